Source: an optimization exercise on an open RTL-to-GDS flow (aim: small area). Production flows keep margins and buffers that such runs may drop.
Where RTL was checked, it was by simulation tests only, not by an equivalence proof against the original.
Runs are listed by start time; runs that overlapped did not see each other's results, and the first one shown may already differ from the original design.
Not every run is shown, and edits may drop behaviour that the tests do not exercise.
The RTL of run 15 was laid out without a check of its function.
The clock cells of runs 5 to 20 come from the design's own scripts or RTL, not from TritonCTS.
The clock input has no modelled driver; a real chip could not lean on it and would need a root buffer or a full tree.
Power figures rest on the tool's default switching activity, not on a simulated workload.

==> flow/design.v <==
module apb_i2c_slave #(
  parameter int APB_ADDR_WIDTH = 8
) (
  input  logic                      pclk,
  input  logic                      presetn,
  input  logic [APB_ADDR_WIDTH-1:0] paddr,
  input  logic                      psel,
  input  logic                      penable,
  input  logic                      pwrite,
  input  logic [31:0]               pwdata,
  output logic [31:0]               prdata,
  output logic                      pready,
  output logic                      pslverr,
  input  logic                      scl_i,
  input  logic                      sda_i,
  output logic                      sda_o,
  output logic                      sda_oe,
  output logic                      irq
);
  typedef enum logic [2:0] {
    SLV_IDLE,
    SLV_ADDR,
    SLV_RW,
    SLV_ACK_ADDR,
    SLV_RX,
    SLV_ACK_RX,
    SLV_TX,
    SLV_ACK_TX
  } slv_state_t;
  localparam logic [APB_ADDR_WIDTH-1:0] REG_CTRL       = 8'h00;
  localparam logic [APB_ADDR_WIDTH-1:0] REG_STATUS     = 8'h04;
  localparam logic [APB_ADDR_WIDTH-1:0] REG_ADDRESS    = 8'h08;
  localparam logic [APB_ADDR_WIDTH-1:0] REG_RXDATA     = 8'h0C;
  localparam logic [APB_ADDR_WIDTH-1:0] REG_TXDATA     = 8'h10;
  localparam logic [APB_ADDR_WIDTH-1:0] REG_IRQ_STATUS = 8'h14;
  localparam logic [APB_ADDR_WIDTH-1:0] REG_IRQ_ENABLE = 8'h18;
  typedef struct packed {
    logic enable;
    logic auto_ack_data;
    logic nack_on_overrun;
    logic general_call_en;
    logic [28:0] rsvd;
  } ctrl_reg_t;
  ctrl_reg_t ctrl_reg;
  logic status_busy;
  logic status_address_hit;
  logic status_start_seen;
  logic status_stop_seen;
  logic status_rx_valid;
  logic status_tx_ready;
  logic status_nack_sent;
  logic status_last_rw;
  logic [6:0] addr_reg;
  logic [7:0] rxdata_reg;
  logic [7:0] txdata_reg;
  logic       tx_valid;
  logic irq_status_start;
  logic irq_status_stop;
  logic irq_status_rx;
  logic irq_status_tx;
  logic [3:0] irq_enable_reg;
  assign irq = ((irq_status_start & irq_enable_reg[0]) |
                (irq_status_stop  & irq_enable_reg[1]) |
                (irq_status_rx    & irq_enable_reg[2]) |
                (irq_status_tx    & irq_enable_reg[3])) & ctrl_reg.enable;
  wire apb_write = psel & penable & pwrite;
  wire apb_read  = psel & penable & ~pwrite;
  assign pready  = 1'b1;
  assign pslverr = 1'b0;
  always_ff @(posedge pclk or negedge presetn) begin
    if (!presetn) begin
      ctrl_reg       <= '0;
      addr_reg       <= 7'h42;
      txdata_reg     <= 8'hFF;
      irq_enable_reg <= 4'b0001;
    end else begin
      if (apb_write) begin
        unique case (paddr)
          REG_CTRL: begin
            ctrl_reg.enable          <= pwdata[0];
            ctrl_reg.auto_ack_data   <= pwdata[1];
            ctrl_reg.nack_on_overrun <= pwdata[2];
            ctrl_reg.general_call_en <= pwdata[3];
          end
          REG_ADDRESS: addr_reg <= pwdata[6:0];
          REG_TXDATA: begin
            txdata_reg <= pwdata[7:0];
          end
          REG_IRQ_ENABLE: irq_enable_reg <= pwdata[3:0];
          default: ;
        endcase
      end
    end
  end
  always_comb begin
    prdata = '0;
    unique case (paddr)
      REG_CTRL: begin
        prdata[0] = ctrl_reg.enable;
        prdata[1] = ctrl_reg.auto_ack_data;
        prdata[2] = ctrl_reg.nack_on_overrun;
        prdata[3] = ctrl_reg.general_call_en;
      end
      REG_STATUS: begin
        prdata[0] = status_busy;
        prdata[1] = status_address_hit;
        prdata[2] = status_start_seen;
        prdata[3] = status_stop_seen;
        prdata[4] = status_rx_valid;
        prdata[5] = status_tx_ready;
        prdata[6] = status_nack_sent;
        prdata[7] = status_last_rw;
      end
      REG_ADDRESS: prdata[6:0] = addr_reg;
      REG_RXDATA: prdata[7:0] = rxdata_reg;
      REG_TXDATA: prdata[7:0] = txdata_reg;
      REG_IRQ_STATUS: begin
        prdata[0] = irq_status_start;
        prdata[1] = irq_status_stop;
        prdata[2] = irq_status_rx;
        prdata[3] = irq_status_tx;
      end
      REG_IRQ_ENABLE: prdata[3:0] = irq_enable_reg;
      default: prdata = '0;
    endcase
  end
  logic [2:0] scl_filter;
  logic [2:0] sda_filter;
  logic       scl_sync;
  logic       sda_sync;
  always_ff @(posedge pclk or negedge presetn) begin
    if (!presetn) begin
      scl_filter <= 3'b111;
      sda_filter <= 3'b111;
      scl_sync   <= 1'b1;
      sda_sync   <= 1'b1;
    end else begin
      scl_filter <= {scl_filter[1:0], scl_i};
      sda_filter <= {sda_filter[1:0], sda_i};
      if (&scl_filter)
        scl_sync <= 1'b1;
      else if (~|scl_filter)
        scl_sync <= 1'b0;
      if (&sda_filter)
        sda_sync <= 1'b1;
      else if (~|sda_filter)
        sda_sync <= 1'b0;
    end
  end
  logic scl_sync_d, sda_sync_d;
  always_ff @(posedge pclk or negedge presetn) begin
    if (!presetn) begin
      scl_sync_d <= 1'b1;
      sda_sync_d <= 1'b1;
    end else begin
      scl_sync_d <= scl_sync;
      sda_sync_d <= sda_sync;
    end
  end
  wire scl_rising = (scl_sync_d == 1'b0) && (scl_sync == 1'b1);
  wire scl_falling= (scl_sync_d == 1'b1) && (scl_sync == 1'b0);
  wire start_cond = (sda_sync_d == 1'b1) && (sda_sync == 1'b0) && (scl_sync == 1'b1);
  wire stop_cond  = (sda_sync_d == 1'b0) && (sda_sync == 1'b1) && (scl_sync == 1'b1);
  slv_state_t state;
  logic [2:0] bit_cnt;
  logic [7:0] shift_reg;
  logic       rw_flag;
  logic       addr_match;
  logic [7:0] rx_shift;
  logic       ack_pending;
  logic       ack_after_high;
  logic       ack_low;      
  logic       ack_val;      
  always_ff @(posedge pclk or negedge presetn) begin
    if (!presetn) begin
      state             <= SLV_IDLE;
      bit_cnt           <= 3'd0;
      shift_reg         <= 8'h00;
      rw_flag           <= 1'b0;
      addr_match        <= 1'b0;
      status_busy       <= 1'b0;
      status_address_hit<= 1'b0;
      status_start_seen <= 1'b0;
      status_stop_seen  <= 1'b0;
      status_rx_valid   <= 1'b0;
      status_tx_ready   <= 1'b1;
      status_nack_sent  <= 1'b0;
      status_last_rw    <= 1'b0;
      sda_oe            <= 1'b0;
      rxdata_reg        <= 8'h00;
      rx_shift          <= 8'h00;
      ack_pending       <= 1'b0;
      ack_after_high    <= 1'b0;
      ack_low           <= 1'b0;
      ack_val           <= 1'b0;
      irq_status_start  <= 1'b0;
      irq_status_stop   <= 1'b0;
      irq_status_rx     <= 1'b0;
      irq_status_tx     <= 1'b0;
      tx_valid          <= 1'b0;
    end else begin
      if (!ctrl_reg.enable) begin
        status_busy       <= 1'b0;
        status_address_hit<= 1'b0;
        status_start_seen <= 1'b0;
        status_stop_seen  <= 1'b0;
        status_rx_valid   <= 1'b0;
        status_tx_ready   <= 1'b1;
        status_nack_sent  <= 1'b0;
        status_last_rw    <= 1'b0;
        irq_status_start  <= 1'b0;
        irq_status_stop   <= 1'b0;
        irq_status_rx     <= 1'b0;
        irq_status_tx     <= 1'b0;
        tx_valid          <= 1'b0;
      end
      if (ctrl_reg.enable && apb_write && paddr == REG_TXDATA) begin
        tx_valid        <= 1'b1;
        status_tx_ready <= 1'b0;
      end
      if (apb_write && paddr == REG_IRQ_STATUS) begin
        if (pwdata[0]) begin
          irq_status_start  <= 1'b0;
          status_start_seen <= 1'b0;
        end
        if (pwdata[1]) begin
          irq_status_stop  <= 1'b0;
          status_stop_seen <= 1'b0;
        end
        if (pwdata[2]) begin
          irq_status_rx   <= 1'b0;
          status_rx_valid <= 1'b0;
        end
        if (pwdata[3]) begin
          irq_status_tx   <= 1'b0;
        end
      end
      if (apb_read && paddr == REG_RXDATA)
        status_rx_valid <= 1'b0;
      if (!ack_pending && state != SLV_TX)
        sda_oe <= 1'b0;
      if (start_cond) begin
        state              <= SLV_ADDR;
        bit_cnt            <= 3'd6;
        status_start_seen  <= 1'b1;
        status_stop_seen   <= 1'b0;
        status_address_hit <= 1'b0;
        status_nack_sent   <= 1'b0;
        status_busy        <= ctrl_reg.enable;
        irq_status_start   <= 1'b1;
        ack_pending        <= 1'b0;
        ack_after_high     <= 1'b0;
        ack_low            <= 1'b0;
        addr_match         <= 1'b0;
        rw_flag            <= 1'b0;
        status_last_rw     <= 1'b0;
      end else if (stop_cond) begin
        state            <= SLV_IDLE;
        status_busy      <= 1'b0;
        status_stop_seen <= 1'b1;
        irq_status_stop  <= 1'b1;
        sda_oe           <= 1'b0;
        ack_pending      <= 1'b0;
        ack_after_high   <= 1'b0;
        ack_low          <= 1'b0;
      end
      case (state)
        SLV_IDLE: begin
          status_busy <= 1'b0;
          addr_match  <= 1'b0;
          rw_flag     <= 1'b0;
        end
        SLV_ADDR: begin
          if (scl_rising) begin
            shift_reg[bit_cnt] <= sda_sync;
            if (bit_cnt == 3'd0)
              state <= SLV_RW;
            else
              bit_cnt <= bit_cnt - 3'd1;
          end
        end
        SLV_RW: begin
          if (scl_rising) begin
            logic match_now;
            match_now = ctrl_reg.enable &&
                        ((shift_reg[6:0] == addr_reg) ||
                         (ctrl_reg.general_call_en && shift_reg[6:0] == 7'h00));
            rw_flag            <= sda_sync;
            addr_match         <= match_now;
            status_address_hit <= match_now;
            status_last_rw     <= sda_sync;
            state         <= SLV_ACK_ADDR;
            ack_pending   <= 1'b1;
            ack_after_high<= 1'b0;
            ack_low       <= 1'b0;
            sda_oe        <= 1'b0;
            if (!match_now)
              status_nack_sent <= 1'b1;
          end
        end
        SLV_ACK_ADDR: begin
          if (scl_falling)
            ack_low <= 1'b1;
          if (addr_match && ctrl_reg.enable && (ack_low || scl_falling))
            sda_oe <= 1'b1;
          else
            sda_oe <= 1'b0;
          if (scl_rising && ack_pending)
            ack_after_high <= 1'b1;
          if (scl_falling && ack_pending && ack_after_high) begin
            ack_pending    <= 1'b0;
            ack_after_high <= 1'b0;
            ack_low        <= 1'b0;
            if (addr_match && ctrl_reg.enable) begin
              if (rw_flag) begin
                state           <= SLV_TX;
                bit_cnt         <= 3'd7;
                shift_reg       <= txdata_reg;
                sda_oe          <= ~txdata_reg[7];
                status_tx_ready <= ~tx_valid;
              end else begin
                state   <= SLV_RX;
                bit_cnt <= 3'd7;
              end
            end else begin
              state <= SLV_IDLE;
            end
          end
        end
        SLV_RX: begin
          if (scl_rising) begin
            shift_reg[bit_cnt] <= sda_sync;
            if (bit_cnt == 3'd0) begin
              rx_shift        <= {shift_reg[7:1], sda_sync};
              state           <= SLV_ACK_RX;
              ack_pending     <= 1'b1;
              ack_after_high  <= 1'b0;
              ack_low         <= 1'b0;
              sda_oe          <= 1'b0;
              if (ctrl_reg.auto_ack_data &&
                 !(ctrl_reg.nack_on_overrun && status_rx_valid)) begin
                ack_val <= 1'b1;
              end else begin
                ack_val          <= 1'b0;
                status_nack_sent <= 1'b1;
              end
            end else begin
              bit_cnt <= bit_cnt - 3'd1;
            end
          end
        end
        SLV_ACK_RX: begin
          if (scl_rising && ack_pending)
            ack_after_high <= 1'b1;
          if (scl_falling && ack_pending && !ack_after_high) begin
            ack_low <= 1'b1;
            sda_oe  <= ack_val;
          end
          if (scl_falling && ack_pending && ack_after_high) begin
            ack_pending    <= 1'b0;
            ack_after_high <= 1'b0;
            ack_low        <= 1'b0;
            sda_oe         <= 1'b0;
            if (ack_val) begin
              rxdata_reg      <= rx_shift;
              status_rx_valid <= 1'b1;
              irq_status_rx   <= 1'b1;
              state           <= SLV_RX;
              bit_cnt         <= 3'd7;
            end else begin
              state <= SLV_IDLE;
            end
          end
        end
        SLV_TX: begin
          if (scl_falling)
            sda_oe <= ~shift_reg[bit_cnt];
          if (scl_rising) begin
            if (bit_cnt == 3'd0) begin
              state          <= SLV_ACK_TX;
              ack_pending    <= 1'b1;
              ack_after_high <= 1'b0;
              ack_low        <= 1'b0;
            end else begin
              bit_cnt <= bit_cnt - 3'd1;
            end
          end
        end
        SLV_ACK_TX: begin
          if (scl_falling && ack_pending && !ack_after_high) begin
            ack_low <= 1'b1;
            sda_oe  <= 1'b0;
          end
          if (scl_rising && ack_pending) begin
            ack_after_high <= 1'b1;
            status_nack_sent <= sda_sync;
          end
          if (scl_falling && ack_pending && ack_after_high) begin
            ack_pending    <= 1'b0;
            ack_after_high <= 1'b0;
            ack_low        <= 1'b0;
            if (sda_sync == 1'b1) begin
              status_tx_ready <= 1'b1;
              tx_valid        <= 1'b0;
              state <= SLV_IDLE;
            end else begin
              status_tx_ready <= 1'b1;
              tx_valid        <= 1'b0;
              irq_status_tx   <= 1'b1;
              shift_reg       <= txdata_reg;
              bit_cnt         <= 3'd7;
              sda_oe          <= ~txdata_reg[7];
              state           <= SLV_TX;
            end
          end
        end
        default: state <= SLV_IDLE;
      endcase
    end
  end
  assign sda_o  = 1'b0;
endmodule
==> flow/run.sh <==
#!/bin/bash
# synth_recipe.tcl (not shown) runs the flow's synth.tcl, then flattens the netlist and writes it again
# the make line also repeats each setting of config.mk as NAME=value (left out here)
make -C /OpenROAD-flow-scripts/flow DESIGN_CONFIG=/design/flow/config.mk WORK_HOME=/design/flow/orfs CLKGATE_MAP_FILE= SYNTH_SCRIPT=/design/flow/synth_recipe.tcl finish
==> flow/config.mk <==
export PLATFORM = sky130hd
export DESIGN_NAME = apb_i2c_slave
export DESIGN_NICKNAME = apb_i2c_slave
export VERILOG_FILES = /design/flow/design.v
export SDC_FILE = /design/flow/constraint.sdc
export NUM_CORES = 4
export LEC_CHECK = 0
export CAP_MARGIN = 20
export CORE_MARGIN = 2
export CORE_UTILIZATION = 40
export SLEW_MARGIN = 20
==> flow/constraint.sdc <==
create_clock -name core_clock -period 10.0 [get_ports {pclk}]
set_input_delay 2.0000 -clock core_clock [delete_from_list [all_inputs] [get_ports {pclk}]]
set_output_delay 2.0000 -clock core_clock [all_outputs]
set_load 0.01 [all_outputs]
==> impl_metrics.json, run 1 <==
{
  "run_status": "no timing/DRC/antenna violations",
  "end_kind": "output pin",
  "endpoint": "prdata[2]",
  "whs_ps": 365,
  "synth_xor_xnor_area_share_pct": 1.42,
  "fin_ws_ps": 3430,
  "synth-seq-area-share_pct": 42.7,
  "clk_latency_ps": 350,
  "totalPowerFinal_w": 0.00106,
  "port_buffers": 32,
  "synth-seq-cells": 83,
  "ys.flop_type": "dfrtp_1",
  "fp.coreArea_um2": 12000,
  "ir_drop_mv": 0.100,
  "cts-hold-fix-buffers": 0,
  "avgSynthCellArea_um2": 9.82,
  "synthArstFlopShare_pct": 100,
  "cts_root_buf": "clkbuf_16",
  "met3_usage_pct": 3.69,
  "synth_compound_area_share_pct": 16.6,
  "p_leak_nw": 2.27,
  "dp_hpwl_um": 8740,
  "netlist_area_um2": 4930,
  "finalCriticalPeriod_ps": 6570,
  "synth_adder_area_share_pct": 1.01,
  "cts_buffers": 9,
  "cap_violations": 0,
  "finalSetupViolCount": 0,
  "path_clk_slew_ps": 60,
  "use_met1_pct": 27.5,
  "worst_clock_skew_ps": 8.76,
  "crit_fanout": 10,
  "synthCells": 502,
  "p_per_area_nw_per_um2": 195,
  "clkSinkCount": 83,
  "row_count": 40,
  "drtPass1Iterations": 5,
  "setup-tns-final_ps": 0,
  "yosys.area_share.simple_pct": 17.3,
  "drt-initial-drc-count": 320,
  "synth_edf_count": 0,
  "worst_pin_slew_ps": 990,
  "num_vias": 3899,
  "drcViolationCount": 0,
  "cts_tree": "yes",
  "synth.distinct_cells": 70,
  "gp_congestion": 0.881,
  "grt_usage_pct": 19.6,
  "grt_pass1_wl_um": 19900,
  "fin_crit_sh_pct": 65.7,
  "initial_utilization_pct": 41.1,
  "cp-startpoint": "paddr[7]",
  "yosys_warnings": 1,
  "cts_buffer_depth": 2,
  "routed_wl_um": 12300,
  "max-slew-margin-rel_pct": 33.5,
  "fillers": 1139,
  "cp.arrival_ps": 4570,
  "io_pins": 84,
  "avgRoutedWirePerCell_um": 18.5,
  "post_cts_resized": 0,
  "die-area_um2": 13200,
  "finalHoldViolations": 0,
  "fmax_mhz": 152,
  "cts_max_level": 3,
  "hold_path.class": "reg -> reg",
  "r2r_end": "bit_cnt[1]",
  "final_nets": 564,
  "areaGrowthSynthToFinish_pct": 10.7,
  "grt_max_degree": 84,
  "die-height_um": 115,
  "grt.busiest_layer": "met2",
  "rsz0062_at_grt": "false",
  "grt_pass1_vias": 3724,
  "report.final.slew_viol_count": 0,
  "grt_remaining_overflow": 0,
  "final_util_pct": 45.4,
  "cp-start-kind": "primary input",
  "required_ps": 8000,
  "rrSetupSlack_ps": 7460,
  "num_antenna_cells": 0,
  "pre_cts_slack_ps": 3330,
  "dieWidth_um": 115,
  "antenna_found_initial": 0,
  "synth_top_family_by_area": "simple AND/OR/NAND/NOR gates",
  "criticalPathCategory": "in -> out",
  "synthMuxAreaShare_pct": 12.9,
  "timing.rr.start": "bit_cnt[0]",
  "rr_worst_depth": 7,
  "vias_per_cell": 5.86,
  "post_cts_buffers": 0,
  "ant_nets": 0,
  "use_met2_pct": 28.8,
  "drive_above_1_share_pct": 19.5
}
[metrics by stage]
| step | area, µm² | cells |
|---|---|---|
| floorplan | 5020 | 527 |
| global placement | 5180 | 649 |
| detailed placement | 5180 | 649 |
| CTS | 5460 | 665 |
| global route | 5460 | 665 |
| finish | 5460 | 665 |
[area by class of cell]
type	instances	area, µm²	share of cell area (%)
Clock buffer	9	225	4.13
Multi-Input combinational cell	373	2520	46.3
Timing Repair Buffer	32	317	5.80
Inverter	14	52.6	0.963
Tap cell	147	184	3.37
Sequential cell	83	2100	38.6
Clock inverter	7	51.3	0.940
[worst min path at each step]
stage / start / endpoint / cells after the start
finish: sda_filter[1] / sda_filter[2] / 0
global route: scl_filter[1] / scl_filter[2] / 0
CTS: sda_filter[1] / sda_filter[2] / 0
detailed placement: sda_filter[1] / sda_filter[2] / 0
global placement: sda_filter[1] / sda_filter[2] / 0
floorplan: scl_filter[1] / scl_filter[2] / 0
[where the power goes]
| group | internal [W] | total [W] | switching [W] |
|---|---|---|---|
| logic | 0.000122 | 0.000304 | 0.000182 |
| clock network | 0.000169 | 0.000314 | 0.000144 |
| registers | 0.000371 | 0.000445 | 0.0000743 |
| total | 0.000662 | 0.00106 | 0.000401 |
[critical path, cell delays in order]
cell	delay (ps)
clkdlybuf4s50_1	420
or4b_1	740
nor2_2	420
a22o_1	220
a222oi_1	60
o21ai_0	130
clkdlybuf4s50_1	570
[cells in the mapped netlist, types with 5 or more instances]
cell type | instances | share of area, %
dfrtp_1 | 61 | 31
o21ai_0 | 38 | 3.9
nand2_1 | 37 | 2.8
mux2_2 | 36 | 8.2
a21oi_1 | 31 | 3.1
nor2_1 | 28 | 2.1
buf_4 | 27 | 4.1
dfstp_2 | 22 | 12
nand3_1 | 18 | 1.8
clkbuf_1 | 16 | 1.2
inv_1 | 14 | 1.1
nor3_1 | 12 | 1.2
buf_2 | 10 | 1.0
a22oi_1 | 9 | 1.4
mux2i_1 | 8 | 1.6
nor2b_1 | 8 | 1.0
mux2_4 | 7 | 2.1
nand4_1 | 7 | 0.89
o22ai_1 | 6 | 0.76
nor4_1 | 5 | 0.63
or2_2 | 5 | 0.63
[cell usage in the layout, fill, tap and decap left out, types with 4 or more instances in the layout]
master,Yosys,layout
xnor2_1,4,4
and3_1,4,4
mux2_2,36,36
ha_1,4,4
clkbuf_16,0,9
mux2_4,7,7
nor3_1,12,12
mux2i_1,8,8
o21ai_0,38,38
a21oi_1,31,31
xor2_1,4,4
nor2b_1,8,8
nand4_1,7,7
nand2_1,37,37
a22oi_1,9,9
dfrtp_1,61,61
inv_1,14,14
nor4_1,5,5
conb_1,2,27
o22ai_1,6,6
clkdlybuf4s50_1,0,30
nand3_1,18,18
or2_2,5,5
a21boi_0,4,4
nor2_1,28,28
dfstp_2,22,22
[layer usage]
| layer | share of wire, % | routed length (µm) |
|---|---|---|
| met1 | 47 | 5720 |
| met2 | 45 | 5490 |
| met3 | 5.4 | 668 |
| met4 | 3.3 | 401 |
| met5 | 0 | 0 |
[cell families (layout without fill, tap and decap cells)]
family          Yosys count  in the layout
buf+inv                  71             62
fa+ha+maj                 4              4
mux                      53             53
xor+xnor                  8              8
simple gates            153            153
other cells               2             27
flops                    83             83
compound gates          128            128
==> run 2: changes to the inputs <==
==> flow/design.v (replaced) <==
module apb_i2c_slave #(
  parameter int APB_ADDR_WIDTH = 8
) (
  input  logic                      pclk,
  input  logic                      presetn,
  input  logic [APB_ADDR_WIDTH-1:0] paddr,
  input  logic                      psel,
  input  logic                      penable,
  input  logic                      pwrite,
  input  logic [31:0]               pwdata,
  output logic [31:0]               prdata,
  output logic                      pready,
  output logic                      pslverr,
  input  logic                      scl_i,
  input  logic                      sda_i,
  output logic                      sda_o,
  output logic                      sda_oe,
  output logic                      irq
);
  localparam logic [2:0] SLV_IDLE     = 3'd0;
  localparam logic [2:0] SLV_ADDR     = 3'd1;
  localparam logic [2:0] SLV_RW       = 3'd2;
  localparam logic [2:0] SLV_ACK_ADDR = 3'd3;
  localparam logic [2:0] SLV_RX       = 3'd4;
  localparam logic [2:0] SLV_ACK_RX   = 3'd5;
  localparam logic [2:0] SLV_TX       = 3'd6;
  localparam logic [2:0] SLV_ACK_TX   = 3'd7;
  localparam logic [7:0] REG_CTRL       = 8'h00;
  localparam logic [7:0] REG_STATUS     = 8'h04;
  localparam logic [7:0] REG_ADDRESS    = 8'h08;
  localparam logic [7:0] REG_RXDATA     = 8'h0C;
  localparam logic [7:0] REG_TXDATA     = 8'h10;
  localparam logic [7:0] REG_IRQ_STATUS = 8'h14;
  localparam logic [7:0] REG_IRQ_ENABLE = 8'h18;
  logic ctrl_enable, ctrl_auto_ack, ctrl_nack_ovr, ctrl_gc_en;
  logic status_busy;
  logic status_address_hit;
  logic status_start_seen;    
  logic status_stop_seen;
  logic status_rx_valid;
  logic status_tx_ready;      
  logic status_nack_sent;
  logic status_last_rw;
  logic [6:0] addr_reg;
  logic [7:0] rxdata_reg;
  logic [7:0] txdata_reg;
  logic irq_status_stop;
  logic irq_status_rx;
  logic irq_status_tx;
  logic [3:0] irq_enable_reg;
  assign irq = ((status_start_seen & irq_enable_reg[0]) |
                (irq_status_stop   & irq_enable_reg[1]) |
                (irq_status_rx     & irq_enable_reg[2]) |
                (irq_status_tx     & irq_enable_reg[3])) & ctrl_enable;
  wire apb_write = psel & penable & pwrite;
  wire apb_read  = psel & penable & ~pwrite;
  assign pready  = 1'b1;
  assign pslverr = 1'b0;
  wire wr_ctrl   = apb_write && paddr == REG_CTRL;
  wire wr_addr   = apb_write && paddr == REG_ADDRESS;
  wire wr_tx     = apb_write && paddr == REG_TXDATA;
  wire wr_irqs   = apb_write && paddr == REG_IRQ_STATUS;
  wire wr_irqe   = apb_write && paddr == REG_IRQ_ENABLE;
  wire rd_rx     = apb_read  && paddr == REG_RXDATA;
  always_ff @(posedge pclk or negedge presetn) begin
    if (!presetn) begin
      ctrl_enable    <= 1'b0;
      ctrl_auto_ack  <= 1'b0;
      ctrl_nack_ovr  <= 1'b0;
      ctrl_gc_en     <= 1'b0;
      addr_reg       <= 7'h42;
      txdata_reg     <= 8'hFF;
      irq_enable_reg <= 4'b0001;
    end else begin
      if (wr_ctrl) begin
        ctrl_enable   <= pwdata[0];
        ctrl_auto_ack <= pwdata[1];
        ctrl_nack_ovr <= pwdata[2];
        ctrl_gc_en    <= pwdata[3];
      end
      if (wr_addr) addr_reg <= pwdata[6:0];
      if (wr_tx)   txdata_reg <= pwdata[7:0];
      if (wr_irqe) irq_enable_reg <= pwdata[3:0];
    end
  end
  always_comb begin
    prdata = '0;
    case (paddr)
      REG_CTRL:       prdata[3:0] = {ctrl_gc_en, ctrl_nack_ovr, ctrl_auto_ack, ctrl_enable};
      REG_STATUS:     prdata[7:0] = {status_last_rw, status_nack_sent, status_tx_ready,
                                     status_rx_valid, status_stop_seen, status_start_seen,
                                     status_address_hit, status_busy};
      REG_ADDRESS:    prdata[6:0] = addr_reg;
      REG_RXDATA:     prdata[7:0] = rxdata_reg;
      REG_TXDATA:     prdata[7:0] = txdata_reg;
      REG_IRQ_STATUS: prdata[3:0] = {irq_status_tx, irq_status_rx, irq_status_stop,
                                     status_start_seen};
      REG_IRQ_ENABLE: prdata[3:0] = irq_enable_reg;
      default:        prdata = '0;
    endcase
  end
  logic [2:0] scl_filter;
  logic [2:0] sda_filter;
  logic       scl_sync;
  logic       sda_sync;
  logic       scl_sync_d, sda_sync_d;
  always_ff @(posedge pclk or negedge presetn) begin
    if (!presetn) begin
      scl_filter <= 3'b111;
      sda_filter <= 3'b111;
      scl_sync   <= 1'b1;
      sda_sync   <= 1'b1;
      scl_sync_d <= 1'b1;
      sda_sync_d <= 1'b1;
    end else begin
      scl_filter <= {scl_filter[1:0], scl_i};
      sda_filter <= {sda_filter[1:0], sda_i};
      if (&scl_filter)
        scl_sync <= 1'b1;
      else if (~|scl_filter)
        scl_sync <= 1'b0;
      if (&sda_filter)
        sda_sync <= 1'b1;
      else if (~|sda_filter)
        sda_sync <= 1'b0;
      scl_sync_d <= scl_sync;
      sda_sync_d <= sda_sync;
    end
  end
  wire scl_rising  = ~scl_sync_d & scl_sync;
  wire scl_falling = scl_sync_d & ~scl_sync;
  wire start_cond  = sda_sync_d & ~sda_sync & scl_sync;
  wire stop_cond   = ~sda_sync_d & sda_sync & scl_sync;
  logic [2:0] state;
  logic [2:0] bit_cnt;       
  logic [7:0] shift_reg;     
  logic       rw_flag;       
  logic       addr_match;    
  logic       ack_after_high;  
  logic       ack_val;       
  wire in_ack = (state == SLV_ACK_ADDR) | (state == SLV_ACK_RX) | (state == SLV_ACK_TX);
  wire ack_low_or_fall = ~scl_sync | ~scl_sync_d | ack_after_high;
  wire match_now = ctrl_enable &&
                   ((shift_reg[6:0] == addr_reg) ||
                    (ctrl_gc_en && shift_reg[6:0] == 7'h00));
  always_ff @(posedge pclk) begin
    ack_after_high <= in_ack & (ack_after_high | scl_rising);
    if (state == SLV_RW && scl_rising) begin
      rw_flag    <= sda_sync;
      addr_match <= match_now;
    end
    if (state == SLV_RX && scl_rising && bit_cnt == 3'd0)
      ack_val <= ctrl_auto_ack && !(ctrl_nack_ovr && status_rx_valid);
  end
  always_ff @(posedge pclk) begin
    if (start_cond)
      bit_cnt <= 3'd6;
    case (state)
      SLV_ADDR, SLV_RX, SLV_TX: begin
        if (scl_rising) begin
          if (state != SLV_TX)
            shift_reg[bit_cnt] <= sda_sync;
          if (bit_cnt != 3'd0)
            bit_cnt <= bit_cnt - 3'd1;
        end
      end
      SLV_ACK_ADDR: begin
        if (scl_falling && ack_after_high) begin
          bit_cnt <= 3'd7;
          if (rw_flag)
            shift_reg <= txdata_reg;
        end
      end
      SLV_ACK_RX: begin
        if (scl_falling && ack_after_high)
          bit_cnt <= 3'd7;
      end
      SLV_ACK_TX: begin
        if (scl_falling && ack_after_high) begin
          shift_reg <= txdata_reg;
          bit_cnt   <= 3'd7;
        end
      end
      default: ;
    endcase
  end
  always_ff @(posedge pclk or negedge presetn) begin
    if (!presetn) begin
      state             <= SLV_IDLE;
      status_busy       <= 1'b0;
      status_address_hit<= 1'b0;
      status_start_seen <= 1'b0;
      status_stop_seen  <= 1'b0;
      status_rx_valid   <= 1'b0;
      status_tx_ready   <= 1'b1;
      status_nack_sent  <= 1'b0;
      status_last_rw    <= 1'b0;
      sda_oe            <= 1'b0;
      rxdata_reg        <= 8'h00;
      irq_status_stop   <= 1'b0;
      irq_status_rx     <= 1'b0;
      irq_status_tx     <= 1'b0;
    end else begin
      if (!ctrl_enable) begin
        status_busy       <= 1'b0;
        status_address_hit<= 1'b0;
        status_start_seen <= 1'b0;
        status_stop_seen  <= 1'b0;
        status_rx_valid   <= 1'b0;
        status_tx_ready   <= 1'b1;
        status_nack_sent  <= 1'b0;
        status_last_rw    <= 1'b0;
        irq_status_stop   <= 1'b0;
        irq_status_rx     <= 1'b0;
        irq_status_tx     <= 1'b0;
      end
      if (ctrl_enable && wr_tx)
        status_tx_ready <= 1'b0;
      if (wr_irqs) begin
        if (pwdata[0]) status_start_seen <= 1'b0;
        if (pwdata[1]) begin
          irq_status_stop  <= 1'b0;
          status_stop_seen <= 1'b0;
        end
        if (pwdata[2]) begin
          irq_status_rx   <= 1'b0;
          status_rx_valid <= 1'b0;
        end
        if (pwdata[3]) irq_status_tx <= 1'b0;
      end
      if (rd_rx)
        status_rx_valid <= 1'b0;
      if (!in_ack && state != SLV_TX)
        sda_oe <= 1'b0;
      if (start_cond) begin
        state              <= SLV_ADDR;
        status_start_seen  <= 1'b1;
        status_stop_seen   <= 1'b0;
        status_address_hit <= 1'b0;
        status_nack_sent   <= 1'b0;
        status_busy        <= ctrl_enable;
        status_last_rw     <= 1'b0;
      end else if (stop_cond) begin
        state            <= SLV_IDLE;
        status_busy      <= 1'b0;
        status_stop_seen <= 1'b1;
        irq_status_stop  <= 1'b1;
        sda_oe           <= 1'b0;
      end
      case (state)
        SLV_IDLE: begin
          status_busy <= 1'b0;
        end
        SLV_ADDR: begin
          if (scl_rising && bit_cnt == 3'd0)
            state <= SLV_RW;
        end
        SLV_RW: begin
          if (scl_rising) begin
            status_address_hit <= match_now;
            status_last_rw     <= sda_sync;
            state              <= SLV_ACK_ADDR;
            sda_oe             <= 1'b0;
            if (!match_now)
              status_nack_sent <= 1'b1;
          end
        end
        SLV_ACK_ADDR: begin
          if (addr_match && ctrl_enable && ack_low_or_fall)
            sda_oe <= 1'b1;
          else
            sda_oe <= 1'b0;
          if (scl_falling && ack_after_high) begin
            if (addr_match && ctrl_enable) begin
              if (rw_flag) begin
                state    <= SLV_TX;
                sda_oe   <= ~txdata_reg[7];
              end else begin
                state <= SLV_RX;
              end
            end else begin
              state <= SLV_IDLE;
            end
          end
        end
        SLV_RX: begin
          if (scl_rising && bit_cnt == 3'd0) begin
            state  <= SLV_ACK_RX;
            sda_oe <= 1'b0;
            if (!(ctrl_auto_ack && !(ctrl_nack_ovr && status_rx_valid)))
              status_nack_sent <= 1'b1;
          end
        end
        SLV_ACK_RX: begin
          if (scl_falling && !ack_after_high)
            sda_oe <= ack_val;
          if (scl_falling && ack_after_high) begin
            sda_oe <= 1'b0;
            if (ack_val) begin
              rxdata_reg      <= shift_reg;
              status_rx_valid <= 1'b1;
              irq_status_rx   <= 1'b1;
              state           <= SLV_RX;
            end else begin
              state <= SLV_IDLE;
            end
          end
        end
        SLV_TX: begin
          if (scl_falling)
            sda_oe <= ~shift_reg[bit_cnt];
          if (scl_rising && bit_cnt == 3'd0)
            state <= SLV_ACK_TX;
        end
        SLV_ACK_TX: begin
          if (scl_falling && !ack_after_high)
            sda_oe <= 1'b0;
          if (scl_rising)
            status_nack_sent <= sda_sync;
          if (scl_falling && ack_after_high) begin
            status_tx_ready <= 1'b1;
            if (sda_sync == 1'b1) begin
              state <= SLV_IDLE;
            end else begin
              irq_status_tx <= 1'b1;
              sda_oe        <= ~txdata_reg[7];
              state         <= SLV_TX;
            end
          end
        end
        default: ;
      endcase
    end
  end
  assign sda_o = 1'b0;
endmodule
==> run 2 against run 1 <==
  * Clock-buffer cell count rose by 1
  * Sequential cell count fell by 12
  * Non-clock buffer count rose by 4
  * Combinational power fell by 55%
  * Critical path type unchanged
  * Routed wire length fell by 20%
  * Clock power fell by 32%
==> impl_metrics.json, run 2 <==
{
  "final-seq-area_um2": 1840,
  "fp.coreArea_um2": 9860,
  "criticalPathCategory": "in -> out",
  "fin_crit_sh_pct": 66.0,
  "num_vias": 3181,
  "fillers": 960,
  "dp_hpwl_um": 6930,
  "whs_ps": 370,
  "fin_area_um2": 4570,
  "worstPathCellList": "clkdlybuf4s50_1, nor3b_2, a32o_1, a21oi_1, o21ai_0, clkdlybuf4s50_1",
  "critPathSlowestCell": "clkdlybuf4s50_1",
  "die-height_um": 105,
  "run_status": "no timing/DRC/antenna violations",
  "antenna_found_initial": 0,
  "finalSetupViolCount": 0,
  "dpl_cell_area_um2": 4400,
  "finalHoldViolations": 0,
  "drcViolationCount": 0,
  "cap_violations": 0,
  "grt_usage_pct": 18.3,
  "yosysMostFrequentCell": "nand2_1",
  "synth-seq-cells": 71,
  "io_pins": 84,
  "netlist_area_um2": 4110,
  "fmax_mhz": 152,
  "end_kind": "output pin",
  "drive_above_1_share_pct": 20.3,
  "ys.flop_type": "dfrtp_1",
  "ant_nets": 0,
  "crit_fanout": 15,
  "dieWidth_um": 105,
  "yosys_warnings": 1,
  "synth_top_area_share_pct": 20.7,
  "routed_wl_um": 9800,
  "finalCriticalPeriod_ps": 6600,
  "avgRoutedWirePerCell_um": 17.1,
  "synth_area_leaders": "dfrtp_1, dfstp_2, mux2_2",
  "synthCells": 408,
  "path_clk_slew_ps": 80,
  "cp-start-kind": "primary input",
  "place_inst": 556,
  "netlist_top_cells_count": "nand2_1, dfrtp_1, mux2_2, buf_4, nor2_1",
  "synth_top_area_cell": "dfrtp_1",
  "pre_cts_slack_ps": 3430,
  "ir_drop_mv": 0.0641,
  "p_sw_share_pct": 33.3,
  "drt-initial-drc-count": 205,
  "clkPwrFrac_pct": 30.0,
  "num_antenna_cells": 0,
  "rsz0062_at_grt": "false",
  "grt_pass1_wl_um": 16000,
  "crit_top_cell": "clkdlybuf4s50_1",
  "critical_path.max_stage_delay_ps": 840,
  "pwr-share-comb_pct": 19.6,
  "areaGrowthSynthToFinish_pct": 11.3,
  "max-slew-margin-rel_pct": 37.1,
  "cts_tree": "yes",
  "synthArstFlopShare_pct": 78.9,
  "cts_max_level": 3,
  "setup-tns-final_ps": 0,
  "clk_latency_ps": 350,
  "p_sw_w": 0.000235,
  "cts_buffer_depth": 2,
  "cts_root_buf": "clkbuf_8",
  "rrSetupSlack_ps": 7650,
  "internal-power_w": 0.000470,
  "gp_congestion": 0.914,
  "final_cells": 572,
  "p_leak_nw": 1.93,
  "grt_remaining_overflow": 0,
  "pwr-share-seq_pct": 50.3,
  "final_common_cell": "nand2_1",
  "cts-hold-fix-buffers": 0,
  "die-area_um2": 11100,
  "cts_buffers": 9,
  "hold_path.class": "reg -> reg",
  "cp.arrival_ps": 4600,
  "p_per_area_nw_per_um2": 154,
  "worst_pin_slew_ps": 935,
  "post_cts_buffers": 0,
  "required_ps": 8000,
  "report.final.slew_viol_count": 0,
  "synth-seq-area-share_pct": 44.8,
  "grt_pass1_vias": 3022,
  "multi_input_area_um2": 2010,
  "port_buffers": 32,
  "worst_clock_skew_ps": 11.4,
  "clkSinkCount": 71,
  "synth.distinct_cells": 64,
  "grt_max_degree": 57,
  "row_count": 36,
  "post_cts_resized": 0,
  "drtPass1Iterations": 6,
  "avgSynthCellArea_um2": 10.1,
  "final_nets": 485,
  "fin_ws_ps": 3400,
  "layout_common_cells": "nand2_1, dfrtp_1, mux2_2, clkdlybuf4s50_1, conb_1",
  "initial_utilization_pct": 41.7,
  "synth_edf_count": 11,
  "vias_per_cell": 5.56
}
[run 2: area by class of cell]
type,count,share of cell area (%)
clock inverter,6,0.930
multi-input combinational,305,44.0
clock buffer,10,2.79
inverter,11,0.903
sequential,71,40.2
timing repair buffer,36,7.55
tap,133,3.64
[run 2: final timing paths]
check                              start       endpoint  depth (start not counted)
min                        sda_filter[0]  sda_filter[1]                          0
min in group asynchronous        presetn  rxdata_reg[5]                          2
max in group asynchronous        presetn  irq_status_rx                          2
max reg2reg                   bit_cnt[0]   shift_reg[6]                          7
min reg2reg                sda_filter[0]  sda_filter[1]                          0
max                             paddr[3]      prdata[0]                          6
[run 2: logic make-up after synthesis]
logic type / synth area share, %
adders and majority gates: 1.22
other: 0.183
muxes: 10.8
buffers and inverters: 8.56
xor gates and xnor gates: 1.71
and+or+nand+nor: 19.1
AOI/OAI and AO/OA: 13.7
DFF: 44.8
[run 2: critical path, delay by kind of cell]
family                 cells  cell delay [ps]
buffers and inverters      2             1410
and+or+nand+nor            1              770
AOI/OAI and AO/OA          3              410
[run 2: power groups by stage]
stage	Clock (W)	Sequential, W	Combinational, W
global route	0.000228	0.000359	0.000156
global placement	0	0.000359	0.000135
detailed placement	0	0.000359	0.000138
finish	0.000212	0.000355	0.000138
floorplan	0	0.000335	0.000123
CTS	0.000216	0.000354	0.000138
[run 2: stage by stage]
| step | util, % | power [W] |
|---|---|---|
| finish | 46.4 | 0.000704 |
| global route | 46.4 | 0.000744 |
| CTS | 46.4 | 0.000709 |
| detailed placement | 44.6 | 0.000497 |
| global placement | 44.6 | 0.000493 |
| floorplan | - | 0.000458 |
[run 2: routing by layer]
metal / global-route usage (%) / wire length, µm / vias up / share of wire (%)
li1: - / - / 1493 / -
met1: 25.8 / 4460 / 1572 / 45
met2: 28.9 / 4730 / 108 / 48
met3: 2.41 / 477 / 8 / 4.9
met4: 6.38 / 134 / 0 / 1.4
met5: 0 / 0 / - / 0
==> run 3: changes to the inputs <==
--- a/flow/design.v
+++ b/flow/design.v
@@ -38,7 +38,8 @@
   logic status_start_seen;    
   logic status_stop_seen;
   logic status_rx_valid;
-  logic status_tx_ready;      
+  logic status_tx_ready;
+  logic tx_valid;             
   logic status_nack_sent;
   logic status_last_rw;
   logic [6:0] addr_reg;
@@ -144,6 +145,10 @@
                    ((shift_reg[6:0] == addr_reg) ||
                     (ctrl_gc_en && shift_reg[6:0] == 7'h00));
   always_ff @(posedge pclk) begin
+    if (!ctrl_enable || (state == SLV_ACK_TX && scl_falling && ack_after_high))
+      tx_valid <= 1'b0;
+    else if (wr_tx)
+      tx_valid <= 1'b1;
     ack_after_high <= in_ack & (ack_after_high | scl_rising);
     if (state == SLV_RW && scl_rising) begin
       rw_flag    <= sda_sync;
@@ -152,37 +157,21 @@
     if (state == SLV_RX && scl_rising && bit_cnt == 3'd0)
       ack_val <= ctrl_auto_ack && !(ctrl_nack_ovr && status_rx_valid);
   end
+  wire shift_state = (state == SLV_ADDR) | (state == SLV_RX) | (state == SLV_TX);
+  wire ack_done    = in_ack & scl_falling & ack_after_high;
   always_ff @(posedge pclk) begin
     if (start_cond)
       bit_cnt <= 3'd6;
-    case (state)
-      SLV_ADDR, SLV_RX, SLV_TX: begin
-        if (scl_rising) begin
-          if (state != SLV_TX)
-            shift_reg[bit_cnt] <= sda_sync;
-          if (bit_cnt != 3'd0)
-            bit_cnt <= bit_cnt - 3'd1;
-        end
-      end
-      SLV_ACK_ADDR: begin
-        if (scl_falling && ack_after_high) begin
-          bit_cnt <= 3'd7;
-          if (rw_flag)
-            shift_reg <= txdata_reg;
-        end
-      end
-      SLV_ACK_RX: begin
-        if (scl_falling && ack_after_high)
-          bit_cnt <= 3'd7;
-      end
-      SLV_ACK_TX: begin
-        if (scl_falling && ack_after_high) begin
-          shift_reg <= txdata_reg;
-          bit_cnt   <= 3'd7;
-        end
-      end
-      default: ;
-    endcase
+    if (shift_state & scl_rising) begin
+      shift_reg <= {shift_reg[6:0], (state == SLV_TX) ? shift_reg[7] : sda_sync};
+      if (bit_cnt != 3'd0)
+        bit_cnt <= bit_cnt - 3'd1;
+    end
+    if (ack_done) begin
+      bit_cnt <= 3'd7;
+      if (state != SLV_ACK_RX)
+        shift_reg <= txdata_reg;
+    end
   end
   always_ff @(posedge pclk or negedge presetn) begin
     if (!presetn) begin
@@ -273,7 +262,8 @@
           if (scl_falling && ack_after_high) begin
             if (addr_match && ctrl_enable) begin
               if (rw_flag) begin
-                state    <= SLV_TX;
+                state           <= SLV_TX;
+                status_tx_ready <= ~tx_valid;
                 sda_oe   <= ~txdata_reg[7];
               end else begin
                 state <= SLV_RX;
@@ -308,7 +298,7 @@
         end
         SLV_TX: begin
           if (scl_falling)
-            sda_oe <= ~shift_reg[bit_cnt];
+            sda_oe <= ~shift_reg[7];
           if (scl_rising && bit_cnt == 3'd0)
             state <= SLV_ACK_TX;
         end
==> run 3 against run 2 <==
  * Final cell count fell by 5.1%
  * Die area down 4.6%
  * Sequential cell count up 1
  * Clock power increased by 23%
  * Core utilization is 0.33 points lower
  * Routed wire length shrank 8.0%
  * First-iteration DRC count shrank 6.8%
  * Critical endpoint is now prdata[1]
  * Register-to-register slack improved by 180 ps
==> impl_metrics.json, run 3 <==
{
  "rrSetupSlack_ps": 7830,
  "avgRoutedWirePerCell_um": 16.6,
  "ant_nets": 0,
  "internal-power_w": 0.000540,
  "ir_drop_mv": 0.0761,
  "post_cts_resized": 0,
  "crit_family": "simple AND/OR/NAND/NOR gates",
  "multi_input_area_um2": 1890,
  "drcViolationCount": 0,
  "drtPass1Iterations": 5,
  "areaGrowthSynthToFinish_pct": 13.4,
  "setup-tns-final_ps": 0,
  "p_sw_share_pct": 29.2,
  "io_pins": 84,
  "fillers": 907,
  "path_clk_slew_ps": 70,
  "final_cells": 543,
  "r2r_end": "rxdata_reg[0]",
  "cp-startpoint": "paddr[3]",
  "dieWidth_um": 103,
  "synth_area_leaders": "dfrtp_1, dfstp_2, mux2_2",
  "cap_violations": 0,
  "hold_path.class": "reg -> reg",
  "place_inst": 527,
  "finalSetupViolCount": 0,
  "netlist_top_cells_count": "dfrtp_1, mux2_2, nand2_1, buf_4, nor2_1",
  "fp.coreArea_um2": 9640,
  "clkPwrFrac_pct": 34.3,
  "layout_common_cells": "dfrtp_1, mux2_2, clkdlybuf4s50_1, nand2_1, conb_1",
  "synth_top_area_share_pct": 21.7,
  "pwr-share-seq_pct": 48.8,
  "required_ps": 8000,
  "max-slew-margin-rel_pct": 36.7,
  "netlist_area_um2": 3910,
  "p_sw_w": 0.000223,
  "pwr-share-comb_pct": 16.9,
  "finalHoldViolations": 0,
  "drt-initial-drc-count": 191,
  "final_common_cell": "dfrtp_1",
  "synthArstFlopShare_pct": 77.8,
  "final-seq-area_um2": 1780,
  "fmax_mhz": 144,
  "synth.distinct_cells": 65,
  "worst_clock_skew_ps": 11.6,
  "num_antenna_cells": 0,
  "critPathSlowestCell": "or4_1",
  "die-height_um": 103,
  "row_count": 36,
  "cts-hold-fix-buffers": 0,
  "cts_tree": "yes",
  "worst_pin_slew_ps": 945,
  "antenna_found_initial": 0,
  "crit_buf_inv": 2,
  "cp-start-kind": "primary input",
  "finalCriticalPeriod_ps": 6950,
  "cts_max_level": 3,
  "crit_fanout": 11,
  "num_vias": 2943,
  "ys.flop_type": "dfrtp_1",
  "grt_pass1_wl_um": 14700,
  "routed_wl_um": 9020,
  "worstPathCellList": "clkdlybuf4s50_1, or4_1, nor2_1, a22o_1, a221oi_1, o22ai_1, clkdlybuf4s50_1",
  "gp_congestion": 0.808,
  "crit_cells": 7,
  "port_buffers": 32,
  "yosys_warnings": 1,
  "yosysMostFrequentCell": "dfrtp_1",
  "grt_remaining_overflow": 0,
  "post_cts_buffers": 0,
  "synth-seq-area-share_pct": 45.5,
  "cp.arrival_ps": 4950,
  "fin_crit_sh_pct": 69.5,
  "vias_per_cell": 5.42,
  "final_nets": 454,
  "synth_top_area_cell": "dfrtp_1",
  "initial_utilization_pct": 40.6,
  "end_kind": "output pin",
  "synth-seq-cells": 72,
  "drive_above_1_share_pct": 19.8,
  "clkSinkCount": 72,
  "rr_worst_depth": 4,
  "cts_root_buf": "clkbuf_8",
  "criticalPathCategory": "in -> out",
  "critical_path.max_stage_delay_ps": 680,
  "avgSynthCellArea_um2": 10.3,
  "endpoint": "prdata[1]",
  "p_per_area_nw_per_um2": 172,
  "p_leak_nw": 1.89,
  "rsz0062_at_grt": "false",
  "report.final.slew_viol_count": 0,
  "synth_edf_count": 3,
  "synthCells": 380,
  "cts_buffers": 9,
  "run_status": "no timing/DRC/antenna violations",
  "cts_buffer_depth": 2,
  "crit_top_cell": "clkdlybuf4s50_1",
  "grt_max_degree": 57,
  "clk_latency_ps": 350,
  "dp_hpwl_um": 6430,
  "grt_pass1_vias": 2757,
  "die-area_um2": 10600,
  "grt_usage_pct": 18.3,
  "timing.rr.start": "state[0]"
}
run 3: cell count changes in the layout (fill, tap and decap cells not counted), moves of 6 or more:
cell / change
nand3_1: -10
mux2i_1: +6
nand4_1: -6
nand2_1: -12
dfxtp_1: +9
edfxtp_1: -8
run 3: area by class of cell:
cell class | instances | share of cell area [%]
clock buffers | 13 | 4.31
multi-input cells | 279 | 42.7
clock inverters | 3 | 0.987
inverters | 9 | 0.761
well taps | 133 | 3.75
flip-flops and latches | 72 | 40.1
repair buffers | 34 | 7.44
run 3: kinds of logic (layout without fill, tap and decap cells):
kind of cell,after synthesis,count (layout),synth area share [%]
xor+xnor,9,9,2.01
fa+ha+maj,2,2,0.639
flops,72,72,45.5
mux,44,44,12.6
simple gates,110,110,15.6
buf+inv,54,59,8.54
other cells,2,27,0.192
compound gates,87,87,14.9
run 3: how the worst min path moves through the flow:
stage	slack, ps	startpoint	to	cells past startpoint
floorplan	350	scl_sync	scl_sync_d	0
global placement	360	scl_filter[1]	scl_filter[2]	0
detailed placement	360	sda_filter[1]	sda_filter[2]	0
CTS	370	sda_filter[1]	sda_filter[2]	0
global route	370	scl_filter[1]	scl_filter[2]	0
finish	370	scl_filter[1]	scl_filter[2]	0
run 3: power by group through the flow:
stage               Sequential, W  Combinational [W]  Clock, W
floorplan                0.000350           0.000120         0
global route             0.000378           0.000149  0.000279
global placement         0.000375           0.000125         0
CTS                      0.000371           0.000130  0.000266
detailed placement       0.000376           0.000129         0
finish                   0.000372           0.000129  0.000261
run 3: per-stage QoR:
stage	area, µm²	setup WS (ps)	util (%)	total power [W]	hold slack, ps
2_1_floorplan	4010	4620	-	0.000470	352
3_3_place_gp	4200	3060	43.6	0.000499	355
3_5_place_dp	4200	3060	43.6	0.000505	356
4_1_cts	4440	3050	46.0	0.000766	368
5_1_grt	4440	2850	46.0	0.000806	370
6_report	4440	3050	46.0	0.000762	366
run 3: routing by layer:
layer	GRT usage, %	routed length [µm]	up-vias
met5	0	0	-
met4	8.00	174	0
met3	2.78	342	13
met2	27.6	4190	80
met1	26.1	4310	1464
li1	-	-	1386
run 3: worst register-to-register path: stages, from the launching register on:
cell,delay (ps)
dfrtp_1,720
nor2b_1,300
nand3_1,140
nor2_2,490
mux2_2,400
==> run 4: changes to the inputs <==
==> flow/flow/run.sh (new file) <==
#!/bin/bash
# Standard ORFS layout, with the smallest buffer on each port and a
# clock tree made of fewer, smaller buffers.
set -euo pipefail
export BUFFER_PORTS_ARGS="-buffer_cell sky130_fd_sc_hd__buf_1"
export CTS_ARGS="-sink_clustering_enable -repair_clock_nets -buf_list sky130_fd_sc_hd__clkbuf_8 -sink_clustering_size 30 -sink_clustering_max_diameter 150"
bash standard.sh > flow_make.log 2>&1
==> flow/standard.sh (new file) <==
#!/bin/bash
# synth_recipe.tcl (not shown) runs the flow's synth.tcl, then flattens the netlist and writes it again
# the make line also repeats each setting of config.mk as NAME=value (left out here)
make -C /OpenROAD-flow-scripts/flow DESIGN_CONFIG=/design/flow/config.mk WORK_HOME=/design/flow/orfs CLKGATE_MAP_FILE= SYNTH_SCRIPT=/design/flow/synth_recipe.tcl "${@:-finish}"
removed: flow/run.sh
==> run 4 against run 3 <==
  * Combinational power fell by 5%
  * Highest routed layer unchanged
  * Worst setup slack improved by 770 ps
  * Still clean on timing, DRC and antenna
  * First-iteration DRC count rose by 33%
==> impl_metrics.json, run 4 <==
{
  "synth-seq-area-share_pct": 45.5,
  "avgRoutedWirePerCell_um": 16.3,
  "cts_tree": "yes",
  "critical_path.max_stage_delay_ps": 710,
  "row_count": 36,
  "dp_hpwl_um": 6370,
  "worst_clock_skew_ps": 10.8,
  "cts_buffers": 9,
  "worstPathCellList": "buf_1, or4_1, nor2_1, a22o_1, a221oi_1, o22ai_1, buf_1",
  "ir_drop_mv": 0.0885,
  "drive_above_1_share_pct": 20.0,
  "final_common_cell": "dfrtp_1",
  "synthArstFlopShare_pct": 77.8,
  "cp-start-kind": "primary input",
  "synth_area_leaders": "dfrtp_1, dfstp_2, mux2_2",
  "synth_top_area_cell": "dfrtp_1",
  "criticalPathCategory": "in -> out",
  "drtPass1Iterations": 5,
  "post_cts_resized": 0,
  "antenna_found_initial": 0,
  "clkSinkCount": 72,
  "critPathSlowestCell": "or4_1",
  "end_kind": "output pin",
  "synth-seq-cells": 72,
  "internal-power_w": 0.000535,
  "report.final.slew_viol_count": 0,
  "drt-initial-drc-count": 254,
  "crit_cells": 7,
  "netlist_area_um2": 3910,
  "grt_remaining_overflow": 0,
  "vias_per_cell": 5.44,
  "grt_pass1_wl_um": 14300,
  "netlist_top_cells_count": "dfrtp_1, mux2_2, nand2_1, buf_4, nor2_1",
  "synth.distinct_cells": 65,
  "setup-tns-final_ps": 0,
  "rr_worst_depth": 4,
  "fmax_mhz": 162,
  "whs_ps": 368,
  "clkPwrFrac_pct": 34.7,
  "cts_root_buf": "clkbuf_8",
  "timing.rr.start": "state[0]",
  "routed_wl_um": 8850,
  "yosysMostFrequentCell": "dfrtp_1",
  "r2r_end": "rxdata_reg[1]",
  "p_sw_w": 0.000222,
  "endpoint": "prdata[0]",
  "synth_edf_count": 3,
  "finalHoldViolations": 0,
  "cts-hold-fix-buffers": 0,
  "pwr-share-comb_pct": 16.3,
  "areaGrowthSynthToFinish_pct": 8.35,
  "grt_usage_pct": 17.8,
  "grt_pass1_vias": 2759,
  "p_sw_share_pct": 29.3,
  "die-area_um2": 10600,
  "max-slew-margin-rel_pct": 43.9,
  "gp_congestion": 0.796,
  "die-height_um": 103,
  "p_leak_nw": 1.81,
  "synth_top_area_share_pct": 21.7,
  "rsz0062_at_grt": "false",
  "num_vias": 2956,
  "synthCells": 380,
  "ant_nets": 0,
  "totalPowerFinal_w": 0.000758,
  "p_per_area_nw_per_um2": 179,
  "initial_utilization_pct": 40.6,
  "layout_common_cells": "dfrtp_1, mux2_2, buf_1, nand2_1, conb_1",
  "yosys_warnings": 1,
  "cts_max_level": 3,
  "crit_top_cell": "buf_1",
  "pwr-share-seq_pct": 49.0,
  "final_nets": 454,
  "crit_fanout": 11,
  "worst_pin_slew_ps": 839,
  "rrSetupSlack_ps": 7820,
  "io_pins": 84,
  "finalCriticalPeriod_ps": 6170,
  "num_antenna_cells": 0,
  "cts_buffer_depth": 2,
  "run_status": "no timing/DRC/antenna violations",
  "finalSetupViolCount": 0,
  "port_buffers": 32,
  "path_clk_slew_ps": 70,
  "ys.flop_type": "dfrtp_1",
  "crit_family": "simple AND/OR/NAND/NOR gates",
  "drcViolationCount": 0,
  "cp.arrival_ps": 4170,
  "clk_latency_ps": 350,
  "avgSynthCellArea_um2": 10.3,
  "fp.coreArea_um2": 9640,
  "post_cts_buffers": 0,
  "hold_path.class": "reg -> reg",
  "cap_violations": 0,
  "cp-startpoint": "paddr[7]",
  "fin_crit_sh_pct": 61.7,
  "required_ps": 8000,
  "dieWidth_um": 103,
  "crit_buf_inv": 2,
  "grt_max_degree": 57
}
run 4: cell counts after synthesis:
Identical to the previous run, type by type.
run 4: worst min path at each step:
stage / cells after the start / startpoint / end / slack [ps]
finish: 0 / scl_filter[1] / scl_filter[2] / 370
global route: 0 / scl_filter[1] / scl_filter[2] / 380
CTS: 0 / scl_filter[1] / scl_filter[2] / 370
detailed placement: 0 / scl_filter[1] / scl_filter[2] / 360
global placement: 0 / sda_filter[1] / sda_filter[2] / 360
floorplan: 0 / scl_sync / scl_sync_d / 350
run 4: kinds of logic after synthesis:
group,synth area share (%)
adder cells (fa/ha/maj),0.639
multiplexers,12.6
AO/OA/AOI/OAI,14.9
XOR/XNOR,2.01
flip-flops,45.5
AND/OR/NAND/NOR,15.6
buffers and inverters,8.54
other,0.192
run 4: layout make-up:
| cell class | instances | area (µm²) |
|---|---|---|
| fill | 953 | 5400 |
| multi-input combinational | 279 | 1890 |
| sequential | 72 | 1780 |
| tap | 133 | 166 |
| clock buffer | 11 | 151 |
| timing repair buffer | 34 | 136 |
| clock inverter | 5 | 78.8 |
| inverter | 9 | 33.8 |
run 4: through the flow:
stage	worst slack (ps)	utilization [%]	instances	cell area (µm²)
after floorplan	4620	-	405	4010
after global placement	3820	41.6	527	4010
after detailed placement	3860	41.6	527	4010
after CTS	3860	44.0	543	4240
after global routing	3690	44.0	543	4240
final	3830	44.0	543	4240
run 4: routing by layer:
layer | vias up | share of wire (%) | track usage, %
li1 | 1382 | - | -
met1 | 1460 | 45 | 24.0
met2 | 100 | 48 | 28.5
met3 | 14 | 5.0 | 3.73
met4 | 0 | 2.2 | 6.28
met5 | - | 0 | 0
run 4: power by group through the flow:
stage	logic (W)	registers [W]	clock network [W]
floorplan	0.000120	0.000350	0
global placement	0.000119	0.000375	0
detailed placement	0.000123	0.000376	0
CTS	0.000124	0.000371	0.000269
global route	0.000140	0.000379	0.000284
finish	0.000123	0.000371	0.000263
==> run 5: changes to the inputs <==
==> flow/flow/run.sh (replaced) <==
#!/bin/bash
# Standard ORFS layout with the smallest buffer on each port and a small
# hand-built clock tree (flow/cts_hook.tcl) in place of TritonCTS.
set -euo pipefail
HERE=$(cd "$(dirname "$0")" && pwd)
export BUFFER_PORTS_ARGS="-buffer_cell sky130_fd_sc_hd__buf_1"
export PRE_CTS_TCL="$HERE/cts_hook.tcl"
export MANUAL_CTS_CLUSTERS=5
export MANUAL_CTS_BUF=sky130_fd_sc_hd__clkbuf_8
export MANUAL_CTS_ROOT=sky130_fd_sc_hd__clkbuf_4
bash standard.sh > flow_make.log 2>&1
==> flow/flow/cts_hook.tcl (new file) <==
# Sourced before CTS: replace TritonCTS with a small clock tree of a few
# clock buffers, each driving one placement cluster of the registers.
source [file join [file dirname [info script]] manual_cts.tcl]
rename clock_tree_synthesis tritoncts_clock_tree_synthesis
proc clock_tree_synthesis { args } {
  manual_cts $::env(MANUAL_CTS_CLUSTERS) $::env(MANUAL_CTS_BUF)
  if {$::env(MANUAL_CTS_ROOT) ne ""} { manual_cts_root $::env(MANUAL_CTS_ROOT) }
  set net [[ord::get_db_block] findNet pclk]
  $net setSigType CLOCK
  foreach it [[ord::get_db_block] getInsts] {
    if {[string match clkbuf_* [$it getName]]} {
      foreach t [$it getITerms] { if {[$t isOutputSignal]} { [$t getNet] setSigType CLOCK } }
    }
  }
}
==> flow/flow/manual_cts.tcl (new file) <==
# Cluster the clock sinks by k-means on their placed locations and drive each
# cluster from one clock buffer placed at the cluster's centre.
proc manual_cts { nclus bufcell } {
  set block [ord::get_db_block]
  set net [$block findNet pclk]
  set sinks {}
  foreach p [get_pins -of_objects [get_nets pclk]] {
    if {[get_property $p direction] ne "input"} continue
    set inst [sta::sta_to_db_inst [get_cells -of_objects $p]]
    set bb [$inst getBBox]
    lappend sinks [list $p 0 [expr {([$bb xMin]+[$bb xMax])/2.0}] [expr {([$bb yMin]+[$bb yMax])/2.0}]]
  }
  set n [llength $sinks]
  # initial centres: spread along sorted x
  set sorted [lsort -real -index 2 $sinks]
  set cent {}
  for {set k 0} {$k < $nclus} {incr k} {
    set s [lindex $sorted [expr {int(($k+0.5)*$n/$nclus)}]]
    lappend cent [list [lindex $s 2] [lindex $s 3]]
  }
  for {set iter 0} {$iter < 50} {incr iter} {
    set asg {}
    foreach s $sinks {
      set best 0; set bd 1e30
      for {set k 0} {$k < $nclus} {incr k} {
        set c [lindex $cent $k]
        set d [expr {abs([lindex $s 2]-[lindex $c 0]) + abs([lindex $s 3]-[lindex $c 1])}]
        if {$d < $bd} { set bd $d; set best $k }
      }
      lappend asg $best
    }
    set newc {}
    for {set k 0} {$k < $nclus} {incr k} {
      set sx 0; set sy 0; set m 0
      foreach s $sinks a $asg { if {$a == $k} { set sx [expr {$sx+[lindex $s 2]}]; set sy [expr {$sy+[lindex $s 3]}]; incr m } }
      if {$m > 0} { lappend newc [list [expr {$sx/$m}] [expr {$sy/$m}]] } else { lappend newc [lindex $cent $k] }
    }
    set cent $newc
  }
  set dbu [$block getDbUnitsPerMicron]
  for {set k 0} {$k < $nclus} {incr k} {
    set pins {}
    foreach s $sinks a $asg { if {$a == $k} { lappend pins [lindex $s 0] } }
    if {[llength $pins] == 0} continue
    set c [lindex $cent $k]
    insert_buffer -buffer_cell $bufcell -net pclk -load_pins $pins \
      -location [list [expr {[lindex $c 0]/$dbu}] [expr {[lindex $c 1]/$dbu}]] \
      -buffer_name clkbuf_leaf_$k -net_name clknet_leaf_$k
    puts "cluster $k: [llength $pins] sinks"
  }
}

# Put one root buffer between the clock port and the leaf buffers.
proc manual_cts_root { bufcell } {
  set block [ord::get_db_block]
  set dbu [$block getDbUnitsPerMicron]
  set sx 0; set sy 0; set m 0
  set pins {}
  foreach p [get_pins -of_objects [get_nets pclk]] {
    if {[get_property $p direction] ne "input"} continue
    set inst [sta::sta_to_db_inst [get_cells -of_objects $p]]
    set bb [$inst getBBox]
    set sx [expr {$sx + ([$bb xMin]+[$bb xMax])/2.0}]
    set sy [expr {$sy + ([$bb yMin]+[$bb yMax])/2.0}]
    incr m
    lappend pins $p
  }
  insert_buffer -buffer_cell $bufcell -net pclk -load_pins $pins \
    -location [list [expr {$sx/$m/$dbu}] [expr {$sy/$m/$dbu}]] \
    -buffer_name clkbuf_root -net_name clknet_root
}
==> run 5 against run 4 <==
  * Clock power down 48%
  * Highest routed layer unchanged
  * Largest power group unchanged
  * Worst setup slack worse by 27 ps
  * Critical path type unchanged
  * Combinational power about the same
  * Largest cell class unchanged
==> impl_metrics.json, run 5 <==
{
  "rr_worst_depth": 4,
  "rrSetupSlack_ps": 7880,
  "port_buffers": 32,
  "r2r_end": "rxdata_reg[1]",
  "cap_violations": 0,
  "whs_ps": 371,
  "cp-startpoint": "paddr[7]",
  "place_inst": 527,
  "setup-tns-final_ps": 0,
  "post_cts_resized": 0,
  "worst_pin_slew_ps": 850,
  "grt_pass1_vias": 2708,
  "endpoint": "prdata[1]",
  "final_common_cell": "dfrtp_1",
  "drcViolationCount": 0,
  "drt-initial-drc-count": 214,
  "areaGrowthSynthToFinish_pct": 4.41,
  "yosys_warnings": 1,
  "max-slew-margin-rel_pct": 43.2,
  "dieWidth_um": 103,
  "dpl_cell_area_um2": 4010,
  "synth-seq-area-share_pct": 45.5,
  "avgSynthCellArea_um2": 10.3,
  "p_leak_nw": 1.73,
  "clk_latency_ps": 410,
  "hold_path.class": "reg -> reg",
  "synth_area_leaders": "dfrtp_1, dfstp_2, mux2_2",
  "synth.distinct_cells": 65,
  "synth_top_area_cell": "dfrtp_1",
  "timing.rr.start": "state[0]",
  "routed_wl_um": 8710,
  "synthArstFlopShare_pct": 77.8,
  "num_vias": 2937,
  "grt_pass1_wl_um": 14000,
  "path_clk_slew_ps": 90,
  "antenna_found_initial": 0,
  "gp_congestion": 0.796,
  "synth_top_area_share_pct": 21.7,
  "finalCriticalPeriod_ps": 6200,
  "required_ps": 8000,
  "drive_above_1_share_pct": 18.0,
  "avgRoutedWirePerCell_um": 16.3,
  "synth-seq-cells": 72,
  "grt_usage_pct": 16.5,
  "drtPass1Iterations": 5,
  "synth_edf_count": 3,
  "post_cts_buffers": 0,
  "final_cells": 533,
  "p_per_area_nw_per_um2": 154,
  "fmax_mhz": 161,
  "die-area_um2": 10600,
  "netlist_top_cells_count": "dfrtp_1, mux2_2, nand2_1, buf_4, nor2_1",
  "grt_remaining_overflow": 0,
  "fin_area_um2": 4090,
  "num_antenna_cells": 0,
  "whs_path_depth": 0,
  "yosysMostFrequentCell": "dfrtp_1",
  "fp.coreArea_um2": 9640,
  "finalHoldViolations": 0,
  "cts-hold-fix-buffers": 0,
  "finalSetupViolCount": 0,
  "ys.flop_type": "dfrtp_1",
  "layout_common_cells": "dfrtp_1, mux2_2, buf_1, nand2_1, conb_1",
  "rsz0062_at_grt": "false",
  "worst_clock_skew_ps": 28.5,
  "crit_fanout": 11,
  "cp.arrival_ps": 4200,
  "run_status": "no timing/DRC/antenna violations",
  "final_util_pct": 42.4,
  "die-height_um": 103,
  "criticalPathCategory": "in -> out",
  "vias_per_cell": 5.51,
  "ir_drop_mv": 0.0985,
  "fin_crit_sh_pct": 62.0,
  "initial_utilization_pct": 40.6,
  "synthCells": 380,
  "final_nets": 451,
  "ant_nets": 0,
  "io_pins": 84,
  "row_count": 36,
  "end_kind": "output pin",
  "netlist_area_um2": 3910,
  "grt_max_degree": 57,
  "cp-start-kind": "primary input",
  "dp_hpwl_um": 6370,
  "report.final.slew_viol_count": 0
}
run 5: cell counts after synthesis:
Identical to the previous run, type by type.
run 5: layout make-up, without the clock buffers:
cell class | count | area, µm²
inverter | 9 | 33.8
fill | 961 | 5550
sequential | 72 | 1780
tap | 133 | 166
multi-input combinational | 279 | 1890
timing repair buffer | 34 | 136
run 5: cells by family after synthesis:
group / Yosys count / share of synthesized area, %
AOI/OAI and AO/OA: 87 / 14.9
xor gates and xnor gates: 9 / 2.01
adders and majority gates: 2 / 0.639
buffers and inverters: 54 / 8.54
DFF: 72 / 45.5
muxes: 44 / 12.6
other: 2 / 0.192
and+or+nand+nor: 110 / 15.6
run 5: stage by stage:
stage	worst slack, ps	total power, W
global placement	3820	0.000493
finish	3800	0.000631
detailed placement	3860	0.000500
CTS	3860	0.000601
floorplan	4620	0.000470
global route	3700	0.000669
run 5: where the power goes:
| part | leakage (nW) | internal [W] | switching, W | total, W |
|---|---|---|---|---|
| registers | 0.831 | 0.000324 | 0.0000477 | 0.000371 |
| clock network | 0.0406 | 0.0000495 | 0.0000868 | 0.000136 |
| logic | 0.860 | 0.0000579 | 0.0000652 | 0.000123 |
run 5: worst min path at each step:
stage	start	end
5_1_grt	scl_filter[1]	scl_filter[2]
6_report	scl_filter[1]	scl_filter[2]
3_3_place_gp	sda_filter[1]	sda_filter[2]
2_1_floorplan	scl_sync	scl_sync_d
3_5_place_dp	scl_filter[1]	scl_filter[2]
4_1_cts	scl_filter[1]	scl_filter[2]
run 5: worst max-delay path, cell delays in order:
cell      delay (ps)
buf_1             90
or4_1            700
nor2_1           720
a22o_1           250
a221oi_1          50
o22ai_1          220
buf_1            180
run 5: metal layers:
layer | GRT usage [%] | up-vias | routed length [µm]
met3 | 1.08 | 14 | 384
met2 | 27.8 | 99 | 4170
li1 | - | 1372 | -
met5 | 0 | - | 0
met1 | 23.4 | 1452 | 3920
met4 | 3.64 | 0 | 234
==> run 6: changes to the inputs <==
==> flow/flow/run.sh (replaced) <==
#!/bin/bash
# Standard ORFS layout with the smallest buffer on each port and a small
# hand-built clock tree (flow/cts_hook.tcl) in place of TritonCTS.
set -euo pipefail
HERE=$(cd "$(dirname "$0")" && pwd)
export BUFFER_PORTS_ARGS="-buffer_cell sky130_fd_sc_hd__buf_1"
export PRE_CTS_TCL="$HERE/cts_hook.tcl"
export MANUAL_CTS_CLUSTERS=3
export MANUAL_CTS_BUF=sky130_fd_sc_hd__clkbuf_16
export MANUAL_CTS_ROOT=
bash standard.sh > flow_make.log 2>&1
==> run 6 against run 5 <==
  * Critical path depth is the same
  * Core utilization about the same
  * Worst setup slack better by 7.9 ps
  * Critical path type unchanged
==> impl_metrics.json, run 6 <==
{
  "fin_crit_sh_pct": 61.9,
  "place_inst": 527,
  "avgSynthCellArea_um2": 10.3,
  "synth_edf_count": 3,
  "p_leak_nw": 1.73,
  "final_nets": 448,
  "cp-startpoint": "paddr[7]",
  "grt.busiest_layer": "met2",
  "routed_wl_um": 8650,
  "rr_worst_depth": 4,
  "num_antenna_cells": 0,
  "initial_utilization_pct": 40.6,
  "cts-hold-fix-buffers": 0,
  "clk_latency_ps": 170,
  "ys.flop_type": "dfrtp_1",
  "fmax_mhz": 162,
  "final_cells": 530,
  "dp_hpwl_um": 6370,
  "rsz0062_at_grt": "false",
  "die-area_um2": 10600,
  "required_ps": 8000,
  "final_util_pct": 42.4,
  "yosys_warnings": 1,
  "finalHoldViolations": 0,
  "path_clk_slew_ps": 90,
  "areaGrowthSynthToFinish_pct": 4.38,
  "post_cts_buffers": 0,
  "worstPathCellList": "buf_1, or4_1, nor2_1, a22o_1, a221oi_1, o22ai_1, buf_1",
  "dieWidth_um": 103,
  "fillers": 964,
  "grt_pass1_vias": 2667,
  "max-slew-margin-rel_pct": 43.7,
  "cap_violations": 0,
  "synth.distinct_cells": 65,
  "met3_usage_pct": 0.814,
  "netlist_area_um2": 3910,
  "final_common_cell": "dfrtp_1",
  "gp_congestion": 0.796,
  "row_count": 36,
  "ant_nets": 0,
  "finalCriticalPeriod_ps": 6190,
  "p_per_area_nw_per_um2": 152,
  "critPathSlowestCell": "or4_1",
  "worst_pin_slew_ps": 841,
  "grt_remaining_overflow": 0,
  "report.final.slew_viol_count": 0,
  "grt_pass1_wl_um": 13900,
  "timing.rr.start": "state[0]",
  "end_kind": "output pin",
  "netlist_top_cells_count": "dfrtp_1, mux2_2, nand2_1, buf_4, nor2_1",
  "drive_above_1_share_pct": 17.4,
  "drcViolationCount": 0,
  "use_met2_pct": 27.9,
  "endpoint": "prdata[1]",
  "crit_fanout": 11,
  "num_vias": 2907,
  "synth_top_area_cell": "dfrtp_1",
  "hp-start": "sda_filter[1]",
  "hold_path.class": "reg -> reg",
  "crit_top_cell": "buf_1",
  "fp.coreArea_um2": 9640,
  "port_buffers": 32,
  "critical_path.max_stage_delay_ps": 700,
  "worst_clock_skew_ps": 21.3,
  "drtPass1Iterations": 4,
  "pre_cts_slack_ps": 3860,
  "synth-seq-area-share_pct": 45.5,
  "layout_common_cells": "dfrtp_1, mux2_2, buf_1, nand2_1, conb_1",
  "avgRoutedWirePerCell_um": 16.3,
  "synth_top_area_share_pct": 21.7,
  "synthCells": 380,
  "die-height_um": 103,
  "vias_per_cell": 5.48,
  "synth-seq-cells": 72,
  "ir_drop_mv": 0.109,
  "setup-tns-final_ps": 0,
  "fin_ws_ps": 3810,
  "synthArstFlopShare_pct": 77.8,
  "drt-initial-drc-count": 226,
  "use_met1_pct": 23.9,
  "grt_usage_pct": 16.4,
  "grt_max_degree": 57,
  "r2r_end": "rxdata_reg[1]",
  "rrSetupSlack_ps": 7850,
  "io_pins": 84,
  "criticalPathCategory": "in -> out",
  "finalSetupViolCount": 0,
  "synth_area_leaders": "dfrtp_1, dfstp_2, mux2_2",
  "antenna_found_initial": 0,
  "post_cts_resized": 0,
  "cp-start-kind": "primary input",
  "cp.arrival_ps": 4190,
  "run_status": "no timing/DRC/antenna violations",
  "yosysMostFrequentCell": "dfrtp_1"
}
## run 6: metal layers
| metal | wire length [µm] | share of wire [%] |
|---|---|---|
| met1 | 3960 | 46 |
| met2 | 4250 | 49 |
| met3 | 291 | 3.4 |
| met4 | 144 | 1.7 |
| met5 | 0 | 0 |
## run 6: cells by family after synthesis
logic type                 count (synthesis)  share of synthesized area (%)
adders and majority gates                  2                          0.639
buffers and inverters                     54                           8.54
and+or+nand+nor                          110                           15.6
muxes                                     44                           12.6
DFF                                       72                           45.5
AOI/OAI and AO/OA                         87                           14.9
other                                      2                          0.192
xor gates and xnor gates                   9                           2.01
## run 6: report_power, final
| part | switching, W | leakage (nW) | total, W | internal, W |
|---|---|---|---|---|
| clock | 0.0000723 | 0.0370 | 0.000127 | 0.0000551 |
| combinational | 0.0000656 | 0.860 | 0.000123 | 0.0000579 |
| sequential | 0.0000475 | 0.831 | 0.000371 | 0.000324 |
## run 6: stage by stage
step	hold slack [ps]	area, µm²	power (W)
3_3_place_gp	356	4010	0.000493
6_report	363	4080	0.000622
5_1_grt	370	4080	0.000663
4_1_cts	358	4080	0.000598
2_1_floorplan	352	4010	0.000470
3_5_place_dp	360	4010	0.000500
## run 6: area by class of cell, without the clock buffers
cell class / instances / area, µm² / area share [%]
multi-input cells: 279 / 1890 / 46.4
flip-flops and latches: 72 / 1780 / 43.6
repair buffers: 34 / 136 / 3.34
inverters: 9 / 33.8 / 0.827
well taps: 133 / 166 / 4.07
## run 6: worst max-delay path, delay by kind of cell
kind | cells | cell delay (ps)
AND/OR/NAND/NOR | 2 | 1390
AO/OA/AOI/OAI | 3 | 540
buffers and inverters | 2 | 260
## run 6: worst min-delay path by stage
stage | end | cells past startpoint
detailed placement | scl_filter[2] | 0
finish | sda_filter[2] | 0
global route | sda_filter[2] | 0
global placement | sda_filter[2] | 0
CTS | scl_filter[2] | 0
floorplan | scl_sync_d | 0
==> run 7: changes to the inputs <==
--- a/flow/flow/run.sh
+++ b/flow/flow/run.sh
@@ -4,6 +4,7 @@
 set -euo pipefail
 HERE=$(cd "$(dirname "$0")" && pwd)
 export BUFFER_PORTS_ARGS="-buffer_cell sky130_fd_sc_hd__buf_1"
+export SKIP_REPAIR_TIE_FANOUT=1
 export PRE_CTS_TCL="$HERE/cts_hook.tcl"
 export MANUAL_CTS_CLUSTERS=3
 export MANUAL_CTS_BUF=sky130_fd_sc_hd__clkbuf_16
==> run 7 against run 6 <==
  * Total power shrank 0.33%
  * Clock power is essentially flat
  * Sequential share of layout area grew 1.0 points
  * Routed wire length grew 1.7%
  * Worst setup slack lost 39 ps
  * Final cell count shrank 4.7%
==> impl_metrics.json, run 7 <==
{
  "post_cts_buffers": 0,
  "avgRoutedWirePerCell_um": 17.4,
  "netlist_top_cells_count": "dfrtp_1, mux2_2, nand2_1, buf_4, nor2_1",
  "finalHoldViolations": 0,
  "grt_pass1_wl_um": 14100,
  "endpoint": "prdata[0]",
  "critical_path.max_stage_delay_ps": 730,
  "vias_per_cell": 5.60,
  "drcViolationCount": 0,
  "end_kind": "output pin",
  "avgSynthCellArea_um2": 10.3,
  "pwr-share-comb_pct": 20.0,
  "cap_violations": 0,
  "port_buffers": 32,
  "ant_nets": 0,
  "synthCells": 380,
  "fillers": 978,
  "required_ps": 8000,
  "timing.rr.start": "state[0]",
  "cts-hold-fix-buffers": 0,
  "pre_cts_slack_ps": 3820,
  "worstPathCellList": "buf_1, or4_1, nor2_1, a22o_1, a221oi_1, o22ai_1, buf_1",
  "yosysMostFrequentCell": "dfrtp_1",
  "final_nets": 423,
  "routed_wl_um": 8800,
  "final_common_cell": "dfrtp_1",
  "internal-power_w": 0.000437,
  "p_sw_share_pct": 29.6,
  "areaGrowthSynthToFinish_pct": 1.98,
  "synth_top_area_share_pct": 21.7,
  "path_clk_slew_ps": 80,
  "drive_above_1_share_pct": 18.5,
  "ys.flop_type": "dfrtp_1",
  "setup-tns-final_ps": 0,
  "layout_common_cells": "dfrtp_1, mux2_2, buf_1, nand2_1, nor2_1",
  "finalSetupViolCount": 0,
  "grt_usage_pct": 16.7,
  "rsz0062_at_grt": "false",
  "die-area_um2": 10600,
  "cp.arrival_ps": 4230,
  "grt_max_degree": 57,
  "crit_top_cell": "buf_1",
  "io_pins": 84,
  "worst_pin_slew_ps": 901,
  "initial_utilization_pct": 40.6,
  "drt-initial-drc-count": 204,
  "cp-start-kind": "primary input",
  "drtPass1Iterations": 5,
  "grt_remaining_overflow": 0,
  "num_antenna_cells": 0,
  "rrSetupSlack_ps": 7870,
  "p_leak_nw": 1.65,
  "r2r_end": "rxdata_reg[5]",
  "fmax_mhz": 161,
  "synth_edf_count": 3,
  "hold_path.class": "reg -> reg",
  "p_per_area_nw_per_um2": 155,
  "rr_worst_depth": 4,
  "finalCriticalPeriod_ps": 6230,
  "grt_pass1_vias": 2706,
  "dieWidth_um": 103,
  "synth_top_area_cell": "dfrtp_1",
  "die-height_um": 103,
  "fin_crit_sh_pct": 62.3,
  "gp_congestion": 0.792,
  "run_status": "no timing/DRC/antenna violations",
  "dpl_cell_area_um2": 3920,
  "antenna_found_initial": 0,
  "synth_area_leaders": "dfrtp_1, dfstp_2, mux2_2",
  "fp.coreArea_um2": 9640,
  "ir_drop_mv": 0.103,
  "synth.distinct_cells": 65,
  "cp-startpoint": "paddr[7]",
  "critPathSlowestCell": "nor2_1",
  "synth-seq-cells": 72,
  "report.final.slew_viol_count": 0,
  "num_vias": 2828,
  "clk_latency_ps": 160,
  "fin_area_um2": 3990,
  "p_sw_w": 0.000183,
  "post_cts_resized": 0,
  "pwr-share-seq_pct": 59.8,
  "max-slew-margin-rel_pct": 39.7,
  "row_count": 36,
  "synth-seq-area-share_pct": 45.5,
  "clkPwrFrac_pct": 20.3,
  "worst_clock_skew_ps": 20.6,
  "netlist_area_um2": 3910,
  "synthArstFlopShare_pct": 77.8,
  "criticalPathCategory": "in -> out",
  "crit_fanout": 11,
  "yosys_warnings": 1,
  "whs_path_depth": 0,
  "dp_hpwl_um": 6380,
  "fin_ws_ps": 3770
}
-- run 7: worst min-delay path by stage --
stage / from / endpoint / slack [ps]
floorplan: scl_sync / scl_sync_d / 350
global placement: sda_filter[1] / sda_filter[2] / 360
detailed placement: sda_filter[1] / sda_filter[2] / 360
CTS: scl_filter[1] / scl_filter[2] / 360
global route: scl_filter[1] / scl_filter[2] / 380
finish: sda_filter[1] / sda_filter[2] / 370
-- run 7: area by class of cell, without the clock buffers --
type | instances | area [µm²] | share of cell area, %
multi-input combinational | 254 | 1800 | 45.1
sequential | 72 | 1780 | 44.6
tap | 133 | 166 | 4.17
timing repair buffer | 34 | 136 | 3.42
inverter | 9 | 33.8 | 0.847
-- run 7: cells by family (layout without fill, tap and decap cells) --
logic type / count (synthesis) / in the layout / synth area share (%)
simple gates: 110 / 110 / 15.6
buf+inv: 54 / 46 / 8.54
fa+ha+maj: 2 / 2 / 0.639
xor+xnor: 9 / 9 / 2.01
compound gates: 87 / 87 / 14.9
flops: 72 / 72 / 45.5
mux: 44 / 44 / 12.6
other cells: 2 / 2 / 0.192
-- run 7: per-layer routing --
layer  track usage, %  routed length (µm)  share of wire (%)
met5                0                   0                  0
met1             24.4                4140                 47
met3             1.15                 324                3.7
met4             3.85                 199                2.3
met2             27.4                4140                 47
-- run 7: worst max-delay path, delay by kind of cell --
family          cells  cell delay, ps
compound gates      3             530
simple gates        2            1430
buf+inv             2             260
-- run 7: power by group through the flow --
stage / clock [W] / sequential [W] / combinational [W]
after floorplan: 0 / 0.000350 / 0.000120
after global placement: 0 / 0.000375 / 0.000119
after detailed placement: 0 / 0.000375 / 0.000123
after CTS: 0.0000975 / 0.000376 / 0.000124
after global routing: 0.000140 / 0.000377 / 0.000140
final: 0.000126 / 0.000371 / 0.000124
-- run 7: per-stage QoR --
| stage | power, W | hold slack, ps | utilization, % | instances |
|---|---|---|---|---|
| after floorplan | 0.000470 | 352 | - | 380 |
| after global placement | 0.000493 | 356 | 40.6 | 502 |
| after detailed placement | 0.000499 | 360 | 40.6 | 502 |
| after CTS | 0.000597 | 359 | 41.4 | 505 |
| after global routing | 0.000657 | 377 | 41.4 | 505 |
| final | 0.000620 | 370 | 41.4 | 505 |
==> run 8: changes to the inputs <==
--- a/flow/flow/run.sh
+++ b/flow/flow/run.sh
@@ -5,6 +5,7 @@
 HERE=$(cd "$(dirname "$0")" && pwd)
 export BUFFER_PORTS_ARGS="-buffer_cell sky130_fd_sc_hd__buf_1"
 export SKIP_REPAIR_TIE_FANOUT=1
+export RECOVER_POWER=100
 export PRE_CTS_TCL="$HERE/cts_hook.tcl"
 export MANUAL_CTS_CLUSTERS=3
 export MANUAL_CTS_BUF=sky130_fd_sc_hd__clkbuf_16
==> run 8 against run 7 <==
  * Critical path type unchanged
  * Register-to-register slack worse by 330 ps
  * Critical path depth is the same
  * Die area is the same
  * Routed wire length fell by 0.61%
  * Final cell count is the same
  * Now fails the layout checks on capacitance limit, slew limit
  * Clock skew is essentially flat
==> impl_metrics.json, run 8 <==
{
  "synthArstFlopShare_pct": 77.8,
  "drive_above_1_share_pct": 15.1,
  "grt_max_degree": 57,
  "drt-initial-drc-count": 212,
  "synth.distinct_cells": 65,
  "p_leak_nw": 1.60,
  "final_common_cell": "dfrtp_1",
  "vias_per_cell": 5.56,
  "yosysMostFrequentCell": "dfrtp_1",
  "die-area_um2": 10600,
  "post_cts_resized": 0,
  "cts-hold-fix-buffers": 0,
  "failed_checks": "capacitance limit, slew limit",
  "row_count": 36,
  "grt_usage_pct": 16.7,
  "fp.coreArea_um2": 9640,
  "crit_buf_inv": 2,
  "areaGrowthSynthToFinish_pct": 0.192,
  "drtPass1Iterations": 5,
  "io_pins": 84,
  "ir_drop_mv": 0.103,
  "dieWidth_um": 103,
  "path_clk_slew_ps": 80,
  "num_vias": 2807,
  "criticalPathCategory": "in -> out",
  "final_cells": 505,
  "avgRoutedWirePerCell_um": 17.3,
  "hold_path.class": "reg -> reg",
  "port_buffers": 32,
  "crit_family": "simple AND/OR/NAND/NOR gates",
  "post_cts_buffers": 0,
  "final_nets": 423,
  "dp_hpwl_um": 6380,
  "clk_latency_ps": 160,
  "rsz0062_at_grt": "false",
  "fin_ws_ps": 3920,
  "layout_common_cells": "dfrtp_1, mux2_2, buf_1, nand2_1, nor2_1",
  "setup-tns-final_ps": 0,
  "fin_area_um2": 3920,
  "critical_path.max_stage_delay_ps": 670,
  "fin_crit_sh_pct": 60.8,
  "synth_top_area_share_pct": 21.7,
  "cp.arrival_ps": 4080,
  "max-slew-margin-rel_pct": -91.6,
  "cap_violations": 2,
  "pre_cts_slack_ps": 3820,
  "drcViolationCount": 0,
  "critPathSlowestCell": "nor2_1",
  "grt_pass1_wl_um": 14100,
  "required_ps": 8000,
  "avgSynthCellArea_um2": 10.3,
  "end_kind": "output pin",
  "fmax_mhz": 164,
  "routed_wl_um": 8750,
  "grt_remaining_overflow": 0,
  "finalSetupViolCount": 0,
  "crit_fanout": 11,
  "report.final.slew_viol_count": 65,
  "dpl_cell_area_um2": 3920,
  "worst_pin_slew_ps": 2870,
  "synth_edf_count": 3,
  "synth_top_area_cell": "dfrtp_1",
  "synth-seq-area-share_pct": 45.5,
  "netlist_area_um2": 3910,
  "ant_nets": 0,
  "grt_pass1_vias": 2706,
  "initial_utilization_pct": 40.6,
  "num_antenna_cells": 0,
  "worst_clock_skew_ps": 21.0,
  "whs_ps": 370,
  "worstPathCellList": "buf_1, or4_1, nor2_1, a22o_1, a221oi_1, o22ai_1, buf_1",
  "ys.flop_type": "dfrtp_1",
  "synth_area_leaders": "dfrtp_1, dfstp_2, mux2_2",
  "crit_top_cell": "buf_1",
  "yosys_warnings": 1,
  "synthCells": 380,
  "antenna_found_initial": 0,
  "netlist_top_cells_count": "dfrtp_1, mux2_2, nand2_1, buf_4, nor2_1",
  "finalHoldViolations": 0,
  "gp_congestion": 0.792,
  "p_per_area_nw_per_um2": 157,
  "finalCriticalPeriod_ps": 6080,
  "die-height_um": 103,
  "place_inst": 502,
  "synth-seq-cells": 72,
  "run_status": "complete, but fails checks",
  "cp-start-kind": "primary input"
}
[run 8: final cells by class, without the clock buffers]
| type | instances | area, µm² |
|---|---|---|
| Fill cell | 987 | 5720 |
| Inverter | 9 | 33.8 |
| Multi-Input combinational cell | 254 | 1740 |
| Sequential cell | 72 | 1780 |
| Tap cell | 133 | 166 |
| Timing Repair Buffer | 34 | 129 |
[run 8: layer usage]
metal / up-vias / GRT usage, % / wire length [µm]
met5: - / 0 / 0
met4: 0 / 3.85 / 189
met3: 11 / 1.15 / 302
met2: 65 / 27.4 / 4170
met1: 1392 / 24.4 / 4090
li1: 1339 / - / -
[run 8: final timing paths]
check	startpoint	endpoint	slack, ps	cells past startpoint
max reg2reg	state[2]	bit_cnt[1]	7540	6
min	scl_filter[1]	scl_filter[2]	370	0
min in group asynchronous	presetn	irq_status_tx	2860	2
min reg2reg	scl_filter[1]	scl_filter[2]	370	0
max in group asynchronous	presetn	rxdata_reg[6]	5520	2
max	paddr[7]	prdata[0]	3920	7
[run 8: logic make-up after synthesis]
kind of cell,count (synthesis),share of synthesized area (%)
AND/OR/NAND/NOR,110,15.6
AO/OA/AOI/OAI,87,14.9
flip-flops,72,45.5
buffers and inverters,54,8.54
multiplexers,44,12.6
XOR/XNOR,9,2.01
adder cells (fa/ha/maj),2,0.639
other,2,0.192
[run 8: where the power goes]
group          total [W]  switching (W)  internal, W
sequential      0.000370      0.0000469     0.000323
combinational   0.000121      0.0000644    0.0000569
clock           0.000126      0.0000706    0.0000550
total           0.000617       0.000182     0.000435
[run 8: per-stage QoR]
step / utilization, % / total power, W
finish: 40.7 / 0.000617
floorplan: - / 0.000470
global route: 40.7 / 0.000654
global placement: 40.6 / 0.000493
detailed placement: 40.6 / 0.000499
CTS: 41.4 / 0.000597
==> run 9: changes to the inputs <==
==> flow/flow/run.sh (replaced) <==
#!/bin/bash
# Standard ORFS layout with the smallest buffer on each port and a small
# hand-built clock tree (flow/cts_hook.tcl) in place of TritonCTS. After
# floorplanning, flow/post_fp.tcl re-maps the logic for area and shares the
# tie cells.
set -euo pipefail
HERE=$(cd "$(dirname "$0")" && pwd)
export BUFFER_PORTS_ARGS="-buffer_cell sky130_fd_sc_hd__buf_1"
export SKIP_REPAIR_TIE_FANOUT=1
export POST_FLOORPLAN_TCL="$HERE/post_fp.tcl"
export PRE_CTS_TCL="$HERE/cts_hook.tcl"
export MANUAL_CTS_CLUSTERS=3
export MANUAL_CTS_BUF=sky130_fd_sc_hd__clkbuf_16
export MANUAL_CTS_ROOT=
bash standard.sh > flow_make.log 2>&1
==> flow/flow/post_fp.tcl (new file) <==
# Sourced at the end of floorplanning: re-map the logic between registers
# for area with ABC (OpenROAD's restructure), then drive all constant
# outputs of each polarity from one tie cell.
proc my_merge_ties { } {
  set block [ord::get_db_block]
  foreach pin {LO HI} {
    set keep ""
    foreach inst [$block getInsts] {
      if {[[$inst getMaster] getName] ne "sky130_fd_sc_hd__conb_1"} continue
      set it [$inst findITerm $pin]
      set net [$it getNet]
      if {$net eq "NULL" || $net eq ""} continue
      if {$keep eq ""} { set keep $net; continue }
      foreach t [$net getITerms] {
        if {$t eq $it} continue
        $t disconnect
        $t connect $keep
      }
      foreach b [$net getBTerms] {
        $b disconnect
        $b connect $keep
      }
    }
  }
  foreach inst [$block getInsts] {
    if {[[$inst getMaster] getName] ne "sky130_fd_sc_hd__conb_1"} continue
    set used 0
    foreach pin {LO HI} {
      set it [$inst findITerm $pin]
      set net [$it getNet]
      if {$net eq "NULL" || $net eq ""} continue
      if {[llength [$net getITerms]] + [llength [$net getBTerms]] > 1} { set used 1 } else { $it disconnect; odb::dbNet_destroy $net }
    }
    if {!$used} { odb::dbInst_destroy $inst }
  }
}
set my_lib [lindex $::env(LIB_FILES) 0]
file mkdir $::env(OBJECTS_DIR)/rmp
restructure -target area -liberty_file $my_lib \
  -tielo_port sky130_fd_sc_hd__conb_1/LO -tiehi_port sky130_fd_sc_hd__conb_1/HI \
  -work_dir $::env(OBJECTS_DIR)/rmp -abc_logfile $::env(LOG_DIR)/2_1_restructure_abc.log
my_merge_ties
==> run 9 against run 8 <==
  * Now clean on timing, DRC and antenna
  * Total power increased by 13%
  * Die area unchanged
  * Sequential share of layout area rose by 1.6 points
  * Largest power group unchanged
==> impl_metrics.json, run 9 <==
{
  "pwr-share-seq_pct": 55.5,
  "p_per_area_nw_per_um2": 184,
  "grt_pass1_wl_um": 15500,
  "synth.distinct_cells": 65,
  "ir_drop_mv": 0.0761,
  "synth_top_area_share_pct": 21.7,
  "die-height_um": 103,
  "drt-initial-drc-count": 277,
  "p_sw_w": 0.000227,
  "finalHoldViolations": 0,
  "critical_path.max_stage_delay_ps": 560,
  "crit_fanout": 7,
  "synth-seq-area-share_pct": 45.5,
  "die-area_um2": 10600,
  "fillers": 1013,
  "grt_remaining_overflow": 0,
  "grt_usage_pct": 18.4,
  "synthArstFlopShare_pct": 77.8,
  "finalCriticalPeriod_ps": 5900,
  "routed_wl_um": 9600,
  "ys.flop_type": "dfrtp_1",
  "areaGrowthSynthToFinish_pct": -3.17,
  "report.final.slew_viol_count": 0,
  "avgRoutedWirePerCell_um": 18.0,
  "critPathSlowestCell": "nor3_1",
  "synth_top_area_cell": "dfrtp_1",
  "gp_congestion": 0.926,
  "run_status": "no timing/DRC/antenna violations",
  "finalSetupViolCount": 0,
  "io_pins": 84,
  "synth_edf_count": 3,
  "drtPass1Iterations": 6,
  "synthCells": 380,
  "grt_max_degree": 57,
  "ant_nets": 0,
  "netlist_area_um2": 3910,
  "internal-power_w": 0.000470,
  "fin_crit_sh_pct": 59.0,
  "vias_per_cell": 5.85,
  "clk_latency_ps": 160,
  "avgSynthCellArea_um2": 10.3,
  "num_antenna_cells": 0,
  "antenna_found_initial": 0,
  "drcViolationCount": 0,
  "required_ps": 8000,
  "post_cts_resized": 0,
  "row_count": 36,
  "netlist_top_cells_count": "dfrtp_1, mux2_2, nand2_1, buf_4, nor2_1",
  "p_leak_nw": 1.27,
  "final_nets": 449,
  "port_buffers": 32,
  "dieWidth_um": 103,
  "pwr-share-comb_pct": 26.3,
  "hold_path.class": "reg -> reg",
  "p_sw_share_pct": 32.6,
  "fp.coreArea_um2": 9640,
  "clkPwrFrac_pct": 18.2,
  "fmax_mhz": 169,
  "yosysMostFrequentCell": "dfrtp_1",
  "final_common_cell": "clkinv_1",
  "place_inst": 530,
  "end_kind": "output pin",
  "cts-hold-fix-buffers": 0,
  "layout_common_cells": "clkinv_1, o22ai_1, dfrtp_1, buf_1, nor2_1",
  "cap_violations": 0,
  "dp_hpwl_um": 7010,
  "final_util_pct": 39.3,
  "drive_above_1_share_pct": 7.50,
  "totalPowerFinal_w": 0.000697,
  "rsz0062_at_grt": "false",
  "path_clk_slew_ps": 90,
  "grt_pass1_vias": 2920,
  "post_cts_buffers": 0,
  "max-slew-margin-rel_pct": 40.8,
  "synth-seq-cells": 72,
  "setup-tns-final_ps": 0,
  "worst_clock_skew_ps": 12.3,
  "initial_utilization_pct": 40.6,
  "worstPathCellList": "buf_1, nor3_1, clkinv_1, nor2_1, clkinv_1, o221ai_1, buf_1",
  "yosys_warnings": 1,
  "cp-start-kind": "primary input",
  "final_cells": 533,
  "worst_pin_slew_ps": 884,
  "synth_area_leaders": "dfrtp_1, dfstp_2, mux2_2",
  "cp.arrival_ps": 3900,
  "criticalPathCategory": "in -> out",
  "num_vias": 3119
}
run 9: final timing paths:
| check | to | startpoint | cells past startpoint | slack (ps) |
|---|---|---|---|---|
| setup / recovery | prdata[6] | paddr[0] | 7 | 4100 |
| hold / removal | scl_filter[1] | scl_filter[0] | 0 | 380 |
| setup reg to reg | status_tx_ready | scl_sync_d | 8 | 6590 |
| hold reg to reg | scl_filter[1] | scl_filter[0] | 0 | 380 |
| max in group asynchronous | addr_reg[3] | presetn | 2 | 7540 |
| min in group asynchronous | state[0] | presetn | 2 | 1960 |
run 9: power by group through the flow:
stage / Clock (W) / Sequential, W / Combinational [W]
floorplan: 0 / 0.000350 / 0.000120
global placement: 0 / 0.000389 / 0.000178
detailed placement: 0 / 0.000391 / 0.000182
CTS: 0.0000975 / 0.000392 / 0.000182
global route: 0.000143 / 0.000392 / 0.000205
finish: 0.000127 / 0.000386 / 0.000183
run 9: kinds of logic after synthesis:
logic type               count (synthesis)  synth area share (%)
buffers and inverters                   54                  8.54
AND/OR/NAND/NOR                        110                  15.6
flip-flops                              72                  45.5
multiplexers                            44                  12.6
XOR/XNOR                                 9                  2.01
other                                    2                 0.192
AO/OA/AOI/OAI                           87                  14.9
adder cells (fa/ha/maj)                  2                 0.639
run 9: cell type report, without the clock buffers:
cell class | count | area [µm²] | area share (%)
multi-input combinational | 213 | 1330 | 35.1
tap | 133 | 166 | 4.39
inverter | 76 | 285 | 7.53
timing repair buffer | 36 | 151 | 4.00
sequential | 72 | 1780 | 47.0
run 9: routing by layer:
layer	wire [µm]	GRT usage, %
met4	255	4.25
met1	4480	27.0
met2	4280	29.3
met3	588	1.97
met5	0	0
run 9: per-stage QoR:
| step | instance area (µm²) | setup WS, ps | hold slack [ps] |
|---|---|---|---|
| floorplan | 3910 | 4620 | 352 |
| global placement | 3710 | 4110 | 364 |
| detailed placement | 3710 | 4130 | 365 |
| CTS | 3790 | 4120 | 366 |
| global route | 3790 | 3880 | 385 |
| finish | 3790 | 4100 | 380 |
run 9: worst max-delay path: cells and delay by family:
| kind | cells | cell delay [ps] |
|---|---|---|
| AO/OA/AOI/OAI | 1 | 200 |
| buffers and inverters | 4 | 820 |
| AND/OR/NAND/NOR | 2 | 880 |
==> run 10: changes to the inputs <==
--- a/flow/flow/run.sh
+++ b/flow/flow/run.sh
@@ -9,7 +9,7 @@
 export SKIP_REPAIR_TIE_FANOUT=1
 export POST_FLOORPLAN_TCL="$HERE/post_fp.tcl"
 export PRE_CTS_TCL="$HERE/cts_hook.tcl"
-export MANUAL_CTS_CLUSTERS=3
-export MANUAL_CTS_BUF=sky130_fd_sc_hd__clkbuf_16
+export MANUAL_CTS_CLUSTERS=4
+export MANUAL_CTS_BUF=sky130_fd_sc_hd__clkbuf_8
 export MANUAL_CTS_ROOT=
 bash standard.sh > flow_make.log 2>&1
--- a/flow/config.mk
+++ b/flow/config.mk
@@ -8,4 +8,5 @@
 export CAP_MARGIN = 20
 export CORE_MARGIN = 2
 export CORE_UTILIZATION = 40
+export PLACE_DENSITY = 0.85
 export SLEW_MARGIN = 20
==> run 10 against run 9 <==
  * Via count up 1.3%
  * Critical path depth up 2
  * First-iteration DRC count up 42%
  * Clock skew up 11 ps
  * Still clean on timing, DRC and antenna
  * Total power down 2.3%
  * Worst setup slack worse by 8.8 ps
  * Die area unchanged
  * Highest routed layer unchanged
  * Largest cell class unchanged
  * Register-to-register slack better by 70 ps
==> impl_metrics.json, run 10 <==
{
  "port_buffers": 32,
  "yosysMostFrequentCell": "dfrtp_1",
  "num_antenna_cells": 0,
  "netlist_top_cells_count": "dfrtp_1, mux2_2, nand2_1, buf_4, nor2_1",
  "timing.rr.start": "scl_sync_d",
  "layout_common_cells": "clkinv_1, o22ai_1, dfrtp_1, buf_1, nor2_1",
  "max-slew-margin-rel_pct": 43.2,
  "finalHoldViolations": 0,
  "met3_usage_pct": 1.97,
  "io_pins": 84,
  "path_clk_slew_ps": 90,
  "grt_pass1_vias": 3085,
  "synth_top_area_share_pct": 21.7,
  "dieWidth_um": 103,
  "p_per_area_nw_per_um2": 181,
  "ys.flop_type": "dfrtp_1",
  "grt_pass1_wl_um": 15200,
  "num_vias": 3159,
  "rr_worst_depth": 8,
  "crit_fanout": 10,
  "place_inst": 530,
  "ir_drop_mv": 0.0685,
  "fmax_mhz": 169,
  "antenna_found_initial": 0,
  "whs_path_depth": 0,
  "grt_max_degree": 57,
  "drt-initial-drc-count": 392,
  "synth.distinct_cells": 65,
  "avgSynthCellArea_um2": 10.3,
  "rsz0062_at_grt": "false",
  "finalCriticalPeriod_ps": 5910,
  "use_met2_pct": 28.5,
  "fin_crit_sh_pct": 59.1,
  "initial_utilization_pct": 40.6,
  "worst_clock_skew_ps": 23.6,
  "final_common_cell": "clkinv_1",
  "grt.busiest_layer": "met2",
  "grt_usage_pct": 17.8,
  "cp-start-kind": "primary input",
  "criticalPathCategory": "in -> out",
  "multi_input_area_um2": 1330,
  "cp.arrival_ps": 3910,
  "totalPowerFinal_w": 0.000681,
  "netlist_area_um2": 3910,
  "synth_area_leaders": "dfrtp_1, dfstp_2, mux2_2",
  "critPathSlowestCell": "or3_1",
  "synth-seq-area-share_pct": 45.5,
  "die-area_um2": 10600,
  "final-seq-area_um2": 1780,
  "avgRoutedWirePerCell_um": 17.3,
  "required_ps": 8000,
  "hold_path.class": "reg -> reg",
  "fillers": 976,
  "final_nets": 450,
  "worst_pin_slew_ps": 850,
  "synth_edf_count": 3,
  "cts-hold-fix-buffers": 0,
  "areaGrowthSynthToFinish_pct": -3.68,
  "setup-tns-final_ps": 0,
  "cap_violations": 0,
  "r2r_end": "status_tx_ready",
  "run_status": "no timing/DRC/antenna violations",
  "synth-seq-cells": 72,
  "grt_remaining_overflow": 0,
  "synthCells": 380,
  "drtPass1Iterations": 7,
  "gp_congestion": 0.913,
  "rrSetupSlack_ps": 6660,
  "drive_above_1_share_pct": 7.73,
  "synth_top_area_cell": "dfrtp_1",
  "final_cells": 534,
  "ant_nets": 0,
  "fp.coreArea_um2": 9640,
  "yosys_warnings": 1,
  "end_kind": "output pin",
  "crit_family": "simple AND/OR/NAND/NOR gates",
  "p_leak_nw": 1.26,
  "routed_wl_um": 9220,
  "report.final.slew_viol_count": 0,
  "use_met1_pct": 25.8,
  "critical_path.max_stage_delay_ps": 460,
  "vias_per_cell": 5.92,
  "synthArstFlopShare_pct": 77.8,
  "post_cts_resized": 0,
  "whs_ps": 381,
  "post_cts_buffers": 0,
  "die-height_um": 103,
  "drcViolationCount": 0,
  "hp-start": "scl_filter[1]",
  "worstPathCellList": "buf_1, or3_1, nor3_1, buf_4, clkinv_1, o22ai_1, a221oi_1, o22ai_1, buf_1",
  "hold_end": "scl_filter[2]",
  "crit_buf_inv": 4,
  "row_count": 36,
  "clk_latency_ps": 170,
  "dp_hpwl_um": 6740,
  "finalSetupViolCount": 0
}
run 10: cell counts after synthesis:
Identical to the previous run, type by type.
run 10: layer usage:
layer	up-vias	wire length, µm
met5	-	0
met4	0	187
met3	18	722
met2	151	4260
met1	1535	4050
li1	1455	-
run 10: worst max path at each step:
stage                         from         to  slack [ps]  cells past startpoint
after detailed placement  paddr[0]  prdata[6]        4150                      7
after CTS                 paddr[0]  prdata[6]        4150                      7
after global placement    paddr[0]  prdata[6]        4140                      7
after global routing      paddr[0]  prdata[6]        3930                      7
final                     paddr[5]  prdata[0]        4090                      9
after floorplan           paddr[7]  prdata[1]        4620                      7
run 10: cell type report, without the clock buffers:
| type | instances | area share (%) |
|---|---|---|
| Multi-Input combinational cell | 213 | 35.3 |
| Inverter | 76 | 7.57 |
| Sequential cell | 72 | 47.2 |
| Tap cell | 133 | 4.42 |
| Timing Repair Buffer | 36 | 4.02 |
run 10: cells by family (layout without fill, tap and decap cells):
| family | Yosys count | in the layout | share of synthesized area [%] |
|---|---|---|---|
| simple gates | 110 | 74 | 15.6 |
| compound gates | 87 | 137 | 14.9 |
| flops | 72 | 72 | 45.5 |
| buf+inv | 54 | 116 | 8.54 |
| mux | 44 | 0 | 12.6 |
| xor+xnor | 9 | 0 | 2.01 |
| fa+ha+maj | 2 | 0 | 0.639 |
| other cells | 2 | 2 | 0.192 |
run 10: through the flow:
step	cell area (µm²)	setup WS, ps	utilization (%)
after floorplan	3910	4620	-
after CTS	3770	4150	39.1
after global routing	3770	3930	39.1
after detailed placement	3710	4150	38.5
after global placement	3710	4140	38.5
final	3770	4090	39.1
run 10: power breakdown:
group          leakage (nW)  switching (W)  internal [W]  total, W
registers             0.768      0.0000432      0.000344  0.000387
clock network        0.0288      0.0000727     0.0000374  0.000110
logic                 0.464       0.000113     0.0000707  0.000184
total                  1.26       0.000229      0.000452  0.000681
==> run 11: changes to the inputs <==
--- a/flow/design.v
+++ b/flow/design.v
@@ -42,13 +42,16 @@
   logic tx_valid;             
   logic status_nack_sent;
   logic status_last_rw;
-  logic [6:0] addr_reg;
+  logic [6:0] addr_x;        
+  wire  [6:0] addr_reg = addr_x ^ 7'h42;
   logic [7:0] rxdata_reg;
-  logic [7:0] txdata_reg;
+  logic [7:0] txdata_n;      
+  wire  [7:0] txdata_reg = ~txdata_n;
   logic irq_status_stop;
   logic irq_status_rx;
   logic irq_status_tx;
-  logic [3:0] irq_enable_reg;
+  logic [3:0] irq_enable_x;   
+  wire  [3:0] irq_enable_reg = irq_enable_x ^ 4'b0001;
   assign irq = ((status_start_seen & irq_enable_reg[0]) |
                 (irq_status_stop   & irq_enable_reg[1]) |
                 (irq_status_rx     & irq_enable_reg[2]) |
@@ -69,9 +72,9 @@
       ctrl_auto_ack  <= 1'b0;
       ctrl_nack_ovr  <= 1'b0;
       ctrl_gc_en     <= 1'b0;
-      addr_reg       <= 7'h42;
-      txdata_reg     <= 8'hFF;
-      irq_enable_reg <= 4'b0001;
+      addr_x         <= 7'h00;
+      txdata_n       <= 8'h00;
+      irq_enable_x   <= 4'b0000;
     end else begin
       if (wr_ctrl) begin
         ctrl_enable   <= pwdata[0];
@@ -79,9 +82,9 @@
         ctrl_nack_ovr <= pwdata[2];
         ctrl_gc_en    <= pwdata[3];
       end
-      if (wr_addr) addr_reg <= pwdata[6:0];
-      if (wr_tx)   txdata_reg <= pwdata[7:0];
-      if (wr_irqe) irq_enable_reg <= pwdata[3:0];
+      if (wr_addr) addr_x <= pwdata[6:0] ^ 7'h42;
+      if (wr_tx)   txdata_n <= ~pwdata[7:0];
+      if (wr_irqe) irq_enable_x <= pwdata[3:0] ^ 4'b0001;
     end
   end
   always_comb begin
@@ -100,32 +103,32 @@
       default:        prdata = '0;
     endcase
   end
-  logic [2:0] scl_filter;
-  logic [2:0] sda_filter;
-  logic       scl_sync;
-  logic       sda_sync;
-  logic       scl_sync_d, sda_sync_d;
+  logic [1:0] scl_run, sda_run;
+  logic       scl_sync_n, sda_sync_n;      
+  logic       scl_sync_dn, sda_sync_dn;    
+  wire        scl_sync = ~scl_sync_n;
+  wire        sda_sync = ~sda_sync_n;
+  wire        scl_sync_d = ~scl_sync_dn;
+  wire        sda_sync_d = ~sda_sync_dn;
+  wire scl_diff = scl_i ^ scl_sync;
+  wire sda_diff = sda_i ^ sda_sync;
+  wire scl_flip = &scl_run;
+  wire sda_flip = &sda_run;
   always_ff @(posedge pclk or negedge presetn) begin
     if (!presetn) begin
-      scl_filter <= 3'b111;
-      sda_filter <= 3'b111;
-      scl_sync   <= 1'b1;
-      sda_sync   <= 1'b1;
-      scl_sync_d <= 1'b1;
-      sda_sync_d <= 1'b1;
+      scl_run    <= 2'd0;
+      sda_run    <= 2'd0;
+      scl_sync_n  <= 1'b0;
+      sda_sync_n  <= 1'b0;
+      scl_sync_dn <= 1'b0;
+      sda_sync_dn <= 1'b0;
     end else begin
-      scl_filter <= {scl_filter[1:0], scl_i};
-      sda_filter <= {sda_filter[1:0], sda_i};
-      if (&scl_filter)
-        scl_sync <= 1'b1;
-      else if (~|scl_filter)
-        scl_sync <= 1'b0;
-      if (&sda_filter)
-        sda_sync <= 1'b1;
-      else if (~|sda_filter)
-        sda_sync <= 1'b0;
-      scl_sync_d <= scl_sync;
-      sda_sync_d <= sda_sync;
+      scl_sync_n <= scl_sync_n ^ scl_flip;
+      sda_sync_n <= sda_sync_n ^ sda_flip;
+      scl_run    <= scl_flip ? {1'b0, ~scl_diff} : (scl_diff ? scl_run + 2'd1 : 2'd0);
+      sda_run    <= sda_flip ? {1'b0, ~sda_diff} : (sda_diff ? sda_run + 2'd1 : 2'd0);
+      scl_sync_dn <= scl_sync_n;
+      sda_sync_dn <= sda_sync_n;
     end
   end
   wire scl_rising  = ~scl_sync_d & scl_sync;
--- a/flow/flow/run.sh
+++ b/flow/flow/run.sh
@@ -9,7 +9,7 @@
 export SKIP_REPAIR_TIE_FANOUT=1
 export POST_FLOORPLAN_TCL="$HERE/post_fp.tcl"
 export PRE_CTS_TCL="$HERE/cts_hook.tcl"
-export MANUAL_CTS_CLUSTERS=4
-export MANUAL_CTS_BUF=sky130_fd_sc_hd__clkbuf_8
+export MANUAL_CTS_CLUSTERS=3
+export MANUAL_CTS_BUF=sky130_fd_sc_hd__clkbuf_16
 export MANUAL_CTS_ROOT=
 bash standard.sh > flow_make.log 2>&1
==> run 11 against run 10 <==
  * Still clean on timing, DRC and antenna
  * First-iteration DRC count is 16% higher
  * Via count up 1.6%
  * Die area increased by 0.67%
  * Clock skew decreased by 19 ps
  * Final cell count down 1.3%
  * Synthesized area is 0.70% higher
  * Routed wire length increased by 0.64%
  * Sequential cell count decreased by 2
  * Critical path type unchanged
  * Largest cell class unchanged
  * Highest routed layer unchanged
==> impl_metrics.json, run 11 <==
{
  "netlist_top_cells_count": "dfrtp_1, nand2_1, buf_4, mux2_2, o21ai_0",
  "io_pins": 84,
  "finalSetupViolCount": 0,
  "vias_per_cell": 6.09,
  "hold_end": "tx_valid",
  "grt_max_degree": 55,
  "run_status": "no timing/DRC/antenna violations",
  "rrSetupSlack_ps": 7410,
  "final_nets": 443,
  "fin_area_um2": 3710,
  "row_count": 36,
  "report.final.slew_viol_count": 0,
  "routed_wl_um": 9280,
  "cp.arrival_ps": 4260,
  "drive_above_1_share_pct": 2.03,
  "yosysMostFrequentCell": "dfrtp_1",
  "finalCriticalPeriod_ps": 6260,
  "synth-seq-area-share_pct": 43.2,
  "max-slew-margin-rel_pct": 43.6,
  "dieWidth_um": 103,
  "drt-initial-drc-count": 454,
  "die-height_um": 103,
  "fmax_mhz": 160,
  "synth_top_area_cell": "dfrtp_1",
  "grt_pass1_wl_um": 14900,
  "netlist_area_um2": 3940,
  "hold_path.class": "reg -> reg",
  "yosys_warnings": 1,
  "dpl_cell_area_um2": 3630,
  "dp_hpwl_um": 6950,
  "avgRoutedWirePerCell_um": 17.6,
  "synth-seq-cells": 70,
  "areaGrowthSynthToFinish_pct": -5.84,
  "fin_ws_ps": 3740,
  "synth_area_leaders": "dfrtp_1, dfxtp_1, mux2_2",
  "p_per_area_nw_per_um2": 201,
  "cap_violations": 0,
  "ys.flop_type": "dfrtp_1",
  "initial_utilization_pct": 40.7,
  "fillers": 960,
  "r2r_end": "shift_reg[0]",
  "gp_congestion": 0.940,
  "die-area_um2": 10700,
  "setup-tns-final_ps": 0,
  "hp-start": "tx_valid",
  "post_cts_resized": 0,
  "layout_common_cells": "clkinv_1, dfrtp_1, o22ai_1, buf_1",
  "antenna_found_initial": 0,
  "synth.distinct_cells": 65,
  "worst_pin_slew_ps": 839,
  "grt_remaining_overflow": 0,
  "crit_fanout": 8,
  "criticalPathCategory": "in -> out",
  "num_vias": 3208,
  "drtPass1Iterations": 5,
  "p_leak_nw": 1.32,
  "clk_latency_ps": 160,
  "grt_usage_pct": 17.4,
  "whs_path_depth": 2,
  "synthArstFlopShare_pct": 77.1,
  "synth_top_area_share_pct": 33.7,
  "cts-hold-fix-buffers": 0,
  "avgSynthCellArea_um2": 9.75,
  "end_kind": "output pin",
  "required_ps": 8000,
  "path_clk_slew_ps": 90,
  "fin_crit_sh_pct": 62.6,
  "rsz0062_at_grt": "false",
  "timing.rr.start": "scl_sync_n",
  "port_buffers": 32,
  "drcViolationCount": 0,
  "worst_clock_skew_ps": 4.07,
  "pre_cts_slack_ps": 3820,
  "final_common_cell": "clkinv_1",
  "post_cts_buffers": 0,
  "ant_nets": 0,
  "grt_pass1_vias": 2901,
  "ir_drop_mv": 0.104,
  "rr_worst_depth": 8,
  "synthCells": 404,
  "cp-start-kind": "primary input",
  "num_antenna_cells": 0,
  "finalHoldViolations": 0,
  "synth_edf_count": 3,
  "fp.coreArea_um2": 9680
}
## run 11: changes by cell type after synthesis, moves of 5 or more
cell,delta
dfstp_2,-21
dfrtp_1,+19
nand2_1,+18
mux2_2,-9
nor2_1,-9
a22o_1,-6
clkbuf_1,+6
o211ai_1,+6
o221ai_1,+6
nor3_1,+5
## run 11: critical path, stage by stage
cell and delay [ps]:
buf_1 70, or3_1 360, nor3_1 650, clkinv_1 340, nor2_1 250, clkinv_1 150, o22ai_1 250, buf_1 180
## run 11: how the worst max path moves through the flow
stage / start / end / slack (ps) / depth (start not counted)
floorplan: paddr[2] / prdata[3] / 4840 / 5
global placement: paddr[5] / prdata[1] / 3830 / 8
detailed placement: paddr[5] / prdata[1] / 3820 / 8
CTS: paddr[5] / prdata[1] / 3830 / 8
global route: paddr[5] / prdata[1] / 3540 / 8
finish: paddr[5] / prdata[1] / 3740 / 8
## run 11: layout make-up, without the clock buffers
cell class	count	area [µm²]	share of cell area, %
multi-input combinational	224	1390	37.4
tap	133	166	4.49
timing repair buffer	35	144	3.88
inverter	62	233	6.27
sequential	70	1700	45.9
## run 11: where the power goes
part | internal (W) | total, W | switching, W
logic | 0.0000801 | 0.000223 | 0.000143
registers | 0.000340 | 0.000396 | 0.0000558
clock network | 0.0000550 | 0.000127 | 0.0000718
## run 11: cell families (layout without fill, tap and decap cells)
group	after synthesis	after routing	share of synthesized area, %
AND/OR/NAND/NOR	139	87	19.4
AO/OA/AOI/OAI	87	135	15.3
flip-flops	70	70	43.2
buffers and inverters	57	100	8.16
multiplexers	33	0	9.72
XOR/XNOR	12	0	2.67
adder cells (fa/ha/maj)	4	0	1.27
other	2	2	0.191
## run 11: metrics by stage
stage          total power, W  hold WS, ps  utilization, %  cells
6_report             0.000746          465            38.3    527
5_1_grt              0.000790          495            38.3    527
4_1_cts              0.000716          455            38.3    527
3_5_place_dp         0.000619          457            37.5    524
3_3_place_gp         0.000606          450            37.5    524
2_1_floorplan        0.000546          352               -    404
## run 11: routing by layer
metal | part of all wire (%) | vias to the layer above | wire length (µm) | track usage, %
li1 | - | 1447 | - | -
met1 | 41 | 1526 | 3830 | 25.0
met2 | 47 | 203 | 4350 | 28.3
met3 | 9.0 | 32 | 833 | 1.68
met4 | 2.9 | 0 | 272 | 4.76
met5 | 0 | - | 0 | 0
==> run 12: changes to the inputs <==
--- a/flow/design.v
+++ b/flow/design.v
@@ -187,7 +187,6 @@
       status_tx_ready   <= 1'b1;
       status_nack_sent  <= 1'b0;
       status_last_rw    <= 1'b0;
-      sda_oe            <= 1'b0;
       rxdata_reg        <= 8'h00;
       irq_status_stop   <= 1'b0;
       irq_status_rx     <= 1'b0;
@@ -222,8 +221,6 @@
       end
       if (rd_rx)
         status_rx_valid <= 1'b0;
-      if (!in_ack && state != SLV_TX)
-        sda_oe <= 1'b0;
       if (start_cond) begin
         state              <= SLV_ADDR;
         status_start_seen  <= 1'b1;
@@ -237,7 +234,6 @@
         status_busy      <= 1'b0;
         status_stop_seen <= 1'b1;
         irq_status_stop  <= 1'b1;
-        sda_oe           <= 1'b0;
       end
       case (state)
         SLV_IDLE: begin
@@ -252,22 +248,16 @@
             status_address_hit <= match_now;
             status_last_rw     <= sda_sync;
             state              <= SLV_ACK_ADDR;
-            sda_oe             <= 1'b0;
             if (!match_now)
               status_nack_sent <= 1'b1;
           end
         end
         SLV_ACK_ADDR: begin
-          if (addr_match && ctrl_enable && ack_low_or_fall)
-            sda_oe <= 1'b1;
-          else
-            sda_oe <= 1'b0;
           if (scl_falling && ack_after_high) begin
             if (addr_match && ctrl_enable) begin
               if (rw_flag) begin
                 state           <= SLV_TX;
                 status_tx_ready <= ~tx_valid;
-                sda_oe   <= ~txdata_reg[7];
               end else begin
                 state <= SLV_RX;
               end
@@ -279,16 +269,12 @@
         SLV_RX: begin
           if (scl_rising && bit_cnt == 3'd0) begin
             state  <= SLV_ACK_RX;
-            sda_oe <= 1'b0;
             if (!(ctrl_auto_ack && !(ctrl_nack_ovr && status_rx_valid)))
               status_nack_sent <= 1'b1;
           end
         end
         SLV_ACK_RX: begin
-          if (scl_falling && !ack_after_high)
-            sda_oe <= ack_val;
           if (scl_falling && ack_after_high) begin
-            sda_oe <= 1'b0;
             if (ack_val) begin
               rxdata_reg      <= shift_reg;
               status_rx_valid <= 1'b1;
@@ -300,14 +286,10 @@
           end
         end
         SLV_TX: begin
-          if (scl_falling)
-            sda_oe <= ~shift_reg[7];
           if (scl_rising && bit_cnt == 3'd0)
             state <= SLV_ACK_TX;
         end
         SLV_ACK_TX: begin
-          if (scl_falling && !ack_after_high)
-            sda_oe <= 1'b0;
           if (scl_rising)
             status_nack_sent <= sda_sync;
           if (scl_falling && ack_after_high) begin
@@ -316,7 +298,6 @@
               state <= SLV_IDLE;
             end else begin
               irq_status_tx <= 1'b1;
-              sda_oe        <= ~txdata_reg[7];
               state         <= SLV_TX;
             end
           end
@@ -325,5 +306,27 @@
       endcase
     end
   end
+  always_ff @(posedge pclk or negedge presetn) begin
+    if (!presetn)
+      sda_oe <= 1'b0;
+    else begin
+      case (state)
+        SLV_ACK_ADDR:
+          sda_oe <= addr_match & ctrl_enable &
+                    ((scl_falling & ack_after_high & rw_flag) ? ~txdata_reg[7] : ack_low_or_fall);
+        SLV_ACK_RX:
+          if (scl_falling)    sda_oe <= ~ack_after_high & ack_val;
+          else if (stop_cond) sda_oe <= 1'b0;
+        SLV_TX:
+          if (scl_falling)    sda_oe <= ~shift_reg[7];
+          else if (stop_cond) sda_oe <= 1'b0;
+        SLV_ACK_TX:
+          if (scl_falling)    sda_oe <= ack_after_high & ~sda_sync & ~txdata_reg[7];
+          else if (stop_cond) sda_oe <= 1'b0;
+        default:
+          sda_oe <= 1'b0;
+      endcase
+    end
+  end
   assign sda_o = 1'b0;
 endmodule
--- a/flow/flow/run.sh
+++ b/flow/flow/run.sh
@@ -9,7 +9,11 @@
 export SKIP_REPAIR_TIE_FANOUT=1
 export POST_FLOORPLAN_TCL="$HERE/post_fp.tcl"
 export PRE_CTS_TCL="$HERE/cts_hook.tcl"
-export MANUAL_CTS_CLUSTERS=3
-export MANUAL_CTS_BUF=sky130_fd_sc_hd__clkbuf_16
+export MANUAL_CTS_CLUSTERS=4
+export MANUAL_CTS_BUF=sky130_fd_sc_hd__clkbuf_8
 export MANUAL_CTS_ROOT=
+# each leaf buffer is then sized up from clkbuf_4 until its estimated
+# register clock slew is at most MANUAL_CTS_SLEW ns
+export MANUAL_CTS_SIZES="sky130_fd_sc_hd__clkbuf_4 sky130_fd_sc_hd__clkbuf_8 sky130_fd_sc_hd__clkbuf_16"
+export MANUAL_CTS_SLEW=0.120
 bash standard.sh > flow_make.log 2>&1
--- a/flow/flow/cts_hook.tcl
+++ b/flow/flow/cts_hook.tcl
@@ -5,6 +5,7 @@
 proc clock_tree_synthesis { args } {
   manual_cts $::env(MANUAL_CTS_CLUSTERS) $::env(MANUAL_CTS_BUF)
   if {$::env(MANUAL_CTS_ROOT) ne ""} { manual_cts_root $::env(MANUAL_CTS_ROOT) }
+  if {$::env(MANUAL_CTS_SIZES) ne ""} { manual_cts_size $::env(MANUAL_CTS_SIZES) $::env(MANUAL_CTS_SLEW) }
   set net [[ord::get_db_block] findNet pclk]
   $net setSigType CLOCK
   foreach it [[ord::get_db_block] getInsts] {
--- a/flow/flow/manual_cts.tcl
+++ b/flow/flow/manual_cts.tcl
@@ -69,3 +69,34 @@
     -location [list [expr {$sx/$m/$dbu}] [expr {$sy/$m/$dbu}]] \
     -buffer_name clkbuf_root -net_name clknet_root
 }
+
+# Size each leaf clock buffer: start every leaf at the smallest buffer in
+# bufs and step a leaf up while the estimated slew at any of its register
+# clock pins is over target_ns.
+proc manual_cts_size { bufs target_ns } {
+  set leaves [get_cells clkbuf_leaf_*]
+  foreach c $leaves { replace_cell $c [lindex $bufs 0] }
+  set_propagated_clock [all_clocks]
+  for {set round 0} {$round < [llength $bufs]} {incr round} {
+    estimate_parasitics -placement
+    set changed 0
+    foreach c $leaves {
+      set out [get_pins -of_objects $c -filter "direction==output"]
+      set worst 0
+      foreach p [get_pins -of_objects [get_nets -of_objects $out]] {
+        if {[get_property $p direction] ne "input"} continue
+        set s [get_property $p slew_max]
+        if {$s > $worst} { set worst $s }
+      }
+      set cur [get_property $c ref_name]
+      set i [lsearch $bufs $cur]
+      if {$worst > $target_ns && $i < [llength $bufs] - 1} {
+        replace_cell $c [lindex $bufs [expr {$i + 1}]]
+        set changed 1
+      }
+      puts "clock leaf [get_name $c]: $cur worst slew $worst"
+    }
+    if {!$changed} break
+  }
+  unset_propagated_clock [all_clocks]
+}
--- a/flow/config.mk
+++ b/flow/config.mk
@@ -8,5 +8,5 @@
 export CAP_MARGIN = 20
 export CORE_MARGIN = 2
 export CORE_UTILIZATION = 40
-export PLACE_DENSITY = 0.85
+export PLACE_DENSITY = 0.95
 export SLEW_MARGIN = 20
==> run 12 against run 11 <==
  * Critical path type unchanged
  * Sequential share of layout area increased by 0.34 points
  * First-iteration DRC count fell by 35%
  * Die area about the same
  * Largest cell class unchanged
==> impl_metrics.json, run 12 <==
{
  "rrSetupSlack_ps": 7020,
  "die-height_um": 103,
  "rsz0062_at_grt": "false",
  "routed_wl_um": 8990,
  "worst_pin_slew_ps": 934,
  "drtPass1Iterations": 5,
  "ir_drop_mv": 0.0856,
  "io_pins": 84,
  "post_cts_resized": 0,
  "layout_common_cells": "clkinv_1, dfrtp_1, o22ai_1, buf_1, nor2_1",
  "synth-seq-cells": 70,
  "setup-tns-final_ps": 0,
  "hp-start": "tx_valid",
  "hold_end": "status_tx_ready",
  "finalCriticalPeriod_ps": 6150,
  "avgRoutedWirePerCell_um": 17.1,
  "initial_utilization_pct": 40.7,
  "synthCells": 394,
  "dieWidth_um": 103,
  "finalHoldViolations": 0,
  "report.final.slew_viol_count": 0,
  "synth-seq-area-share_pct": 43.2,
  "yosys_warnings": 1,
  "ys.flop_type": "dfrtp_1",
  "grt_usage_pct": 17.4,
  "multi_input_area_um2": 1380,
  "final_cells": 524,
  "worst_clock_skew_ps": 25.7,
  "cp.arrival_ps": 4150,
  "grt_max_degree": 55,
  "p_leak_nw": 1.28,
  "grt_pass1_vias": 3095,
  "synthArstFlopShare_pct": 77.1,
  "grt_pass1_wl_um": 15100,
  "fin_crit_sh_pct": 61.5,
  "dp_hpwl_um": 6610,
  "path_clk_slew_ps": 100,
  "max-slew-margin-rel_pct": 37.8,
  "end_kind": "output pin",
  "cts-hold-fix-buffers": 0,
  "yosysMostFrequentCell": "dfrtp_1",
  "final_common_cell": "clkinv_1",
  "fmax_mhz": 163,
  "required_ps": 8000,
  "die-area_um2": 10700,
  "avgSynthCellArea_um2": 10.0,
  "areaGrowthSynthToFinish_pct": -6.57,
  "worstPathCellList": "buf_1, or3_1, nor3_1, clkinv_1, o32ai_1, buf_1",
  "final-seq-area_um2": 1700,
  "gp_congestion": 0.956,
  "netlist_area_um2": 3940,
  "final_nets": 440,
  "num_vias": 3166,
  "whs_path_depth": 1,
  "grt_remaining_overflow": 0,
  "ant_nets": 0,
  "fillers": 955,
  "synth_top_area_share_pct": 33.7,
  "cap_violations": 0,
  "rr_worst_depth": 6,
  "post_cts_buffers": 0,
  "drcViolationCount": 0,
  "run_status": "no timing/DRC/antenna violations",
  "synth.distinct_cells": 65,
  "hold_path.class": "reg -> reg",
  "num_antenna_cells": 0,
  "place_inst": 520,
  "timing.rr.start": "state[0]",
  "critPathSlowestCell": "nor3_1",
  "critical_path.max_stage_delay_ps": 700,
  "antenna_found_initial": 0,
  "finalSetupViolCount": 0,
  "fp.coreArea_um2": 9680,
  "whs_ps": 436,
  "criticalPathCategory": "in -> out",
  "drive_above_1_share_pct": 1.79,
  "r2r_end": "shift_reg[6]",
  "synth_area_leaders": "dfrtp_1, mux2_2, dfxtp_1",
  "netlist_top_cells_count": "dfrtp_1, nand2_1, buf_4, mux2_2, nor2_1",
  "vias_per_cell": 6.04,
  "clk_latency_ps": 160,
  "p_per_area_nw_per_um2": 203,
  "crit_fanout": 7,
  "cp-start-kind": "primary input",
  "synth_top_area_cell": "dfrtp_1",
  "port_buffers": 32,
  "drt-initial-drc-count": 296,
  "crit_top_cell": "buf_1",
  "row_count": 36,
  "synth_edf_count": 3
}
[run 12: cell types whose count changed after synthesis, moves of 3 or more]
cell | before | now
nor2_1 | 14 | 19
nand3_1 | 12 | 7
o31ai_1 | 0 | 9
and3_1 | 1 | 5
buf_2 | 2 | 5
nand2_1 | 47 | 30
nor3_1 | 11 | 7
o21ai_0 | 21 | 16
a21oi_1 | 18 | 14
clkbuf_1 | 13 | 16
[run 12: metrics by stage]
| stage | total power (W) | setup WS [ps] | util [%] | instance area [µm²] |
|---|---|---|---|---|
| after floorplan | 0.000544 | 4520 | - | 3940 |
| after global placement | 0.000615 | 3980 | 37.3 | 3620 |
| after detailed placement | 0.000627 | 3940 | 37.3 | 3620 |
| after CTS | 0.000716 | 3910 | 38.0 | 3680 |
| after global routing | 0.000794 | 3680 | 38.0 | 3680 |
| final | 0.000746 | 3850 | 38.0 | 3680 |
[run 12: cells by family after synthesis]
family	share of synthesized area [%]
buffers and inverters	8.63
DFF	43.2
muxes	11.1
xor gates and xnor gates	2.67
other	0.191
and+or+nand+nor	16.4
adders and majority gates	1.27
AOI/OAI and AO/OA	16.5
[run 12: how the worst max path moves through the flow]
| stage | from | endpoint | depth (start not counted) |
|---|---|---|---|
| after detailed placement | paddr[5] | prdata[5] | 6 |
| after global placement | paddr[5] | prdata[5] | 6 |
| final | paddr[5] | prdata[5] | 6 |
| after CTS | paddr[5] | prdata[5] | 6 |
| after global routing | paddr[5] | prdata[5] | 6 |
| after floorplan | paddr[5] | prdata[7] | 5 |
[run 12: layout make-up, without the clock buffers]
cell class	instances	area share (%)
inverter	63	6.42
sequential	70	46.2
timing repair buffer	33	3.50
multi-input combinational	221	37.5
tap	133	4.52
[run 12: worst max-delay path, delay by kind of cell]
family	cells	cell delay, ps
simple gates	2	1050
compound gates	1	470
buf+inv	3	620
[run 12: power breakdown]
part / internal (W) / leakage [nW] / total [W] / switching, W
clock network: 0.0000462 / 0.0339 / 0.000117 / 0.0000709
registers: 0.000342 / 0.786 / 0.000399 / 0.0000563
logic: 0.0000816 / 0.463 / 0.000230 / 0.000149
[run 12: layer usage]
layer | vias up | wire (µm) | track usage, %
li1 | 1442 | - | -
met5 | - | 0 | 0
met4 | 0 | 331 | 6.48
met3 | 34 | 781 | 2.62
met1 | 1505 | 3810 | 23.5
met2 | 185 | 4060 | 28.3
==> run 13: changes to the inputs <==
--- a/flow/config.mk
+++ b/flow/config.mk
@@ -8,5 +8,5 @@
 export CAP_MARGIN = 20
 export CORE_MARGIN = 2
 export CORE_UTILIZATION = 40
-export PLACE_DENSITY = 0.95
+export PLACE_DENSITY = 0.85
 export SLEW_MARGIN = 20
==> run 13 against run 12 <==
  * Register-to-register slack improved by 40 ps
  * Critical path depth unchanged
  * Sequential power about the same
  * Critical endpoint unchanged
  * Largest cell class unchanged
==> impl_metrics.json, run 13 <==
{
  "run_status": "no timing/DRC/antenna violations",
  "layout_common_cells": "clkinv_1, dfrtp_1, o22ai_1, buf_1, nor2_1",
  "cp-start-kind": "primary input",
  "grt_max_degree": 55,
  "ir_drop_mv": 0.106,
  "synth_top_area_cell": "dfrtp_1",
  "gp_congestion": 0.979,
  "io_pins": 84,
  "wl_met3_um": 594,
  "num_vias": 3060,
  "synth-seq-area-share_pct": 43.2,
  "rr_worst_depth": 6,
  "final_nets": 440,
  "yosysMostFrequentCell": "dfrtp_1",
  "post_cts_buffers": 0,
  "synth-seq-cells": 70,
  "finalSetupViolCount": 0,
  "grt_pass1_vias": 2944,
  "dp_hpwl_um": 6700,
  "grt_pass1_wl_um": 15100,
  "synth_top_area_share_pct": 33.7,
  "p_per_area_nw_per_um2": 202,
  "worst_clock_skew_ps": 15.9,
  "drcViolationCount": 0,
  "report.final.slew_viol_count": 0,
  "rsz0062_at_grt": "false",
  "wl_met1_um": 4090,
  "vias_per_cell": 5.84,
  "hold_path.class": "reg -> reg",
  "post_cts_resized": 0,
  "required_ps": 8000,
  "initial_utilization_pct": 40.7,
  "crit_top_cell": "buf_1",
  "avgSynthCellArea_um2": 10.0,
  "drt-initial-drc-count": 316,
  "path_clk_slew_ps": 100,
  "areaGrowthSynthToFinish_pct": -6.57,
  "final_common_cell": "clkinv_1",
  "cts-hold-fix-buffers": 0,
  "grt_usage_pct": 17.3,
  "die-area_um2": 10700,
  "max-slew-margin-rel_pct": 37.8,
  "end_kind": "output pin",
  "cp.arrival_ps": 4110,
  "grt_remaining_overflow": 0,
  "synth_edf_count": 3,
  "drtPass1Iterations": 5,
  "wl_met2_um": 4180,
  "fmax_mhz": 164,
  "fp.coreArea_um2": 9680,
  "dieWidth_um": 103,
  "crit_cells": 6,
  "synth_area_leaders": "dfrtp_1, mux2_2, dfxtp_1",
  "ys.flop_type": "dfrtp_1",
  "netlist_top_cells_count": "dfrtp_1, nand2_1, buf_4, mux2_2, nor2_1",
  "finalCriticalPeriod_ps": 6110,
  "avgRoutedWirePerCell_um": 17.1,
  "fin_crit_sh_pct": 61.1,
  "highest_layer": "met4",
  "yosys_warnings": 1,
  "finalHoldViolations": 0,
  "synthArstFlopShare_pct": 77.1,
  "drive_above_1_share_pct": 1.79,
  "criticalPathCategory": "in -> out",
  "crit_family": "simple AND/OR/NAND/NOR gates",
  "die-height_um": 103,
  "antenna_found_initial": 0,
  "row_count": 36,
  "routed_wl_um": 8980,
  "crit_fanout": 7,
  "rrSetupSlack_ps": 7060,
  "setup-tns-final_ps": 0,
  "worst_pin_slew_ps": 933,
  "p_leak_nw": 1.28,
  "final_util_pct": 38.0,
  "crit_buf_inv": 3,
  "worstPathCellList": "buf_1, or3_1, nor3_1, clkinv_1, o32ai_1, buf_1",
  "fin_area_um2": 3680,
  "critical_path.max_stage_delay_ps": 670,
  "whs_path_depth": 1,
  "netlist_area_um2": 3940,
  "ant_nets": 0,
  "clk_latency_ps": 160,
  "synth.distinct_cells": 65,
  "port_buffers": 32,
  "dpl_cell_area_um2": 3620,
  "synthCells": 394,
  "critPathSlowestCell": "nor3_1",
  "num_antenna_cells": 0,
  "cap_violations": 0
}
-- run 13: cell counts after synthesis --
Identical to the previous run, type by type.
-- run 13: where the power goes --
| group | leakage, nW | internal (W) | switching, W | total, W |
|---|---|---|---|---|
| logic | 0.463 | 0.0000815 | 0.000148 | 0.000230 |
| registers | 0.786 | 0.000342 | 0.0000584 | 0.000401 |
| clock network | 0.0339 | 0.0000460 | 0.0000687 | 0.000115 |
| total | 1.28 | 0.000470 | 0.000275 | 0.000745 |
-- run 13: layout make-up, without the clock buffers --
type / count / area [µm²]
tap: 133 / 166
fill: 995 / 6000
inverter: 63 / 236
timing repair buffer: 33 / 129
multi-input combinational: 221 / 1380
sequential: 70 / 1700
-- run 13: metrics by stage --
stage	power [W]	setup slack, ps	hold slack, ps	instances
5_1_grt	0.000796	3850	434	524
6_report	0.000745	3890	405	524
2_1_floorplan	0.000544	4520	372	394
3_5_place_dp	0.000630	3990	412	520
3_3_place_gp	0.000615	3990	401	520
4_1_cts	0.000719	3970	412	524
-- run 13: layer usage --
| layer | track usage (%) | vias to the layer above |
|---|---|---|
| met2 | 29.1 | 134 |
| li1 | - | 1437 |
| met5 | 0 | - |
| met1 | 25.6 | 1477 |
| met4 | 1.62 | 0 |
| met3 | 1.21 | 12 |
-- run 13: path summary, 6_finish.rpt --
check	startpoint	endpoint
hold reg to reg	tx_valid	status_tx_ready
min in group asynchronous	presetn	txdata_n[3]
max in group asynchronous	presetn	addr_x[4]
setup reg to reg	state[0]	shift_reg[2]
setup / recovery	paddr[5]	prdata[5]
hold / removal	tx_valid	status_tx_ready
-- run 13: kinds of logic (layout without fill, tap and decap cells) --
family | after synthesis | in the layout | synth area share (%)
AO/OA/AOI/OAI | 91 | 144 | 16.5
AND/OR/NAND/NOR | 116 | 75 | 16.4
multiplexers | 37 | 0 | 11.1
flip-flops | 70 | 70 | 43.2
other | 2 | 2 | 0.191
adder cells (fa/ha/maj) | 4 | 0 | 1.27
XOR/XNOR | 12 | 0 | 2.67
buffers and inverters | 62 | 100 | 8.63
==> run 14: changes to the inputs <==
--- a/flow/config.mk
+++ b/flow/config.mk
@@ -5,8 +5,9 @@
 export SDC_FILE = /design/flow/constraint.sdc
 export NUM_CORES = 4
 export LEC_CHECK = 0
-export CAP_MARGIN = 20
+export CAP_MARGIN = 0
 export CORE_MARGIN = 2
 export CORE_UTILIZATION = 40
+export GPL_TIMING_DRIVEN = 0
 export PLACE_DENSITY = 0.85
-export SLEW_MARGIN = 20
+export SLEW_MARGIN = 0
==> run 14 against run 13 <==
  * Critical path type unchanged
  * Sequential share of layout area decreased by 0.16 points
  * Design area rose by 0.34%
  * Routed wire length grew 1.6%
  * Synthesized cell count unchanged
  * Maximum frequency increased by 0.47%
  * Still clean on timing, DRC and antenna
  * Via count increased by 2.2%
  * Final cell count unchanged
  * First-iteration DRC count shrank 21%
  * Worst hold slack better by 20 ps
==> impl_metrics.json, run 14 <==
{
  "hp-start": "tx_valid",
  "vias_per_cell": 5.97,
  "crit_top_cell": "buf_1",
  "synth_top_area_share_pct": 33.7,
  "post_cts_buffers": 0,
  "whs_path_depth": 1,
  "max-slew-margin-rel_pct": 36.5,
  "fin_area_um2": 3690,
  "synthCells": 394,
  "dp_hpwl_um": 6840,
  "required_ps": 8000,
  "drt-initial-drc-count": 251,
  "finalSetupViolCount": 0,
  "initial_utilization_pct": 40.7,
  "synthArstFlopShare_pct": 77.1,
  "worst_pin_slew_ps": 952,
  "setup-tns-final_ps": 0,
  "synth_top_area_cell": "dfrtp_1",
  "fin_crit_sh_pct": 60.9,
  "hold_end": "status_tx_ready",
  "clk_latency_ps": 160,
  "avgSynthCellArea_um2": 10.0,
  "fillers": 972,
  "grt_max_degree": 38,
  "areaGrowthSynthToFinish_pct": -6.25,
  "cts-hold-fix-buffers": 0,
  "avgRoutedWirePerCell_um": 17.4,
  "cp-start-kind": "primary input",
  "hold_path.class": "reg -> reg",
  "grt_remaining_overflow": 0,
  "worst_clock_skew_ps": 13.1,
  "ys.flop_type": "dfrtp_1",
  "synth-seq-area-share_pct": 43.2,
  "drcViolationCount": 0,
  "totalPowerFinal_w": 0.000747,
  "grt_pass1_wl_um": 14900,
  "gp_congestion": 0.990,
  "multi_input_area_um2": 1380,
  "finalCriticalPeriod_ps": 6090,
  "cp.arrival_ps": 4090,
  "netlist_top_cells_count": "dfrtp_1, nand2_1, buf_4, mux2_2, nor2_1",
  "final_nets": 440,
  "ir_drop_mv": 0.0828,
  "post_cts_resized": 0,
  "drive_above_1_share_pct": 1.79,
  "num_antenna_cells": 0,
  "cap_violations": 0,
  "drtPass1Iterations": 5,
  "port_buffers": 32,
  "ant_nets": 0,
  "finalHoldViolations": 0,
  "rrSetupSlack_ps": 6970,
  "criticalPathCategory": "in -> out",
  "fmax_mhz": 164,
  "antenna_found_initial": 0,
  "dpl_cell_area_um2": 3630,
  "netlist_area_um2": 3940,
  "routed_wl_um": 9120,
  "die-height_um": 103,
  "rr_worst_depth": 6,
  "rsz0062_at_grt": "false",
  "crit_buf_inv": 3,
  "yosysMostFrequentCell": "dfrtp_1",
  "report.final.slew_viol_count": 0,
  "grt_pass1_vias": 2978,
  "final_common_cell": "clkinv_1",
  "dieWidth_um": 103,
  "critical_path.max_stage_delay_ps": 660,
  "critPathSlowestCell": "nor3_1",
  "num_vias": 3126,
  "synth.distinct_cells": 65,
  "synth_edf_count": 3,
  "crit_family": "simple AND/OR/NAND/NOR gates",
  "yosys_warnings": 1,
  "die-area_um2": 10700,
  "grt_usage_pct": 17.1,
  "io_pins": 84,
  "run_status": "no timing/DRC/antenna violations",
  "end_kind": "output pin",
  "path_clk_slew_ps": 100,
  "whs_ps": 425,
  "r2r_end": "shift_reg[4]",
  "final-seq-area_um2": 1700,
  "synth-seq-cells": 70,
  "row_count": 36,
  "timing.rr.start": "state[0]",
  "p_per_area_nw_per_um2": 202,
  "layout_common_cells": "clkinv_1, dfrtp_1, o22ai_1, buf_1, nor2_1",
  "fp.coreArea_um2": 9680,
  "synth_area_leaders": "dfrtp_1, mux2_2, dfxtp_1",
  "worstPathCellList": "buf_1, or3_1, nor3_1, clkinv_1, o32ai_1, buf_1",
  "crit_fanout": 7,
  "p_leak_nw": 1.29
}
==> run 14: worst max path at each step <==
stage,depth (start not counted),from,endpoint,slack (ps)
after global placement,6,paddr[5],prdata[5],3990
after floorplan,5,paddr[5],prdata[7],4520
after detailed placement,6,paddr[5],prdata[5],4020
after CTS,6,paddr[5],prdata[5],3990
final,6,paddr[5],prdata[5],3910
after global routing,6,paddr[5],prdata[5],3840
==> run 14: worst reg2reg max path: stages, from the launching register on <==
cell      delay, ps
dfrtp_1         550
clkinv_1        300
o221ai_1        810
clkinv_1        450
nor2_1          590
nand2_1         150
o221ai_1        110
==> run 14: layer usage <==
layer	share of wire [%]	GRT usage, %
met3	8.3	1.95
met4	2.5	3.74
met2	45	27.7
met5	0	0
met1	44	24.7
==> run 14: report_power, final <==
| part | internal (W) | leakage, nW | switching (W) |
|---|---|---|---|
| Combinational | 0.0000820 | 0.467 | 0.000149 |
| Sequential | 0.000343 | 0.786 | 0.0000590 |
| Clock | 0.0000460 | 0.0339 | 0.0000680 |
| Total | 0.000471 | 1.29 | 0.000276 |
==> run 14: per-stage QoR <==
stage	utilization (%)	setup WS, ps	std cells
2_1_floorplan	-	4520	394
6_report	38.2	3910	524
3_3_place_gp	37.2	3990	519
4_1_cts	38.2	3990	524
5_1_grt	38.2	3840	524
3_5_place_dp	37.5	4020	520
==> run 14: area by class of cell, without the clock buffers <==
class	count	area share, %
multi-input cells	221	37.4
well taps	133	4.50
flip-flops and latches	70	46.1
inverters	63	6.40
repair buffers	33	3.83
==> run 14: kinds of logic (layout without fill, tap and decap cells) <==
group / after synthesis / count (layout) / synth area share (%)
AOI/OAI and AO/OA: 91 / 144 / 16.5
other: 2 / 2 / 0.191
DFF: 70 / 70 / 43.2
and+or+nand+nor: 116 / 75 / 16.4
adders and majority gates: 4 / 0 / 1.27
muxes: 37 / 0 / 11.1
xor gates and xnor gates: 12 / 0 / 2.67
buffers and inverters: 62 / 100 / 8.63
==> run 15: changes to the inputs <==
--- a/flow/design.v
+++ b/flow/design.v
@@ -17,14 +17,14 @@
   output logic                      sda_oe,
   output logic                      irq
 );
-  localparam logic [2:0] SLV_IDLE     = 3'd0;
-  localparam logic [2:0] SLV_ADDR     = 3'd1;
-  localparam logic [2:0] SLV_RW       = 3'd2;
+  localparam logic [2:0] SLV_IDLE = 3'd0;
+  localparam logic [2:0] SLV_ADDR = 3'd5;
+  localparam logic [2:0] SLV_RW = 3'd7;
   localparam logic [2:0] SLV_ACK_ADDR = 3'd3;
-  localparam logic [2:0] SLV_RX       = 3'd4;
-  localparam logic [2:0] SLV_ACK_RX   = 3'd5;
-  localparam logic [2:0] SLV_TX       = 3'd6;
-  localparam logic [2:0] SLV_ACK_TX   = 3'd7;
+  localparam logic [2:0] SLV_RX = 3'd6;
+  localparam logic [2:0] SLV_ACK_RX = 3'd2;
+  localparam logic [2:0] SLV_TX = 3'd4;
+  localparam logic [2:0] SLV_ACK_TX = 3'd1;
   localparam logic [7:0] REG_CTRL       = 8'h00;
   localparam logic [7:0] REG_STATUS     = 8'h04;
   localparam logic [7:0] REG_ADDRESS    = 8'h08;
--- a/flow/config.mk
+++ b/flow/config.mk
@@ -5,9 +5,8 @@
 export SDC_FILE = /design/flow/constraint.sdc
 export NUM_CORES = 4
 export LEC_CHECK = 0
-export CAP_MARGIN = 0
+export CAP_MARGIN = 20
 export CORE_MARGIN = 2
 export CORE_UTILIZATION = 40
-export GPL_TIMING_DRIVEN = 0
 export PLACE_DENSITY = 0.85
-export SLEW_MARGIN = 0
+export SLEW_MARGIN = 20
==> run 15 against run 14 <==
  * Maximum frequency down 1.1%
  * Clock power is essentially flat
  * Via count grew 0.42%
  * Design area decreased by 0.27%
  * Combinational power increased by about 10%
  * Highest routed layer unchanged
  * Largest power group unchanged
  * Critical path depth is 2 higher
  * Routed wire length is 2.6% lower
  * Clock skew is essentially flat
  * Global-route usage down 0.48 points
  * Still clean
  * Sequential cell count unchanged
==> impl_metrics.json, run 15 <==
{
  "run_status": "no timing/DRC/antenna violations",
  "fillers": 985,
  "row_count": 36,
  "drt-initial-drc-count": 296,
  "synth_top_area_cell": "dfrtp_1",
  "end_kind": "output pin",
  "path_clk_slew_ps": 100,
  "crit_fanout": 5,
  "areaGrowthSynthToFinish_pct": -5.97,
  "ys.flop_type": "dfrtp_1",
  "use_met2_pct": 28.0,
  "synth.distinct_cells": 62,
  "pre_cts_slack_ps": 3940,
  "synth_top_area_share_pct": 33.8,
  "synth_edf_count": 3,
  "ant_nets": 0,
  "cp-start-kind": "primary input",
  "num_vias": 3139,
  "yosys_warnings": 1,
  "gp_congestion": 0.916,
  "worst_clock_skew_ps": 13.3,
  "critical_path.max_stage_delay_ps": 450,
  "criticalPathCategory": "in -> out",
  "finalSetupViolCount": 0,
  "cap_violations": 0,
  "drtPass1Iterations": 8,
  "cts-hold-fix-buffers": 0,
  "synth_compound_area_share_pct": 12.8,
  "grt_pass1_vias": 2991,
  "cp-startpoint": "paddr[5]",
  "grt_remaining_overflow": 0,
  "final_nets": 441,
  "yosys.area_share.simple_pct": 15.1,
  "p_per_area_nw_per_um2": 215,
  "antenna_found_initial": 0,
  "finalCriticalPeriod_ps": 6150,
  "r2r_end": "shift_reg[0]",
  "synthArstFlopShare_pct": 77.1,
  "rrSetupSlack_ps": 7270,
  "report.final.slew_viol_count": 0,
  "rsz0062_at_grt": "false",
  "worstPathCellList": "buf_1, or3_1, nor3_1, clkinv_1, nor2_1, clkinv_1, o32ai_1, buf_1",
  "num_antenna_cells": 0,
  "place_inst": 521,
  "vias_per_cell": 5.98,
  "max-slew-margin-rel_pct": 45.2,
  "io_pins": 84,
  "final_cells": 525,
  "grt_usage_pct": 16.6,
  "final_common_cell": "clkinv_1",
  "rr_worst_depth": 7,
  "grt_max_degree": 55,
  "post_cts_resized": 0,
  "port_buffers": 32,
  "avgRoutedWirePerCell_um": 16.9,
  "grt.busiest_layer": "met2",
  "timing.rr.start": "state[2]",
  "synthMuxAreaShare_pct": 15.7,
  "fmax_mhz": 163,
  "endpoint": "prdata[7]",
  "synth_top_family_by_area": "multiplexers",
  "synth-seq-cells": 70,
  "use_met1_pct": 21.9,
  "grt_pass1_wl_um": 14300,
  "drcViolationCount": 0,
  "initial_utilization_pct": 40.7,
  "p_leak_nw": 1.34,
  "die-area_um2": 10600,
  "worst_pin_slew_ps": 819,
  "netlist_area_um2": 3920,
  "whs_ps": 481,
  "synth-seq-area-share_pct": 43.5,
  "synth_area_leaders": "dfrtp_1, dfxtp_1, mux2_2",
  "met3_usage_pct": 2.58,
  "netlist_top_cells_count": "dfrtp_1, a21oi_1, buf_4, mux2i_1",
  "die-height_um": 103,
  "cp.arrival_ps": 4150,
  "fp.coreArea_um2": 9640,
  "synth_xor_xnor_area_share_pct": 2.68,
  "post_cts_buffers": 0,
  "hold_path.class": "reg -> reg",
  "required_ps": 8000,
  "finalHoldViolations": 0,
  "fin_crit_sh_pct": 61.5,
  "avgSynthCellArea_um2": 10.3,
  "setup-tns-final_ps": 0,
  "layout_common_cells": "clkinv_1, o22ai_1, dfrtp_1, buf_1, nor2_1",
  "dp_hpwl_um": 6570,
  "dieWidth_um": 103,
  "drive_above_1_share_pct": 2.30,
  "clk_latency_ps": 160,
  "routed_wl_um": 8880,
  "critPathSlowestCell": "o32ai_1",
  "fin_ws_ps": 3850,
  "synth_adder_area_share_pct": 1.53,
  "ir_drop_mv": 0.100,
  "yosysMostFrequentCell": "dfrtp_1",
  "synthCells": 382
}
==> run 15: cells by family after synthesis <==
family	count (synthesis)
AOI/OAI and AO/OA	80
other	2
and+or+nand+nor	104
muxes	52
DFF	70
buffers and inverters	57
xor gates and xnor gates	12
adders and majority gates	5
==> run 15: per-layer routing <==
layer / routed length, µm / vias up
met5: 0 / -
met4: 357 / 0
met3: 866 / 49
met2: 4110 / 201
met1: 3550 / 1477
li1: - / 1412
==> run 15: final cells by class, without the clock buffers <==
| cell class | count | area, µm² | share of cell area (%) |
|---|---|---|---|
| Inverter | 64 | 240 | 6.52 |
| Multi-Input combinational cell | 219 | 1370 | 37.0 |
| Sequential cell | 70 | 1700 | 46.2 |
| Tap cell | 133 | 166 | 4.52 |
| Timing Repair Buffer | 35 | 144 | 3.90 |
==> run 15: report_power, final <==
group | total (W) | internal (W) | switching [W]
sequential | 0.000420 | 0.000348 | 0.0000726
clock | 0.000115 | 0.0000461 | 0.0000694
combinational | 0.000255 | 0.0000997 | 0.000155
total | 0.000791 | 0.000493 | 0.000297
==> run 15: stage by stage <==
| stage | util [%] | cell area [µm²] | total power [W] |
|---|---|---|---|
| after floorplan | - | 3920 | 0.000592 |
| after global placement | 37.5 | 3620 | 0.000655 |
| after detailed placement | 37.5 | 3620 | 0.000671 |
| after CTS | 38.2 | 3680 | 0.000761 |
| after global routing | 38.2 | 3680 | 0.000837 |
| final | 38.2 | 3680 | 0.000791 |
==> run 15: worst min path at each step <==
stage,start,cells past startpoint,endpoint
5_1_grt,txdata_n[1],1,shift_reg[1]
3_3_place_gp,tx_valid,2,tx_valid
2_1_floorplan,sda_sync_n,0,sda_sync_dn
4_1_cts,scl_run[0],1,scl_run[0]
6_report,txdata_n[1],1,shift_reg[1]
3_5_place_dp,txdata_n[1],1,shift_reg[1]
==> run 15: critical path: cells and delay by family <==
kind	cells	cell delay, ps
AND/OR/NAND/NOR	3	980
AO/OA/AOI/OAI	1	450
buffers and inverters	4	700
==> run 16: changes to the inputs <==
--- a/flow/design.v
+++ b/flow/design.v
@@ -17,14 +17,14 @@
   output logic                      sda_oe,
   output logic                      irq
 );
-  localparam logic [2:0] SLV_IDLE = 3'd0;
-  localparam logic [2:0] SLV_ADDR = 3'd5;
-  localparam logic [2:0] SLV_RW = 3'd7;
+  localparam logic [2:0] SLV_IDLE     = 3'd0;
+  localparam logic [2:0] SLV_ADDR     = 3'd1;
+  localparam logic [2:0] SLV_RW       = 3'd2;
   localparam logic [2:0] SLV_ACK_ADDR = 3'd3;
-  localparam logic [2:0] SLV_RX = 3'd6;
-  localparam logic [2:0] SLV_ACK_RX = 3'd2;
-  localparam logic [2:0] SLV_TX = 3'd4;
-  localparam logic [2:0] SLV_ACK_TX = 3'd1;
+  localparam logic [2:0] SLV_RX       = 3'd4;
+  localparam logic [2:0] SLV_ACK_RX   = 3'd5;
+  localparam logic [2:0] SLV_TX       = 3'd6;
+  localparam logic [2:0] SLV_ACK_TX   = 3'd7;
   localparam logic [7:0] REG_CTRL       = 8'h00;
   localparam logic [7:0] REG_STATUS     = 8'h04;
   localparam logic [7:0] REG_ADDRESS    = 8'h08;
--- a/flow/flow/run.sh
+++ b/flow/flow/run.sh
@@ -16,4 +16,6 @@
 # register clock slew is at most MANUAL_CTS_SLEW ns
 export MANUAL_CTS_SIZES="sky130_fd_sc_hd__clkbuf_4 sky130_fd_sc_hd__clkbuf_8 sky130_fd_sc_hd__clkbuf_16"
 export MANUAL_CTS_SLEW=0.120
+# registers are split into clusters of near-equal size (at most 2 over even)
+export MANUAL_CTS_CAP=2
 bash standard.sh > flow_make.log 2>&1
--- a/flow/flow/manual_cts.tcl
+++ b/flow/flow/manual_cts.tcl
@@ -20,14 +20,36 @@
   }
   for {set iter 0} {$iter < 50} {incr iter} {
     set asg {}
-    foreach s $sinks {
-      set best 0; set bd 1e30
-      for {set k 0} {$k < $nclus} {incr k} {
-        set c [lindex $cent $k]
-        set d [expr {abs([lindex $s 2]-[lindex $c 0]) + abs([lindex $s 3]-[lindex $c 1])}]
-        if {$d < $bd} { set bd $d; set best $k }
+    if {[info exists ::env(MANUAL_CTS_CAP)]} {
+      # balanced assignment: nearest free cluster, closest pairs first
+      set cap [expr {($n + $nclus - 1) / $nclus + $::env(MANUAL_CTS_CAP)}]
+      set pairs {}
+      set i 0
+      foreach s $sinks {
+        for {set k 0} {$k < $nclus} {incr k} {
+          set c [lindex $cent $k]
+          lappend pairs [list [expr {abs([lindex $s 2]-[lindex $c 0]) + abs([lindex $s 3]-[lindex $c 1])}] $i $k]
+        }
+        incr i
       }
-      lappend asg $best
+      set asg [lrepeat $n -1]
+      set fill [lrepeat $nclus 0]
+      foreach p [lsort -real -index 0 $pairs] {
+        lassign $p d i k
+        if {[lindex $asg $i] >= 0 || [lindex $fill $k] >= $cap} continue
+        lset asg $i $k
+        lset fill $k [expr {[lindex $fill $k] + 1}]
+      }
+    } else {
+      foreach s $sinks {
+        set best 0; set bd 1e30
+        for {set k 0} {$k < $nclus} {incr k} {
+          set c [lindex $cent $k]
+          set d [expr {abs([lindex $s 2]-[lindex $c 0]) + abs([lindex $s 3]-[lindex $c 1])}]
+          if {$d < $bd} { set bd $d; set best $k }
+        }
+        lappend asg $best
+      }
     }
     set newc {}
     for {set k 0} {$k < $nclus} {incr k} {
==> run 16 against run 15 <==
  * Synthesized area increased by 0.57%
  * Critical path type unchanged
  * Die area increased by 0.55%
  * Still clean on timing, DRC and antenna
  * Combinational power decreased by 9.8%
  * Synthesized cell count increased by 3.1%
  * Via count decreased by 2.3%
  * Design area decreased by 0.37%
  * Largest cell class unchanged
  * Clock skew increased by 8.2 ps
  * Sequential power decreased by 5%
==> impl_metrics.json, run 16 <==
{
  "run_status": "no timing/DRC/antenna violations",
  "yosys_warnings": 1,
  "fin_crit_sh_pct": 60.9,
  "die-area_um2": 10700,
  "ant_nets": 0,
  "grt_remaining_overflow": 0,
  "p_per_area_nw_per_um2": 201,
  "row_count": 36,
  "pre_cts_slack_ps": 3990,
  "dp_hpwl_um": 6700,
  "report.final.slew_viol_count": 0,
  "dieWidth_um": 103,
  "synth-seq-cells": 70,
  "finalCriticalPeriod_ps": 6090,
  "num_vias": 3068,
  "path_clk_slew_ps": 110,
  "synthArstFlopShare_pct": 77.1,
  "vias_per_cell": 5.85,
  "port_buffers": 32,
  "ys.flop_type": "dfrtp_1",
  "hold_path.class": "reg -> reg",
  "setup-tns-final_ps": 0,
  "synth-seq-area-share_pct": 43.2,
  "criticalPathCategory": "in -> out",
  "fp.coreArea_um2": 9680,
  "yosysMostFrequentCell": "dfrtp_1",
  "wl_met2_um": 4210,
  "drtPass1Iterations": 5,
  "highest_layer": "met4",
  "final_common_cell": "clkinv_1",
  "num_antenna_cells": 0,
  "final_util_pct": 37.9,
  "die-height_um": 103,
  "layout_common_cells": "clkinv_1, dfrtp_1, o22ai_1, buf_1, nor2_1",
  "crit_fanout": 7,
  "finalSetupViolCount": 0,
  "avgSynthCellArea_um2": 10.0,
  "max-slew-margin-rel_pct": 39.0,
  "cp.arrival_ps": 4090,
  "cap_violations": 0,
  "cts-hold-fix-buffers": 0,
  "areaGrowthSynthToFinish_pct": -6.86,
  "synth_edf_count": 3,
  "synth_area_leaders": "dfrtp_1, mux2_2, dfxtp_1",
  "required_ps": 8000,
  "post_cts_buffers": 0,
  "clk_latency_ps": 170,
  "totalPowerFinal_w": 0.000736,
  "drcViolationCount": 0,
  "synth_top_area_cell": "dfrtp_1",
  "post_cts_resized": 0,
  "cp-startpoint": "paddr[5]",
  "netlist_top_cells_count": "dfrtp_1, nand2_1, buf_4, mux2_2, nor2_1",
  "ir_drop_mv": 0.0754,
  "synth_top_area_share_pct": 33.7,
  "finalHoldViolations": 0,
  "initial_utilization_pct": 40.7,
  "antenna_found_initial": 0,
  "final_nets": 440,
  "hp-start": "tx_valid",
  "wl_met3_um": 635,
  "timing.rr.start": "state[0]",
  "fmax_mhz": 164,
  "grt_usage_pct": 17.4,
  "synth.distinct_cells": 65,
  "io_pins": 84,
  "avgRoutedWirePerCell_um": 17.2,
  "routed_wl_um": 9010,
  "grt_max_degree": 55,
  "p_leak_nw": 1.28,
  "fin_ws_ps": 3910,
  "end_kind": "output pin",
  "worst_pin_slew_ps": 915,
  "wl_met1_um": 4050,
  "rsz0062_at_grt": "false",
  "gp_congestion": 0.979,
  "grt_pass1_vias": 2946,
  "grt_pass1_wl_um": 15200,
  "drt-initial-drc-count": 302,
  "netlist_area_um2": 3940,
  "cp-start-kind": "primary input",
  "worst_clock_skew_ps": 21.5,
  "drive_above_1_share_pct": 1.79,
  "synthCells": 394
}
==> run 16: cell types whose count changed after synthesis, sizes merged, moves of 4 or more <==
cell / before / now
o221ai: 0 / 9
o31ai: 1 / 9
nand2: 17 / 30
a21oi: 27 / 15
nand3b: 3 / 7
nand3: 12 / 7
mux2i: 23 / 10
o211ai: 2 / 7
==> run 16: area by class of cell, without the clock buffers <==
cell class | instances | area, µm²
multi-input combinational | 221 | 1380
inverter | 63 | 236
fill | 997 | 6010
sequential | 70 | 1700
timing repair buffer | 33 | 129
tap | 133 | 166
==> run 16: final timing paths <==
| check | end | slack, ps | depth (start not counted) |
|---|---|---|---|
| max | prdata[5] | 3910 | 6 |
| min | status_tx_ready | 400 | 1 |
| max reg2reg | shift_reg[1] | 7110 | 6 |
| min reg2reg | status_tx_ready | 400 | 1 |
| max in group asynchronous | scl_sync_dn | 7580 | 2 |
| min in group asynchronous | txdata_n[3] | 1940 | 2 |
==> run 16: where the power goes <==
part	switching (W)	internal, W	total [W]	leakage (nW)
combinational	0.000148	0.0000815	0.000230	0.463
sequential	0.0000582	0.000342	0.000401	0.786
clock	0.0000689	0.0000372	0.000106	0.0288
total	0.000275	0.000461	0.000736	1.28
==> run 16: kinds of logic after synthesis <==
group | Yosys count | share of synthesized area, %
compound gates | 91 | 16.5
xor+xnor | 12 | 2.67
fa+ha+maj | 4 | 1.27
buf+inv | 62 | 8.63
flops | 70 | 43.2
mux | 37 | 11.1
other cells | 2 | 0.191
simple gates | 116 | 16.4
==> run 16: per-layer routing <==
layer,vias to the layer above,global-route usage [%]
met5,-,0
met4,0,1.62
met3,12,1.21
met2,146,29.3
met1,1470,25.6
li1,1440,-
==> run 16: worst max-delay path: stages <==
cell	delay [ps]
buf_1	70
or3_1	370
nor3_1	650
clkinv_1	360
o32ai_1	450
buf_1	200
==> run 16: through the flow <==
stage,std cells,area [µm²],hold slack (ps)
finish,524,3670,397
global route,524,3670,425
CTS,524,3670,412
detailed placement,520,3620,412
global placement,520,3620,401
floorplan,394,3940,372
==> run 17: changes to the inputs <==
--- a/flow/config.mk
+++ b/flow/config.mk
@@ -5,6 +5,7 @@
 export SDC_FILE = /design/flow/constraint.sdc
 export NUM_CORES = 4
 export LEC_CHECK = 0
+export ABC_AREA = 1
 export CAP_MARGIN = 20
 export CORE_MARGIN = 2
 export CORE_UTILIZATION = 40
==> run 17 against run 16 <==
  * Highest routed layer unchanged
  * Clock skew fell by 2.0 ps
  * Sequential share of layout area up 0.17 points
  * Routed wire length down 0.77%
  * Die area up 1.7%
  * Clock power about the same
  * Sequential cell count did not move
  * Global-route usage is 1.2 points lower
  * Critical path depth rose by 2
  * Design area down 0.37%
  * Register-to-register slack better by 190 ps
==> impl_metrics.json, run 17 <==
{
  "setup-tns-final_ps": 0,
  "drive_above_1_share_pct": 2.61,
  "layout_common_cells": "clkinv_1, dfrtp_1, o22ai_1, nor2_1, buf_1",
  "fillers": 1005,
  "rsz0062_at_grt": "false",
  "whs_path_depth": 1,
  "die-area_um2": 10800,
  "required_ps": 8000,
  "routed_wl_um": 8950,
  "cts-hold-fix-buffers": 0,
  "grt_remaining_overflow": 0,
  "post_cts_resized": 0,
  "grt_pass1_vias": 2850,
  "drcViolationCount": 0,
  "path_clk_slew_ps": 90,
  "synthCells": 516,
  "fmax_mhz": 170,
  "synth.distinct_cells": 41,
  "synth-seq-cells": 70,
  "avgSynthCellArea_um2": 7.78,
  "netlist_top_cells_count": "nand2_1, inv_1, dfrtp_1, nor2_1, nand3_1",
  "cap_violations": 0,
  "drt-initial-drc-count": 398,
  "max-slew-margin-rel_pct": 34.8,
  "hold_end": "status_tx_ready",
  "yosysMostFrequentCell": "nand2_1",
  "num_vias": 2989,
  "synth_top_area_cell": "dfrtp_1",
  "finalHoldViolations": 0,
  "r2r_end": "shift_reg[3]",
  "final-seq-area_um2": 1700,
  "fp.coreArea_um2": 9770,
  "vias_per_cell": 5.79,
  "ir_drop_mv": 0.0618,
  "worst_clock_skew_ps": 19.5,
  "rr_worst_depth": 7,
  "ys.flop_type": "dfrtp_1",
  "final_nets": 432,
  "end_kind": "output pin",
  "dieWidth_um": 104,
  "synth_top_area_share_pct": 33.1,
  "num_antenna_cells": 0,
  "finalSetupViolCount": 0,
  "drtPass1Iterations": 5,
  "crit_fanout": 8,
  "final_common_cell": "clkinv_1",
  "grt_pass1_wl_um": 14600,
  "final_util_pct": 37.4,
  "yosys_warnings": 1,
  "p_per_area_nw_per_um2": 192,
  "ant_nets": 0,
  "row_count": 36,
  "post_cts_buffers": 0,
  "fin_crit_sh_pct": 58.8,
  "avgRoutedWirePerCell_um": 17.3,
  "synth_area_leaders": "dfrtp_1, nand2_1, dfxtp_1",
  "timing.rr.start": "state[2]",
  "grt_max_degree": 55,
  "initial_utilization_pct": 41.1,
  "run_status": "no timing/DRC/antenna violations",
  "finalCriticalPeriod_ps": 5880,
  "hp-start": "tx_valid",
  "multi_input_area_um2": 1360,
  "synth_edf_count": 3,
  "report.final.slew_viol_count": 0,
  "synthArstFlopShare_pct": 77.1,
  "hold_path.class": "reg -> reg",
  "dp_hpwl_um": 6920,
  "p_leak_nw": 1.29,
  "cp.arrival_ps": 3880,
  "antenna_found_initial": 0,
  "grt_usage_pct": 16.2,
  "port_buffers": 32,
  "gp_congestion": 0.947,
  "criticalPathCategory": "in -> out",
  "rrSetupSlack_ps": 7300,
  "worst_pin_slew_ps": 974,
  "die-height_um": 104,
  "areaGrowthSynthToFinish_pct": -8.86,
  "synth-seq-area-share_pct": 42.4,
  "netlist_area_um2": 4010,
  "cp-start-kind": "primary input",
  "clk_latency_ps": 170,
  "io_pins": 84
}
run 17: changes by cell type after synthesis, sizes merged, moves of 10 or more:
cell    previous run  this run
o21ai             16        65
inv               12        66
clkbuf            16         1
mux2i             10         0
nor2              19        48
mux2              24         0
nand2             30       128
nand3              7        40
run 17: worst max-delay path: stages:
cell and delay (ps):
buf_1 80, nor4_1 280, buf_4 220, clkinv_1 160, nor2_1 460, clkinv_1 240, o221ai_1 260, buf_1 180
run 17: final cells by class, without the clock buffers:
class,instances,share of cell area (%)
sequential,70,46.6
multi-input combinational,212,37.1
inverter,62,6.36
tap,133,4.55
timing repair buffer,35,3.93
run 17: power breakdown:
| group | internal (W) | switching, W |
|---|---|---|
| combinational | 0.0000775 | 0.000124 |
| clock | 0.0000372 | 0.0000684 |
| sequential | 0.000337 | 0.0000565 |
run 17: stage by stage:
step / area (µm²) / hold WS [ps] / setup slack (ps) / total power, W / cells
2_1_floorplan: 4010 / 349 / 5150 / 0.000551 / 516
3_3_place_gp: 3600 / 436 / 4120 / 0.000583 / 512
3_5_place_dp: 3600 / 452 / 4120 / 0.000596 / 512
4_1_cts: 3650 / 457 / 4120 / 0.000676 / 516
5_1_grt: 3660 / 498 / 3860 / 0.000743 / 516
6_report: 3660 / 471 / 4120 / 0.000701 / 516
run 17: routing by layer:
layer,vias to the layer above,global-route usage (%),share of wire [%]
met3,23,1.75,7.2
met1,1432,21.9,42
met2,132,27.7,48
li1,1402,-,-
met4,0,4.25,2.8
met5,-,0,0
run 17: how the worst max path moves through the flow:
stage	start	to	slack, ps	cells after the start
after detailed placement	paddr[6]	prdata[2]	4120	8
after CTS	paddr[6]	prdata[2]	4120	8
after floorplan	paddr[1]	prdata[1]	5150	7
after global placement	paddr[6]	prdata[2]	4120	8
after global routing	paddr[6]	prdata[6]	3860	8
final	paddr[6]	prdata[6]	4120	8
run 17: logic make-up after synthesis:
logic type | count (synthesis) | share of synthesized area [%]
compound gates | 102 | 15.0
xor+xnor | 5 | 1.09
fa+ha+maj | 4 | 1.25
buf+inv | 103 | 13.4
flops | 70 | 42.4
other cells | 2 | 0.187
simple gates | 230 | 26.7
==> run 18: changes to the inputs <==
--- a/flow/design.v
+++ b/flow/design.v
@@ -38,7 +38,8 @@
   logic status_start_seen;    
   logic status_stop_seen;
   logic status_rx_valid;
-  logic status_tx_ready;
+  logic status_tx_busy;      
+  wire  status_tx_ready = ~status_tx_busy;
   logic tx_valid;             
   logic status_nack_sent;
   logic status_last_rw;
@@ -184,7 +185,7 @@
       status_start_seen <= 1'b0;
       status_stop_seen  <= 1'b0;
       status_rx_valid   <= 1'b0;
-      status_tx_ready   <= 1'b1;
+      status_tx_busy   <= 1'b0;
       status_nack_sent  <= 1'b0;
       status_last_rw    <= 1'b0;
       rxdata_reg        <= 8'h00;
@@ -198,7 +199,7 @@
         status_start_seen <= 1'b0;
         status_stop_seen  <= 1'b0;
         status_rx_valid   <= 1'b0;
-        status_tx_ready   <= 1'b1;
+        status_tx_busy   <= 1'b0;
         status_nack_sent  <= 1'b0;
         status_last_rw    <= 1'b0;
         irq_status_stop   <= 1'b0;
@@ -206,7 +207,7 @@
         irq_status_tx     <= 1'b0;
       end
       if (ctrl_enable && wr_tx)
-        status_tx_ready <= 1'b0;
+        status_tx_busy <= 1'b1;
       if (wr_irqs) begin
         if (pwdata[0]) status_start_seen <= 1'b0;
         if (pwdata[1]) begin
@@ -257,7 +258,7 @@
             if (addr_match && ctrl_enable) begin
               if (rw_flag) begin
                 state           <= SLV_TX;
-                status_tx_ready <= ~tx_valid;
+                status_tx_busy <= tx_valid;
               end else begin
                 state <= SLV_RX;
               end
@@ -293,7 +294,7 @@
           if (scl_rising)
             status_nack_sent <= sda_sync;
           if (scl_falling && ack_after_high) begin
-            status_tx_ready <= 1'b1;
+            status_tx_busy <= 1'b0;
             if (sda_sync == 1'b1) begin
               state <= SLV_IDLE;
             end else begin
==> run 18 against run 17 <==
  * Still clean on timing, DRC and antenna
  * First-iteration DRC count down 23%
  * Sequential power hardly changed
  * Critical path depth down 2
  * Via count fell by 0.10%
  * Global-route usage fell by 0.095 points
  * Combinational power increased by 7%
  * Clock skew rose by 5.3 ps
  * Register-to-register slack got worse by 1000 ps
  * Clock power up about 10%
  * Synthesized area is 1.3% lower
  * Maximum frequency up 1.3%
  * Final cell count rose by 0.58%
  * Largest power group unchanged
==> impl_metrics.json, run 18 <==
{
  "synth-seq-area-share_pct": 43.0,
  "grt_pass1_wl_um": 14700,
  "fillers": 937,
  "synth_top_area_cell": "dfrtp_1",
  "fp.coreArea_um2": 9680,
  "criticalPathCategory": "in -> out",
  "drtPass1Iterations": 7,
  "avgSynthCellArea_um2": 7.49,
  "cp-start-kind": "primary input",
  "fmax_mhz": 172,
  "synth_adder_area_share_pct": 1.26,
  "drcViolationCount": 0,
  "synth_compound_area_share_pct": 13.4,
  "ys.flop_type": "dfrtp_1",
  "final_common_cell": "clkinv_1",
  "grt_max_degree": 55,
  "io_pins": 84,
  "ant_nets": 0,
  "fin_crit_sh_pct": 58.1,
  "crit_fanout": 8,
  "drt-initial-drc-count": 307,
  "final_util_pct": 37.7,
  "cap_violations": 0,
  "initial_utilization_pct": 40.9,
  "num_antenna_cells": 0,
  "avgRoutedWirePerCell_um": 17.1,
  "rr_worst_depth": 8,
  "dp_hpwl_um": 6600,
  "yosysMostFrequentCell": "nand2_1",
  "clk_latency_ps": 170,
  "row_count": 36,
  "finalHoldViolations": 0,
  "post_cts_resized": 0,
  "required_ps": 8000,
  "max-slew-margin-rel_pct": 39.4,
  "final_nets": 435,
  "run_status": "no timing/DRC/antenna violations",
  "post_cts_buffers": 0,
  "netlist_top_cells_count": "nand2_1, inv_1, dfrtp_1, o21ai_0, nand3_1",
  "multi_input_area_um2": 1300,
  "synthArstFlopShare_pct": 77.1,
  "path_clk_slew_ps": 100,
  "synth_xor_xnor_area_share_pct": 1.11,
  "die-height_um": 104,
  "worst_pin_slew_ps": 902,
  "p_per_area_nw_per_um2": 200,
  "totalPowerFinal_w": 0.000731,
  "port_buffers": 32,
  "netlist_area_um2": 3960,
  "synthCells": 529,
  "finalCriticalPeriod_ps": 5810,
  "synth_top_area_share_pct": 34.1,
  "end_kind": "output pin",
  "rsz0062_at_grt": "false",
  "setup-tns-final_ps": 0,
  "synth-seq-cells": 70,
  "synth_top_family_by_area": "simple AND/OR/NAND/NOR gates",
  "cp.arrival_ps": 3810,
  "yosys_warnings": 1,
  "die-area_um2": 10700,
  "ir_drop_mv": 0.0729,
  "grt_usage_pct": 16.1,
  "report.final.slew_viol_count": 0,
  "whs_path_depth": 0,
  "routed_wl_um": 8850,
  "cts-hold-fix-buffers": 0,
  "worst_clock_skew_ps": 24.8,
  "synth_edf_count": 3,
  "layout_common_cells": "clkinv_1, dfrtp_1, o22ai_1, nor2_1, buf_1",
  "finalSetupViolCount": 0,
  "p_leak_nw": 1.26,
  "hold_path.class": "reg -> reg",
  "num_vias": 2986,
  "areaGrowthSynthToFinish_pct": -7.83,
  "synthMuxAreaShare_pct": 0,
  "synth.distinct_cells": 42,
  "grt_remaining_overflow": 0,
  "grt_pass1_vias": 2919,
  "gp_congestion": 0.909,
  "drive_above_1_share_pct": 2.33,
  "yosys.area_share.simple_pct": 27.6,
  "vias_per_cell": 5.75,
  "final-seq-area_um2": 1700,
  "antenna_found_initial": 0,
  "synth_area_leaders": "dfrtp_1, nand2_1, inv_1",
  "dieWidth_um": 104
}
-- run 18: changes by cell type after synthesis, moves of 4 or more --
cell | previous run | this run
buf_6 | 6 | 2
inv_1 | 60 | 71
nand2_1 | 122 | 134
nand3_1 | 37 | 41
o21ai_0 | 36 | 42
o21ai_2 | 15 | 2
-- run 18: worst paths after layout --
check	from	end	slack, ps
max	paddr[0]	prdata[0]	4190
min	sda_sync_n	sda_sync_dn	440
max reg2reg	scl_sync_n	status_tx_busy	6270
min reg2reg	sda_sync_n	sda_sync_dn	440
max in group asynchronous	presetn	state[0]	7570
min in group asynchronous	presetn	txdata_n[6]	1930
-- run 18: metal layers --
layer	part of all wire, %	up-vias	global-route usage (%)
met4	2.0	0	4.34
li1	-	1398	-
met3	8.8	15	1.13
met1	42	1414	22.1
met5	0	-	0
met2	48	159	27.6
-- run 18: critical path, stage by stage --
cell and delay, ps:
buf_1 90, or4_1 600, nor2_1 540, a222oi_1 240, o211ai_1 160, buf_1 180
-- run 18: power by group --
| group | internal, W | leakage, nW | switching, W |
|---|---|---|---|
| sequential | 0.000339 | 0.759 | 0.0000572 |
| combinational | 0.0000841 | 0.467 | 0.000133 |
| clock | 0.0000461 | 0.0339 | 0.0000712 |
-- run 18: final cells by class, without the clock buffers --
class / count / area share, %
Sequential cell: 70 / 46.6
Tap cell: 133 / 4.56
Multi-Input combinational cell: 206 / 35.7
Timing Repair Buffer: 36 / 4.15
Inverter: 70 / 7.20
-- run 18: cell families (layout without fill, tap and decap cells) --
family | count (synthesis) | in the layout
AOI/OAI and AO/OA | 96 | 129
xor gates and xnor gates | 5 | 0
adders and majority gates | 4 | 0
buffers and inverters | 109 | 110
DFF | 70 | 70
other | 2 | 2
and+or+nand+nor | 243 | 75
-- run 18: metrics by stage --
step / std cells / setup WS (ps) / hold slack [ps] / cell area [µm²]
after floorplan: 529 / 5080 / 355 / 3960
after global placement: 515 / 4260 / 424 / 3580
after detailed placement: 515 / 4240 / 425 / 3580
after CTS: 519 / 4240 / 425 / 3650
after global routing: 519 / 4140 / 453 / 3650
final: 519 / 4190 / 444 / 3650
==> run 19: changes to the inputs <==
==> flow/flow/run.sh (replaced) <==
#!/bin/bash
# Standard ORFS layout with the smallest buffer on each port and a small
# hand-built clock tree (flow/cts_hook.tcl) in place of TritonCTS. After
# floorplanning, flow/post_fp.tcl re-maps the logic for area and shares the
# tie cells.
set -euo pipefail
HERE=$(cd "$(dirname "$0")" && pwd)
export BUFFER_PORTS_ARGS="-buffer_cell sky130_fd_sc_hd__buf_1"
export SKIP_REPAIR_TIE_FANOUT=1
export POST_FLOORPLAN_TCL="$HERE/post_fp.tcl"
export PRE_CTS_TCL="$HERE/cts_hook.tcl"
export MANUAL_CTS_CLUSTERS="4 3"
# sink balance settings tried (clusters at most this many sinks over even)
export MANUAL_CTS_BALANCE="0 1 2 3 4 6 100"
export MANUAL_CTS_SIZES="sky130_fd_sc_hd__clkbuf_4 sky130_fd_sc_hd__clkbuf_8 sky130_fd_sc_hd__clkbuf_16"
export MANUAL_CTS_SLEW=0.120
bash standard.sh > flow_make.log 2>&1
==> flow/flow/cts_hook.tcl (replaced) <==
# Sourced before CTS: replace TritonCTS with a small clock tree. The
# registers are split into a few placement clusters, each driven straight
# from the clock port by one clock buffer at its centre; every buffer is
# sized up until its estimated clock slew meets MANUAL_CTS_SLEW, and the
# cluster count and balance with the least buffer area are kept.
source [file join [file dirname [info script]] manual_cts.tcl]
rename clock_tree_synthesis tritoncts_clock_tree_synthesis
proc clock_tree_synthesis { args } {
  manual_cts_best $::env(MANUAL_CTS_CLUSTERS) $::env(MANUAL_CTS_SIZES) \
    $::env(MANUAL_CTS_SLEW) $::env(MANUAL_CTS_BALANCE)
  set block [ord::get_db_block]
  [$block findNet pclk] setSigType CLOCK
  foreach it [$block getInsts] {
    if {[string match clkbuf_* [$it getName]]} {
      foreach t [$it getITerms] { if {[$t isOutputSignal]} { [$t getNet] setSigType CLOCK } }
    }
  }
}
--- a/flow/flow/manual_cts.tcl
+++ b/flow/flow/manual_cts.tcl
@@ -122,3 +122,49 @@
   }
   unset_propagated_clock [all_clocks]
 }
+
+# Undo manual_cts: reconnect the registers to the clock port and delete the
+# leaf buffers.
+proc manual_cts_undo { } {
+  set leaves [get_cells -quiet clkbuf_leaf_*]
+  if {![llength $leaves]} return
+  # remove_buffers may also take out other buffers: protect them
+  set others {}
+  foreach c [get_cells *] {
+    if {[string match clkbuf_leaf_* [get_name $c]]} continue
+    if {[string match *buf* [get_property $c ref_name]]} { lappend others $c }
+  }
+  if {[llength $others]} { set_dont_touch $others }
+  remove_buffers $leaves
+  if {[llength $others]} { unset_dont_touch $others }
+}
+
+proc manual_cts_area { } {
+  set a 0
+  foreach c [get_cells clkbuf_leaf_*] {
+    set a [expr {$a + [get_property [get_lib_cells [get_property $c ref_name]] area]}]
+  }
+  return $a
+}
+
+# Try each cluster count in nclus_list and sink-balance setting in caps;
+# keep the one whose sized leaf buffers take the least area.
+proc manual_cts_best { nclus_list bufs target_ns caps } {
+  set best ""; set besta 1e30
+  foreach nclus $nclus_list {
+    foreach cap $caps {
+      set ::env(MANUAL_CTS_CAP) $cap
+      manual_cts $nclus [lindex $bufs 0]
+      manual_cts_size $bufs $target_ns
+      set a [manual_cts_area]
+      puts "manual cts: $nclus clusters, balance $cap, area $a"
+      if {$a < $besta - 1e-6} { set besta $a; set best [list $nclus $cap] }
+      manual_cts_undo
+    }
+  }
+  lassign $best nclus cap
+  set ::env(MANUAL_CTS_CAP) $cap
+  manual_cts $nclus [lindex $bufs 0]
+  manual_cts_size $bufs $target_ns
+  puts "manual cts: chose $nclus clusters, balance $cap, area [manual_cts_area]"
+}
==> run 19 against run 18 <==
  * Sequential share of layout area is 0.14 points higher
  * Combinational power about the same
  * Still clean
  * Critical path depth stayed put
  * Clock power shrank 7%
  * Sequential cell count stayed put
  * Synthesized area stayed put
==> impl_metrics.json, run 19 <==
{
  "rr_worst_depth": 8,
  "r2r_end": "status_tx_busy",
  "cp.arrival_ps": 3780,
  "critPathSlowestCell": "or4_1",
  "drt-initial-drc-count": 369,
  "place_inst": 515,
  "areaGrowthSynthToFinish_pct": -8.12,
  "p_leak_nw": 1.25,
  "netlist_area_um2": 3960,
  "cp-start-kind": "primary input",
  "final_nets": 435,
  "final_common_cell": "clkinv_1",
  "crit_top_cell": "buf_1",
  "finalSetupViolCount": 0,
  "synthArstFlopShare_pct": 77.1,
  "die-area_um2": 10700,
  "synth_area_leaders": "dfrtp_1, nand2_1, inv_1",
  "port_buffers": 32,
  "report.final.slew_viol_count": 0,
  "crit_fanout": 8,
  "required_ps": 8000,
  "yosysMostFrequentCell": "nand2_1",
  "antenna_found_initial": 0,
  "hold_end": "sda_sync_dn",
  "grt_max_degree": 55,
  "layout_common_cells": "clkinv_1, dfrtp_1, o22ai_1, nor2_1, buf_1",
  "criticalPathCategory": "in -> out",
  "finalCriticalPeriod_ps": 5780,
  "pre_cts_slack_ps": 4240,
  "path_clk_slew_ps": 100,
  "synth_xor_xnor_area_share_pct": 1.11,
  "dp_hpwl_um": 6600,
  "synth-seq-cells": 70,
  "p_per_area_nw_per_um2": 198,
  "fmax_mhz": 173,
  "synthMuxAreaShare_pct": 0,
  "grt_usage_pct": 16.1,
  "setup-tns-final_ps": 0,
  "avgRoutedWirePerCell_um": 17.0,
  "pwr-share-seq_pct": 54.9,
  "fin_ws_ps": 4220,
  "clkPwrFrac_pct": 15.1,
  "num_antenna_cells": 0,
  "synth_compound_area_share_pct": 13.4,
  "timing.rr.start": "scl_sync_n",
  "max-slew-margin-rel_pct": 38.4,
  "drtPass1Iterations": 5,
  "initial_utilization_pct": 40.9,
  "ant_nets": 0,
  "fin_crit_sh_pct": 57.8,
  "num_vias": 3010,
  "pwr-share-comb_pct": 30.0,
  "synthCells": 529,
  "drive_above_1_share_pct": 2.33,
  "synth_top_family_by_area": "simple AND/OR/NAND/NOR gates",
  "grt_pass1_vias": 2916,
  "clk_latency_ps": 170,
  "synth_edf_count": 3,
  "internal-power_w": 0.000460,
  "run_status": "no timing/DRC/antenna violations",
  "netlist_top_cells_count": "nand2_1, inv_1, dfrtp_1, o21ai_0, nand3_1",
  "dieWidth_um": 104,
  "synth_adder_area_share_pct": 1.26,
  "p_sw_w": 0.000261,
  "die-height_um": 104,
  "final_util_pct": 37.6,
  "hold_path.class": "reg -> reg",
  "rrSetupSlack_ps": 6310,
  "grt_pass1_wl_um": 14700,
  "crit_buf_inv": 2,
  "io_pins": 84,
  "worst_pin_slew_ps": 917,
  "worstPathCellList": "buf_1, or4_1, nor2_1, a222oi_1, o211ai_1, buf_1",
  "drcViolationCount": 0,
  "post_cts_resized": 0,
  "yosys_warnings": 1,
  "grt_remaining_overflow": 0,
  "end_kind": "output pin",
  "cap_violations": 0,
  "rsz0062_at_grt": "false",
  "routed_wl_um": 8820,
  "ys.flop_type": "dfrtp_1",
  "vias_per_cell": 5.80,
  "crit_family": "simple AND/OR/NAND/NOR gates",
  "gp_congestion": 0.909,
  "p_sw_share_pct": 36.2,
  "avgSynthCellArea_um2": 7.49,
  "fp.coreArea_um2": 9680,
  "synth.distinct_cells": 42,
  "synth-seq-area-share_pct": 43.0,
  "fin_area_um2": 3640,
  "hp-start": "sda_sync_n",
  "row_count": 36,
  "yosys.area_share.simple_pct": 27.6,
  "critical_path.max_stage_delay_ps": 590,
  "final_cells": 519,
  "synth_top_area_share_pct": 34.1,
  "worst_clock_skew_ps": 7.25,
  "ir_drop_mv": 0.0873,
  "post_cts_buffers": 0,
  "finalHoldViolations": 0,
  "synth_top_area_cell": "dfrtp_1",
  "dpl_cell_area_um2": 3580,
  "whs_path_depth": 0,
  "cts-hold-fix-buffers": 0
}
-- run 19: cell counts after synthesis --
Identical to the previous run, type by type.
-- run 19: logic make-up (layout without fill, tap and decap cells) --
| kind of cell | Yosys count | count (layout) |
|---|---|---|
| fa+ha+maj | 4 | 0 |
| buf+inv | 109 | 110 |
| flops | 70 | 70 |
| other cells | 2 | 2 |
| simple gates | 243 | 75 |
| xor+xnor | 5 | 0 |
| compound gates | 96 | 129 |
-- run 19: stage by stage --
stage	total power (W)	hold slack [ps]
2_1_floorplan	0.000543	355
3_3_place_gp	0.000601	424
3_5_place_dp	0.000615	425
4_1_cts	0.000695	425
5_1_grt	0.000768	472
6_report	0.000722	441
-- run 19: worst max path at each step --
stage,from,to,slack (ps),cells past startpoint
finish,paddr[0],prdata[0],4220,6
global placement,paddr[0],prdata[0],4260,6
global route,paddr[0],prdata[0],4140,6
detailed placement,paddr[0],prdata[0],4240,6
floorplan,paddr[6],prdata[1],5080,8
CTS,paddr[0],prdata[0],4240,6
-- run 19: power groups by stage --
| stage | clock network (W) | registers, W | logic (W) |
|---|---|---|---|
| global placement | 0 | 0.000397 | 0.000204 |
| detailed placement | 0 | 0.000401 | 0.000214 |
| CTS | 0.0000789 | 0.000401 | 0.000215 |
| global route | 0.000122 | 0.000405 | 0.000241 |
| floorplan | 0 | 0.000360 | 0.000183 |
| finish | 0.000109 | 0.000396 | 0.000216 |
-- run 19: per-layer routing --
metal | share of wire (%) | global-route usage [%]
met1 | 42 | 22.2
met2 | 48 | 27.7
met3 | 8.4 | 1.57
met4 | 2.0 | 3.19
met5 | 0 | 0
-- run 19: cell type report, without the clock buffers --
type                            instances  area [µm²]
Tap cell                              133         166
Sequential cell                        70        1700
Fill cell                             936        6040
Timing Repair Buffer                   36         151
Inverter                               70         263
Multi-Input combinational cell        206        1300
==> run 20: changes to the inputs <==
--- a/flow/design.v
+++ b/flow/design.v
@@ -17,14 +17,14 @@
   output logic                      sda_oe,
   output logic                      irq
 );
-  localparam logic [2:0] SLV_IDLE     = 3'd0;
-  localparam logic [2:0] SLV_ADDR     = 3'd1;
-  localparam logic [2:0] SLV_RW       = 3'd2;
-  localparam logic [2:0] SLV_ACK_ADDR = 3'd3;
-  localparam logic [2:0] SLV_RX       = 3'd4;
-  localparam logic [2:0] SLV_ACK_RX   = 3'd5;
-  localparam logic [2:0] SLV_TX       = 3'd6;
-  localparam logic [2:0] SLV_ACK_TX   = 3'd7;
+  localparam logic [2:0] SLV_IDLE = 3'd1;
+  localparam logic [2:0] SLV_ADDR = 3'd4;
+  localparam logic [2:0] SLV_RW = 3'd6;
+  localparam logic [2:0] SLV_ACK_ADDR = 3'd0;
+  localparam logic [2:0] SLV_RX = 3'd5;
+  localparam logic [2:0] SLV_ACK_RX = 3'd2;
+  localparam logic [2:0] SLV_TX = 3'd7;
+  localparam logic [2:0] SLV_ACK_TX = 3'd3;
   localparam logic [7:0] REG_CTRL       = 8'h00;
   localparam logic [7:0] REG_STATUS     = 8'h04;
   localparam logic [7:0] REG_ADDRESS    = 8'h08;
==> flow/flow/filter_lib.py (new file) <==
#!/usr/bin/env python3
"""Copy a Liberty file without the named cells (glob patterns), so that
restructure's ABC run cannot map to cells the platform marks don't-use."""
import fnmatch
import re
import sys

src, dst = sys.argv[1], sys.argv[2]
pats = sys.argv[3:]
text = open(src).read()
out = []
pos = 0
cell_re = re.compile(r'^\s*cell\s*\(\s*"?([^")\s]+)"?\s*\)\s*\{', re.M)
for m in cell_re.finditer(text):
    if m.start() < pos:
        continue
    name = m.group(1)
    if not any(fnmatch.fnmatchcase(name, p) for p in pats):
        continue
    # find the end of this cell's group by brace counting
    depth = 0
    i = m.end() - 1
    while True:
        c = text[i]
        if c == '{':
            depth += 1
        elif c == '}':
            depth -= 1
            if depth == 0:
                break
        i += 1
    out.append(text[pos:m.start()])
    pos = i + 1
out.append(text[pos:])
open(dst, 'w').write(''.join(out))
--- a/flow/flow/post_fp.tcl
+++ b/flow/flow/post_fp.tcl
@@ -34,8 +34,11 @@
     if {!$used} { odb::dbInst_destroy $inst }
   }
 }
-set my_lib [lindex $::env(LIB_FILES) 0]
 file mkdir $::env(OBJECTS_DIR)/rmp
+# ABC gets the library without the don't-use cells
+set my_lib $::env(OBJECTS_DIR)/rmp/restructure.lib
+exec python3 [file join [file dirname [info script]] filter_lib.py] \
+  [lindex $::env(LIB_FILES) 0] $my_lib {*}$::env(DONT_USE_CELLS)
 restructure -target area -liberty_file $my_lib \
   -tielo_port sky130_fd_sc_hd__conb_1/LO -tiehi_port sky130_fd_sc_hd__conb_1/HI \
   -work_dir $::env(OBJECTS_DIR)/rmp -abc_logfile $::env(LOG_DIR)/2_1_restructure_abc.log
==> run 20 against run 19 <==
  * Critical endpoint is now prdata[5]
  * Maximum frequency is 6.8% lower
  * Clock power hardly changed
  * Routed wire length is 2.0% lower
  * Sequential share of layout area is 0.41 points higher
  * Largest cell class unchanged
  * Critical path type unchanged
==> impl_metrics.json, run 20 <==
{
  "run_status": "no timing/DRC/antenna violations",
  "drtPass1Iterations": 5,
  "ys.flop_type": "dfrtp_1",
  "num_antenna_cells": 0,
  "netlist_area_um2": 3840,
  "netlist_top_cells_count": "nand2_1, inv_1, o21ai_0, dfrtp_1, nor2_1",
  "hold_path.class": "reg -> reg",
  "fin_crit_sh_pct": 62.0,
  "multi_input_area_um2": 1280,
  "port_buffers": 32,
  "path_clk_slew_ps": 100,
  "finalHoldViolations": 0,
  "crit_fanout": 8,
  "gp_congestion": 0.920,
  "report.final.slew_viol_count": 0,
  "drive_above_1_share_pct": 2.36,
  "row_count": 35,
  "worst_pin_slew_ps": 995,
  "grt_pass1_wl_um": 14200,
  "grt_max_degree": 55,
  "end_kind": "output pin",
  "num_vias": 3001,
  "areaGrowthSynthToFinish_pct": -6.05,
  "yosys_warnings": 1,
  "criticalPathCategory": "in -> out",
  "dieWidth_um": 102,
  "p_leak_nw": 1.27,
  "routed_wl_um": 8650,
  "ir_drop_mv": 0.124,
  "io_pins": 84,
  "antenna_found_initial": 0,
  "post_cts_buffers": 0,
  "synth_top_area_share_pct": 34.5,
  "synth.distinct_cells": 42,
  "synthArstFlopShare_pct": 77.1,
  "required_ps": 8000,
  "synth_area_leaders": "dfrtp_1, nand2_1, o21ai_0",
  "fillers": 957,
  "finalSetupViolCount": 0,
  "final-seq-area_um2": 1700,
  "avgRoutedWirePerCell_um": 16.9,
  "max-slew-margin-rel_pct": 33.2,
  "final_common_cell": "clkinv_1",
  "post_cts_resized": 0,
  "grt_usage_pct": 16.7,
  "layout_common_cells": "clkinv_1, dfrtp_1, o22ai_1, buf_1, nor2_1",
  "fp.coreArea_um2": 9280,
  "drt-initial-drc-count": 286,
  "cp-start-kind": "primary input",
  "cp.arrival_ps": 4200,
  "worst_clock_skew_ps": 12.4,
  "yosysMostFrequentCell": "nand2_1",
  "synth-seq-area-share_pct": 44.3,
  "fin_ws_ps": 3800,
  "pre_cts_slack_ps": 3890,
  "synth-seq-cells": 70,
  "ant_nets": 0,
  "initial_utilization_pct": 41.4,
  "die-area_um2": 10400,
  "p_per_area_nw_per_um2": 208,
  "clk_latency_ps": 170,
  "synth_edf_count": 3,
  "avgSynthCellArea_um2": 7.60,
  "synth_top_area_cell": "dfrtp_1",
  "vias_per_cell": 5.87,
  "setup-tns-final_ps": 0,
  "dp_hpwl_um": 6430,
  "cap_violations": 0,
  "finalCriticalPeriod_ps": 6200,
  "rsz0062_at_grt": "false",
  "drcViolationCount": 0,
  "final_nets": 431,
  "grt_pass1_vias": 2945,
  "cts-hold-fix-buffers": 0,
  "die-height_um": 102,
  "synthCells": 506,
  "fmax_mhz": 161,
  "grt_remaining_overflow": 0
}
## run 20: cell count changes in the layout (fill, tap and decap cells not counted), moves of 3 or more
cell | before | now
o221ai_1 | 2 | 6
a31o_1 | 0 | 4
a221oi_1 | 2 | 6
o22a_1 | 3 | 8
a222oi_1 | 12 | 5
nor2_1 | 34 | 27
o211ai_1 | 6 | 1
o21ai_0 | 11 | 5
a22oi_1 | 0 | 3
a21oi_1 | 5 | 8
nand3_1 | 4 | 8
o22ai_1 | 45 | 39
## run 20: final timing paths
path / cells after the start / startpoint / slack (ps) / end
worst max-delay path: 7 / paddr[5] / 3800 / prdata[5]
worst min-delay path: 2 / tx_valid / 450 / tx_valid
worst max register to register: 6 / scl_sync_n / 7380 / rxdata_reg[4]
worst min register to register: 2 / tx_valid / 450 / tx_valid
max in group asynchronous: 2 / presetn / 7580 / sda_oe
min in group asynchronous: 2 / presetn / 1950 / irq_enable_x[0]
## run 20: critical path, cell delays in order
cell	delay, ps
buf_1	70
nor3_1	230
nand2b_1	220
nor3_1	810
clkinv_1	380
o221ai_1	290
buf_1	190
## run 20: cell type report, without the clock buffers
class                   count  area share (%)
flip-flops and latches     70            47.2
multi-input cells         202            35.5
inverters                  71            7.38
well taps                 129            4.47
repair buffers             35            3.98
## run 20: per-stage QoR
stage | cells | cell area (µm²) | hold WS [ps] | util, % | total power (W)
final | 511 | 3610 | 448 | 38.9 | 0.000752
after global routing | 511 | 3610 | 480 | 38.9 | 0.000797
after CTS | 511 | 3610 | 437 | 38.9 | 0.000723
after detailed placement | 507 | 3560 | 437 | 38.3 | 0.000641
after global placement | 507 | 3560 | 434 | 38.3 | 0.000626
after floorplan | 506 | 3840 | 355 | - | 0.000561
## run 20: cell families (layout without fill, tap and decap cells)
family / Yosys count / after routing / synth area share (%)
buffers and inverters: 104 / 110 / 13.2
XOR/XNOR: 4 / 1 / 0.911
AND/OR/NAND/NOR: 217 / 81 / 24.3
adder cells (fa/ha/maj): 4 / 0 / 1.30
flip-flops: 70 / 70 / 44.3
other: 2 / 2 / 0.195
AO/OA/AOI/OAI: 105 / 118 / 15.8
## run 20: power breakdown
group	switching [W]	leakage, nW	total [W]	internal (W)
clock network	0.0000717	0.0288	0.000109	0.0000373
logic	0.000141	0.478	0.000238	0.0000967
registers	0.0000573	0.763	0.000406	0.000348
total	0.000270	1.27	0.000752	0.000482
## run 20: routing by layer
metal | GRT usage [%] | vias up | part of all wire, %
met2 | 29.1 | 171 | 48
met5 | 0 | - | 0
met4 | 4.72 | 0 | 2.9
li1 | - | 1363 | -
met3 | 2.05 | 25 | 9.7
met1 | 21.8 | 1442 | 40

[static timing again, ports no longer ideal]
In the flow no input, the clock included, has a driving cell. The finished layouts below were timed again as built, in two steps. Step 1 sets driving cells, clkbuf_16 on the clock port and buf_2 on the other inputs (assumed; they add their load-dependent delay and slew). Step 2 adds t to the input delays and takes it off the output delays; t is the mean of the earliest and latest rising clock arrival at the registers after step 1. Input paths then give back, and output paths get back, about the clock's delay inside the block. a / b / c = no drivers / after step 1 / after step 2; a / b = the first two.
run | t, ns | setup WS [ns] | worst hold slack (ns) | clock arrival spread, ns | pins driven straight from the clock port
run 1 | 0.384 | 3.426 / 3.401 / 3.401 | 0.365 / 0.365 / 0.365 | 0.009 / 0.009 | 1
run 2 | 0.383 | 3.401 / 3.369 / 3.369 | 0.370 / 0.370 / 0.370 | 0.012 / 0.012 | 1
run 3 | 0.377 | 3.055 / 3.035 / 3.035 | 0.366 / 0.366 / 0.366 | 0.012 / 0.011 | 1
run 4 | 0.376 | 3.829 / 3.809 / 3.809 | 0.368 / 0.368 / 0.368 | 0.011 / 0.011 | 1
run 5 | 0.427 | 3.802 / 3.782 / 3.782 | 0.371 / 0.371 / 0.371 | 0.030 / 0.030 | 1
run 6 | 0.218 | 3.809 / 3.790 / 3.790 | 0.363 / 0.363 / 0.363 | 0.022 / 0.021 | 3
run 7 | 0.222 | 3.771 / 3.744 / 3.744 | 0.370 / 0.370 / 0.370 | 0.022 / 0.022 | 3
run 8 | 0.223 | 3.917 / 3.891 / 3.891 | 0.370 / 0.370 / 0.370 | 0.022 / 0.023 | 3
run 9 | 0.220 | 4.100 / 4.076 / 4.076 | 0.380 / 0.380 / 0.380 | 0.012 / 0.012 | 3
run 10 | 0.224 | 4.091 / 4.070 / 4.070 | 0.381 / 0.381 / 0.381 | 0.024 / 0.024 | 4
run 11 | 0.224 | 3.743 / 3.724 / 3.724 | 0.465 / 0.465 / 0.465 | 0.004 / 0.004 | 3
run 12 | 0.223 | 3.846 / 3.826 / 3.826 | 0.436 / 0.436 / 0.436 | 0.026 / 0.026 | 4
run 13 | 0.225 | 3.885 / 3.859 / 3.859 | 0.405 / 0.405 / 0.405 | 0.017 / 0.017 | 4
run 14 | 0.221 | 3.914 / 3.881 / 3.881 | 0.425 / 0.425 / 0.425 | 0.013 / 0.014 | 4
run 15 | 0.221 | 3.849 / 3.826 / 3.826 | 0.481 / 0.481 / 0.481 | 0.013 / 0.014 | 4
run 16 | 0.225 | 3.905 / 3.880 / 3.880 | 0.397 / 0.397 / 0.397 | 0.022 / 0.021 | 4
run 17 | 0.230 | 4.117 / 4.096 / 4.096 | 0.471 / 0.471 / 0.471 | 0.020 / 0.021 | 4
run 18 | 0.231 | 4.191 / 4.168 / 4.168 | 0.444 / 0.444 / 0.444 | 0.025 / 0.025 | 4
run 19 | 0.229 | 4.216 / 4.194 / 4.194 | 0.441 / 0.441 / 0.441 | 0.007 / 0.007 | 4
run 20 | 0.220 | 3.795 / 3.773 / 3.773 | 0.448 / 0.448 / 0.448 | 0.013 / 0.012 | 4
The setup slack of run 14, which loses most, moves by -0.033 ns with the drivers and by -0.033 ns with both steps.
